From an optimization exercise on the open Yosys and OpenROAD flow, aimed at small area, a short achievable clock period and few clock cycles per item; shortcuts taken in it are not production practice.
At most, simulation tests tie the RTL to the original design; equivalence was not proved.
The runs stand in the order in which they began. Some may have run side by side, so a run need not build on the results above it, and the first need not be the original design.
The series may have gaps, and a smaller design here may also do less where the tests do not look.
Only the layout flow was run in runs 2 to 4 and 9; the RTL was not checked for function there.

### design/flow/design.v
`timescale 1ns / 1ps
module xoodoo_nc#(
parameter integer x=1,  
parameter integer y=3,  
parameter integer z=32,  
parameter integer HASH_IN_SIZE = 96,  
parameter integer CONCAT_FACTOR = 1,  
parameter integer HASH_SIZE = CONCAT_FACTOR*96,
parameter integer rounds = 3,
parameter integer rc_round = 12-rounds,  
parameter integer RC_0=32'h00000058,
parameter integer RC_1=32'h00000038,
parameter integer RC_2=32'h000003C0,
parameter integer RC_3=32'h000000D0,
parameter integer RC_4=32'h00000120,
parameter integer RC_5=32'h00000014,
parameter integer RC_6=32'h00000060,
parameter integer RC_7=32'h0000002C,
parameter integer RC_8=32'h00000380,
parameter integer RC_9=32'h000000F0,
parameter integer RC_10=32'h000001A0,
parameter integer RC_11=32'h00000012
)
(
input clk,
input rst,  
input dv,
input [HASH_IN_SIZE-1:0] state,  
output [HASH_SIZE-1:0] out,
output out_valid
    );
    reg [HASH_SIZE-1:0] out_o;
    wire [HASH_IN_SIZE-1:0]round_out[0:rounds-1];
    reg out_valid_o;
    assign out=out_o;
    assign out_valid = out_valid_o;
    generate
        round_fn ROUND_1(     
        .state(state),
        .RC(RC_8),
        .round(round_out[0])
        );
        round_fn ROUND_2(     
        .state(round_out[0]),
        .RC(RC_9),
        .round(round_out[1])
        );
        round_fn ROUND_3(     
        .state(round_out[1]),
        .RC(RC_10),
        .round(round_out[2])
        );
    endgenerate
    integer i,j,k;
    always@(posedge clk) begin
        if(rst)begin
            out_valid_o <= 1'b0;
        end
        else if(dv)begin
            out_o <= round_out[rounds-1];
            out_valid_o <= dv;
        end
        else begin
            out_valid_o <= 1'b0;
        end
    end
endmodule
module round_fn#(
parameter integer y=3  
)
(
input [95:0] state,
input [31:0] RC,
output reg [95:0] round
);
    reg [31:0] A [0:y-1];  
    reg [31:0] P;
    reg [31:0] E, E1, E2;
    reg [31:0] B [0:y-1];
    integer i,j;
    always@(*)begin
        A[0] = state[31:0];
        A[1] = state[63:32];
        A[2] = state[95:64];
        P = A[0] ^ A[1] ^ A[2];  
        E = {P[26:0],P[31:27]} ^ {P[17:0],P[31:18]};  
        for(i=0;i<y;i=i+1)begin
            A[i] = A[i] ^ E;
        end
        A[2] = {A[2][20:0],A[2][31:21]};  
        A[0] = A[0] ^ RC;
        B[0] = ~A[1] & A[2];
        B[1] = ~A[2] & A[0];
        B[2] = ~A[0] & A[1];
        for(j=0;j<y;j=j+1)begin
            A[j] = A[j] ^ B[j];
        end
        A[1] = {A[1][30:0],A[1][31]};  
        A[2] = {A[2][23:0],A[2][31:24]};  
        round={A[2],A[1],A[0]};
    end
endmodule
### design/flow/run.sh
#!/bin/bash
# synth_recipe.tcl (not shown) runs the flow's synth.tcl, then flattens the netlist and writes it again
# the make line also repeats each setting of config.mk as NAME=value (left out here)
make -C /OpenROAD-flow-scripts/flow DESIGN_CONFIG=/design/flow/config.mk WORK_HOME=/design/flow/orfs CLKGATE_MAP_FILE= SYNTH_SCRIPT=/design/flow/synth_recipe.tcl finish
### design/flow/config.mk
export PLATFORM = sky130hd
export DESIGN_NAME = xoodoo_nc
export DESIGN_NICKNAME = xoodoo_nc
export VERILOG_FILES = /design/flow/design.v
export SDC_FILE = /design/flow/constraint.sdc
export NUM_CORES = 4
export LEC_CHECK = 0
export CAP_MARGIN = 20
export CORE_MARGIN = 2
export CORE_UTILIZATION = 40
export SLEW_MARGIN = 20
### design/flow/constraint.sdc
create_clock -name core_clock -period 7.0 [get_ports {clk}]
set_input_delay 1.4000 -clock core_clock [delete_from_list [all_inputs] [get_ports {clk}]]
set_output_delay 1.4000 -clock core_clock [all_outputs]
set_load 0.01 [all_outputs]
==> flow_summary_export.csv, run 1 <==
group,metric,value,unit
outcome,outcome,"timing/DRC/antenna clean",
sta,setup_viol,0,
setup_path,critPathRequiredTime,7.11,ns
logic_synthesis,postSynthCellCount,1214,
place,gp_congestion,0.907,
cts,cts_setup_buffers,0,
logic_synthesis,synth-simple-area-share,0.0699,
floorplan,core,39500,sq um
logic_synthesis,synth_xor_area_frac,0.614,
floorplan,die_area,41400,sq um
global_route,met1_usage,0.331,
setup_path,crit_top_cell,"xnor3_1",
place,io_buffers,195,
logic_synthesis,seq_area_frac_synth,0.182,
floorplan,ioPinCount,196,
cts,ctsResizeCount,0,
cts,numCtsBuffers,9,
floorplan,die_w,204,um
routing,antenna_left,0,
setup_path,worst_path_largest_cell_delay,0.71,ns
global_route,top_usage_layer,"met2",
min_path,hp-class,"input port to flop",
floorplan,die_height,204,um
setup_path,crit_path_end_kind,"flop",
global_route,track_usage,0.239,
sta,relSlewSlack,0.426,
sta,tightestPinTransition,0.855,ns
routing,first_iter_violations,646,
routing,drt_first_pass_iters,5,
global_route,grt_use_met3,0.0243,
layout,finish.utilization,0.520,
sta,fin_crit_sh,0.971,
cts,cts-root-buf,"clkbuf_16",
layout,area_growth,29.2,%
sta,min_period,6.79,ns
global_route,antenna_found_initial,0,
logic_synthesis,synth_compound_area_frac,0.000786,
cts,clock_sink_count,97,
setup_path,cpMaxStageDelayCell,"xnor3_1",
sta,rsz0062_at_grt,"no",
layout,drive_gt1_frac,0.214,
layout,final_nets,1746,
sta,max_freq,0.147,GHz
cts,clockBufferDepth,2,
global_route,grt_start_max_net_pins,68,
sta,drv_slew,0,
setup_path,worstPathMaxFanout,6,
logic_synthesis,yosysWarningCount,4,
setup_path,cp-start-kind,"input port",
logic_synthesis,synth_top_family_by_area,"XOR/XNOR gates",
layout,layout_common_cells,"xnor2_1 (244), buf_4 (232), clkdlybuf4s50_1 (195)",
logic_synthesis,yosysUniqueCellTypes,30,
routing,wl_per_cell,22.3,um
global_route,grt_pass1_vias,10900,
global_route,grtUsageMet2,0.410,
place,dp.final_hpwl,42400,um
layout,num-fill-cells,3432,
cts,cts_max_level,3,
global_route,overflow,0,
layout,multi_input_area,12900,sq um
cts,cts_tree,"yes",
job,maxCapViolCount,0,
routing,drcViolationCount,0,
logic_synthesis,muxShareOfSynthArea,0.123,
sta,hold_viol_final,0,
logic_synthesis,ys_ff_latch,97,
logic_synthesis,synth_area,15900,sq um
setup_path,cp.arrival,6.91,ns
cts,clk_pin_slew,0.07,ns
floorplan,rows,73,
layout,layout.cells.most_common,"xnor2_1",
layout,ff_latch_area,2900,sq um
logic_synthesis,synth_nets,1313,
setup_path,criticalPathCategory,"input port to flop",
routing,viasPerCell,4.90,
routing,routed_wl,48600,um
floorplan,initial_core_util,0.403,
logic_synthesis,syn_avg_cell_area,13.1,sq um
cts,cts_hold_buf,0,
routing,route.vias.total,10700,
global_route,grt_pass1_wl,71100,um
setup_path,path_cells,"clkdlybuf4s50_1, xnor3_1, xnor3_1, mux2i_1, xor2_1, xnor3_1, xnor3_1, mux2i_1, xnor2_1, xnor3_1, xor3_1, nor2_1, xnor2_1",
logic_synthesis,synth-adder-area-share,0,
## routing by layer
metal	part of all wire	vias to the layer above
met5	0	-
met4	0.015	0
met3	0.047	39
met2	0.48	279
met1	0.46	5314
li1	-	5045
## registers in the layout, summed over array words and instances, names as in the netlist
register	flops
out_o	96
out_valid_o	1
## layout make-up
class | instances | share of cell area
Timing Repair Buffer | 428 | 0.180
Clock buffer | 9 | 0.0109
Clock inverter | 7 | 0.00413
Tap cell | 525 | 0.0319
Sequential cell | 97 | 0.141
Multi-Input combinational cell | 1079 | 0.626
Antenna cell | 1 | 0.000122
Inverter | 32 | 0.00584
## logic make-up after synthesis
kind of cell | count (synthesis)
multiplexers | 191
AO/OA/AOI/OAI | 2
AND/OR/NAND/NOR | 228
XOR/XNOR | 658
buffers and inverters | 38
flip-flops | 97
## per-stage QoR
step | TNS [ns] | instances | instance area [sq um] | hold slack, ns | worst slack [ns]
after floorplan | 0 | 1214 | 15900 | 1.47 | 0.764
after global placement | -0.182 | 2161 | 20300 | 2.00 | -0.0746
after detailed placement | -0.440 | 2161 | 20300 | 2.00 | -0.131
after CTS | 0 | 2177 | 20600 | 1.61 | 0.233
after global routing | 0 | 2177 | 20600 | 1.65 | 0.0445
final | 0 | 2178 | 20600 | 1.63 | 0.205
## synthesized netlist by cell type
cell | number | area share
inv_1 | 32 | 0.0075
edfxtp_1 | 96 | 0.18
xnor2_2 | 21 | 0.021
mux2i_1 | 177 | 0.11
nand2b_1 | 28 | 0.011
and2b_1 | 1 | 0.00047
xor2_1 | 117 | 0.064
xor2_2 | 12 | 0.012
or2_2 | 12 | 0.0047
buf_2 | 1 | 0.00031
nand2_1 | 66 | 0.016
nand2b_4 | 1 | 0.00086
xor3_1 | 49 | 0.073
or3_1 | 1 | 0.00039
mux2i_4 | 1 | 0.0014
xnor3_1 | 173 | 0.24
nor2_1 | 64 | 0.015
dfxtp_1 | 1 | 0.0013
o21ai_0 | 1 | 0.00031
xnor2_1 | 244 | 0.13
clkbuf_1 | 2 | 0.00047
o211ai_1 | 1 | 0.00047
mux2_2 | 5 | 0.0035
and2_1 | 17 | 0.0067
mux2i_2 | 8 | 0.0069
buf_4 | 3 | 0.0014
nor2b_1 | 37 | 0.015
nor2b_2 | 1 | 0.00055
xnor3_2 | 24 | 0.036
xor3_2 | 18 | 0.028
## path summary, 6_finish.rpt
path | startpoint | end | slack [ns] | depth (start not counted)
worst max-delay path | state[42] | out_o[38] | 0.21 | 13
worst min-delay path | dv | out_valid_o | 1.63 | 2
## worst max-delay path: cells and delay by family
| kind | cells | cell delay, ns |
|---|---|---|
| XOR/XNOR | 9 | 4.28 |
| AND/OR/NAND/NOR | 1 | 0.18 |
| buffers and inverters | 1 | 0.60 |
| multiplexers | 2 | 0.42 |
Testbench counts, summed over its fixed seeds: cycles 16,000, items 16,000.
Power of run 1 is not shown: default switching activity piles up to over one toggle a cycle in this logic, so the estimate is an artifact.
==> run 2: changes to the inputs <==
==> design/flow/design.v (replaced) <==
module xoodoo_nc #(
    parameter [5:0] CUT = 6'b100010
) (
    input         clk,
    input         rst,    
    input         dv,
    input  [95:0] state,
    output [95:0] out,
    output        out_valid
);
    localparam integer NST = CUT[0] + CUT[1] + CUT[2] + CUT[3] + CUT[4] + 1;
    function [31:0] rotl;
        input [31:0] v;
        input integer n;
        rotl = (v << n) | (v >> (32 - n));
    endfunction
    function [95:0] half_a;
        input [95:0] s;
        input [31:0] rc;
        reg [31:0] a0, a1, a2, p, e;
        begin
            a0 = s[31:0]; a1 = s[63:32]; a2 = s[95:64];
            p = a0 ^ a1 ^ a2;
            e = rotl(p, 5) ^ rotl(p, 14);
            a0 = a0 ^ e ^ rc;
            a1 = a1 ^ e;
            a2 = rotl(a2 ^ e, 11);
            half_a = {a2, a1, a0};
        end
    endfunction
    function [95:0] half_b;
        input [95:0] s;
        reg [31:0] a0, a1, a2, b0, b1, b2;
        begin
            a0 = s[31:0]; a1 = s[63:32]; a2 = s[95:64];
            b0 = a0 ^ (~a1 & a2);
            b1 = a1 ^ (~a2 & a0);
            b2 = a2 ^ (~a0 & a1);
            half_b = {rotl(b2, 8), rotl(b1, 1), b0};
        end
    endfunction
    wire [95:0] h [0:6];
    assign h[0] = state;
    genvar k;
    generate
        for (k = 0; k < 6; k = k + 1) begin : g_half
            wire [95:0] c;
            if (k % 2 == 0) begin : g_a
                assign c = half_a(h[k], k == 0 ? 32'h380 : k == 2 ? 32'hF0 : 32'h1A0);
            end else begin : g_b
                assign c = half_b(h[k]);
            end
            if (CUT[k] || k == 5) begin : g_reg
                reg [95:0] r;
                always @(posedge clk) r <= c;
                assign h[k+1] = r;
            end else begin : g_comb
                assign h[k+1] = c;
            end
        end
    endgenerate
    assign out = h[6];
    reg  [NST-1:0] v;
    wire [NST:0]   v_in = {v, dv};
    always @(posedge clk) begin
        if (rst) v <= {NST{1'b0}};
        else     v <= v_in[NST-1:0];
    end
    assign out_valid = v[NST-1];
endmodule
==> flow_summary_export.csv, run 2 <==
group,metric,value,unit
routing,viasPerCell,4.75,
job,maxCapViolCount,0,
logic_synthesis,postSynthCellCount,1410,
cts,ctsResizeCount,0,
floorplan,ioPinCount,196,
layout,layout.cells.most_common,"xnor2_1",
outcome,outcome,"timing/DRC/antenna clean",
place,gp_congestion,0.906,
floorplan,rows,71,
cts,clk_pin_slew,0.08,ns
setup_path,worstPathMaxFanout,6,
cts,insertion_delay,0.45,ns
place,io_buffers,195,
global_route,met1_usage,0.318,
cts,clock_sink_count,194,
layout,largest_reg_flops,192,
layout,drive_gt1_frac,0.0557,
logic_synthesis,ys_ff_latch,194,
cts,cts_tree,"yes",
place,dp.final_hpwl,40200,um
routing,drt_first_pass_iters,6,
logic_synthesis,async_reset_ff_frac,0,
global_route,grt_pass1_vias,9702,
layout,reg_top3,"g_half.g_reg.r x192, v x2",
setup_path,rr_worst_depth,8,
cts,cts_setup_buffers,0,
logic_synthesis,synth_top_area_share,0.254,
global_route,grt_pass1_wl,65400,um
setup_path,worst_path_largest_cell_delay,0.68,ns
setup_path,critPathRequiredTime,7.34,ns
min_path,min_to,"v[1]",
sta,clock_skew,0.0112,ns
min_path,hp-class,"flop to flop",
global_route,track_usage,0.235,
routing,route.vias.total,10200,
logic_synthesis,synth_nets,1509,
setup_path,criticalPathCategory,"flop to flop",
logic_synthesis,yosysUniqueCellTypes,29,
logic_synthesis,seq_area_frac_synth,0.254,
global_route,grt_start_max_net_pins,19,
floorplan,die_height,199,um
floorplan,die_w,199,um
min_path,min_from,"v[0]",
logic_synthesis,yosysMostFrequentCell,"xnor2_1",
global_route,antenna_found_initial,1,
sta,min_period,4.17,ns
global_route,overflow,0,
floorplan,core,37600,sq um
global_route,top_usage_layer,"met2",
setup_path,cp_top_family,"XOR/XNOR gates",
layout,area_growth,20.7,%
min_path,hold_path_depth,1,
sta,drv_slew,0,
logic_synthesis,syn_avg_cell_area,10.8,sq um
floorplan,die_area,39700,sq um
global_route,grtUsageMet2,0.396,
setup_path,timing.rr.start,"g_half[1].g_reg.r[6]",
sta,hold_viol_final,0,
setup_path,cp-start-kind,"flop",
routing,routed_wl,46200,um
sta,tightestPinTransition,0.975,ns
setup_path,crit_path_end_kind,"flop",
routing,first_iter_violations,612,
cts,cts_max_level,4,
layout,final_nets,1719,
routing,drcViolationCount,0,
routing,antenna_left,0,
setup_path,path_buf_inv,0,
logic_synthesis,synth_area,15300,sq um
layout,largest-register,"g_half.g_reg.r",
logic_synthesis,yosysWarningCount,1,
cts,clockBufferDepth,2,
cts,cts_hold_buf,0,
cts,numCtsBuffers,17,
sta,fin_crit_sh,0.595,
layout,layout_common_cells,"xnor2_1 (311), mux2i_1 (220), clkdlybuf4s50_1 (195)",
logic_synthesis,synth_edf_count,0,
logic_synthesis,synthTopCellsByArea,"dfxtp_1 (25%), xnor2_1 (18%), mux2i_1 (14%)",
setup_path,path_cells,"xnor3_1, xor3_1, mux2_2, xor2_1, xnor3_1, xnor3_1, mux2i_1, xnor2_1",
logic_synthesis,ys_top_cells_by_count,"xnor2_1 (311), mux2i_1 (220), dfxtp_1 (194)",
cts,cts-root-buf,"clkbuf_16",
setup_path,timing.rr.end,"g_half[5].g_reg.r[6]",
sta,relSlewSlack,0.345,
floorplan,initial_core_util,0.406,
global_route,grt_use_met3,0.0294,
sta,rsz0062_at_grt,"no",
setup_path,cpMaxStageDelayCell,"dfxtp_1",
logic_synthesis,ys.flop_type,"dfxtp_1",
sta,max_freq,0.240,GHz
setup_path,crit_top_cell,"xnor3_1",
routing,wl_per_cell,21.6,um
setup_path,cp.arrival,4.51,ns
setup_path,rrSetupSlack,2.83,ns
sta,fin_tns_setup,0,ns
sta,setup_viol,0,
layout,antennaDiodeCount,0,
logic_synthesis,synth_top_area_cell,"dfxtp_1",
## run 2: changes by cell type after synthesis, sizes merged, moves of 29 or more
cell	before	now
xnor3	197	88
xor2	129	176
mux2i	186	222
edfxtp	96	0
o21ai	1	30
xnor2	265	316
nor2	64	96
a21oi	0	31
dfxtp	1	194
## run 2: cell type report
type | count | area, sq um
Tap cell | 511 | 639
Inverter | 42 | 158
Sequential cell | 194 | 3880
Clock inverter | 13 | 139
Multi-Input combinational cell | 1169 | 11200
Clock buffer | 19 | 453
Timing Repair Buffer | 196 | 1960
Fill cell | 3367 | 19100
## run 2: kinds of logic after synthesis
logic type	Yosys count	synth area share
xor gates and xnor gates	624	0.489
and+or+nand+nor	257	0.0745
muxes	227	0.150
DFF	194	0.254
AOI/OAI and AO/OA	61	0.0200
buffers and inverters	47	0.0120
## run 2: layer usage
metal,vias up,part of all wire
li1,5058,-
met4,0,0.021
met2,261,0.47
met3,35,0.037
met5,-,0
met1,4836,0.47
## run 2: worst max-delay path by stage
stage	end	slack [ns]	start	depth (start not counted)
CTS	g_half[5].g_reg.r[39]	2.89	g_half[1].g_reg.r[6]	8
floorplan	g_half[5].g_reg.r[17]	3.79	g_half[1].g_reg.r[48]	8
detailed placement	g_half[1].g_reg.r[22]	2.62	state[61]	7
global route	g_half[5].g_reg.r[39]	2.78	g_half[1].g_reg.r[6]	8
global placement	g_half[1].g_reg.r[22]	2.65	state[61]	7
finish	g_half[5].g_reg.r[6]	2.83	g_half[1].g_reg.r[6]	8
## run 2: metrics by stage
stage               setup WS (ns)  area [sq um]  hold WS [ns]  instances  utilization
global placement             2.65         17800         0.419       2112        0.475
CTS                          2.89         18400         0.453       2144        0.490
detailed placement           2.62         17800         0.429       2112        0.475
floorplan                    3.79         15300         0.414       1410            -
finish                       2.83         18400         0.448       2144        0.490
global route                 2.78         18400         0.459       2144        0.490
Power of run 2 is left out for the same reason.
==> run 3: changes to the inputs <==
--- a/design/flow/design.v
+++ b/design/flow/design.v
@@ -1,4 +1,4 @@
 module xoodoo_nc #(
-    parameter [5:0] CUT = 6'b100010
+    parameter [5:0] CUT = 6'b100101
 ) (
     input         clk,
==> flow_summary_export.csv, run 3 <==
group,metric,value,unit
setup_path,path_cells,"nor2b_1, xnor2_1, xnor3_2, xor2_1, mux2i_1, xnor2_1",
global_route,met1_usage,0.249,
logic_synthesis,synth_compound_area_frac,0,
sta,setup_viol,0,
global_route,grt_pass1_vias,9750,
logic_synthesis,syn_avg_cell_area,11.4,sq um
logic_synthesis,synth_top_area_share,0.355,
min_path,hp-class,"flop to flop",
logic_synthesis,yosysMostFrequentCell,"xnor2_1",
layout,layout.cells.most_common,"xnor2_1",
layout,num-fill-cells,3620,
layout,antennaDiodeCount,0,
floorplan,core,40600,sq um
global_route,overflow,0,
cts,cts_max_level,2,
routing,antenna_left,0,
logic_synthesis,synth-simple-area-share,0.0983,
setup_path,worst_path_largest_cell_delay,0.85,ns
cts,cts_setup_buffers,0,
cts,cts_hold_buf,0,
routing,wl_per_cell,19.3,um
cts,cts-root-buf,"clkbuf_16",
cts,insertion_delay,0.52,ns
layout,drive_gt1_frac,0.0726,
logic_synthesis,async_reset_ff_frac,0,
logic_synthesis,synth_edf_count,0,
layout,ff_latch_area,5830,sq um
logic_synthesis,synth-adder-area-share,0,
routing,drt_first_pass_iters,4,
floorplan,initial_core_util,0.404,
routing,routed_wl,42900,um
layout,layout_common_cells,"xnor2_1 (475), dfxtp_1 (291), xor2_1 (210)",
cts,cts_tree,"yes",
logic_synthesis,yosysWarningCount,1,
logic_synthesis,muxShareOfSynthArea,0.0585,
sta,relSlewSlack,0.267,
floorplan,die_w,207,um
logic_synthesis,ys_top_cells_by_count,"xnor2_1 (475), dfxtp_1 (291), xor2_1 (210)",
logic_synthesis,postSynthCellCount,1442,
global_route,top_usage_layer,"met2",
logic_synthesis,ys_ff_latch,291,
routing,first_iter_violations,294,
global_route,antenna_found_initial,0,
sta,max_freq,0.346,GHz
job,maxCapViolCount,0,
cts,ctsResizeCount,0,
logic_synthesis,synth_nets,1541,
cts,clk_pin_slew,0.06,ns
sta,fin_tns_setup,0,ns
floorplan,ioPinCount,196,
routing,drcViolationCount,0,
floorplan,rows,74,
layout,multi_input_area,10500,sq um
global_route,grt_use_met3,0.0331,
sta,min_period,2.89,ns
setup_path,critPathRequiredTime,7.44,ns
logic_synthesis,synth_area,16400,sq um
logic_synthesis,synthTopCellsByArea,"dfxtp_1 (35%), xnor2_1 (25%), xor2_1 (11%)",
outcome,outcome,"timing/DRC/antenna clean",
setup_path,path_buf_inv,0,
sta,rsz0062_at_grt,"no",
global_route,grt_pass1_wl,61300,um
sta,fin_crit_sh,0.413,
cts,clockBufferDepth,3,
sta,hold_viol_final,0,
setup_path,cp_top_family,"XOR/XNOR gates",
setup_path,crit_top_cell,"xnor2_1",
global_route,grtUsageMet2,0.347,
setup_path,cp.arrival,3.33,ns
setup_path,cp-start-kind,"flop",
setup_path,crit_path_end_kind,"flop",
routing,route.vias.total,9647,
floorplan,die_height,207,um
cts,numCtsBuffers,34,
global_route,track_usage,0.202,
logic_synthesis,seq_area_frac_synth,0.355,
layout,largest_reg_flops,288,
sta,clock_skew,0.0199,ns
floorplan,die_area,42700,sq um
global_route,grt_start_max_net_pins,14,
place,gp_congestion,0.872,
logic_synthesis,synth_top_family_by_area,"XOR/XNOR gates",
setup_path,worstPathMaxFanout,5,
cts,clock_sink_count,291,
logic_synthesis,ys.flop_type,"dfxtp_1",
layout,largest-register,"g_half.g_reg.r",
logic_synthesis,synth_xor_area_frac,0.483,
layout,area_growth,23.2,%
setup_path,criticalPathCategory,"flop to flop",
routing,viasPerCell,4.33,
place,io_buffers,195,
sta,tightestPinTransition,1.09,ns
logic_synthesis,yosysUniqueCellTypes,24,
sta,drv_slew,0,
place,dp.final_hpwl,37900,um
layout,reg_top3,"g_half.g_reg.r x288, v x3",
setup_path,cpMaxStageDelayCell,"xnor2_1",
logic_synthesis,synth_top_area_cell,"dfxtp_1",
layout,final_nets,1772,
run 3: cell types whose count changed after synthesis, sizes merged, moves of 8 or more:
cell	previous run	this run
a21oi	31	0
and2	11	3
dfxtp	194	291
inv	42	21
mux2i	222	96
nand2	91	18
nor2	96	13
nor2b	20	189
o21ai	30	0
xnor2	316	499
xnor3	88	53
xor2	176	210
xor3	44	13
run 3: cells by family (layout without fill, tap and decap cells):
logic type | count (synthesis) | after routing
DFF | 291 | 291
and+or+nand+nor | 259 | 259
xor gates and xnor gates | 775 | 775
muxes | 96 | 96
buffers and inverters | 21 | 273
run 3: worst paths after layout:
check | startpoint | to | slack (ns) | cells past startpoint
worst min-delay path | v[1] | v[2] | 0.45 | 1
worst min register to register | v[1] | v[2] | 0.45 | 1
worst max register to register | g_half[2].g_reg.r[73] | g_half[5].g_reg.r[86] | 4.11 | 6
worst max-delay path | g_half[2].g_reg.r[73] | g_half[5].g_reg.r[86] | 4.11 | 6
run 3: routing by layer:
layer | share of wire | routed length, um | up-vias
met3 | 0.046 | 1980 | 67
li1 | - | - | 4972
met2 | 0.48 | 20400 | 230
met1 | 0.43 | 18600 | 4378
met5 | 0 | 0 | -
met4 | 0.043 | 1840 | 0
run 3: area by class of cell:
cell class                      instances  share of cell area
Sequential cell                       291               0.288
Inverter                               21             0.00390
Timing Repair Buffer                  195              0.0965
Clock buffer                           44              0.0491
Multi-Input combinational cell       1130               0.520
Tap cell                              532              0.0329
Clock inverter                         13              0.0100
run 3: through the flow:
| step | area (sq um) | hold WS [ns] | instances | worst slack [ns] | util |
|---|---|---|---|---|---|
| floorplan | 16400 | 0.414 | 1442 | 4.74 | - |
| global placement | 19000 | 0.426 | 2169 | 3.77 | 0.468 |
| detailed placement | 19000 | 0.435 | 2169 | 3.77 | 0.468 |
| CTS | 20200 | 0.449 | 2226 | 4.11 | 0.498 |
| global route | 20200 | 0.459 | 2226 | 4.03 | 0.498 |
| finish | 20200 | 0.446 | 2226 | 4.11 | 0.498 |
Power of run 3 is left out for the same reason.
==> run 4: changes to the inputs <==
--- a/design/flow/design.v
+++ b/design/flow/design.v
@@ -1,4 +1,4 @@
 module xoodoo_nc #(
-    parameter [5:0] CUT = 6'b100101
+    parameter [5:0] CUT = 6'b110101
 ) (
     input         clk,
==> flow_summary_export.csv, run 4 <==
group,metric,value,unit
outcome,outcome,"timing/DRC/antenna clean",
global_route,track_usage,0.195,
routing,route.vias.total,10200,
setup_path,worst_path_largest_cell_delay,0.54,ns
logic_synthesis,yosysUniqueCellTypes,11,
setup_path,path_cells,"clkdlybuf4s50_1",
sta,relSlewSlack,0.392,
setup_path,timing.rr.end,"g_half[4].g_reg.r[67]",
min_path,min_to,"v[2]",
cts,cts_tree,"yes",
cts,cts_hold_buf,0,
layout,final_nets,1882,
routing,routed_wl,45700,um
layout,layout_common_cells,"xnor2_1 (718), dfxtp_1 (388), clkdlybuf4s50_1 (195)",
routing,first_iter_violations,351,
sta,hold_viol_final,0,
global_route,grt_pass1_vias,10500,
setup_path,critPathRequiredTime,5.60,ns
logic_synthesis,ys_ff_latch,388,
floorplan,die_area,47700,sq um
global_route,top_usage_layer,"met2",
logic_synthesis,muxShareOfSynthArea,0,
floorplan,core,45400,sq um
setup_path,rr_worst_depth,5,
sta,clock_skew,0.0167,ns
logic_synthesis,synth_top_area_cell,"dfxtp_1",
cts,clk_pin_slew,0.06,ns
logic_synthesis,ys_top_cells_by_count,"xnor2_1 (718), dfxtp_1 (388), nor2b_1 (170)",
setup_path,worstPathMaxFanout,1,
routing,antenna_left,0,
cts,cts_setup_buffers,0,
cts,cts_max_level,2,
setup_path,cp_top_family,"buffers and inverters",
logic_synthesis,yosysWarningCount,1,
logic_synthesis,yosysMostFrequentCell,"xnor2_1",
floorplan,die_height,218,um
floorplan,ioPinCount,196,
logic_synthesis,synth_top_family_by_area,"XOR/XNOR gates",
layout,area_growth,22.5,%
place,io_buffers,195,
cts,insertion_delay,0.58,ns
logic_synthesis,syn_avg_cell_area,11.9,sq um
sta,max_freq,0.352,GHz
min_path,hp-class,"flop to flop",
floorplan,die_w,218,um
setup_path,cpMaxStageDelayCell,"clkdlybuf4s50_1",
logic_synthesis,async_reset_ff_frac,0,
floorplan,rows,78,
setup_path,rrSetupSlack,4.53,ns
cts,clockBufferDepth,3,
layout,reg_top3,"g_half.g_reg.r x384, v x4",
setup_path,crit_path_end_kind,"primary output",
logic_synthesis,synth_compound_area_frac,0,
global_route,antenna_found_initial,1,
routing,viasPerCell,4.21,
global_route,overflow,0,
min_path,min_from,"v[1]",
cts,numCtsBuffers,42,
logic_synthesis,ys.flop_type,"dfxtp_1",
logic_synthesis,synth_xor_area_frac,0.476,
min_path,hold_path_depth,1,
place,gp_congestion,0.876,
place,dp.final_hpwl,40200,um
layout,largest_reg_flops,384,
logic_synthesis,synth_area,18400,sq um
layout,drive_gt1_frac,0.0688,
cts,ctsResizeCount,0,
floorplan,initial_core_util,0.405,
sta,rsz0062_at_grt,"no",
layout,largest-register,"g_half.g_reg.r",
setup_path,path_buf_inv,1,
logic_synthesis,synthTopCellsByArea,"dfxtp_1 (42%), xnor2_1 (34%), xnor3_1 (6.2%)",
setup_path,criticalPathCategory,"flop to primary output",
logic_synthesis,synth_top_area_share,0.422,
logic_synthesis,synth_edf_count,0,
sta,tightestPinTransition,0.905,ns
global_route,met1_usage,0.228,
global_route,grt_start_max_net_pins,15,
sta,min_period,2.84,ns
sta,setup_viol,0,
logic_synthesis,seq_area_frac_synth,0.422,
sta,fin_crit_sh,0.405,
global_route,grt_pass1_wl,66400,um
job,maxCapViolCount,0,
global_route,grtUsageMet2,0.338,
logic_synthesis,synth-adder-area-share,0,
layout,num-fill-cells,4078,
routing,drt_first_pass_iters,4,
logic_synthesis,postSynthCellCount,1544,
setup_path,cp.arrival,1.44,ns
logic_synthesis,synth_nets,1643,
sta,drv_slew,0,
routing,drcViolationCount,0,
logic_synthesis,synth-simple-area-share,0.102,
layout,layout.cells.most_common,"xnor2_1",
setup_path,timing.rr.start,"g_half[2].g_reg.r[83]",
routing,wl_per_cell,18.9,um
cts,cts-root-buf,"clkbuf_16",
cts,clock_sink_count,388,
global_route,grt_use_met3,0.0392,
sta,fin_tns_setup,0,ns
setup_path,cp-start-kind,"flop",
## run 4: cell count changes after synthesis, sizes merged, moves of 16 or more
cell	delta
dfxtp	+97
mux2i	-96
nand2	-18
inv	-21
nor2b	-16
xor2	-168
nand2b	+72
xnor2	+259
and2b	+16
## run 4: worst max path at each step
stage | cells past startpoint | startpoint | end | slack, ns
floorplan | 4 | state[25] | g_half[0].g_reg.r[7] | 4.74
global placement | 5 | state[31] | g_half[0].g_reg.r[79] | 3.77
detailed placement | 5 | state[31] | g_half[0].g_reg.r[45] | 3.75
CTS | 1 | g_half[5].g_reg.r[47] | out[47] | 4.11
global route | 1 | g_half[5].g_reg.r[10] | out[10] | 4.10
finish | 1 | g_half[5].g_reg.r[14] | out[14] | 4.16
## run 4: per-stage QoR
stage	utilization	instance area, sq um	instances	worst slack (ns)	hold WS, ns
CTS	0.497	22500	2417	4.11	0.452
floorplan	-	18400	1544	4.74	0.414
detailed placement	0.465	21100	2339	3.75	0.439
finish	0.497	22500	2418	4.16	0.443
global route	0.497	22500	2417	4.10	0.469
global placement	0.465	21100	2339	3.77	0.431
## run 4: kinds of logic (layout without fill, tap and decap cells)
| family | after synthesis | in the layout |
|---|---|---|
| xor gates and xnor gates | 864 | 864 |
| DFF | 388 | 388 |
| and+or+nand+nor | 292 | 292 |
| other | 0 | 1 |
| buffers and inverters | 0 | 273 |
## run 4: cell type report
class                   instances  area, sq um  share of cell area
multi-input cells            1156        10600               0.472
flip-flops and latches        388         7770               0.345
repair buffers                195         1950              0.0866
clock buffers                  58         1190              0.0529
well taps                     600          751              0.0333
clock inverters                20          243              0.0108
diodes                          1         2.50            0.000111
## run 4: layer usage
metal	part of all wire	wire length (um)	vias up
li1	-	-	5248
met1	0.42	19200	4609
met2	0.49	22200	229
met3	0.040	1850	85
met4	0.053	2420	0
met5	0	0	-
Power of run 4 is left out for the same reason.
==> run 5: changes to the inputs <==
==> design/flow/design.v (replaced) <==
module xoodoo_nc #(
    parameter [5:0] CUT = 6'b100101
) (
    input         clk,
    input         rst,    
    input         dv,
    input  [95:0] state,
    output [95:0] out,
    output        out_valid
);
    localparam integer NST = CUT[0] + CUT[1] + CUT[2] + CUT[3] + CUT[4] + 1;
    wire [95:0] h [0:6];
    assign h[0] = state;
    genvar k;
    generate
        for (k = 0; k < 6; k = k + 1) begin : g_half
            wire [95:0] c;
            if (k % 2 == 0) begin : g_a
                xoo_theta #(.RC(k == 0 ? 32'h380 : k == 2 ? 32'hF0 : 32'h1A0))
                    u_theta (.s(h[k]), .o(c));
            end else begin : g_b
                xoo_chi u_chi (.s(h[k]), .o(c));
            end
            if (CUT[k] || k == 5) begin : g_reg
                reg [95:0] r;
                always @(posedge clk) r <= c;
                assign h[k+1] = r;
            end else begin : g_comb
                assign h[k+1] = c;
            end
        end
    endgenerate
    assign out = h[6];
    reg  [NST-1:0] v;
    wire [NST:0]   v_in = {v, dv};
    always @(posedge clk) begin
        if (rst) v <= {NST{1'b0}};
        else     v <= v_in[NST-1:0];
    end
    assign out_valid = v[NST-1];
endmodule
module xoo_xor32 #(
    parameter [31:0] K = 32'h0
) (
    input  [31:0] a,
    input  [31:0] b,
    output [31:0] y
);
    assign y = a ^ b ^ K;
endmodule
module xoo_theta #(
    parameter [31:0] RC = 32'h0
) (
    input  [95:0] s,
    output [95:0] o
);
    wire [31:0] a0 = s[31:0], a1 = s[63:32], a2 = s[95:64];
    wire [31:0] p01, p, e, b0, b1, b2;
    xoo_xor32 u_p01 (.a(a0),  .b(a1), .y(p01));
    xoo_xor32 u_p   (.a(p01), .b(a2), .y(p));
    xoo_xor32 u_e   (.a({p[26:0], p[31:27]}), .b({p[17:0], p[31:18]}), .y(e));
    xoo_xor32 #(.K(RC)) u_b0 (.a(a0), .b(e), .y(b0));
    xoo_xor32 u_b1  (.a(a1), .b(e), .y(b1));
    xoo_xor32 u_b2  (.a(a2), .b(e), .y(b2));
    assign o = {b2[20:0], b2[31:21], b1, b0};
endmodule
module xoo_chi (
    input  [95:0] s,
    output [95:0] o
);
    wire [31:0] a0 = s[31:0], a1 = s[63:32], a2 = s[95:64];
    wire [31:0] b0 = a0 ^ (~a1 & a2);
    wire [31:0] b1 = a1 ^ (~a2 & a0);
    wire [31:0] b2 = a2 ^ (~a0 & a1);
    assign o = {b2[23:0], b2[31:24], b1[30:0], b1[31], b0};
endmodule
--- a/design/flow/config.mk
+++ b/design/flow/config.mk
@@ -10,2 +10,3 @@
 export CORE_UTILIZATION = 40
 export SLEW_MARGIN = 20
+export SYNTH_HIERARCHICAL = 1
==> flow_summary_export.csv, run 5 <==
group,metric,value,unit
outcome,outcome,"timing/DRC/antenna clean",
global_route,grt_start_max_net_pins,15,
cts,numCtsBuffers,31,
setup_path,cp-start-kind,"flop",
setup_path,worstPathMaxFanout,3,
routing,drcViolationCount,0,
floorplan,rows,71,
sta,setup_viol,0,
layout,largest-register,"g_half.g_reg.r",
floorplan,initial_core_util,0.405,
routing,drt-met1-wl,17900,um
logic_synthesis,yosysMostFrequentCell,"xor2_1",
logic_synthesis,synthTopCellsByArea,"dfxtp_1 (38%), xor2_1 (33%), xnor2_1 (17%)",
routing,route.vias.total,9294,
logic_synthesis,ys.flop_type,"dfxtp_1",
routing,wl_met3,1380,um
layout,finish.utilization,0.501,
logic_synthesis,seq_area_frac_synth,0.383,
logic_synthesis,async_reset_ff_frac,0,
routing,antenna_left,0,
setup_path,worst_path_largest_cell_delay,0.51,ns
cts,clockBufferDepth,3,
sta,tightestPinTransition,0.741,ns
floorplan,core,37600,sq um
logic_synthesis,yosysWarningCount,7,
setup_path,rrSetupSlack,4.15,ns
sta,fin_crit_sh,0.407,
min_path,hp-class,"flop to flop",
cts,clock_sink_count,291,
cts,cts_tree,"yes",
sta,min_period,2.85,ns
floorplan,ioPinCount,196,
setup_path,critPathRequiredTime,7.44,ns
layout,final_nets,1773,
setup_path,criticalPathCategory,"flop to flop",
setup_path,cpMaxStageDelayCell,"xor2_1",
setup_path,crit_top_cell,"xor2_1",
cts,cts_setup_buffers,0,
logic_synthesis,synth_area,15200,sq um
cts,insertion_delay,0.57,ns
setup_path,cp.arrival,3.29,ns
logic_synthesis,synth_top_area_share,0.383,
global_route,overflow,0,
sta,max_freq,0.351,GHz
sta,relSlewSlack,0.503,
setup_path,timing.rr.end,"g_half[5].g_reg.r[51]",
global_route,track_usage,0.216,
sta,rsz0062_at_grt,"no",
place,placed_area,17800,sq um
global_route,grt_pass1_wl,60600,um
sta,hold_viol_final,0,
cts,cts-root-buf,"clkbuf_16",
setup_path,path_cells,"nand2b_1, xnor2_1, xor2_1, xor2_1, xor2_1, xor2_1, nand2b_1, xnor2_1",
cts,clk_pin_slew,0.06,ns
routing,wl_met2,21400,um
min_path,hold_path_depth,1,
layout,antennaDiodeCount,0,
layout,layout.cells.most_common,"xor2_1",
setup_path,cp_top_family,"XOR/XNOR gates",
logic_synthesis,syn_avg_cell_area,10.5,sq um
layout,reg_top3,"g_half.g_reg.r x288, v x3",
place,io_buffers,195,
layout,largest_reg_flops,288,
setup_path,crit_path_end_kind,"flop",
setup_path,path_buf_inv,0,
routing,viasPerCell,4.21,
job,maxCapViolCount,0,
logic_synthesis,synth_edf_count,0,
floorplan,die_area,39600,sq um
logic_synthesis,ys_top_cells_by_count,"xor2_1 (566), xnor2_1 (298), dfxtp_1 (291)",
global_route,antenna_found_initial,0,
setup_path,rr_worst_depth,8,
cts,ctsResizeCount,0,
layout,num-fill-cells,3491,
logic_synthesis,yosysUniqueCellTypes,5,
cts,cts_max_level,1,
logic_synthesis,synth_nets,1545,
sta,clock_skew,0.0183,ns
logic_synthesis,synth_top_area_cell,"dfxtp_1",
logic_synthesis,postSynthCellCount,1446,
logic_synthesis,ys_ff_latch,291,
place,dp.final_hpwl,37800,um
setup_path,timing.rr.start,"g_half[2].g_reg.r[76]",
layout,drive_gt1_frac,0.0318,
routing,routed.top_layer,"met4",
routing,routed_wl,41900,um
setup_path,startpoint,"g_half[2].g_reg.r[76]",
routing,wl_per_cell,19.0,um
min_path,min_from,"v[0]",
layout,final_area,18800,sq um
floorplan,die_w,199,um
routing,drt_first_pass_iters,4,
cts,cts_hold_buf,0,
min_path,min_to,"v[1]",
layout,layout_common_cells,"xor2_1 (566), xnor2_1 (298), dfxtp_1 (291)",
layout,area_growth,23.9,%
place,gp_congestion,0.874,
sta,drv_slew,0,
sta,fin_tns_setup,0,ns
routing,first_iter_violations,275,
floorplan,die_height,199,um
global_route,grt_pass1_vias,9619,
-- run 5: metal layers --
layer	global-route usage	up-vias
met4	0.0702	0
li1	-	4841
met1	0.255	4189
met3	0.0249	55
met5	0	-
met2	0.403	209
-- run 5: cells by family after synthesis --
family | Yosys count | synth area share
xor+xnor | 864 | 0.497
simple gates | 291 | 0.120
flops | 291 | 0.383
-- run 5: area by class of cell --
cell class              count  area [sq um]  area share
repair buffers            195          1950       0.104
clock buffers              37           828      0.0440
clock inverters            20           209      0.0111
well taps                 511           639      0.0339
flip-flops and latches    291          5830       0.309
multi-input cells        1155          9390       0.498
-- run 5: modules after synthesis (local to each module, per instance), a selection --
module | flops+latches | cells inside | times used
xoo_chi | 0 | 192 | 3
xoodoo_nc | 291 | 294 | 1
xoo_xor32 | 0 | 32 | 15
-- run 5: worst max-delay path by stage --
stage / endpoint / slack, ns / cells after the start
finish: g_half[5].g_reg.r[51] / 4.15 / 8
global route: g_half[5].g_reg.r[68] / 4.00 / 7
CTS: g_half[5].g_reg.r[7] / 3.98 / 7
detailed placement: g_half[0].g_reg.r[60] / 3.52 / 5
global placement: g_half[0].g_reg.r[48] / 3.50 / 5
floorplan: g_half[0].g_reg.r[7] / 4.67 / 4
-- run 5: worst register-to-register path, cell delays in order, from the launching register on --
cell and delay [ns]:
dfxtp_1 0.33, nand2b_1 0.15, xnor2_1 0.40, xor2_1 0.25, xor2_1 0.51, xor2_1 0.49, xor2_1 0.33, nand2b_1 0.12
xnor2_1 0.14
-- run 5: metrics by stage --
stage                     cells  hold slack [ns]  setup slack (ns)
after floorplan            1446            0.414              4.67
after CTS                  2209            0.457              3.98
after global routing       2209            0.469              4.00
after global placement     2152            0.432              3.50
after detailed placement   2152            0.431              3.52
final                      2209            0.455              4.15
Testbench counts for the RTL of run 5, summed over its fixed seeds: cycles 16,016, items 16,000.
Power of run 5 is left out for the same reason.
==> run 6: changes to the inputs <==
--- a/design/flow/config.mk
+++ b/design/flow/config.mk
@@ -9,4 +9,5 @@
 export CORE_MARGIN = 2
 export CORE_UTILIZATION = 40
+export SETUP_SLACK_MARGIN = 4.6
 export SLEW_MARGIN = 20
 export SYNTH_HIERARCHICAL = 1
==> flow_summary_export.csv, run 6 <==
group,metric,value,unit
place,io_buffers,195,
setup_path,worstPathMaxFanout,3,
cts,clock_sink_count,291,
global_route,grt_pass1_wl,63200,um
logic_synthesis,ys_top_cells_by_count,"xor2_1 (566), xnor2_1 (298), dfxtp_1 (291)",
setup_path,path_cells,"nand2b_1, xnor2_4, xor2_1, xor2_2, buf_4, xor2_4, xor2_1, nand2b_1, xnor2_1",
sta,tightestPinTransition,0.738,ns
floorplan,die_area,39600,sq um
setup_path,path_buf_inv,1,
logic_synthesis,ys_ff_latch,291,
layout,antennaDiodeCount,0,
sta,clock_skew,0.0198,ns
job,maxCapViolCount,0,
sta,fin_tns_setup,0,ns
sta,setup_viol,0,
layout,largest_reg_flops,288,
sta,relSlewSlack,0.505,
sta,rsz0062_at_grt,"yes",
global_route,overflow,0,
setup_path,crit_path_end_kind,"flop",
place,dp.final_hpwl,37800,um
cts,cts-root-buf,"clkbuf_16",
outcome,outcome,"timing/DRC/antenna clean",
routing,drt_first_pass_iters,4,
routing,viasPerCell,4.20,
logic_synthesis,synth_area,15200,sq um
floorplan,die_height,199,um
setup_path,cpMaxStageDelayCell,"dfxtp_1",
global_route,track_usage,0.226,
routing,wl_per_cell,19.3,um
layout,layout_common_cells,"xor2_1 (315), nand2b_1 (287), dfxtp_1 (256)",
logic_synthesis,yosysUniqueCellTypes,5,
routing,route.vias.total,9735,
logic_synthesis,ys.flop_type,"dfxtp_1",
layout,finish.utilization,0.606,
logic_synthesis,synth_nets,1545,
floorplan,rows,71,
global_route,antenna_found_initial,0,
floorplan,initial_core_util,0.405,
setup_path,critPathRequiredTime,7.44,ns
layout,area_growth,49.6,%
logic_synthesis,yosysMostFrequentCell,"xor2_1",
sta,drv_slew,0,
place,placed_area,17800,sq um
cts,clk_pin_slew,0.07,ns
setup_path,cp-start-kind,"flop",
setup_path,timing.rr.end,"g_half[5].g_reg.r[32]",
logic_synthesis,yosysWarningCount,7,
sta,min_period,2.41,ns
place,gp_congestion,0.874,
cts,cts_hold_buf,0,
logic_synthesis,syn_avg_cell_area,10.5,sq um
sta,fin_crit_sh,0.344,
setup_path,cp.arrival,2.85,ns
logic_synthesis,synth_top_area_cell,"dfxtp_1",
logic_synthesis,synth_top_area_share,0.383,
routing,drcViolationCount,0,
setup_path,criticalPathCategory,"flop to flop",
logic_synthesis,async_reset_ff_frac,0,
cts,insertion_delay,0.57,ns
layout,final_area,22800,sq um
floorplan,die_w,199,um
cts,clockBufferDepth,3,
layout,largest-register,"g_half.g_reg.r",
cts,cts_max_level,1,
logic_synthesis,synthTopCellsByArea,"dfxtp_1 (38%), xor2_1 (33%), xnor2_1 (17%)",
cts,cts_tree,"yes",
setup_path,rrSetupSlack,4.59,ns
setup_path,cp_top_family,"XOR/XNOR gates",
logic_synthesis,synth_edf_count,0,
layout,layout.cells.most_common,"xor2_1",
sta,hold_viol_final,0,
logic_synthesis,postSynthCellCount,1446,
floorplan,core,37600,sq um
min_path,hold_path_depth,1,
setup_path,startpoint,"g_half[2].g_reg.r[89]",
min_path,min_to,"v[1]",
setup_path,timing.rr.start,"g_half[2].g_reg.r[89]",
layout,reg_top3,"g_half.g_reg.r x288, v x3",
global_route,grt_start_max_net_pins,15,
layout,drive_gt1_frac,0.350,
min_path,min_from,"v[0]",
setup_path,worst_path_largest_cell_delay,0.34,ns
cts,numCtsBuffers,31,
logic_synthesis,seq_area_frac_synth,0.383,
layout,final_nets,1884,
floorplan,ioPinCount,196,
global_route,grt_pass1_vias,10200,
routing,routed_wl,44700,um
routing,antenna_left,0,
routing,first_iter_violations,245,
min_path,hp-class,"flop to flop",
sta,max_freq,0.415,GHz
setup_path,rr_worst_depth,9,
## run 6: worst max-delay path by stage
stage | to | slack [ns] | depth (start not counted)
6_report | g_half[5].g_reg.r[32] | 4.59 | 9
5_1_grt | g_half[5].g_reg.r[32] | 4.41 | 9
4_1_cts | g_half[5].g_reg.r[90] | 4.51 | 8
3_5_place_dp | g_half[0].g_reg.r[60] | 3.52 | 5
3_3_place_gp | g_half[0].g_reg.r[48] | 3.50 | 5
2_1_floorplan | g_half[0].g_reg.r[7] | 4.67 | 4
## run 6: layer usage
layer / routed length, um / track usage / share of wire / vias to the layer above
met1: 18000 / 0.263 / 0.40 / 4578
met3: 1590 / 0.0324 / 0.036 / 87
met2: 22900 / 0.406 / 0.51 / 234
li1: - / - / - / 4836
met5: 0 / 0 / 0 / -
met4: 2190 / 0.110 / 0.049 / 0
## run 6: per-module statistics from Yosys, one instance, submodules excluded, excerpt
module	cells	area, sq um	times used
xoo_xor32	32	280	15
xoo_chi	192	1440	3
xoodoo_nc	294	5840	1
## run 6: cells by family after synthesis
logic type,Yosys count,share of synthesized area
xor+xnor,864,0.497
simple gates,291,0.120
flops,291,0.383
## run 6: through the flow
| stage | worst slack, ns | hold slack (ns) | instances |
|---|---|---|---|
| 6_report | 4.59 | 0.455 | 2320 |
| 3_5_place_dp | 3.52 | 0.431 | 2152 |
| 5_1_grt | 4.41 | 0.469 | 2320 |
| 3_3_place_gp | 3.50 | 0.432 | 2152 |
| 2_1_floorplan | 4.67 | 0.414 | 1446 |
| 4_1_cts | 4.51 | 0.457 | 2272 |
## run 6: timing repair
| action | in CTS | in global routing |
|---|---|---|
| endpoints found under the hold margin | 0 | 0 |
| pin swaps | 81 | 57 |
| gates resized for setup | 670 | 251 |
| setup buffers | 63 | 48 |
| setup endpoints to repair | 297 | 281 |
## run 6: cell type report
| class | instances | area, sq um |
|---|---|---|
| clock buffers | 37 | 828 |
| clock inverters | 20 | 209 |
| fillers | 3072 | 14800 |
| multi-input cells | 1155 | 12500 |
| flip-flops and latches | 291 | 5870 |
| well taps | 511 | 639 |
| repair buffers | 306 | 2660 |
Power of run 6 is left out for the same reason.
==> run 7: changes to the inputs <==
==> design/flow/flow/run.sh (new file) <==
#!/bin/bash
# The standard layout, with plain buffers (not delay cells) on the ports.
set -euo pipefail
bash standard.sh "BUFFER_PORTS_ARGS=-buffer_cell sky130_fd_sc_hd__buf_1" finish > standard.log 2>&1
==> design/flow/standard.sh (new file) <==
#!/bin/bash
# synth_recipe.tcl (not shown) runs the flow's synth.tcl, then flattens the netlist and writes it again
# the make line also repeats each setting of config.mk as NAME=value (left out here)
make -C /OpenROAD-flow-scripts/flow DESIGN_CONFIG=/design/flow/config.mk WORK_HOME=/design/flow/orfs CLKGATE_MAP_FILE= SYNTH_SCRIPT=/design/flow/synth_recipe.tcl "${@:-finish}"
--- a/design/flow/config.mk
+++ b/design/flow/config.mk
@@ -9,5 +9,4 @@
 export CORE_MARGIN = 2
 export CORE_UTILIZATION = 40
-export SETUP_SLACK_MARGIN = 4.6
 export SLEW_MARGIN = 20
 export SYNTH_HIERARCHICAL = 1
removed: design/flow/run.sh
==> flow_summary_export.csv, run 7 <==
group,metric,value,unit
setup_path,rrSetupSlack,4.19,ns
routing,routed_wl,40800,um
place,gp_congestion,0.894,
sta,min_period,2.81,ns
sta,drv_slew,0,
sta,fin_crit_sh,0.401,
logic_synthesis,synth_nets,1545,
setup_path,startpoint,"g_half[2].g_reg.r[71]",
cts,cts-root-buf,"clkbuf_16",
setup_path,worst_path_largest_cell_delay,0.58,ns
sta,relSlewSlack,0.520,
routing,viasPerCell,4.23,
logic_synthesis,seq_area_frac_synth,0.383,
cts,clk_pin_slew,0.06,ns
floorplan,initial_core_util,0.405,
logic_synthesis,yosysUniqueCellTypes,5,
sta,tightestPinTransition,0.715,ns
layout,largest-register,"g_half.g_reg.r",
setup_path,crit_path_end_kind,"flop",
logic_synthesis,syn_avg_cell_area,10.5,sq um
setup_path,timing.rr.end,"g_half[5].g_reg.r[1]",
logic_synthesis,synth_top_area_share,0.383,
routing,wl_per_cell,18.4,um
cts,clockBufferDepth,3,
cts,numCtsBuffers,34,
min_path,hp-class,"flop to flop",
place,io_buffers,195,
cts,cts_hold_buf,0,
global_route,grt_pass1_vias,9535,
cts,insertion_delay,0.54,ns
sta,clock_skew,0.0235,ns
logic_synthesis,ys_top_cells_by_count,"xor2_1 (566), xnor2_1 (298), dfxtp_1 (291)",
routing,first_iter_violations,324,
logic_synthesis,ys.flop_type,"dfxtp_1",
layout,drive_gt1_frac,0.0329,
global_route,overflow,0,
logic_synthesis,synthTopCellsByArea,"dfxtp_1 (38%), xor2_1 (33%), xnor2_1 (17%)",
logic_synthesis,yosysWarningCount,7,
layout,final_nets,1776,
sta,fin_tns_setup,0,ns
setup_path,timing.rr.start,"g_half[2].g_reg.r[71]",
routing,route.vias.total,9351,
min_path,min_to,"v[2]",
layout,largest_reg_flops,288,
sta,rsz0062_at_grt,"no",
min_path,hold_path_depth,1,
floorplan,core,37600,sq um
logic_synthesis,postSynthCellCount,1446,
logic_synthesis,synth_top_area_cell,"dfxtp_1",
setup_path,criticalPathCategory,"flop to flop",
setup_path,cp_top_family,"XOR/XNOR gates",
setup_path,path_cells,"nand2b_1, xnor2_1, xor2_1, xor2_1, xor2_1, xor2_1, nand2b_1, xnor2_1",
layout,layout_common_cells,"xor2_1 (566), xnor2_1 (298), dfxtp_1 (291)",
setup_path,path_buf_inv,0,
layout,layout.cells.most_common,"xor2_1",
place,dp.final_hpwl,36100,um
setup_path,cp.arrival,3.23,ns
logic_synthesis,synth_area,15200,sq um
setup_path,crit_top_cell,"xor2_1",
sta,max_freq,0.356,GHz
logic_synthesis,ys_ff_latch,291,
cts,cts_max_level,2,
outcome,outcome,"timing/DRC/antenna clean",
setup_path,rr_worst_depth,8,
floorplan,die_height,199,um
layout,area_growth,16.6,%
layout,reg_top3,"g_half.g_reg.r x288, v x3",
logic_synthesis,async_reset_ff_frac,0,
job,maxCapViolCount,0,
cts,cts_tree,"yes",
cts,cts_setup_buffers,0,
setup_path,critPathRequiredTime,7.42,ns
floorplan,die_w,199,um
floorplan,rows,71,
cts,ctsResizeCount,0,
floorplan,die_area,39600,sq um
cts,clock_sink_count,291,
sta,hold_viol_final,0,
routing,drcViolationCount,0,
global_route,antenna_found_initial,1,
min_path,min_from,"v[1]",
routing,drt_first_pass_iters,4,
logic_synthesis,synth_edf_count,0,
setup_path,cpMaxStageDelayCell,"xor2_1",
global_route,grt_start_max_net_pins,14,
logic_synthesis,yosysMostFrequentCell,"xor2_1",
sta,setup_viol,0,
layout,antennaDiodeCount,0,
setup_path,worstPathMaxFanout,3,
global_route,grt_pass1_wl,59100,um
global_route,track_usage,0.209,
setup_path,cp-start-kind,"flop",
floorplan,ioPinCount,196,
routing,antenna_left,0,
[run 7: kinds of logic after synthesis]
group         count (synthesis)  share of synthesized area
xor+xnor                    864                      0.497
flops                       291                      0.383
simple gates                291                      0.120
[run 7: metal layers]
layer  up-vias  track usage  part of all wire  wire, um
li1       4841            -                 -         -
met1      4276        0.259              0.45     18500
met2       186        0.376              0.49     20100
met3        48       0.0280             0.033      1350
met4         0       0.0572             0.020       827
met5         -            0                 0         0
[run 7: worst max path at each step]
stage               cells after the start  slack [ns]                     to
CTS                                     7        4.17   g_half[5].g_reg.r[1]
detailed placement                      5        3.90  g_half[0].g_reg.r[48]
global route                            8        4.10   g_half[5].g_reg.r[6]
global placement                        5        3.93  g_half[0].g_reg.r[48]
finish                                  8        4.19   g_half[5].g_reg.r[1]
floorplan                               4        4.67   g_half[0].g_reg.r[7]
[run 7: final cells by class]
class                           instances  area [sq um]
Fill cell                            3617         19800
Multi-Input combinational cell       1155          9390
Sequential cell                       291          5830
Clock buffer                           43           956
Timing Repair Buffer                  195           732
Tap cell                              511           639
Clock inverter                         16           194
[run 7: Yosys stat by module (local to each module, per instance), excerpt]
module,copies in the design,cells inside,area (sq um),flip-flops and latches
xoo_xor32,15,32,280,0
xoodoo_nc,1,294,5840,291
xoo_chi,3,192,1440,0
[run 7: metrics by stage]
step	setup slack [ns]	hold WS [ns]	std cells	util	instance area, sq um
2_1_floorplan	4.67	0.414	1446	-	15200
3_3_place_gp	3.93	0.425	2152	0.441	16600
3_5_place_dp	3.90	0.437	2152	0.441	16600
4_1_cts	4.17	0.444	2211	0.472	17700
5_1_grt	4.10	0.472	2211	0.472	17700
6_report	4.19	0.441	2211	0.472	17700
Power of run 7 is left out for the same reason.
==> run 8: changes to the inputs <==
==> design/flow/flow/run.sh (replaced) <==
#!/bin/bash
# The standard layout, with plain buffers (not delay cells) on the ports.
set -euo pipefail
bash standard.sh "BUFFER_PORTS_ARGS=-buffer_cell sky130_fd_sc_hd__buf_2" finish > standard.log 2>&1
==> flow_summary_export.csv, run 8 <==
group,metric,value,unit
logic_synthesis,synth_nets,1545,
routing,wl_per_cell,18.4,um
global_route,grt_start_max_net_pins,15,
global_route,grt_pass1_vias,9468,
min_path,min_to,"v[2]",
logic_synthesis,synthTopCellsByArea,"dfxtp_1 (38%), xor2_1 (33%), xnor2_1 (17%)",
layout,area_growth,17.1,%
setup_path,worst_path_largest_cell_delay,0.58,ns
sta,rsz0062_at_grt,"no",
sta,fin_tns_setup,0,ns
logic_synthesis,ys.flop_type,"dfxtp_1",
layout,largest_reg_flops,288,
floorplan,core,37600,sq um
sta,relSlewSlack,0.490,
routing,first_iter_violations,277,
cts,numCtsBuffers,31,
logic_synthesis,ys_top_cells_by_count,"xor2_1 (566), xnor2_1 (298), dfxtp_1 (291)",
cts,cts_setup_buffers,0,
cts,cts_tree,"yes",
logic_synthesis,synth_top_area_cell,"dfxtp_1",
cts,cts_max_level,1,
floorplan,ioPinCount,196,
routing,routed_wl,40700,um
routing,antenna_left,0,
floorplan,die_w,199,um
logic_synthesis,muxShareOfSynthArea,0,
logic_synthesis,ys_ff_latch,291,
routing,viasPerCell,4.23,
sta,clock_skew,0.0121,ns
cts,clockBufferDepth,3,
logic_synthesis,synth_area,15200,sq um
logic_synthesis,synth_top_family_by_area,"XOR/XNOR gates",
sta,drv_slew,0,
setup_path,rrSetupSlack,4.19,ns
min_path,hold_path_depth,1,
setup_path,timing.rr.end,"g_half[5].g_reg.r[1]",
cts,ctsResizeCount,0,
logic_synthesis,synth_compound_area_frac,0,
global_route,antenna_found_initial,0,
sta,min_period,2.81,ns
setup_path,cp.arrival,3.26,ns
global_route,overflow,0,
cts,cts_hold_buf,0,
layout,final_nets,1773,
min_path,hp-class,"flop to flop",
cts,insertion_delay,0.57,ns
setup_path,crit_top_cell,"xor2_1",
routing,drt_first_pass_iters,4,
setup_path,critPathRequiredTime,7.45,ns
place,dp.final_hpwl,36400,um
floorplan,die_area,39600,sq um
layout,layout.cells.most_common,"xor2_1",
logic_synthesis,synth_edf_count,0,
layout,antennaDiodeCount,0,
cts,clock_sink_count,291,
layout,reg_top3,"g_half.g_reg.r x288, v x3",
sta,max_freq,0.356,GHz
layout,layout_common_cells,"xor2_1 (566), xnor2_1 (298), dfxtp_1 (291)",
logic_synthesis,yosysMostFrequentCell,"xor2_1",
sta,fin_crit_sh,0.402,
logic_synthesis,synth-adder-area-share,0,
global_route,track_usage,0.208,
place,gp_congestion,0.912,
logic_synthesis,yosysWarningCount,7,
min_path,min_from,"v[1]",
place,io_buffers,195,
floorplan,die_height,199,um
setup_path,cpMaxStageDelayCell,"xnor2_1",
floorplan,initial_core_util,0.405,
setup_path,cp-start-kind,"flop",
logic_synthesis,seq_area_frac_synth,0.383,
layout,drive_gt1_frac,0.142,
outcome,outcome,"timing/DRC/antenna clean",
global_route,grt_pass1_wl,59200,um
logic_synthesis,async_reset_ff_frac,0,
logic_synthesis,synth_top_area_share,0.383,
setup_path,timing.rr.start,"g_half[2].g_reg.r[0]",
logic_synthesis,syn_avg_cell_area,10.5,sq um
routing,drcViolationCount,0,
floorplan,rows,71,
cts,clk_pin_slew,0.06,ns
setup_path,path_cells,"nand2b_1, xnor2_1, xor2_1, xor2_1, xor2_1, nand2b_1, xnor2_1",
setup_path,worstPathMaxFanout,3,
logic_synthesis,synth_xor_area_frac,0.497,
sta,tightestPinTransition,0.759,ns
logic_synthesis,postSynthCellCount,1446,
routing,route.vias.total,9319,
setup_path,criticalPathCategory,"flop to flop",
layout,largest-register,"g_half.g_reg.r",
logic_synthesis,yosysUniqueCellTypes,5,
sta,setup_viol,0,
job,maxCapViolCount,0,
cts,cts-root-buf,"clkbuf_16",
setup_path,rr_worst_depth,7,
logic_synthesis,synth-simple-area-share,0.120,
sta,hold_viol_final,0,
setup_path,crit_path_end_kind,"flop",
-- run 8: cell types whose count changed in the layout (fill, tap and decap cells not counted) --
cell and change:
buf_1 -195, bufinv_16 -1, clkbuf_16 -4, clkinv_8 -2, buf_2 +195, clkinvlp_4 +1, inv_6 -1, clkbuf_1 +5
clkinv_2 -4
-- run 8: cell families (layout without fill, tap and decap cells) --
kind of cell	count (synthesis)	in the layout
AND/OR/NAND/NOR	291	291
XOR/XNOR	864	864
flip-flops	291	291
buffers and inverters	0	248
-- run 8: final cells by class --
cell class	instances	area [sq um]
clock inverter	9	110
multi-input combinational	1155	9390
sequential	291	5830
fill	3564	19800
tap	511	639
clock buffer	44	875
timing repair buffer	195	976
-- run 8: worst max-delay path by stage --
stage | from | end | slack (ns) | cells after the start
after floorplan | state[57] | g_half[0].g_reg.r[7] | 4.67 | 4
after global placement | state[33] | g_half[0].g_reg.r[38] | 4.00 | 5
after detailed placement | state[33] | g_half[0].g_reg.r[38] | 3.96 | 5
after CTS | g_half[2].g_reg.r[0] | g_half[5].g_reg.r[1] | 4.13 | 7
after global routing | g_half[2].g_reg.r[0] | g_half[5].g_reg.r[1] | 4.06 | 7
final | g_half[2].g_reg.r[0] | g_half[5].g_reg.r[1] | 4.19 | 7
-- run 8: stage by stage --
stage | cell area [sq um] | hold slack (ns) | std cells | setup slack (ns) | util
after global placement | 16800 | 0.431 | 2152 | 4.00 | 0.448
final | 17800 | 0.457 | 2205 | 4.19 | 0.474
after global routing | 17800 | 0.456 | 2205 | 4.06 | 0.474
after CTS | 17800 | 0.453 | 2205 | 4.13 | 0.474
after detailed placement | 16800 | 0.423 | 2152 | 3.96 | 0.448
after floorplan | 15200 | 0.414 | 1446 | 4.67 | -
-- run 8: worst max-delay path, delay by kind of cell, from the launching register on --
family / cells / cell delay [ns]
flip-flops: 1 / 0.33
AND/OR/NAND/NOR: 2 / 0.29
XOR/XNOR: 5 / 2.06
-- run 8: per-layer routing --
| layer | wire length [um] | track usage | vias up |
|---|---|---|---|
| met4 | 794 | 0.0500 | 0 |
| li1 | - | - | 4834 |
| met5 | 0 | 0 | - |
| met3 | 1500 | 0.0280 | 42 |
| met2 | 20200 | 0.378 | 194 |
| met1 | 18100 | 0.259 | 4249 |
-- run 8: modules after synthesis (local to each module, per instance), excerpt --
module	flip-flops and latches	times used	cells
xoodoo_nc	291	1	294
xoo_chi	0	3	192
xoo_xor32	0	15	32
Power of run 8 is left out for the same reason.
==> run 9: changes to the inputs <==
--- a/design/flow/design.v
+++ b/design/flow/design.v
@@ -1,4 +1,4 @@
 module xoodoo_nc #(
-    parameter [5:0] CUT = 6'b100101
+    parameter [5:0] CUT = 6'b110101
 ) (
     input         clk,
==> flow_summary_export.csv, run 9 <==
group,metric,value,unit
outcome,outcome,"timing/DRC/antenna clean",
logic_synthesis,synthTopCellsByArea,"dfxtp_1 (45%), xor2_1 (29%), xnor2_1 (15%)",
cts,cts_tree,"yes",
routing,drt_first_pass_iters,4,
sta,clock_skew,0.0132,ns
global_route,grt_start_max_net_pins,15,
cts,insertion_delay,0.56,ns
floorplan,core,42100,sq um
sta,tightestPinTransition,0.724,ns
place,gp_congestion,0.875,
routing,route.vias.total,9895,
sta,relSlewSlack,0.514,
logic_synthesis,async_reset_ff_frac,0,
min_path,min_from,"v[1]",
floorplan,ioPinCount,196,
logic_synthesis,syn_avg_cell_area,11.1,sq um
sta,fin_tns_setup,0,ns
logic_synthesis,synth_edf_count,0,
sta,setup_viol,0,
layout,antennaDiodeCount,0,
setup_path,worstPathMaxFanout,3,
cts,ctsResizeCount,0,
routing,drcViolationCount,0,
setup_path,criticalPathCategory,"flop to flop",
layout,final_area,20200,sq um
sta,min_period,2.44,ns
routing,wl_per_cell,18.3,um
logic_synthesis,postSynthCellCount,1544,
global_route,track_usage,0.195,
sta,max_freq,0.411,GHz
cts,clock_sink_count,388,
logic_synthesis,yosysWarningCount,7,
setup_path,startpoint,"g_half[0].g_reg.r[95]",
logic_synthesis,synth_nets,1643,
layout,drive_gt1_frac,0.143,
routing,antenna_left,0,
floorplan,die_height,211,um
setup_path,cp.arrival,2.86,ns
sta,drv_slew,0,
layout,final_nets,1881,
routing,first_iter_violations,306,
logic_synthesis,yosysMostFrequentCell,"xor2_1",
sta,hold_viol_final,0,
logic_synthesis,synth_area,17200,sq um
cts,cts_setup_buffers,0,
logic_synthesis,synth_top_area_cell,"dfxtp_1",
layout,largest_reg_flops,384,
logic_synthesis,ys_ff_latch,388,
layout,largest-register,"g_half.g_reg.r",
layout,finish.utilization,0.480,
logic_synthesis,seq_area_frac_synth,0.453,
floorplan,die_area,44600,sq um
place,io_buffers,195,
floorplan,rows,75,
logic_synthesis,yosysUniqueCellTypes,5,
job,maxCapViolCount,0,
routing,viasPerCell,4.21,
sta,rsz0062_at_grt,"no",
global_route,overflow,0,
cts,clk_pin_slew,0.06,ns
logic_synthesis,synth_top_area_share,0.453,
place,dp.final_hpwl,37700,um
layout,reg_top3,"g_half.g_reg.r x384, v x4",
global_route,grt_pass1_vias,10000,
layout,layout.cells.most_common,"xor2_1",
floorplan,die_w,211,um
floorplan,initial_core_util,0.407,
cts,cts_hold_buf,0,
setup_path,crit_path_end_kind,"flop",
layout,num-fill-cells,3900,
cts,clockBufferDepth,3,
setup_path,cp-start-kind,"flop",
layout,area_growth,17.9,%
routing,routed_wl,43000,um
setup_path,critPathRequiredTime,7.42,ns
setup_path,timing.rr.start,"g_half[0].g_reg.r[95]",
sta,fin_crit_sh,0.348,
layout,layout_common_cells,"xor2_1 (566), dfxtp_1 (388), xnor2_1 (298)",
place,placed_area,18800,sq um
min_path,hp-class,"flop to flop",
global_route,antenna_found_initial,0,
logic_synthesis,ys.flop_type,"dfxtp_1",
cts,numCtsBuffers,41,
cts,cts-root-buf,"clkbuf_16",
logic_synthesis,ys_top_cells_by_count,"xor2_1 (566), dfxtp_1 (388), xnor2_1 (298)",
cts,cts_max_level,2,
global_route,grt_pass1_wl,62000,um
-- run 9: changes by cell type in the layout (fill, tap and decap cells not counted), moves of 2 or more --
cell,delta
bufinv_16,+2
dfxtp_1,+97
clkinvlp_4,-2
clkbuf_8,+5
clkbuf_16,+12
-- run 9: Yosys stat by module (local to each module, per instance), a selection --
module,copies in the design,flip-flops and latches
xoo_chi,3,0
xoo_xor32,15,0
xoodoo_nc,1,388
-- run 9: through the flow --
stage / cells / setup slack, ns / hold slack (ns)
after floorplan: 1544 / 4.67 / 0.414
after global routing: 2350 / 4.48 / 0.460
final: 2350 / 4.56 / 0.446
after global placement: 2278 / 3.94 / 0.425
after CTS: 2350 / 4.52 / 0.453
after detailed placement: 2278 / 3.95 / 0.438
-- run 9: path summary, 6_finish.rpt --
check,end,slack (ns),depth (start not counted)
worst min register to register,v[2],0.45,1
worst min-delay path,v[2],0.45,1
worst max register to register,g_half[2].g_reg.r[37],4.56,6
worst max-delay path,g_half[2].g_reg.r[37],4.56,6
-- run 9: cell type report --
cell class / count / area [sq um] / area share
clock buffer: 61 / 1240 / 0.0615
clock inverter: 11 / 171 / 0.00847
multi-input combinational: 1156 / 9390 / 0.464
sequential: 388 / 7770 / 0.384
tap: 539 / 674 / 0.0333
timing repair buffer: 195 / 976 / 0.0482
-- run 9: cell families (layout without fill, tap and decap cells) --
| group | Yosys count | after routing | synth area share |
|---|---|---|---|
| flops | 388 | 388 | 0.453 |
| simple gates | 292 | 292 | 0.106 |
| xor+xnor | 864 | 864 | 0.441 |
| buf+inv | 0 | 267 | 0 |
-- run 9: critical path, cell delays in order, from the launching register on --
cell	delay (ns)
dfxtp_1	0.33
nand2b_1	0.16
xnor2_1	0.39
xor2_1	0.22
xor2_1	0.29
xor2_1	0.54
xor2_1	0.38
-- run 9: metal layers --
metal  up-vias  global-route usage  part of all wire
met2       206               0.355              0.50
li1       5158                   -                 -
met4         0              0.0546             0.025
met1      4471               0.235              0.44
met3        60              0.0335             0.040
met5         -                   0                 0
Power of run 9 is left out for the same reason.
==> run 10: changes to the inputs <==
--- a/design/flow/design.v
+++ b/design/flow/design.v
@@ -1,4 +1,4 @@
 module xoodoo_nc #(
-    parameter [5:0] CUT = 6'b110101
+    parameter [5:0] CUT = 6'b100101
 ) (
     input         clk,
--- a/design/flow/config.mk
+++ b/design/flow/config.mk
@@ -9,4 +9,5 @@
 export CORE_MARGIN = 2
 export CORE_UTILIZATION = 40
+export SETUP_SLACK_MARGIN = 4.5
 export SLEW_MARGIN = 20
 export SYNTH_HIERARCHICAL = 1
==> flow_summary_export.csv, run 10 <==
group,metric,value,unit
cts,cts_max_level,1,
sta,hold_viol_final,0,
logic_synthesis,synth_edf_count,0,
logic_synthesis,synth_compound_area_frac,0,
place,gp_congestion,0.912,
sta,tightestPinTransition,0.703,ns
routing,drcViolationCount,0,
setup_path,crit_top_cell,"xor2_2",
layout,layout.cells.most_common,"xor2_1",
min_path,hold_path_depth,1,
logic_synthesis,async_reset_ff_frac,0,
routing,viasPerCell,4.21,
layout,largest-register,"g_half.g_reg.r",
setup_path,path_cells,"nand2b_1, xnor2_1, xor2_1, xor2_2, buf_4, xor2_2, xor2_2, nand2b_1, xnor2_1",
sta,fin_crit_sh,0.349,
min_path,hp-class,"flop to flop",
logic_synthesis,synthTopCellsByArea,"dfxtp_1 (38%), xor2_1 (33%), xnor2_1 (17%)",
setup_path,worstPathMaxFanout,3,
logic_synthesis,synth_top_family_by_area,"XOR/XNOR gates",
cts,cts-root-buf,"clkbuf_16",
logic_synthesis,synth-adder-area-share,0,
layout,area_growth,26.7,%
setup_path,timing.rr.start,"g_half[2].g_reg.r[91]",
logic_synthesis,ys_ff_latch,291,
floorplan,initial_core_util,0.405,
floorplan,rows,71,
logic_synthesis,synth_xor_area_frac,0.497,
outcome,outcome,"timing/DRC/antenna clean",
cts,cts_hold_buf,0,
logic_synthesis,synth_top_area_cell,"dfxtp_1",
logic_synthesis,synth_area,15200,sq um
floorplan,ioPinCount,196,
logic_synthesis,ys.flop_type,"dfxtp_1",
setup_path,rr_worst_depth,9,
global_route,grt_pass1_vias,9583,
setup_path,timing.rr.end,"g_half[5].g_reg.r[54]",
layout,largest_reg_flops,288,
setup_path,startpoint,"g_half[2].g_reg.r[91]",
cts,insertion_delay,0.57,ns
routing,drt_first_pass_iters,4,
setup_path,rrSetupSlack,4.56,ns
logic_synthesis,syn_avg_cell_area,10.5,sq um
sta,setup_viol,0,
cts,clk_pin_slew,0.06,ns
layout,ff_latch_area,5830,sq um
global_route,grt_pass1_wl,59700,um
min_path,min_to,"v[2]",
logic_synthesis,postSynthCellCount,1446,
setup_path,path_buf_inv,1,
cts,clock_sink_count,291,
layout,drive_gt1_frac,0.242,
job,maxCapViolCount,0,
sta,relSlewSlack,0.528,
layout,num-fill-cells,3412,
routing,first_iter_violations,273,
global_route,overflow,0,
floorplan,die_w,199,um
cts,clockBufferDepth,3,
global_route,track_usage,0.210,
global_route,top_usage_layer,"met2",
logic_synthesis,synth_nets,1545,
layout,final_nets,1802,
setup_path,cp_top_family,"XOR/XNOR gates",
routing,antenna_left,0,
sta,min_period,2.44,ns
logic_synthesis,yosysMostFrequentCell,"xor2_1",
setup_path,crit_path_end_kind,"flop",
routing,routed_wl,41100,um
setup_path,cpMaxStageDelayCell,"xor2_2",
place,io_buffers,195,
setup_path,cp.arrival,2.89,ns
sta,fin_tns_setup,0,ns
setup_path,cp-start-kind,"flop",
layout,multi_input_area,10600,sq um
global_route,met1_usage,0.260,
sta,clock_skew,0.0121,ns
floorplan,die_height,199,um
logic_synthesis,seq_area_frac_synth,0.383,
setup_path,critPathRequiredTime,7.44,ns
min_path,min_from,"v[1]",
global_route,grtUsageMet2,0.387,
place,dp.final_hpwl,36400,um
logic_synthesis,synth-simple-area-share,0.120,
layout,reg_top3,"g_half.g_reg.r x288, v x3",
floorplan,die_area,39600,sq um
layout,antennaDiodeCount,0,
logic_synthesis,yosysWarningCount,7,
global_route,antenna_found_initial,0,
setup_path,criticalPathCategory,"flop to flop",
global_route,grt_start_max_net_pins,15,
logic_synthesis,muxShareOfSynthArea,0,
sta,whs,0.456,ns
routing,wl_per_cell,18.4,um
sta,drv_slew,0,
cts,cts_tree,"yes",
setup_path,worst_path_largest_cell_delay,0.38,ns
layout,layout_common_cells,"xor2_1 (473), dfxtp_1 (291), nand2b_1 (288)",
routing,route.vias.total,9407,
logic_synthesis,ys_top_cells_by_count,"xor2_1 (566), xnor2_1 (298), dfxtp_1 (291)",
sta,max_freq,0.409,GHz
cts,numCtsBuffers,31,
floorplan,core,37600,sq um
logic_synthesis,synth_top_area_share,0.383,
sta,rsz0062_at_grt,"yes",
global_route,grt_use_met3,0.0281,
logic_synthesis,yosysUniqueCellTypes,5,
[run 10: cell types whose count changed after synthesis]
cell	change
nor2b_1	-1
dfxtp_1	-97
[run 10: per-stage QoR]
step,util,std cells,worst slack [ns],cell area (sq um)
floorplan,-,1446,4.67,15200
CTS,0.490,2217,4.47,18400
detailed placement,0.448,2152,3.96,16800
global placement,0.448,2152,4.00,16800
global route,0.513,2234,4.41,19300
finish,0.513,2234,4.56,19300
[run 10: worst reg2reg max path: stages (launching register included)]
cell,delay (ns)
dfxtp_1,0.35
nand2b_1,0.17
xnor2_1,0.31
xor2_1,0.26
xor2_2,0.14
buf_4,0.18
xor2_2,0.38
xor2_2,0.18
nand2b_1,0.21
xnor2_1,0.13
[run 10: Yosys stat by module, one instance, submodules excluded, a selection]
module / cells inside / copies in the design
xoo_chi: 192 / 3
xoodoo_nc: 294 / 1
xoo_xor32: 32 / 15
[run 10: worst max path at each step]
stage          cells past startpoint                     to
2_1_floorplan                      4   g_half[0].g_reg.r[7]
3_3_place_gp                       5  g_half[0].g_reg.r[38]
3_5_place_dp                       5  g_half[0].g_reg.r[38]
4_1_cts                            7  g_half[5].g_reg.r[13]
5_1_grt                            9  g_half[5].g_reg.r[28]
6_report                           9  g_half[5].g_reg.r[54]
[run 10: layout make-up]
type / instances / area share
Sequential cell: 291 / 0.302
Timing Repair Buffer: 224 / 0.0619
Clock buffer: 44 / 0.0454
Clock inverter: 9 / 0.00571
Tap cell: 511 / 0.0332
Multi-Input combinational cell: 1155 / 0.552
[run 10: repair_timing]
action,in CTS,in global routing
endpoints found under the setup margin,91,94
setup buffers,12,17
gates resized for setup,68,92
gates cloned,0,0
pin swaps,2,9
[run 10: routing by layer]
metal | routed length, um | up-vias
met5 | 0 | -
met4 | 744 | 0
met3 | 1500 | 44
met2 | 21000 | 200
met1 | 17900 | 4348
li1 | - | 4815
[run 10: logic make-up (layout without fill, tap and decap cells)]
| family | count (synthesis) | in the layout |
|---|---|---|
| XOR/XNOR | 864 | 864 |
| flip-flops | 291 | 291 |
| AND/OR/NAND/NOR | 291 | 291 |
| buffers and inverters | 0 | 277 |
Testbench counts for the RTL of run 10, summed over its fixed seeds: cycles 16,016, items 16,000.
Power of run 10 is left out for the same reason.
==> run 11: changes to the inputs <==
--- a/design/flow/config.mk
+++ b/design/flow/config.mk
@@ -8,5 +8,6 @@
 export CAP_MARGIN = 20
 export CORE_MARGIN = 2
-export CORE_UTILIZATION = 40
+export CORE_UTILIZATION = 60
+export PLACE_DENSITY = 0.75
 export SETUP_SLACK_MARGIN = 4.5
 export SLEW_MARGIN = 20
==> flow_summary_export.csv, run 11 <==
group,metric,value,unit
place,placed_area,16600,sq um
routing,antenna_left,0,
logic_synthesis,synth-simple-area-share,0.120,
layout,area_growth,24.7,%
floorplan,die_w,163,um
cts,cts_tree,"yes",
setup_path,worstPathMaxFanout,3,
sta,relSlewSlack,0.512,
sta,hold_viol_final,0,
logic_synthesis,seq_area_frac_synth,0.383,
sta,tightestPinTransition,0.727,ns
setup_path,cp.arrival,3.00,ns
min_path,hold_path_depth,1,
layout,largest-register,"g_half.g_reg.r",
logic_synthesis,synth_top_family_by_area,"XOR/XNOR gates",
place,gp_congestion,0.920,
logic_synthesis,synth-adder-area-share,0,
cts,numCtsBuffers,30,
setup_path,crit_path_end_kind,"flop",
sta,fin_crit_sh,0.366,
cts,clk_pin_slew,0.06,ns
sta,rsz0062_at_grt,"yes",
sta,fin_tns_setup,0,ns
routing,viasPerCell,4.73,
sta,drv_slew,0,
layout,layout_common_cells,"xor2_1 (480), dfxtp_1 (291), nand2b_1 (288)",
floorplan,initial_core_util,0.608,
global_route,grt_start_max_net_pins,15,
cts,cts-root-buf,"clkbuf_16",
logic_synthesis,synth_edf_count,0,
logic_synthesis,synth_xor_area_frac,0.497,
outcome,outcome,"timing/DRC/antenna clean",
floorplan,die_area,26600,sq um
layout,antennaDiodeCount,0,
routing,drcViolationCount,0,
setup_path,critPathRequiredTime,7.43,ns
sta,setup_viol,0,
routing,first_iter_violations,416,
floorplan,die_height,163,um
setup_path,rr_worst_depth,9,
layout,largest_reg_flops,288,
floorplan,ioPinCount,196,
global_route,antenna_found_initial,0,
logic_synthesis,yosysWarningCount,7,
layout,final_area,19000,sq um
place,io_buffers,195,
global_route,grt_pass1_wl,56600,um
logic_synthesis,synth_top_area_cell,"dfxtp_1",
cts,cts_max_level,1,
routing,routed_wl,39000,um
logic_synthesis,yosysMostFrequentCell,"xor2_1",
min_path,hp-class,"flop to flop",
layout,reg_top3,"g_half.g_reg.r x288, v x3",
setup_path,criticalPathCategory,"flop to flop",
routing,route.vias.total,9702,
logic_synthesis,ys_ff_latch,291,
floorplan,rows,58,
setup_path,cp-start-kind,"flop",
layout,drive_gt1_frac,0.235,
logic_synthesis,yosysUniqueCellTypes,5,
sta,max_freq,0.390,GHz
logic_synthesis,postSynthCellCount,1446,
logic_synthesis,async_reset_ff_frac,0,
global_route,grt_pass1_vias,9900,
cts,clock_sink_count,291,
sta,min_period,2.56,ns
routing,wl_per_cell,19.0,um
logic_synthesis,synth_nets,1545,
cts,clockBufferDepth,3,
logic_synthesis,synthTopCellsByArea,"dfxtp_1 (38%), xor2_1 (33%), xnor2_1 (17%)",
logic_synthesis,ys_top_cells_by_count,"xor2_1 (566), xnor2_1 (298), dfxtp_1 (291)",
logic_synthesis,synth_compound_area_frac,0,
place,dp.final_hpwl,33300,um
sta,clock_skew,0.0199,ns
floorplan,core,25000,sq um
layout,layout.cells.most_common,"xor2_1",
cts,insertion_delay,0.56,ns
logic_synthesis,synth_area,15200,sq um
sta,whs,0.444,ns
logic_synthesis,muxShareOfSynthArea,0,
logic_synthesis,synth_top_area_share,0.383,
logic_synthesis,ys.flop_type,"dfxtp_1",
global_route,track_usage,0.291,
job,maxCapViolCount,0,
logic_synthesis,syn_avg_cell_area,10.5,sq um
layout,final_nets,1795,
global_route,overflow,0,
routing,drt_first_pass_iters,4,
run 11: changes by cell type in the layout (fill, tap and decap cells not counted), moves of 4 or more:
cell,previous run,this run
xnor2_2,55,51
clkinv_2,2,8
xor2_2,81,77
xnor2_1,243,247
buf_4,29,22
xor2_1,473,480
run 11: worst paths after layout:
kind,slack [ns],end,startpoint
setup / recovery,4.44,g_half[5].g_reg.r[73],g_half[2].g_reg.r[91]
setup reg to reg,4.44,g_half[5].g_reg.r[73],g_half[2].g_reg.r[91]
hold / removal,0.44,v[2],v[1]
hold reg to reg,0.44,v[2],v[1]
run 11: what timing repair did:
item / in CTS / in global routing
cloned: 0 / 0
pin swaps: 2 / 10
setup endpoints to repair: 90 / 95
hold buffers: 0 / 0
gates resized for setup: 67 / 79
buffers inserted: 1 / 22
run 11: worst max-delay path, stage by stage (launching register included):
cell	delay [ns]
dfxtp_1	0.34
nand2b_1	0.19
xnor2_2	0.26
xor2_1	0.36
xor2_2	0.17
buf_4	0.19
xor2_4	0.30
xor2_1	0.37
nand2b_1	0.12
xnor2_1	0.13
run 11: per-layer routing:
metal  vias up  GRT usage  part of all wire
li1       4810          -                 -
met1      4562      0.325              0.40
met2       250      0.566              0.52
met3        80     0.0328             0.034
met4         0     0.0969             0.048
met5         -          0                 0
run 11: cells by family (layout without fill, tap and decap cells):
group,Yosys count,count (layout)
flip-flops,291,291
AND/OR/NAND/NOR,291,291
XOR/XNOR,864,864
buffers and inverters,0,274
run 11: stage by stage:
step                      instances  utilization  setup slack (ns)
final                          2050        0.758              4.44
after global routing           2050        0.758              4.36
after CTS                      2028        0.726              4.44
after detailed placement       1971        0.663              4.00
after global placement         1971        0.663              4.10
after floorplan                1446            -              4.67
run 11: area by class of cell:
class                           count  area [sq um]
Clock inverter                     16           215
Timing Repair Buffer              218          1160
Sequential cell                   291          5830
Multi-Input combinational cell   1155         10500
Fill cell                        1689          6060
Clock buffer                       40           840
Tap cell                          330           413
run 11: per-module statistics from Yosys (local to each module, per instance), excerpt:
module / flip-flops and latches / area (sq um) / copies in the design / cells
xoo_chi: 0 / 1440 / 3 / 192
xoo_xor32: 0 / 280 / 15 / 32
xoodoo_nc: 291 / 5840 / 1 / 294
Power of run 11 is left out for the same reason.
==> run 12: changes to the inputs <==
--- a/design/flow/config.mk
+++ b/design/flow/config.mk
@@ -8,6 +8,6 @@
 export CAP_MARGIN = 20
 export CORE_MARGIN = 2
-export CORE_UTILIZATION = 60
-export PLACE_DENSITY = 0.75
+export CORE_UTILIZATION = 40
+export CTS_BUF_LIST = sky130_fd_sc_hd__clkbuf_8
 export SETUP_SLACK_MARGIN = 4.5
 export SLEW_MARGIN = 20
==> flow_summary_export.csv, run 12 <==
group,metric,value,unit
setup_path,path_cells,"buf_6",
logic_synthesis,synth_edf_count,0,
routing,antenna_left,0,
logic_synthesis,ys_ff_latch,291,
global_route,overflow,0,
sta,drv_slew,0,
sta,fin_crit_sh,0.350,
floorplan,core,37600,sq um
routing,viasPerCell,4.18,
place,dp.final_hpwl,36400,um
routing,route.vias.total,9472,
place,gp_congestion,0.912,
setup_path,critPathRequiredTime,5.60,ns
job,maxCapViolCount,0,
routing,wl_met2,20500,um
sta,fin_tns_setup,0,ns
setup_path,worst_path_largest_cell_delay,0.33,ns
sta,min_period,2.45,ns
routing,drcViolationCount,0,
sta,relSlewSlack,0.496,
floorplan,die_height,199,um
logic_synthesis,ys.flop_type,"dfxtp_1",
logic_synthesis,yosysUniqueCellTypes,5,
layout,largest_reg_flops,288,
cts,clock_sink_count,291,
cts,cts_tree,"yes",
layout,area_growth,27.8,%
floorplan,ioPinCount,196,
logic_synthesis,seq_area_frac_synth,0.383,
cts,clockBufferDepth,3,
global_route,grt_pass1_vias,9751,
global_route,antenna_found_initial,0,
global_route,grt_start_max_net_pins,13,
layout,reg_top3,"g_half.g_reg.r x288, v x3",
routing,first_iter_violations,256,
setup_path,crit_path_end_kind,"primary output",
layout,layout_common_cells,"xor2_1 (478), nand2b_1 (288), dfxtp_1 (269)",
logic_synthesis,syn_avg_cell_area,10.5,sq um
logic_synthesis,synth_top_area_share,0.383,
logic_synthesis,async_reset_ff_frac,0,
sta,setup_viol,0,
setup_path,worstPathMaxFanout,1,
cts,cts-root-buf,"clkbuf_8",
sta,rsz0062_at_grt,"yes",
logic_synthesis,yosysMostFrequentCell,"xor2_1",
floorplan,initial_core_util,0.405,
cts,insertion_delay,0.61,ns
setup_path,cp_top_family,"flip-flops",
logic_synthesis,synth_area,15200,sq um
cts,cts_max_level,2,
routing,drt_first_pass_iters,4,
floorplan,die_area,39600,sq um
floorplan,rows,71,
routing,routed.top_layer,"met4",
setup_path,path_buf_inv,1,
floorplan,die_w,199,um
logic_synthesis,postSynthCellCount,1446,
outcome,outcome,"timing/DRC/antenna clean",
global_route,track_usage,0.212,
routing,wl_per_cell,18.3,um
min_path,hp-class,"flop to flop",
sta,hold_viol_final,0,
sta,tightestPinTransition,0.751,ns
setup_path,cp.arrival,1.05,ns
cts,numCtsBuffers,49,
setup_path,cpMaxStageDelayCell,"dfxtp_2",
layout,antennaDiodeCount,0,
place,io_buffers,195,
routing,routed_wl,41300,um
logic_synthesis,synth_top_area_cell,"dfxtp_1",
routing,drt-met1-wl,17900,um
layout,layout.cells.most_common,"xor2_1",
setup_path,cp-start-kind,"flop",
layout,final_nets,1820,
logic_synthesis,ys_top_cells_by_count,"xor2_1 (566), xnor2_1 (298), dfxtp_1 (291)",
layout,drive_gt1_frac,0.261,
logic_synthesis,synthTopCellsByArea,"dfxtp_1 (38%), xor2_1 (33%), xnor2_1 (17%)",
setup_path,criticalPathCategory,"flop to primary output",
logic_synthesis,yosysWarningCount,7,
cts,clk_pin_slew,0.06,ns
sta,clock_skew,0.0272,ns
layout,largest-register,"g_half.g_reg.r",
logic_synthesis,synth_nets,1545,
routing,wl_met3,1590,um
global_route,grt_pass1_wl,59700,um
sta,max_freq,0.408,GHz
-- run 12: cell counts after synthesis --
No cell type changed its count.
-- run 12: repair_timing --
item	in CTS	in global routing
buffers inserted	7	22
hold buffers	0	0
resized for setup	85	107
setup endpoints to repair	106	117
pin swaps	3	10
-- run 12: path summary, 6_finish.rpt --
check / startpoint / to / slack (ns) / cells past startpoint
max reg2reg: g_half[2].g_reg.r[46] / g_half[5].g_reg.r[30] / 4.56 / 9
max: g_half[5].g_reg.r[68] / out[68] / 4.55 / 1
min: v[1] / v[2] / 0.46 / 1
min reg2reg: v[1] / v[2] / 0.46 / 1
-- run 12: cells by family after synthesis --
family | count (synthesis) | synth area share
xor gates and xnor gates | 864 | 0.497
DFF | 291 | 0.383
and+or+nand+nor | 291 | 0.120
-- run 12: cell type report --
cell class,count,area (sq um)
timing repair buffer,224,1310
multi-input combinational,1155,10600
tap,511,639
clock inverter,27,277
fill,3422,18100
sequential,291,5850
clock buffer,57,785
-- run 12: layer usage --
metal	vias up	track usage
met4	0	0.0630
met1	4317	0.257
met2	224	0.384
li1	4858	-
met5	-	0
met3	73	0.0329
-- run 12: Yosys stat by module, one instance, submodules excluded, a selection --
| module | flops+latches | cells |
|---|---|---|
| xoo_xor32 | 0 | 32 |
| xoodoo_nc | 291 | 294 |
| xoo_chi | 0 | 192 |
-- run 12: stage by stage --
| step | cell area, sq um | utilization | instances | setup WS [ns] | hold WS, ns |
|---|---|---|---|---|---|
| floorplan | 15200 | - | 1446 | 4.67 | 0.414 |
| global placement | 16800 | 0.448 | 2152 | 4.00 | 0.431 |
| detailed placement | 16800 | 0.448 | 2152 | 3.96 | 0.423 |
| CTS | 18500 | 0.493 | 2243 | 4.45 | 0.452 |
| global route | 19400 | 0.517 | 2265 | 4.40 | 0.455 |
| finish | 19400 | 0.517 | 2265 | 4.55 | 0.456 |
-- run 12: worst reg2reg max path: cells and delay by family (launching register included) --
kind,cells,cell delay (ns)
flip-flops,1,0.35
buffers and inverters,1,0.20
XOR/XNOR,6,1.48
AND/OR/NAND/NOR,2,0.30
Power of run 12 is left out for the same reason.
==> run 13: changes to the inputs <==
--- a/design/flow/config.mk
+++ b/design/flow/config.mk
@@ -9,5 +9,6 @@
 export CORE_MARGIN = 2
 export CORE_UTILIZATION = 40
-export CTS_BUF_LIST = sky130_fd_sc_hd__clkbuf_8
+export CTS_CLUSTER_DIAMETER = 100
+export CTS_CLUSTER_SIZE = 25
 export SETUP_SLACK_MARGIN = 4.5
 export SLEW_MARGIN = 20
==> flow_summary_export.csv, run 13 <==
group,metric,value,unit
setup_path,rrSetupSlack,4.54,ns
layout,final_nets,1789,
cts,cts-root-buf,"clkbuf_16",
routing,antenna_left,0,
floorplan,initial_core_util,0.405,
outcome,outcome,"timing/DRC/antenna clean",
global_route,grt_start_max_net_pins,26,
logic_synthesis,ys.flop_type,"dfxtp_1",
min_path,min_from,"v[1]",
cts,insertion_delay,0.51,ns
min_path,hp-class,"flop to flop",
logic_synthesis,synth_top_area_cell,"dfxtp_1",
routing,routed_wl,40500,um
min_path,hold_path_depth,1,
setup_path,worstPathMaxFanout,3,
cts,clockBufferDepth,3,
routing,route.vias.total,9265,
floorplan,core,37600,sq um
place,dp.final_hpwl,36400,um
logic_synthesis,seq_area_frac_synth,0.383,
sta,max_freq,0.406,GHz
global_route,overflow,0,
logic_synthesis,ys_ff_latch,291,
logic_synthesis,synth_top_area_share,0.383,
job,maxCapViolCount,0,
cts,clock_sink_count,291,
floorplan,die_w,199,um
sta,setup_viol,0,
layout,area_growth,23.7,%
routing,viasPerCell,4.20,
layout,reg_top3,"g_half.g_reg.r x288, v x3",
setup_path,rr_worst_depth,5,
sta,fin_crit_sh,0.352,
logic_synthesis,ys_top_cells_by_count,"xor2_1 (566), xnor2_1 (298), dfxtp_1 (291)",
logic_synthesis,postSynthCellCount,1446,
floorplan,rows,71,
place,io_buffers,195,
layout,drive_gt1_frac,0.234,
setup_path,path_cells,"nand2b_1, xnor2_1, xor2_1, xor2_1, xor2_1",
sta,fin_tns_setup,0,ns
setup_path,timing.rr.end,"g_half[2].g_reg.r[92]",
place,gp_congestion,0.912,
routing,drt_first_pass_iters,4,
logic_synthesis,yosysWarningCount,7,
setup_path,cp.arrival,2.87,ns
layout,num-fill-cells,3457,
sta,hold_viol_final,0,
logic_synthesis,synthTopCellsByArea,"dfxtp_1 (38%), xor2_1 (33%), xnor2_1 (17%)",
setup_path,worst_path_largest_cell_delay,0.58,ns
routing,wl_per_cell,18.3,um
setup_path,crit_top_cell,"xor2_1",
layout,layout.cells.most_common,"xor2_1",
setup_path,critPathRequiredTime,7.40,ns
sta,min_period,2.46,ns
global_route,antenna_found_initial,0,
setup_path,criticalPathCategory,"flop to flop",
layout,layout_common_cells,"xor2_1 (475), dfxtp_1 (291), nand2b_1 (288)",
sta,tightestPinTransition,0.699,ns
cts,cts_tree,"yes",
layout,largest_reg_flops,288,
setup_path,path_buf_inv,0,
layout,antennaDiodeCount,0,
cts,clk_pin_slew,0.09,ns
floorplan,die_area,39600,sq um
sta,clock_skew,0.0224,ns
logic_synthesis,yosysMostFrequentCell,"xor2_1",
floorplan,die_height,199,um
setup_path,cp_top_family,"XOR/XNOR gates",
sta,rsz0062_at_grt,"yes",
global_route,grt_pass1_wl,58500,um
cts,numCtsBuffers,16,
setup_path,timing.rr.start,"g_half[0].g_reg.r[27]",
setup_path,startpoint,"g_half[0].g_reg.r[27]",
logic_synthesis,yosysUniqueCellTypes,5,
cts,cts_hold_buf,0,
routing,first_iter_violations,301,
sta,relSlewSlack,0.531,
routing,drcViolationCount,0,
logic_synthesis,synth_nets,1545,
global_route,grt_pass1_vias,9433,
setup_path,crit_path_end_kind,"flop",
global_route,track_usage,0.207,
logic_synthesis,async_reset_ff_frac,0,
layout,largest-register,"g_half.g_reg.r",
min_path,min_to,"v[2]",
logic_synthesis,synth_edf_count,0,
cts,cts_max_level,1,
sta,drv_slew,0,
floorplan,ioPinCount,196,
setup_path,cpMaxStageDelayCell,"xor2_1",
logic_synthesis,synth_area,15200,sq um
setup_path,cp-start-kind,"flop",
logic_synthesis,syn_avg_cell_area,10.5,sq um
run 13: cell families after synthesis:
group            after synthesis  synth area share
XOR/XNOR                     864             0.497
flip-flops                   291             0.383
AND/OR/NAND/NOR              291             0.120
run 13: worst max path at each step:
stage / endpoint / slack, ns / cells past startpoint
after floorplan: g_half[0].g_reg.r[7] / 4.67 / 4
after global placement: g_half[0].g_reg.r[38] / 4.00 / 5
after detailed placement: g_half[0].g_reg.r[38] / 3.96 / 5
after CTS: g_half[5].g_reg.r[1] / 4.43 / 8
after global routing: g_half[5].g_reg.r[17] / 4.43 / 9
final: g_half[2].g_reg.r[92] / 4.54 / 5
run 13: per-layer routing:
metal | vias up | part of all wire | global-route usage
met2 | 191 | 0.49 | 0.360
li1 | 4774 | - | -
met1 | 4246 | 0.44 | 0.256
met3 | 54 | 0.036 | 0.0285
met5 | - | 0 | 0
met4 | 0 | 0.039 | 0.0871
run 13: stage by stage:
| stage | instances | util | setup WS (ns) | hold WS, ns | cell area, sq um |
|---|---|---|---|---|---|
| final | 2207 | 0.501 | 4.54 | 0.460 | 18800 |
| after global routing | 2207 | 0.501 | 4.43 | 0.462 | 18800 |
| after floorplan | 1446 | - | 4.67 | 0.414 | 15200 |
| after global placement | 2152 | 0.448 | 4.00 | 0.431 | 16800 |
| after detailed placement | 2152 | 0.448 | 3.96 | 0.423 | 16800 |
| after CTS | 2186 | 0.479 | 4.43 | 0.459 | 18000 |
run 13: modules after synthesis, one instance, submodules excluded, excerpt:
module / area (sq um) / flip-flops and latches
xoodoo_nc: 5840 / 291
xoo_xor32: 280 / 0
xoo_chi: 1440 / 0
run 13: layout make-up:
type | instances | area, sq um | share of cell area
Timing Repair Buffer | 226 | 1210 | 0.0642
Clock inverter | 6 | 115 | 0.00612
Tap cell | 511 | 639 | 0.0340
Multi-Input combinational cell | 1155 | 10600 | 0.563
Sequential cell | 291 | 5830 | 0.310
Clock buffer | 18 | 429 | 0.0228
run 13: timing repair:
item,4_1_cts,5_1_grt
hold endpoints to repair,0,0
resized for setup,70,87
setup buffers,10,21
setup endpoints to repair,93,95
pin swaps,2,7
Power of run 13 is left out for the same reason.
==> run 14: changes to the inputs <==
--- a/design/flow/config.mk
+++ b/design/flow/config.mk
@@ -9,6 +9,6 @@
 export CORE_MARGIN = 2
 export CORE_UTILIZATION = 40
-export CTS_CLUSTER_DIAMETER = 100
-export CTS_CLUSTER_SIZE = 25
+export CTS_CLUSTER_DIAMETER = 120
+export CTS_CLUSTER_SIZE = 30
 export SETUP_SLACK_MARGIN = 4.5
 export SLEW_MARGIN = 20
==> flow_summary_export.csv, run 14 <==
group,metric,value,unit
routing,drcViolationCount,0,
logic_synthesis,synthTopCellsByArea,"dfxtp_1 (38%), xor2_1 (33%), xnor2_1 (17%)",
outcome,outcome,"timing/DRC/antenna clean",
setup_path,critPathCapture,"g_half[5].g_reg.r[82]",
logic_synthesis,synth_edf_count,0,
logic_synthesis,ys_top_cells_by_count,"xor2_1 (566), xnor2_1 (298), dfxtp_1 (291)",
place,io_buffers,195,
routing,wl_per_cell,18.5,um
setup_path,cp-start-kind,"flop",
setup_path,rr_worst_depth,9,
setup_path,criticalPathCategory,"flop to flop",
global_route,grt_pass1_vias,9408,
routing,route.vias.total,9288,
logic_synthesis,synth_area,15200,sq um
layout,multi_input_area,10800,sq um
logic_synthesis,yosysWarningCount,7,
setup_path,crit_path_end_kind,"flop",
cts,numCtsBuffers,13,
layout,final_nets,1785,
setup_path,timing.rr.end,"g_half[5].g_reg.r[82]",
setup_path,worstPathMaxFanout,3,
floorplan,core,37600,sq um
setup_path,worst_path_largest_cell_delay,0.37,ns
cts,clock_sink_count,291,
floorplan,rows,71,
sta,clock_skew,0.0124,ns
routing,viasPerCell,4.23,
logic_synthesis,ys.flop_type,"dfxtp_1",
layout,largest-register,"g_half.g_reg.r",
logic_synthesis,muxShareOfSynthArea,0,
setup_path,timing.rr.start,"g_half[2].g_reg.r[91]",
logic_synthesis,syn_avg_cell_area,10.5,sq um
logic_synthesis,synth_top_family_by_area,"XOR/XNOR gates",
layout,antennaDiodeCount,0,
setup_path,critPathRequiredTime,7.38,ns
global_route,track_usage,0.207,
global_route,antenna_found_initial,0,
logic_synthesis,ys_ff_latch,291,
routing,drt_first_pass_iters,4,
place,dp.final_hpwl,36400,um
cts,clk_pin_slew,0.11,ns
floorplan,initial_core_util,0.405,
global_route,grt_pass1_wl,59000,um
logic_synthesis,synth_top_area_cell,"dfxtp_1",
setup_path,crit_cells,9,
routing,routed_wl,40600,um
layout,drive_gt1_frac,0.238,
floorplan,die_area,39600,sq um
sta,hold_viol_final,0,
routing,first_iter_violations,331,
logic_synthesis,seq_area_frac_synth,0.383,
layout,layout_common_cells,"xor2_1 (468), dfxtp_1 (291), nand2b_1 (288)",
sta,min_period,2.46,ns
layout,num-fill-cells,3453,
setup_path,cpMaxStageDelayCell,"dfxtp_1",
sta,drv_slew,0,
setup_path,path_buf_inv,1,
min_path,hp-class,"flop to flop",
floorplan,die_height,199,um
logic_synthesis,synth_nets,1545,
logic_synthesis,async_reset_ff_frac,0,
cts,clockBufferDepth,3,
layout,area_growth,23.3,%
sta,fin_crit_sh,0.351,
setup_path,startpoint,"g_half[2].g_reg.r[91]",
floorplan,ioPinCount,196,
layout,ff_latch_area,5830,sq um
cts,cts_tree,"yes",
logic_synthesis,postSynthCellCount,1446,
logic_synthesis,yosysMostFrequentCell,"xor2_1",
global_route,overflow,0,
cts,cts_hold_buf,0,
cts,insertion_delay,0.50,ns
setup_path,rrSetupSlack,4.54,ns
logic_synthesis,yosysUniqueCellTypes,5,
sta,max_freq,0.406,GHz
sta,setup_viol,0,
layout,reg_top3,"g_half.g_reg.r x288, v x3",
cts,cts-root-buf,"clkbuf_16",
cts,cts_max_level,1,
layout,largest_reg_flops,288,
sta,fin_tns_setup,0,ns
layout,layout.cells.most_common,"xor2_1",
place,gp_congestion,0.912,
logic_synthesis,synth_compound_area_frac,0,
floorplan,die_w,199,um
setup_path,cp.arrival,2.84,ns
global_route,grt_start_max_net_pins,31,
setup_path,path_cells,"nand2b_1, xnor2_1, xor2_1, xor2_2, buf_4, xor2_2, xor2_2, nand2b_1, xnor2_1",
job,maxCapViolCount,0,
sta,rsz0062_at_grt,"yes",
logic_synthesis,synth-adder-area-share,0,
logic_synthesis,synth_top_area_share,0.383,
routing,antenna_left,0,
logic_synthesis,synth-simple-area-share,0.120,
logic_synthesis,synth_xor_area_frac,0.497,
setup_path,crit_top_cell,"xor2_2",
setup_path,cp_top_family,"XOR/XNOR gates",
sta,relSlewSlack,0.523,
sta,tightestPinTransition,0.710,ns
## run 14: cell count changes in the layout (fill, tap and decap cells not counted), sizes merged
cell,previous run,this run
buf,226,225
clkinvlp,1,0
bufinv,3,0
inv,2,0
clkbuf,18,13
clkinv,0,2
## run 14: worst min path at each step
| stage | slack (ns) | cells after the start | to | startpoint |
|---|---|---|---|---|
| floorplan | 0.41 | 1 | v[1] | v[0] |
| global placement | 0.43 | 1 | v[1] | v[0] |
| detailed placement | 0.42 | 1 | v[1] | v[0] |
| CTS | 0.46 | 1 | v[1] | v[0] |
| global route | 0.46 | 1 | v[1] | v[0] |
| finish | 0.46 | 1 | v[1] | v[0] |
## run 14: modules after synthesis (local to each module, per instance), a selection
module / copies in the design / cells inside
xoo_xor32: 15 / 32
xoodoo_nc: 1 / 294
xoo_chi: 3 / 192
## run 14: worst register-to-register path, stage by stage (launching register included)
cell      delay [ns]
dfxtp_1         0.37
nand2b_1        0.17
xnor2_1         0.33
xor2_1          0.27
xor2_2          0.15
buf_4           0.18
xor2_2          0.38
xor2_2          0.27
nand2b_1        0.11
xnor2_1         0.14
## run 14: routing by layer
metal / share of wire / track usage / up-vias / wire [um]
met5: 0 / 0 / - / 0
met4: 0.022 / 0.0437 / 0 / 905
met3: 0.028 / 0.0207 / 32 / 1130
met2: 0.51 / 0.383 / 178 / 20600
met1: 0.44 / 0.259 / 4327 / 18000
li1: - / - / 4751 / -
## run 14: cell type report
cell class,instances,share of cell area
clock inverters,2,0.000734
well taps,511,0.0341
multi-input cells,1155,0.573
repair buffers,225,0.0640
clock buffers,13,0.0173
flip-flops and latches,291,0.311
## run 14: cells by family after synthesis
kind of cell	count (synthesis)
and+or+nand+nor	291
xor gates and xnor gates	864
DFF	291
## run 14: timing repair
action	CTS	global route
cloned	0	0
gates resized for setup	70	105
setup endpoints to repair	94	96
buffers inserted	13	17
pin swaps	2	12
## run 14: metrics by stage
step	hold WS, ns	util	cells	worst slack [ns]	cell area [sq um]
6_report	0.464	0.499	2197	4.54	18800
3_5_place_dp	0.423	0.448	2152	3.96	16800
5_1_grt	0.465	0.499	2197	4.42	18800
2_1_floorplan	0.414	-	1446	4.67	15200
4_1_cts	0.461	0.474	2180	4.46	17800
3_3_place_gp	0.431	0.448	2152	4.00	16800
Power of run 14 is left out for the same reason.
==> run 15: changes to the inputs <==
--- a/design/flow/config.mk
+++ b/design/flow/config.mk
@@ -9,7 +9,7 @@
 export CORE_MARGIN = 2
 export CORE_UTILIZATION = 40
-export CTS_CLUSTER_DIAMETER = 120
-export CTS_CLUSTER_SIZE = 30
-export SETUP_SLACK_MARGIN = 4.5
+export CTS_CLUSTER_DIAMETER = 100
+export CTS_CLUSTER_SIZE = 25
+export SETUP_SLACK_MARGIN = 4.6
 export SLEW_MARGIN = 20
 export SYNTH_HIERARCHICAL = 1
==> flow_summary_export.csv, run 15 <==
group,metric,value,unit
sta,setup_viol,0,
routing,viasPerCell,4.23,
logic_synthesis,yosysWarningCount,7,
place,placed_area,16800,sq um
logic_synthesis,synth_area,15200,sq um
setup_path,crit_path_end_kind,"flop",
cts,clock_sink_count,291,
cts,cts_hold_buf,0,
sta,setup_ws,4.62,ns
global_route,overflow,0,
global_route,antenna_found_initial,0,
place,place_ws,3.96,ns
sta,max_freq,0.420,GHz
setup_path,cp-start-kind,"flop",
logic_synthesis,yosysUniqueCellTypes,5,
cts,cts_tree,"yes",
floorplan,die_area,39600,sq um
layout,antennaDiodeCount,0,
job,maxCapViolCount,0,
min_path,hp-class,"flop to flop",
sta,relSlewSlack,0.504,
sta,fin_crit_sh,0.340,
logic_synthesis,synthTopCellsByArea,"dfxtp_1 (38%), xor2_1 (33%), xnor2_1 (17%)",
routing,first_iter_violations,258,
logic_synthesis,syn_avg_cell_area,10.5,sq um
layout,final_area,20100,sq um
routing,drcViolationCount,0,
logic_synthesis,ys_ff_latch,291,
sta,tightestPinTransition,0.739,ns
layout,drive_gt1_frac,0.314,
cts,clk_pin_slew,0.09,ns
floorplan,die_height,199,um
global_route,grt_pass1_vias,9523,
outcome,outcome,"timing/DRC/antenna clean",
cts,cts-root-buf,"clkbuf_16",
setup_path,rr_worst_depth,9,
cts,clockBufferDepth,3,
logic_synthesis,synth_top_area_cell,"dfxtp_1",
floorplan,rows,71,
min_path,hold_path_depth,1,
logic_synthesis,async_reset_ff_frac,0,
setup_path,critPathRequiredTime,7.44,ns
sta,fin_tns_setup,0,ns
layout,layout_common_cells,"xor2_1 (402), nand2b_1 (285), dfxtp_1 (275)",
sta,whs,0.460,ns
logic_synthesis,ys.flop_type,"dfxtp_1",
place,io_buffers,195,
global_route,grt_start_max_net_pins,26,
cts,cts_max_level,1,
layout,largest-register,"g_half.g_reg.r",
routing,route.vias.total,9439,
setup_path,worstPathMaxFanout,3,
logic_synthesis,yosysMostFrequentCell,"xor2_1",
place,dp.final_hpwl,36400,um
layout,area_growth,32.4,%
sta,min_period,2.38,ns
cts,insertion_delay,0.51,ns
sta,hold_viol_final,0,
floorplan,initial_core_util,0.405,
global_route,track_usage,0.208,
sta,clock_skew,0.0225,ns
floorplan,die_w,199,um
logic_synthesis,seq_area_frac_synth,0.383,
place,gp_congestion,0.912,
logic_synthesis,ys_top_cells_by_count,"xor2_1 (566), xnor2_1 (298), dfxtp_1 (291)",
setup_path,criticalPathCategory,"flop to flop",
floorplan,core,37600,sq um
cts,numCtsBuffers,16,
layout,layout.cells.most_common,"xor2_1",
routing,drt_first_pass_iters,4,
logic_synthesis,postSynthCellCount,1446,
layout,reg_top3,"g_half.g_reg.r x288, v x3",
layout,final_nets,1815,
logic_synthesis,synth_edf_count,0,
layout,largest_reg_flops,288,
floorplan,ioPinCount,196,
global_route,grt_pass1_wl,59300,um
setup_path,cp.arrival,2.82,ns
sta,drv_slew,0,
logic_synthesis,synth_nets,1545,
routing,antenna_left,0,
routing,wl_per_cell,18.6,um
routing,routed_wl,41500,um
sta,rsz0062_at_grt,"yes",
logic_synthesis,synth_top_area_share,0.383,
run 15: cell counts after synthesis:
Identical to the previous run, type by type.
run 15: layout make-up:
class	instances	area, sq um
fillers	3276	17400
clock buffers	18	429
multi-input cells	1155	11600
repair buffers	252	1480
clock inverters	6	115
flip-flops and latches	291	5850
well taps	511	639
run 15: modules after synthesis (local to each module, per instance), excerpt:
module / flip-flops and latches / cells inside
xoo_chi: 0 / 192
xoo_xor32: 0 / 32
xoodoo_nc: 291 / 294
run 15: cell families (layout without fill, tap and decap cells):
logic type	Yosys count	after routing	synth area share
DFF	291	291	0.383
buffers and inverters	0	276	0
and+or+nand+nor	291	291	0.120
xor gates and xnor gates	864	864	0.497
run 15: final timing paths:
kind	slack, ns	endpoint	from
max	4.62	g_half[5].g_reg.r[24]	g_half[2].g_reg.r[51]
min	0.46	v[2]	v[1]
max reg2reg	4.62	g_half[5].g_reg.r[24]	g_half[2].g_reg.r[51]
min reg2reg	0.46	v[2]	v[1]
run 15: critical path, cell delays in order (launching register included):
cell      delay (ns)
dfxtp_1         0.36
nand2b_1        0.19
xnor2_2         0.27
xor2_2          0.25
xor2_2          0.14
buf_4           0.17
xor2_2          0.33
xor2_1          0.32
nand2b_1        0.17
xnor2_1         0.12
run 15: repair_timing:
action	4_1_cts	5_1_grt
pin swaps	8	36
buffers inserted	23	34
setup endpoints to repair	106	129
resized for setup	125	180
hold endpoints to repair	0	0
run 15: per-stage QoR:
step	util	std cells
final	0.536	2233
after global routing	0.536	2233
after CTS	0.492	2199
after detailed placement	0.448	2152
after global placement	0.448	2152
after floorplan	-	1446
run 15: metal layers:
| layer | part of all wire | up-vias | global-route usage | wire, um |
|---|---|---|---|---|
| met4 | 0.022 | 0 | 0.0345 | 921 |
| met5 | 0 | - | 0 | 0 |
| met3 | 0.032 | 45 | 0.0214 | 1320 |
| met1 | 0.43 | 4452 | 0.261 | 18000 |
| met2 | 0.51 | 193 | 0.388 | 21200 |
| li1 | - | 4749 | - | - |
Power of run 15 is left out for the same reason.
==> run 16: changes to the inputs <==
--- a/design/flow/config.mk
+++ b/design/flow/config.mk
@@ -11,5 +11,5 @@
 export CTS_CLUSTER_DIAMETER = 100
 export CTS_CLUSTER_SIZE = 25
-export SETUP_SLACK_MARGIN = 4.6
+export SETUP_SLACK_MARGIN = 4.4
 export SLEW_MARGIN = 20
 export SYNTH_HIERARCHICAL = 1
==> flow_summary_export.csv, run 16 <==
group,metric,value,unit
logic_synthesis,seq_area_frac_synth,0.383,
floorplan,die_height,199,um
logic_synthesis,yosysWarningCount,7,
sta,fin_tns_setup,0,ns
logic_synthesis,ys.flop_type,"dfxtp_1",
sta,min_period,2.51,ns
routing,route.vias.total,9216,
floorplan,die_w,199,um
routing,routed_wl,40400,um
global_route,track_usage,0.206,
routing,drcViolationCount,0,
floorplan,initial_core_util,0.405,
routing,first_iter_violations,273,
logic_synthesis,synthTopCellsByArea,"dfxtp_1 (38%), xor2_1 (33%), xnor2_1 (17%)",
layout,largest-register,"g_half.g_reg.r",
global_route,top_usage_layer,"met2",
sta,relSlewSlack,0.524,
floorplan,rows,71,
cts,clockBufferDepth,3,
min_path,hp-class,"flop to flop",
logic_synthesis,synth_top_area_cell,"dfxtp_1",
sta,drv_slew,0,
layout,layout.cells.most_common,"xor2_1",
logic_synthesis,async_reset_ff_frac,0,
layout,drive_gt1_frac,0.197,
routing,viasPerCell,4.20,
outcome,outcome,"timing/DRC/antenna clean",
logic_synthesis,ys_top_cells_by_count,"xor2_1 (566), xnor2_1 (298), dfxtp_1 (291)",
layout,layout_common_cells,"xor2_1 (500), dfxtp_1 (291), nand2b_1 (288)",
sta,whs,0.460,ns
logic_synthesis,syn_avg_cell_area,10.5,sq um
cts,numCtsBuffers,16,
floorplan,die_area,39600,sq um
layout,instances_no_fill,2193,
setup_path,rrSetupSlack,4.49,ns
job,maxCapViolCount,0,
cts,cts_tree,"yes",
layout,area_growth,20.2,%
cts,cts_hold_buf,0,
logic_synthesis,synth_top_area_share,0.383,
logic_synthesis,synth_edf_count,0,
routing,antenna_left,0,
global_route,grt_pass1_wl,58200,um
sta,fin_crit_sh,0.359,
layout,final_nets,1775,
routing,wl_per_cell,18.4,um
global_route,overflow,0,
setup_path,criticalPathCategory,"flop to flop",
setup_path,cp.arrival,2.89,ns
place,dp.cells,2152,
logic_synthesis,synth_area,15200,sq um
layout,finish.utilization,0.487,
setup_path,crit_path_end_kind,"flop",
cts,clk_pin_slew,0.09,ns
cts,insertion_delay,0.51,ns
setup_path,worstPathMaxFanout,3,
logic_synthesis,yosysUniqueCellTypes,5,
sta,tightestPinTransition,0.709,ns
sta,clock_skew,0.0256,ns
floorplan,ioPinCount,196,
global_route,grt_pass1_vias,9374,
routing,drt_first_pass_iters,4,
layout,num-fill-cells,3504,
layout,largest_reg_flops,288,
setup_path,startpoint,"g_half[2].g_reg.r[86]",
place,dp.final_hpwl,36400,um
logic_synthesis,yosysMostFrequentCell,"xor2_1",
layout,reg_top3,"g_half.g_reg.r x288, v x3",
setup_path,critPathRequiredTime,7.38,ns
min_path,min_from,"v[1]",
sta,setup_viol,0,
floorplan,core,37600,sq um
global_route,grtUsageMet2,0.358,
place,io_buffers,195,
cts,cts-root-buf,"clkbuf_16",
layout,ff_latch_area,5830,sq um
setup_path,cp-start-kind,"flop",
global_route,antenna_found_initial,0,
global_route,grt_use_met3,0.0288,
logic_synthesis,postSynthCellCount,1446,
sta,rsz0062_at_grt,"yes",
place,gp_congestion,0.912,
cts,cts_max_level,1,
layout,antennaDiodeCount,0,
logic_synthesis,synth_nets,1545,
global_route,met1_usage,0.255,
global_route,grt_start_max_net_pins,26,
sta,hold_viol_final,0,
cts,clock_sink_count,291,
setup_path,timing.rr.start,"g_half[2].g_reg.r[86]",
layout,multi_input_area,10200,sq um
sta,max_freq,0.398,GHz
logic_synthesis,ys_ff_latch,291,
==> run 16: final cells by class <==
class / instances / area share
multi-input cells: 1155 / 0.556
well taps: 511 / 0.0350
clock inverters: 6 / 0.00630
repair buffers: 212 / 0.0604
flip-flops and latches: 291 / 0.319
clock buffers: 18 / 0.0235
==> run 16: path summary, 6_finish.rpt <==
| check | to | cells past startpoint |
|---|---|---|
| min reg2reg | v[2] | 1 |
| max reg2reg | g_half[5].g_reg.r[77] | 8 |
| max | g_half[5].g_reg.r[77] | 8 |
| min | v[2] | 1 |
==> run 16: metal layers <==
layer  vias up  part of all wire
li1       4762                 -
met3        56             0.039
met5         -                 0
met4         0             0.038
met2       202              0.48
met1      4196              0.44
==> run 16: Yosys stat by module (local to each module, per instance), excerpt <==
module | cell area [sq um] | copies in the design | flip-flops and latches | cells
xoodoo_nc | 5840 | 1 | 291 | 294
xoo_chi | 1440 | 3 | 0 | 192
xoo_xor32 | 280 | 15 | 0 | 32
==> run 16: what timing repair did <==
item | CTS | global route
gates resized for setup | 35 | 67
setup buffers | 2 | 15
setup endpoints to repair | 71 | 92
pin swaps | 0 | 1
==> run 16: kinds of logic (layout without fill, tap and decap cells) <==
kind of cell	count (synthesis)	in the layout	share of synthesized area
buf+inv	0	236	0
flops	291	291	0.383
simple gates	291	291	0.120
xor+xnor	864	864	0.497
==> run 16: critical path, stage by stage (launching register included) <==
cell	delay [ns]
dfxtp_1	0.36
nand2b_1	0.17
xnor2_1	0.31
xor2_1	0.26
xor2_2	0.32
xor2_2	0.40
xnor2_1	0.23
nand2b_1	0.20
xnor2_1	0.12
==> run 16: stage by stage <==
step / area [sq um] / setup WS (ns)
floorplan: 15200 / 4.67
global placement: 16800 / 4.00
detailed placement: 16800 / 3.96
CTS: 17700 / 4.37
global route: 18300 / 4.33
finish: 18300 / 4.49
Power of run 16 is left out for the same reason.
==> run 17: changes to the inputs <==
==> design/flow/flow/run.sh (replaced) <==
#!/bin/bash
# The standard layout, with plain buffers (not delay cells) on the ports.
set -euo pipefail
bash standard.sh "BUFFER_PORTS_ARGS=-buffer_cell sky130_fd_sc_hd__buf_1" finish > standard.log 2>&1
--- a/design/flow/config.mk
+++ b/design/flow/config.mk
@@ -11,5 +11,5 @@
 export CTS_CLUSTER_DIAMETER = 100
 export CTS_CLUSTER_SIZE = 25
-export SETUP_SLACK_MARGIN = 4.4
+export SETUP_SLACK_MARGIN = 4.5
 export SLEW_MARGIN = 20
 export SYNTH_HIERARCHICAL = 1
==> flow_summary_export.csv, run 17 <==
group,metric,value,unit
logic_synthesis,yosysUniqueCellTypes,5,
setup_path,timing.rr.start,"g_half[2].g_reg.r[21]",
floorplan,rows,71,
sta,relSlewSlack,0.483,
setup_path,critPathRequiredTime,7.41,ns
floorplan,initial_core_util,0.405,
sta,min_period,2.50,ns
cts,cts_tree,"yes",
layout,ff_latch_area,5830,sq um
logic_synthesis,postSynthCellCount,1446,
setup_path,path_cells,"nand2b_1, xnor2_1, xor2_2, buf_4, xor2_2, xor2_1, nand2b_1, xnor2_1",
logic_synthesis,async_reset_ff_frac,0,
global_route,grt_pass1_vias,9449,
layout,reg_top3,"g_half.g_reg.r x288, v x3",
sta,clock_skew,0.0391,ns
layout,layout.cells.most_common,"xor2_1",
floorplan,die_w,199,um
setup_path,rrSetupSlack,4.50,ns
min_path,min_to,"v[2]",
logic_synthesis,synth_top_area_cell,"dfxtp_1",
cts,clk_pin_slew,0.11,ns
setup_path,worst_path_largest_cell_delay,0.61,ns
global_route,grt_use_met3,0.0283,
routing,routed_wl,40500,um
place,placed_area,16600,sq um
setup_path,crit_path_end_kind,"flop",
outcome,outcome,"timing/DRC/antenna clean",
layout,num-fill-cells,3507,
floorplan,ioPinCount,196,
setup_path,rr_worst_depth,8,
logic_synthesis,ys_ff_latch,291,
layout,drive_gt1_frac,0.122,
job,maxCapViolCount,0,
routing,drcViolationCount,0,
global_route,grt_pass1_wl,58300,um
sta,fin_crit_sh,0.357,
layout,antennaDiodeCount,0,
routing,route.vias.total,9307,
logic_synthesis,synth_nets,1545,
logic_synthesis,syn_avg_cell_area,10.5,sq um
cts,numCtsBuffers,16,
cts,clock_sink_count,291,
sta,setup_viol,0,
place,dp.cells,2152,
floorplan,core,37600,sq um
sta,drv_slew,0,
floorplan,die_area,39600,sq um
sta,hold_viol_final,0,
layout,largest-register,"g_half.g_reg.r",
sta,rsz0062_at_grt,"yes",
global_route,overflow,0,
cts,clockBufferDepth,3,
layout,final_area,18600,sq um
logic_synthesis,seq_area_frac_synth,0.383,
min_path,hp-class,"flop to flop",
min_path,hold_path_depth,1,
layout,area_growth,22.4,%
setup_path,timing.rr.end,"g_half[5].g_reg.r[13]",
floorplan,die_height,199,um
setup_path,cp.arrival,2.90,ns
logic_synthesis,synth_edf_count,0,
routing,antenna_left,0,
sta,fin_tns_setup,0,ns
logic_synthesis,yosysMostFrequentCell,"xor2_1",
layout,multi_input_area,10700,sq um
cts,cts-root-buf,"clkbuf_16",
setup_path,cpMaxStageDelayCell,"xnor2_1",
logic_synthesis,ys_top_cells_by_count,"xor2_1 (566), xnor2_1 (298), dfxtp_1 (291)",
layout,largest_reg_flops,288,
global_route,grt_start_max_net_pins,26,
logic_synthesis,synth_top_area_share,0.383,
setup_path,criticalPathCategory,"flop to flop",
sta,whs,0.447,ns
logic_synthesis,synth_area,15200,sq um
cts,insertion_delay,0.52,ns
place,gp_congestion,0.894,
logic_synthesis,yosysWarningCount,7,
sta,tightestPinTransition,0.769,ns
global_route,met1_usage,0.256,
routing,wl_per_cell,18.4,um
setup_path,cp-start-kind,"flop",
cts,cts_max_level,1,
layout,instances_no_fill,2204,
min_path,min_from,"v[1]",
global_route,top_usage_layer,"met2",
place,io_buffers,195,
layout,layout_common_cells,"xor2_1 (465), dfxtp_1 (291), nand2b_1 (288)",
place,dp.final_hpwl,36100,um
routing,drt_first_pass_iters,4,
setup_path,worstPathMaxFanout,3,
global_route,track_usage,0.205,
logic_synthesis,ys.flop_type,"dfxtp_1",
layout,final_nets,1787,
routing,viasPerCell,4.22,
global_route,antenna_found_initial,0,
sta,max_freq,0.401,GHz
routing,first_iter_violations,275,
global_route,grtUsageMet2,0.357,
logic_synthesis,synthTopCellsByArea,"dfxtp_1 (38%), xor2_1 (33%), xnor2_1 (17%)",
run 17: cell types whose count changed in the layout (fill, tap and decap cells not counted), moves of 2 or more:
cell / previous run / this run
buf_1: 0 / 195
buf_2: 195 / 0
xor2_1: 500 / 465
xor2_2: 61 / 88
xnor2_1: 267 / 244
xnor2_2: 31 / 53
buf_4: 17 / 27
xor2_4: 5 / 13
bufinv_16: 3 / 0
buf_12: 0 / 2
clkinv_2: 0 / 2
inv_8: 0 / 2
run 17: how the worst max path moves through the flow:
stage,start,to,slack (ns)
CTS,g_half[2].g_reg.r[53],g_half[5].g_reg.r[5],4.45
floorplan,state[57],g_half[0].g_reg.r[7],4.67
global route,g_half[2].g_reg.r[75],g_half[5].g_reg.r[5],4.37
finish,g_half[2].g_reg.r[21],g_half[5].g_reg.r[13],4.50
detailed placement,state[43],g_half[0].g_reg.r[48],3.90
global placement,state[11],g_half[0].g_reg.r[48],3.93
run 17: critical path, delay by kind of cell, from the launching register on:
family,cells,cell delay [ns]
AND/OR/NAND/NOR,2,0.28
buffers and inverters,1,0.19
XOR/XNOR,5,1.54
flip-flops,1,0.36
run 17: modules after synthesis (local to each module, per instance), a selection:
module / times used / cells inside
xoodoo_nc: 1 / 294
xoo_chi: 3 / 192
xoo_xor32: 15 / 32
run 17: through the flow:
| stage | worst slack (ns) | utilization |
|---|---|---|
| after global routing | 4.37 | 0.495 |
| after CTS | 4.45 | 0.471 |
| after floorplan | 4.67 | - |
| final | 4.50 | 0.495 |
| after detailed placement | 3.90 | 0.441 |
| after global placement | 3.93 | 0.441 |
run 17: cell families (layout without fill, tap and decap cells):
| family | after synthesis | count (layout) | share of synthesized area |
|---|---|---|---|
| xor+xnor | 864 | 864 | 0.497 |
| buf+inv | 0 | 247 | 0 |
| flops | 291 | 291 | 0.383 |
| simple gates | 291 | 291 | 0.120 |
run 17: timing repair:
item / 4_1_cts / 5_1_grt
resized for setup: 71 / 98
hold buffers: 0 / 0
hold endpoints to repair: 0 / 0
pin swaps: 6 / 8
setup buffers: 11 / 18
endpoints found under the setup margin: 96 / 100
run 17: cell type report:
class | count | area share
clock buffer | 18 | 0.0230
multi-input combinational | 1155 | 0.575
timing repair buffer | 224 | 0.0523
sequential | 291 | 0.313
tap | 511 | 0.0343
clock inverter | 5 | 0.00222
run 17: per-layer routing:
layer	share of wire	wire, um	vias to the layer above
met5	0	0	-
met4	0.041	1660	0
met3	0.037	1490	62
met2	0.48	19400	207
met1	0.44	18000	4291
li1	-	-	4747
Power of run 17 is left out for the same reason.
==> run 18: changes to the inputs <==
==> design/flow/flow/run.sh (replaced) <==
#!/bin/bash
# The standard layout, with plain buffers (not delay cells) on the ports and
# no dummy loads in the clock tree.
set -euo pipefail
bash standard.sh "BUFFER_PORTS_ARGS=-buffer_cell sky130_fd_sc_hd__buf_2" \
  "CTS_ARGS=-sink_clustering_enable -repair_clock_nets -dont_use_dummy_load -sink_clustering_size 25 -sink_clustering_max_diameter 100" \
  finish > standard.log 2>&1
==> flow_summary_export.csv, run 18 <==
group,metric,value,unit
sta,setup_viol,0,
sta,relSlewSlack,0.528,
logic_synthesis,synth_area,15200,sq um
floorplan,die_height,199,um
logic_synthesis,ys_ff_latch,291,
outcome,outcome,"timing/DRC/antenna clean",
routing,drt_first_pass_iters,4,
logic_synthesis,ys.flop_type,"dfxtp_1",
layout,antennaDiodeCount,0,
global_route,track_usage,0.207,
routing,wl_per_cell,18.5,um
layout,final_area,18800,sq um
floorplan,ioPinCount,196,
global_route,overflow,0,
logic_synthesis,async_reset_ff_frac,0,
routing,route.vias.total,9215,
cts,cts_max_level,1,
min_path,hp-class,"flop to flop",
sta,min_period,2.45,ns
setup_path,crit_top_cell,"xor2_2",
routing,antenna_left,0,
place,dp.final_hpwl,36400,um
cts,clk_pin_slew,0.09,ns
floorplan,core,37600,sq um
layout,largest_reg_flops,288,
layout,layout.cells.most_common,"xor2_1",
logic_synthesis,synth_edf_count,0,
sta,clock_skew,0.0408,ns
cts,numCtsBuffers,16,
cts,clock_sink_count,291,
logic_synthesis,synth_nets,1545,
cts,clockBufferDepth,3,
global_route,grt_start_max_net_pins,26,
floorplan,initial_core_util,0.405,
logic_synthesis,synth_top_area_share,0.383,
setup_path,crit_path_end_kind,"flop",
setup_path,criticalPathCategory,"flop to flop",
setup_path,path_cells,"nand2b_1, xnor2_1, xor2_1, xor2_2, xor2_2, xor2_2, nand2b_1, xnor2_1",
setup_path,worstPathMaxFanout,3,
global_route,grt_pass1_vias,9398,
layout,drive_gt1_frac,0.237,
sta,tightestPinTransition,0.703,ns
floorplan,rows,71,
setup_path,cpMaxStageDelayCell,"xor2_2",
layout,layout_common_cells,"xor2_1 (463), dfxtp_1 (291), nand2b_1 (288)",
place,placed_area,16800,sq um
logic_synthesis,postSynthCellCount,1446,
sta,drv_slew,0,
logic_synthesis,yosysUniqueCellTypes,5,
cts,cts-root-buf,"clkbuf_16",
sta,hold_viol_final,0,
sta,fin_tns_setup,0,ns
setup_path,worst_path_largest_cell_delay,0.39,ns
logic_synthesis,ys_top_cells_by_count,"xor2_1 (566), xnor2_1 (298), dfxtp_1 (291)",
routing,drcViolationCount,0,
job,maxCapViolCount,0,
sta,whs,0.459,ns
place,gp_congestion,0.912,
logic_synthesis,yosysMostFrequentCell,"xor2_1",
layout,largest-register,"g_half.g_reg.r",
global_route,antenna_found_initial,0,
cts,insertion_delay,0.51,ns
layout,final_nets,1787,
routing,first_iter_violations,273,
logic_synthesis,synth_top_area_cell,"dfxtp_1",
sta,max_freq,0.408,GHz
routing,viasPerCell,4.19,
logic_synthesis,yosysWarningCount,7,
logic_synthesis,seq_area_frac_synth,0.383,
setup_path,rrSetupSlack,4.55,ns
cts,cts_hold_buf,0,
layout,area_growth,23.5,%
logic_synthesis,syn_avg_cell_area,10.5,sq um
layout,reg_top3,"g_half.g_reg.r x288, v x3",
logic_synthesis,synthTopCellsByArea,"dfxtp_1 (38%), xor2_1 (33%), xnor2_1 (17%)",
setup_path,cp-start-kind,"flop",
sta,rsz0062_at_grt,"yes",
setup_path,critPathRequiredTime,7.38,ns
floorplan,die_w,199,um
cts,cts_tree,"yes",
setup_path,cp.arrival,2.83,ns
place,io_buffers,195,
sta,fin_crit_sh,0.350,
routing,routed_wl,40600,um
global_route,grt_pass1_wl,58400,um
floorplan,die_area,39600,sq um
==> run 18: cell count changes in the layout (fill, tap and decap cells not counted), sizes merged <==
cell	before	now
inv	3	0
clkbuf	18	16
clkinv	2	0
==> run 18: cell families after synthesis <==
group,share of synthesized area
and+or+nand+nor,0.120
xor gates and xnor gates,0.497
DFF,0.383
==> run 18: metal layers <==
metal | vias to the layer above | routed length [um] | track usage
li1 | 4750 | - | -
met1 | 4206 | 17700 | 0.256
met2 | 200 | 19700 | 0.360
met3 | 59 | 1510 | 0.0285
met4 | 0 | 1640 | 0.0835
met5 | - | 0 | 0
==> run 18: Yosys stat by module (local to each module, per instance), a selection <==
module | flip-flops and latches | cell area [sq um]
xoo_chi | 0 | 1440
xoodoo_nc | 291 | 5840
xoo_xor32 | 0 | 280
==> run 18: path summary, 6_finish.rpt <==
kind                      endpoint  cells past startpoint                  start
min reg2reg                   v[2]                      1                   v[1]
max reg2reg  g_half[5].g_reg.r[82]                      8  g_half[2].g_reg.r[91]
max          g_half[5].g_reg.r[82]                      8  g_half[2].g_reg.r[91]
min                           v[2]                      1                   v[1]
==> run 18: critical path: cells and delay by family (launching register included) <==
kind	cells	cell delay [ns]
flip-flops	1	0.36
XOR/XNOR	6	1.71
AND/OR/NAND/NOR	2	0.28
==> run 18: layout make-up <==
type	count	area (sq um)
fill	3446	18800
multi-input combinational	1155	10700
tap	511	639
sequential	291	5830
timing repair buffer	224	1210
clock buffer	16	400
==> run 18: timing repair <==
action                     4_1_cts  5_1_grt
pin swaps                        2        8
setup endpoints to repair       95       95
resized for setup               74       98
setup buffers                    9       20
==> run 18: metrics by stage <==
stage,util,instances,setup WS [ns]
after floorplan,-,1446,4.67
after global placement,0.448,2152,4.00
after detailed placement,0.448,2152,3.96
after CTS,0.475,2177,4.44
after global routing,0.500,2197,4.37
final,0.500,2197,4.55
Power of run 18 is left out for the same reason.
==> run 19: changes to the inputs <==
==> design/flow/flow/run.sh (replaced) <==
#!/bin/bash
# The standard layout, with plain buffers (not delay cells) on the ports.
set -euo pipefail
bash standard.sh "BUFFER_PORTS_ARGS=-buffer_cell sky130_fd_sc_hd__buf_2" finish > standard.log 2>&1
--- a/design/flow/config.mk
+++ b/design/flow/config.mk
@@ -11,4 +11,5 @@
 export CTS_CLUSTER_DIAMETER = 100
 export CTS_CLUSTER_SIZE = 25
+export PLACE_DENSITY = 0.8
 export SETUP_SLACK_MARGIN = 4.5
 export SLEW_MARGIN = 20
==> flow_summary_export.csv, run 19 <==
group,metric,value,unit
outcome,outcome,"timing/DRC/antenna clean",
setup_path,crit_path_end_kind,"flop",
global_route,overflow,0,
setup_path,cp-start-kind,"input port",
logic_synthesis,seq_area_frac_synth,0.383,
routing,antenna_left,0,
floorplan,ioPinCount,196,
logic_synthesis,yosysUniqueCellTypes,5,
setup_path,critPathRequiredTime,7.43,ns
logic_synthesis,yosysMostFrequentCell,"xor2_1",
logic_synthesis,synthTopCellsByArea,"dfxtp_1 (38%), xor2_1 (33%), xnor2_1 (17%)",
sta,hold_viol_final,0,
cts,cts_tree,"yes",
routing,drt_first_pass_iters,4,
sta,fin_crit_sh,0.352,
global_route,grt_start_max_net_pins,26,
cts,clock_sink_count,291,
layout,largest-register,"g_half.g_reg.r",
floorplan,die_w,199,um
global_route,antenna_found_initial,0,
layout,largest_reg_flops,288,
setup_path,criticalPathCategory,"input port to flop",
place,dp.final_hpwl,35700,um
min_path,hp-class,"flop to flop",
sta,relSlewSlack,0.445,
logic_synthesis,synth_top_area_share,0.383,
global_route,grt_pass1_vias,9814,
min_path,min_from,"v[1]",
layout,layout.cells.most_common,"xor2_1",
global_route,grt_pass1_wl,57700,um
routing,first_iter_violations,297,
cts,insertion_delay,0.53,ns
setup_path,timing.rr.start,"g_half[2].g_reg.r[41]",
logic_synthesis,synth_top_area_cell,"dfxtp_1",
place,io_buffers,195,
place,gp_congestion,0.933,
routing,viasPerCell,4.31,
logic_synthesis,ys_top_cells_by_count,"xor2_1 (566), xnor2_1 (298), dfxtp_1 (291)",
sta,rsz0062_at_grt,"yes",
cts,clockBufferDepth,3,
logic_synthesis,syn_avg_cell_area,10.5,sq um
job,maxCapViolCount,0,
min_path,min_to,"v[2]",
setup_path,worstPathMaxFanout,3,
sta,tightestPinTransition,0.826,ns
logic_synthesis,ys_ff_latch,291,
layout,final_nets,1793,
logic_synthesis,yosysWarningCount,7,
setup_path,rrSetupSlack,4.54,ns
logic_synthesis,ys.flop_type,"dfxtp_1",
logic_synthesis,synth_nets,1545,
cts,clk_pin_slew,0.09,ns
layout,finish.utilization,0.501,
floorplan,core,37600,sq um
layout,layout_common_cells,"xor2_1 (466), dfxtp_1 (291), nand2b_1 (288)",
layout,reg_top3,"g_half.g_reg.r x288, v x3",
sta,drv_slew,0,
floorplan,die_area,39600,sq um
layout,area_growth,23.7,%
layout,drive_gt1_frac,0.237,
logic_synthesis,postSynthCellCount,1446,
floorplan,rows,71,
global_route,track_usage,0.201,
setup_path,timing.rr.end,"g_half[5].g_reg.r[23]",
logic_synthesis,synth_area,15200,sq um
floorplan,initial_core_util,0.405,
routing,wl_per_cell,18.4,um
sta,setup_viol,0,
cts,numCtsBuffers,16,
setup_path,cp.arrival,2.90,ns
logic_synthesis,async_reset_ff_frac,0,
floorplan,die_height,199,um
sta,fin_tns_setup,0,ns
layout,antennaDiodeCount,0,
routing,routed_wl,40600,um
routing,route.vias.total,9527,
setup_path,rr_worst_depth,9,
logic_synthesis,synth_edf_count,0,
sta,clock_skew,0.0357,ns
sta,max_freq,0.406,GHz
cts,cts-root-buf,"clkbuf_16",
routing,drcViolationCount,0,
min_path,hold_path_depth,1,
sta,min_period,2.47,ns
cts,cts_max_level,1,
==> run 19: worst max path at each step <==
stage / start / to / cells past startpoint
2_1_floorplan: state[57] / g_half[0].g_reg.r[7] / 4
3_3_place_gp: state[54] / g_half[0].g_reg.r[59] / 5
3_5_place_dp: state[54] / g_half[0].g_reg.r[70] / 5
4_1_cts: g_half[2].g_reg.r[64] / g_half[5].g_reg.r[15] / 8
5_1_grt: g_half[2].g_reg.r[34] / g_half[5].g_reg.r[88] / 9
6_report: state[33] / g_half[0].g_reg.r[81] / 5
==> run 19: timing repair <==
| action | 4_1_cts | 5_1_grt |
|---|---|---|
| gates cloned | 0 | 0 |
| pin swaps | 9 | 19 |
| hold buffers | 0 | 0 |
| resized for setup | 67 | 94 |
| endpoints found under the setup margin | 94 | 96 |
| setup buffers | 3 | 32 |
==> run 19: cell families (layout without fill, tap and decap cells) <==
family        count (synthesis)  count (layout)  synth area share
xor+xnor                    864             864             0.497
flops                       291             291             0.383
simple gates                291             291             0.120
buf+inv                       0             253                 0
==> run 19: per-module statistics from Yosys, one instance, submodules excluded, excerpt <==
| module | flops+latches | cells |
|---|---|---|
| xoo_chi | 0 | 192 |
| xoo_xor32 | 0 | 32 |
| xoodoo_nc | 291 | 294 |
==> run 19: area by class of cell <==
type / instances / area [sq um]
Clock buffer: 19 / 443
Timing Repair Buffer: 230 / 1240
Sequential cell: 291 / 5830
Multi-Input combinational cell: 1155 / 10600
Clock inverter: 4 / 41.3
Tap cell: 511 / 639
Fill cell: 3394 / 18800
==> run 19: through the flow <==
step / worst slack, ns / hold slack (ns) / area (sq um) / std cells
final: 4.53 / 0.457 / 18800 / 2210
after detailed placement: 3.99 / 0.438 / 16800 / 2152
after global placement: 4.02 / 0.431 / 16800 / 2152
after global routing: 4.40 / 0.473 / 18800 / 2210
after CTS: 4.43 / 0.461 / 17800 / 2178
after floorplan: 4.67 / 0.414 / 15200 / 1446
==> run 19: critical path, stage by stage <==
cell    delay, ns
buf_2        0.11
xor2_1       0.19
xor2_1       0.52
xor2_1       0.47
xor2_1       0.20
==> run 19: per-layer routing <==
layer / track usage / wire length, um / up-vias
met5: 0 / 0 / -
met4: 0.0597 / 1420 / 0
met3: 0.0258 / 1580 / 55
met2: 0.364 / 20000 / 226
met1: 0.248 / 17600 / 4484
li1: - / - / 4762
Power of run 19 is left out for the same reason.
==> run 20: changes to the inputs <==
--- a/design/flow/config.mk
+++ b/design/flow/config.mk
@@ -8,8 +8,8 @@
 export CAP_MARGIN = 20
 export CORE_MARGIN = 2
-export CORE_UTILIZATION = 40
+export CORE_UTILIZATION = 55
 export CTS_CLUSTER_DIAMETER = 100
 export CTS_CLUSTER_SIZE = 25
-export PLACE_DENSITY = 0.8
+export PLACE_DENSITY = 0.65
 export SETUP_SLACK_MARGIN = 4.5
 export SLEW_MARGIN = 20
==> flow_summary_export.csv, run 20 <==
group,metric,value,unit
min_path,hp-class,"flop to flop",
setup_path,rr_worst_depth,10,
global_route,antenna_found_initial,0,
sta,setup_viol,0,
logic_synthesis,ys_top_cells_by_count,"xor2_1 (566), xnor2_1 (298), dfxtp_1 (291)",
global_route,track_usage,0.263,
place,io_buffers,195,
setup_path,cp-start-kind,"flop",
global_route,grt_pass1_wl,55000,um
layout,num-fill-cells,2150,
layout,layout_common_cells,"xor2_1 (480), dfxtp_1 (291), nand2b_1 (288)",
logic_synthesis,yosysMostFrequentCell,"xor2_1",
sta,min_period,2.50,ns
cts,clockBufferDepth,3,
logic_synthesis,synth_edf_count,0,
logic_synthesis,postSynthCellCount,1446,
setup_path,startpoint,"g_half[2].g_reg.r[76]",
sta,max_freq,0.400,GHz
floorplan,ioPinCount,196,
min_path,hold_path_depth,1,
logic_synthesis,synth_nets,1545,
logic_synthesis,syn_avg_cell_area,10.5,sq um
floorplan,core,27000,sq um
layout,multi_input_area,10500,sq um
logic_synthesis,ys_ff_latch,291,
layout,antennaDiodeCount,0,
sta,clock_skew,0.0151,ns
routing,route.vias.total,9380,
routing,viasPerCell,4.62,
logic_synthesis,yosysUniqueCellTypes,5,
place,gp_congestion,0.879,
logic_synthesis,ys.flop_type,"dfxtp_1",
setup_path,criticalPathCategory,"flop to flop",
floorplan,initial_core_util,0.563,
sta,relSlewSlack,0.482,
cts,cts_tree,"yes",
logic_synthesis,synth_area,15200,sq um
cts,clk_pin_slew,0.09,ns
setup_path,crit_path_end_kind,"flop",
sta,tightestPinTransition,0.771,ns
cts,insertion_delay,0.50,ns
cts,cts_max_level,1,
sta,hold_viol_final,0,
setup_path,timing.rr.start,"g_half[2].g_reg.r[76]",
cts,clock_sink_count,291,
place,dp.cells,1982,
logic_synthesis,synth_top_area_cell,"dfxtp_1",
outcome,outcome,"timing/DRC/antenna clean",
sta,drv_slew,0,
layout,layout.cells.most_common,"xor2_1",
job,maxCapViolCount,0,
logic_synthesis,async_reset_ff_frac,0,
layout,instances_no_fill,2032,
place,dp.final_hpwl,33700,um
setup_path,path_buf_inv,2,
layout,largest-register,"g_half.g_reg.r",
logic_synthesis,synthTopCellsByArea,"dfxtp_1 (38%), xor2_1 (33%), xnor2_1 (17%)",
logic_synthesis,yosysWarningCount,7,
routing,wl_per_cell,18.8,um
setup_path,crit_cells,10,
global_route,grt_start_max_net_pins,26,
logic_synthesis,synth_top_area_share,0.383,
routing,drt_first_pass_iters,4,
setup_path,critPathRequiredTime,7.42,ns
floorplan,die_height,170,um
setup_path,worstPathMaxFanout,3,
sta,fin_crit_sh,0.357,
cts,numCtsBuffers,15,
setup_path,worst_path_largest_cell_delay,0.35,ns
global_route,overflow,0,
min_path,min_from,"v[1]",
cts,cts_hold_buf,0,
layout,final_nets,1790,
global_route,grt_pass1_vias,9389,
layout,ff_latch_area,5830,sq um
cts,cts-root-buf,"clkbuf_16",
setup_path,cp.arrival,2.92,ns
setup_path,path_cells,"nand2b_1, xnor2_2, xor2_1, xor2_2, buf_4, xor2_2, buf_4, xor2_1, nand2b_1, xnor2_1",
sta,rsz0062_at_grt,"yes",
setup_path,cp_top_family,"XOR/XNOR gates",
routing,first_iter_violations,308,
floorplan,die_area,29000,sq um
layout,reg_top3,"g_half.g_reg.r x288, v x3",
layout,largest_reg_flops,288,
logic_synthesis,seq_area_frac_synth,0.383,
setup_path,cpMaxStageDelayCell,"dfxtp_1",
routing,routed_wl,38100,um
floorplan,die_w,170,um
floorplan,rows,60,
sta,fin_tns_setup,0,ns
layout,drive_gt1_frac,0.226,
layout,area_growth,20.8,%
routing,drcViolationCount,0,
routing,antenna_left,0,
## run 20: cell counts after synthesis
Identical to the previous run, type by type.
## run 20: final cells by class
class	count	area share
well taps	341	0.0232
repair buffers	228	0.0673
multi-input cells	1155	0.571
clock inverters	2	0.000749
clock buffers	15	0.0204
flip-flops and latches	291	0.317
## run 20: what timing repair did
item / 4_1_cts / 5_1_grt
gates resized for setup: 65 / 80
buffers inserted: 4 / 29
pin swaps: 3 / 14
setup endpoints to repair: 93 / 96
## run 20: final timing paths
kind / slack, ns / endpoint
setup / recovery: 4.50 / g_half[5].g_reg.r[90]
hold / removal: 0.45 / v[2]
setup reg to reg: 4.50 / g_half[5].g_reg.r[90]
hold reg to reg: 0.45 / v[2]
## run 20: cell families (layout without fill, tap and decap cells)
family                 after synthesis  in the layout  synth area share
XOR/XNOR                           864            864             0.497
buffers and inverters                0            245                 0
AND/OR/NAND/NOR                    291            291             0.120
flip-flops                         291            291             0.383
## run 20: per-module statistics from Yosys, one instance, submodules excluded, excerpt
module / cell area, sq um / flip-flops and latches / cells / times used
xoo_chi: 1440 / 0 / 192 / 3
xoodoo_nc: 5840 / 291 / 294 / 1
xoo_xor32: 280 / 0 / 32 / 15
## run 20: layer usage
metal / part of all wire / vias to the layer above / track usage
met2: 0.52 / 208 / 0.487
met1: 0.41 / 4339 / 0.303
met3: 0.033 / 57 / 0.0300
met4: 0.045 / 0 / 0.120
li1: - / 4776 / -
met5: 0 / - / 0
## run 20: metrics by stage
| step | hold WS, ns | setup slack [ns] | area, sq um | utilization |
|---|---|---|---|---|
| 5_1_grt | 0.468 | 4.37 | 18400 | 0.680 |
| 4_1_cts | 0.454 | 4.42 | 17500 | 0.649 |
| 2_1_floorplan | 0.414 | 4.67 | 15200 | - |
| 6_report | 0.450 | 4.50 | 18400 | 0.680 |
| 3_3_place_gp | 0.422 | 4.09 | 16600 | 0.615 |
| 3_5_place_dp | 0.430 | 4.06 | 16600 | 0.615 |
## run 20: worst register-to-register path, delay by kind of cell, from the launching register on
family,cells,cell delay (ns)
XOR/XNOR,6,1.35
buffers and inverters,2,0.36
flip-flops,1,0.35
AND/OR/NAND/NOR,2,0.35
Power of run 20 is left out for the same reason.
==> run 21: changes to the inputs <==
==> design/flow/flow/run.sh (replaced) <==
#!/bin/bash
# The standard layout, with plain buffers (not delay cells) on the ports and
# no dummy loads in the clock tree.
set -euo pipefail
bash standard.sh "BUFFER_PORTS_ARGS=-buffer_cell sky130_fd_sc_hd__buf_2" \
  "CTS_ARGS=-sink_clustering_enable -repair_clock_nets -dont_use_dummy_load -sink_clustering_size 25 -sink_clustering_max_diameter 100" \
  finish > standard.log 2>&1
==> design/flow/config.mk (replaced) <==
export PLATFORM = sky130hd
export DESIGN_NAME = xoodoo_nc
export DESIGN_NICKNAME = xoodoo_nc
export VERILOG_FILES = /design/flow/design.v
export SDC_FILE = /design/flow/constraint.sdc
export NUM_CORES = 4
export LEC_CHECK = 0
export CAP_MARGIN = 20
export CORE_MARGIN = 2
export CORE_UTILIZATION = 40
export SETUP_SLACK_MARGIN = 4.55
export SLEW_MARGIN = 20
export SYNTH_HIERARCHICAL = 1
==> flow_summary_export.csv, run 21 <==
group,metric,value,unit
routing,drt_first_pass_iters,4,
sta,rsz0062_at_grt,"yes",
cts,insertion_delay,0.51,ns
cts,cts_max_level,1,
sta,max_freq,0.409,GHz
sta,setup_viol,0,
logic_synthesis,synth_top_area_share,0.383,
sta,relSlewSlack,0.511,
sta,min_period,2.44,ns
layout,area_growth,27.5,%
floorplan,rows,71,
setup_path,worstPathMaxFanout,3,
logic_synthesis,synth_nets,1545,
layout,drive_gt1_frac,0.270,
logic_synthesis,ys_top_cells_by_count,"xor2_1 (566), xnor2_1 (298), dfxtp_1 (291)",
global_route,antenna_found_initial,0,
global_route,grt_pass1_wl,59100,um
logic_synthesis,yosysMostFrequentCell,"xor2_1",
layout,largest_reg_flops,288,
outcome,outcome,"timing/DRC/antenna clean",
cts,numCtsBuffers,16,
logic_synthesis,postSynthCellCount,1446,
setup_path,cp.arrival,2.86,ns
cts,clockBufferDepth,3,
logic_synthesis,yosysWarningCount,7,
floorplan,die_area,39600,sq um
logic_synthesis,seq_area_frac_synth,0.383,
logic_synthesis,synthTopCellsByArea,"dfxtp_1 (38%), xor2_1 (33%), xnor2_1 (17%)",
routing,routed_wl,41100,um
floorplan,die_height,199,um
cts,clock_sink_count,291,
logic_synthesis,synth_area,15200,sq um
floorplan,ioPinCount,196,
layout,layout.cells.most_common,"xor2_1",
sta,clock_skew,0.0407,ns
setup_path,rrSetupSlack,4.56,ns
place,io_buffers,195,
routing,viasPerCell,4.22,
routing,wl_per_cell,18.5,um
floorplan,initial_core_util,0.405,
sta,tightestPinTransition,0.728,ns
floorplan,core,37600,sq um
place,gp_congestion,0.912,
cts,clk_pin_slew,0.09,ns
sta,hold_viol_final,0,
routing,route.vias.total,9347,
layout,num-fill-cells,3389,
setup_path,cp-start-kind,"flop",
sta,fin_tns_setup,0,ns
logic_synthesis,synth_edf_count,0,
cts,cts-root-buf,"clkbuf_16",
global_route,grt_pass1_vias,9447,
layout,final_nets,1806,
min_path,hp-class,"flop to flop",
logic_synthesis,synth_top_area_cell,"dfxtp_1",
routing,antenna_left,0,
layout,antennaDiodeCount,0,
logic_synthesis,syn_avg_cell_area,10.5,sq um
sta,fin_crit_sh,0.349,
floorplan,die_w,199,um
routing,first_iter_violations,258,
layout,layout_common_cells,"xor2_1 (440), dfxtp_1 (290), nand2b_1 (287)",
layout,reg_top3,"g_half.g_reg.r x288, v x3",
layout,largest-register,"g_half.g_reg.r",
global_route,overflow,0,
logic_synthesis,async_reset_ff_frac,0,
routing,drcViolationCount,0,
logic_synthesis,ys_ff_latch,291,
global_route,track_usage,0.207,
cts,cts_hold_buf,0,
logic_synthesis,yosysUniqueCellTypes,5,
global_route,grt_start_max_net_pins,26,
place,dp.final_hpwl,36400,um
setup_path,critPathRequiredTime,7.41,ns
sta,drv_slew,0,
setup_path,criticalPathCategory,"flop to flop",
cts,cts_tree,"yes",
logic_synthesis,ys.flop_type,"dfxtp_1",
setup_path,crit_path_end_kind,"flop",
job,maxCapViolCount,0,
[run 21: final cells by class]
type,instances,area (sq um),share of cell area
Sequential cell,291,5830,0.300
Multi-Input combinational cell,1155,11200,0.575
Timing Repair Buffer,243,1380,0.0710
Tap cell,511,639,0.0330
Clock buffer,16,400,0.0206
[run 21: logic make-up after synthesis]
family,count (synthesis),synth area share
simple gates,291,0.120
flops,291,0.383
xor+xnor,864,0.497
[run 21: final timing paths]
path,from,to,cells past startpoint
worst min register to register,v[1],v[2],1
worst min-delay path,v[1],v[2],1
worst max-delay path,g_half[2].g_reg.r[71],g_half[5].g_reg.r[94],9
worst max register to register,g_half[2].g_reg.r[71],g_half[5].g_reg.r[94],9
[run 21: per-layer routing]
metal / vias up / part of all wire / global-route usage / routed length, um
met2: 175 / 0.51 / 0.384 / 20900
met5: - / 0 / 0 / 0
met3: 41 / 0.031 / 0.0212 / 1270
met1: 4364 / 0.44 / 0.261 / 18100
li1: 4767 / - / - / -
met4: 0 / 0.020 / 0.0370 / 811
[run 21: modules after synthesis (local to each module, per instance), a selection]
module / flops+latches / times used / cells inside / area, sq um
xoodoo_nc: 291 / 1 / 294 / 5840
xoo_chi: 0 / 3 / 192 / 1440
xoo_xor32: 0 / 15 / 32 / 280
[run 21: critical path: stages (launching register included)]
cell and delay [ns]:
dfxtp_1 0.36, nand2b_1 0.19, xnor2_2 0.30, xor2_1 0.26
xor2_2 0.14, buf_4 0.19, xor2_4 0.27, xor2_1 0.32
nand2b_1 0.12, xnor2_1 0.22
[run 21: what timing repair did]
item / CTS / global route
setup buffers: 15 / 33
setup endpoints to repair: 99 / 104
resized for setup: 95 / 131
pin swaps: 2 / 29
[run 21: metrics by stage]
step | setup slack [ns] | utilization | area, sq um | hold WS (ns) | instances
after floorplan | 4.67 | - | 15200 | 0.414 | 1446
after global placement | 4.00 | 0.448 | 16800 | 0.431 | 2152
final | 4.56 | 0.516 | 19400 | 0.459 | 2216
after CTS | 4.47 | 0.481 | 18100 | 0.458 | 2183
after global routing | 4.46 | 0.516 | 19400 | 0.461 | 2216
after detailed placement | 3.96 | 0.448 | 16800 | 0.423 | 2152
Power of run 21 is left out for the same reason.
==> run 22: changes to the inputs <==
==> design/flow/flow/run.sh (replaced) <==
#!/bin/bash
# The standard layout, with plain buffers (not delay cells) on the ports and
# no dummy loads in the clock tree.
set -euo pipefail
bash standard.sh "BUFFER_PORTS_ARGS=-buffer_cell sky130_fd_sc_hd__buf_2" \
  "CTS_ARGS=-sink_clustering_enable -repair_clock_nets -dont_use_dummy_load -sink_clustering_size 30 -sink_clustering_max_diameter 120" \
  finish > standard.log 2>&1
--- a/design/flow/config.mk
+++ b/design/flow/config.mk
@@ -9,5 +9,5 @@
 export CORE_MARGIN = 2
 export CORE_UTILIZATION = 40
-export SETUP_SLACK_MARGIN = 4.55
+export SETUP_SLACK_MARGIN = 4.5
 export SLEW_MARGIN = 20
 export SYNTH_HIERARCHICAL = 1
==> flow_summary_export.csv, run 22 <==
group,metric,value,unit
job,maxCapViolCount,0,
sta,setup_ws,4.56,ns
cts,cts-root-buf,"clkbuf_16",
cts,numCtsBuffers,13,
cts,cts_tree,"yes",
global_route,track_usage,0.206,
routing,route.vias.total,9238,
place,dp.final_hpwl,36400,um
logic_synthesis,synth_compound_area_frac,0,
routing,routed_wl,40600,um
place,io_buffers,195,
cts,cts_hold_buf,0,
floorplan,ioPinCount,196,
layout,area_growth,22.6,%
sta,clock_skew,0.0149,ns
routing,antenna_left,0,
sta,min_period,2.44,ns
layout,layout.cells.most_common,"xor2_1",
layout,largest_reg_flops,288,
logic_synthesis,synth_edf_count,0,
cts,cts_max_level,1,
global_route,grt_start_max_net_pins,31,
setup_path,crit_path_end_kind,"flop",
sta,hold_viol_final,0,
layout,finish.utilization,0.496,
cts,clock_sink_count,291,
routing,drcViolationCount,0,
logic_synthesis,synthTopCellsByArea,"dfxtp_1 (38%), xor2_1 (33%), xnor2_1 (17%)",
logic_synthesis,synth-simple-area-share,0.120,
layout,reg_top3,"g_half.g_reg.r x288, v x3",
logic_synthesis,ys.flop_type,"dfxtp_1",
sta,fin_crit_sh,0.349,
global_route,overflow,0,
setup_path,critPathRequiredTime,7.38,ns
logic_synthesis,synth_xor_area_frac,0.497,
setup_path,cp-start-kind,"flop",
layout,largest-register,"g_half.g_reg.r",
logic_synthesis,ys_ff_latch,291,
logic_synthesis,postSynthCellCount,1446,
min_path,hp-class,"flop to flop",
layout,antennaDiodeCount,0,
logic_synthesis,async_reset_ff_frac,0,
logic_synthesis,syn_avg_cell_area,10.5,sq um
sta,relSlewSlack,0.515,
setup_path,cp.arrival,2.82,ns
sta,max_freq,0.409,GHz
logic_synthesis,seq_area_frac_synth,0.383,
logic_synthesis,synth_top_area_share,0.383,
sta,setup_viol,0,
logic_synthesis,synth_nets,1545,
floorplan,die_area,39600,sq um
layout,drive_gt1_frac,0.231,
place,place_ws,3.96,ns
setup_path,criticalPathCategory,"flop to flop",
logic_synthesis,yosysWarningCount,7,
logic_synthesis,synth_area,15200,sq um
global_route,grt_pass1_vias,9351,
cts,insertion_delay,0.50,ns
global_route,grt_pass1_wl,58700,um
setup_path,worstPathMaxFanout,3,
sta,tightestPinTransition,0.722,ns
floorplan,rows,71,
floorplan,core,37600,sq um
routing,viasPerCell,4.21,
place,gp_congestion,0.912,
logic_synthesis,ys_top_cells_by_count,"xor2_1 (566), xnor2_1 (298), dfxtp_1 (291)",
logic_synthesis,synth_top_family_by_area,"XOR/XNOR gates",
routing,first_iter_violations,312,
cts,clk_pin_slew,0.11,ns
logic_synthesis,synth_top_area_cell,"dfxtp_1",
floorplan,die_height,199,um
layout,final_nets,1784,
layout,layout_common_cells,"xor2_1 (469), dfxtp_1 (291), nand2b_1 (288)",
logic_synthesis,muxShareOfSynthArea,0,
global_route,antenna_found_initial,0,
sta,fin_tns_setup,0,ns
floorplan,initial_core_util,0.405,
cts,clockBufferDepth,3,
logic_synthesis,synth-adder-area-share,0,
outcome,outcome,"timing/DRC/antenna clean",
sta,rsz0062_at_grt,"yes",
logic_synthesis,yosysUniqueCellTypes,5,
logic_synthesis,yosysMostFrequentCell,"xor2_1",
sta,drv_slew,0,
routing,drt_first_pass_iters,4,
floorplan,die_w,199,um
routing,wl_per_cell,18.5,um
==> run 22: path summary, 6_finish.rpt <==
path / startpoint / endpoint / slack [ns] / depth (start not counted)
setup / recovery: g_half[2].g_reg.r[12] / g_half[5].g_reg.r[67] / 4.56 / 9
hold / removal: v[0] / v[1] / 0.46 / 1
setup reg to reg: g_half[2].g_reg.r[12] / g_half[5].g_reg.r[67] / 4.56 / 9
hold reg to reg: v[0] / v[1] / 0.46 / 1
==> run 22: critical path, cell delays in order (launching register included) <==
cell,delay (ns)
dfxtp_1,0.44
nand2b_1,0.13
xnor2_2,0.25
xor2_1,0.28
xor2_2,0.16
buf_4,0.20
xor2_2,0.29
xor2_1,0.31
nand2b_1,0.11
xnor2_1,0.14
==> run 22: area by class of cell <==
| cell class | count | area, sq um |
|---|---|---|
| clock buffer | 13 | 325 |
| fill | 3452 | 18900 |
| multi-input combinational | 1155 | 10700 |
| sequential | 291 | 5830 |
| tap | 511 | 639 |
| timing repair buffer | 224 | 1190 |
==> run 22: kinds of logic after synthesis <==
logic type and after synthesis:
flip-flops 291, AND/OR/NAND/NOR 291, XOR/XNOR 864
==> run 22: metal layers <==
metal  up-vias  wire length [um]  part of all wire  track usage
met5         -                 0                 0            0
met4         0               726             0.018       0.0370
met1      4284             18100              0.45        0.259
met3        29              1130             0.028       0.0207
li1       4745                 -                 -            -
met2       180             20700              0.51        0.382
==> run 22: what timing repair did <==
action / 4_1_cts / 5_1_grt
resized for setup: 64 / 100
endpoints found under the setup margin: 94 / 96
pin swaps: 2 / 7
setup buffers: 7 / 22
==> run 22: per-stage QoR <==
stage / hold slack [ns] / cell area, sq um / instances
after detailed placement: 0.423 / 16800 / 2152
after global routing: 0.465 / 18600 / 2194
final: 0.464 / 18600 / 2194
after global placement: 0.431 / 16800 / 2152
after CTS: 0.461 / 17700 / 2172
after floorplan: 0.414 / 15200 / 1446
==> run 22: modules after synthesis, one instance, submodules excluded, excerpt <==
module / flops+latches / cells inside / area, sq um
xoo_chi: 0 / 192 / 1440
xoo_xor32: 0 / 32 / 280
xoodoo_nc: 291 / 294 / 5840
Power of run 22 is left out for the same reason.
==> run 23: changes to the inputs <==
==> design/flow/design.v (replaced) <==
module xoodoo_nc (
    input         clk,
    input         rst,    
    input         dv,
    input  [95:0] state,
    output [95:0] out,
    output        out_valid
);
    localparam [31:0] RC1 = 32'h00000380;
    localparam [31:0] RC2 = 32'h000000F0;
    localparam [31:0] RC3 = 32'h000001A0;
    wire [31:0] s0 = state[31:0], s1 = state[63:32], s2 = state[95:64];
    wire [31:0] d1, p1, e1, n0_1, t2_1;
    xoo_xor32 #(.K(RC1))  u1_d  (.a(s0), .b(s1), .y(d1));    
    xoo_xor32 #(.K(RC1))  u1_p  (.a(d1), .b(s2), .y(p1));    
    xoo_xor32             u1_e  (.a({p1[26:0], p1[31:27]}), .b({p1[17:0], p1[31:18]}), .y(e1));
    xoo_xor32 #(.K(~RC1)) u1_n0 (.a(s0), .b(e1), .y(n0_1));  
    xoo_xor32             u1_a2 (.a(s2), .b(e1), .y(t2_1));
    wire [31:0] a2_1 = {t2_1[20:0], t2_1[31:21]};
    reg [95:0] r1;    
    always @(posedge clk) r1 <= {a2_1, d1, n0_1};
    wire [31:0] q1_n0 = r1[31:0], q1_d = r1[63:32], q1_a2 = r1[95:64];
    wire [31:0] c1_b0, c1_g, c1_b1, c1_h, c1_b2;
    xoo_mux2i32           u2_b0 (.s(q1_a2), .a1(q1_d), .a0(q1_n0), .y(c1_b0));
    xoo_nand2b32          u2_g  (.a(q1_n0), .b(q1_a2), .y(c1_g));     
    xoo_xor32 #(.K(~32'h0)) u2_b1 (.a(q1_d), .b(c1_g), .y(c1_b1));
    xoo_nand2_32          u2_h  (.a(q1_n0), .b(q1_d), .y(c1_h));      
    xoo_xor32 #(.K(~32'h0)) u2_b2 (.a(q1_a2), .b(c1_h), .y(c1_b2));
    wire [31:0] x0_2 = c1_b0;
    wire [31:0] x1_2 = {c1_b1[30:0], c1_b1[31]};
    wire [31:0] x2_2 = {c1_b2[23:0], c1_b2[31:24]};
    wire [31:0] d2, p2, e2, n0_2, a1_2, t2_2;
    xoo_xor32 #(.K(RC2))  u2_d  (.a(x0_2), .b(x1_2), .y(d2));
    xoo_xor32 #(.K(RC2))  u2_p  (.a(d2), .b(x2_2), .y(p2));
    xoo_xor32             u2_e  (.a({p2[26:0], p2[31:27]}), .b({p2[17:0], p2[31:18]}), .y(e2));
    xoo_xor32 #(.K(~RC2)) u2_n0 (.a(x0_2), .b(e2), .y(n0_2));
    xoo_xor32             u2_a1 (.a(x1_2), .b(e2), .y(a1_2));
    xoo_xor32             u2_a2 (.a(x2_2), .b(e2), .y(t2_2));
    wire [31:0] a2_2 = {t2_2[20:0], t2_2[31:21]};
    wire [31:0] c2_b0, c2_nb1;
    xoo_mux2i32           u2_c0 (.s(a2_2), .a1(d2), .a0(n0_2), .y(c2_b0));
    xoo_mux2i32           u2_c1 (.s(a2_2), .a1(a1_2), .a0(d2), .y(c2_nb1));
    reg [95:0] r2;    
    always @(posedge clk) r2 <= {a2_2, c2_nb1, c2_b0};
    wire [31:0] q2_b0 = r2[31:0], q2_nb1 = r2[63:32], q2_a2 = r2[95:64];
    wire [31:0] c2_g, c2_b2;
    xoo_nor2_32           u3_g  (.a(q2_b0), .b(q2_nb1), .y(c2_g));    
    xoo_xor32             u3_b2 (.a(q2_a2), .b(c2_g), .y(c2_b2));
    wire [31:0] x0_3  = q2_b0;
    wire [31:0] x1n_3 = {q2_nb1[30:0], q2_nb1[31]};
    wire [31:0] x2_3  = {c2_b2[23:0], c2_b2[31:24]};
    wire [31:0] d3, p3, e3, n0_3, t2_3;
    xoo_xor32 #(.K(~RC3)) u3_d  (.a(x0_3), .b(x1n_3), .y(d3));
    xoo_xor32 #(.K(RC3))  u3_p  (.a(d3), .b(x2_3), .y(p3));
    xoo_xor32             u3_e  (.a({p3[26:0], p3[31:27]}), .b({p3[17:0], p3[31:18]}), .y(e3));
    xoo_xor32 #(.K(~RC3)) u3_n0 (.a(x0_3), .b(e3), .y(n0_3));
    xoo_xor32             u3_a2 (.a(x2_3), .b(e3), .y(t2_3));
    wire [31:0] a2_3 = {t2_3[20:0], t2_3[31:21]};
    wire [31:0] c3_b0, c3_g, c3_b1, c3_h, c3_b2;
    xoo_mux2i32           u3_b0 (.s(a2_3), .a1(d3), .a0(n0_3), .y(c3_b0));
    xoo_nand2b32          u3_gg (.a(n0_3), .b(a2_3), .y(c3_g));
    xoo_xor32 #(.K(~32'h0)) u3_b1 (.a(d3), .b(c3_g), .y(c3_b1));
    xoo_nand2_32          u3_h  (.a(n0_3), .b(d3), .y(c3_h));
    xoo_xor32 #(.K(~32'h0)) u3_b2o (.a(a2_3), .b(c3_h), .y(c3_b2));
    reg [95:0] r3;    
    always @(posedge clk)
        r3 <= {c3_b2[23:0], c3_b2[31:24], c3_b1[30:0], c3_b1[31], c3_b0};
    assign out = r3;
    reg [2:0] v;
    always @(posedge clk) begin
        if (rst) v <= 3'b000;
        else     v <= {v[1:0], dv};
    end
    assign out_valid = v[2];
endmodule
module xoo_xor32 #(
    parameter [31:0] K = 32'h0
) (
    input  [31:0] a,
    input  [31:0] b,
    output [31:0] y
);
    assign y = a ^ b ^ K;
endmodule
module xoo_mux2i32 (
    input  [31:0] s,
    input  [31:0] a1,
    input  [31:0] a0,
    output [31:0] y
);
    assign y = ~((s & a1) | (~s & a0));
endmodule
module xoo_nand2b32 (
    input  [31:0] a,
    input  [31:0] b,
    output [31:0] y
);
    assign y = ~(~a & b);
endmodule
module xoo_nand2_32 (
    input  [31:0] a,
    input  [31:0] b,
    output [31:0] y
);
    assign y = ~(a & b);
endmodule
module xoo_nor2_32 (
    input  [31:0] a,
    input  [31:0] b,
    output [31:0] y
);
    assign y = ~(a | b);
endmodule
==> design/flow/flow/run.sh (replaced) <==
#!/bin/bash
# The standard layout, with plain buffers (not delay cells) on the ports.
set -euo pipefail
bash standard.sh "BUFFER_PORTS_ARGS=-buffer_cell sky130_fd_sc_hd__buf_2" finish > standard.log 2>&1
--- a/design/flow/config.mk
+++ b/design/flow/config.mk
@@ -9,5 +9,6 @@
 export CORE_MARGIN = 2
 export CORE_UTILIZATION = 40
-export SETUP_SLACK_MARGIN = 4.5
+export CTS_CLUSTER_DIAMETER = 100
+export CTS_CLUSTER_SIZE = 25
 export SLEW_MARGIN = 20
 export SYNTH_HIERARCHICAL = 1
==> flow_summary_export.csv, run 23 <==
group,metric,value,unit
global_route,met1_usage,0.272,
layout,final_area,15700,sq um
layout,final_nets,1565,
logic_synthesis,synth_edf_count,0,
setup_path,criticalPathCategory,"flop to flop",
global_route,antenna_found_initial,0,
logic_synthesis,synth_top_area_cell,"dfxtp_1",
routing,first_iter_violations,323,
cts,cts_max_level,1,
sta,hold_viol_final,0,
setup_path,timing.rr.start,"r1[8]",
place,io_buffers,195,
sta,min_period,3.25,ns
setup_path,cp.arrival,3.67,ns
routing,drt_first_pass_iters,6,
sta,drv_slew,0,
layout,drive_gt1_frac,0.144,
logic_synthesis,yosysMostFrequentCell,"xor2_1",
global_route,overflow,0,
global_route,grt_use_met3,0.0223,
cts,ctsResizeCount,0,
routing,antenna_left,0,
place,dp.final_hpwl,33600,um
outcome,outcome,"timing/DRC/antenna clean",
place,gp_congestion,0.939,
sta,fin_crit_sh,0.464,
setup_path,startpoint,"r1[8]",
setup_path,worst_path_largest_cell_delay,0.61,ns
routing,routed_wl,37700,um
setup_path,worstPathMaxFanout,3,
setup_path,critPathRequiredTime,7.42,ns
setup_path,crit_path_end_kind,"flop",
logic_synthesis,synth_nets,1353,
logic_synthesis,yosysUniqueCellTypes,8,
layout,instances_no_fill,1913,
cts,numCtsBuffers,15,
cts,cts_hold_buf,0,
sta,setup_viol,0,
sta,whs,0.461,ns
logic_synthesis,yosysWarningCount,7,
cts,clock_sink_count,291,
floorplan,initial_core_util,0.409,
floorplan,rows,67,
routing,route.vias.total,8336,
place,dp.cells,1897,
sta,relSlewSlack,0.491,
sta,rsz0062_at_grt,"no",
setup_path,cp-start-kind,"flop",
layout,area_growth,14.0,%
sta,max_freq,0.308,GHz
setup_path,cpMaxStageDelayCell,"xor2_1",
logic_synthesis,ys_ff_latch,291,
cts,clk_pin_slew,0.09,ns
global_route,grt_pass1_wl,54100,um
global_route,grt_start_max_net_pins,26,
job,maxCapViolCount,0,
logic_synthesis,ys.flop_type,"dfxtp_1",
setup_path,path_cells,"nand2b_1, xnor2_1, xor2_1, xor2_1, xor2_1, xor2_1, mux2i_1",
routing,drcViolationCount,0,
min_path,min_from,"v[0]",
floorplan,die_height,190,um
global_route,grt_pass1_vias,8321,
sta,fin_tns_setup,0,ns
floorplan,die_area,35900,sq um
global_route,top_usage_layer,"met2",
layout,layout_common_cells,"xor2_1 (412), dfxtp_1 (291), xnor2_1 (260)",
logic_synthesis,synthTopCellsByArea,"dfxtp_1 (42%), xor2_1 (26%), xnor2_1 (17%)",
global_route,track_usage,0.207,
sta,tightestPinTransition,0.758,ns
layout,reg_top3,"r1 x96, r2 x96, r3 x96",
min_path,hp-class,"flop to flop",
cts,insertion_delay,0.50,ns
logic_synthesis,seq_area_frac_synth,0.423,
logic_synthesis,synth_top_area_share,0.423,
layout,antennaDiodeCount,0,
setup_path,rr_worst_depth,7,
logic_synthesis,async_reset_ff_frac,0,
cts,clockBufferDepth,3,
routing,wl_per_cell,19.7,um
floorplan,die_w,190,um
layout,layout.cells.most_common,"xor2_1",
cts,cts-root-buf,"clkbuf_16",
min_path,hold_path_depth,1,
floorplan,ioPinCount,196,
logic_synthesis,synth_area,13800,sq um
global_route,grtUsageMet2,0.364,
cts,cts_setup_buffers,0,
logic_synthesis,postSynthCellCount,1254,
place,placed_area,15300,sq um
logic_synthesis,syn_avg_cell_area,11.0,sq um
setup_path,crit_top_cell,"xor2_1",
floorplan,core,33700,sq um
sta,clock_skew,0.0199,ns
routing,viasPerCell,4.36,
logic_synthesis,ys_top_cells_by_count,"xor2_1 (412), dfxtp_1 (291), xnor2_1 (260)",
cts,cts_tree,"yes",
-- run 23: changes by cell type after synthesis --
| cell | before | now |
|---|---|---|
| nand2b_1 | 288 | 64 |
| xnor2_1 | 298 | 260 |
| nand2_1 | 0 | 64 |
| xor2_1 | 566 | 412 |
| mux2i_1 | 0 | 128 |
| nor2_1 | 0 | 32 |
-- run 23: final cells by class --
| type | instances | area, sq um |
|---|---|---|
| fill | 3266 | 18000 |
| multi-input combinational | 963 | 7950 |
| sequential | 291 | 5830 |
| timing repair buffer | 195 | 976 |
| tap | 448 | 561 |
| clock buffer | 15 | 375 |
| clock inverter | 1 | 11.3 |
-- run 23: path summary, 6_finish.rpt --
path             to  slack [ns]
max reg2reg  r2[25]        3.75
max          r2[25]        3.75
min            v[1]        0.46
min reg2reg    v[1]        0.46
-- run 23: Yosys stat by module (local to each module, per instance), a selection --
| module | cells | times used | flip-flops and latches | area (sq um) |
|---|---|---|---|---|
| xoodoo_nc | 294 | 1 | 291 | 5840 |
| xoo_mux2i32 | 32 | 4 | 0 | 320 |
| xoo_xor32 | 32 | 8 | 0 | 280 |
| xoo_nand2b32 | 32 | 2 | 0 | 200 |
| xoo_nand2_32 | 32 | 2 | 0 | 120 |
| xoo_nor2_32 | 32 | 1 | 0 | 120 |
-- run 23: per-stage QoR --
| stage | util | setup slack, ns |
|---|---|---|
| 2_1_floorplan | - | 4.72 |
| 3_3_place_gp | 0.454 | 3.79 |
| 3_5_place_dp | 0.454 | 3.78 |
| 4_1_cts | 0.466 | 3.75 |
| 5_1_grt | 0.466 | 3.62 |
| 6_report | 0.466 | 3.75 |
-- run 23: cell families after synthesis --
group | share of synthesized area
and+or+nand+nor | 0.0566
muxes | 0.0930
xor gates and xnor gates | 0.427
DFF | 0.423
-- run 23: metal layers --
metal | vias to the layer above | wire, um | part of all wire
li1 | 4335 | - | -
met1 | 3742 | 17500 | 0.46
met2 | 216 | 17800 | 0.47
met3 | 43 | 1420 | 0.038
met4 | 0 | 961 | 0.025
met5 | - | 0 | 0
-- run 23: critical path, delay by kind of cell, from the launching register on --
kind,cells,cell delay [ns]
flops,1,0.33
xor+xnor,5,2.42
simple gates,1,0.15
mux,1,0.26
Testbench counts for the RTL of run 23, summed over its fixed seeds: cycles 16,016, items 16,000.
Power of run 23 is left out for the same reason.
==> run 24: changes to the inputs <==
--- a/design/flow/config.mk
+++ b/design/flow/config.mk
@@ -11,4 +11,5 @@
 export CTS_CLUSTER_DIAMETER = 100
 export CTS_CLUSTER_SIZE = 25
+export SETUP_SLACK_MARGIN = 4.5
 export SLEW_MARGIN = 20
 export SYNTH_HIERARCHICAL = 1
==> flow_summary_export.csv, run 24 <==
group,metric,value,unit
outcome,outcome,"timing/DRC/antenna clean",
floorplan,die_area,35900,sq um
logic_synthesis,synth_nets,1353,
logic_synthesis,ys_ff_latch,291,
layout,num-fill-cells,3035,
routing,wl_per_cell,19.5,um
sta,max_freq,0.405,GHz
global_route,track_usage,0.210,
logic_synthesis,yosysMostFrequentCell,"xor2_1",
global_route,grt_pass1_wl,54600,um
setup_path,startpoint,"state[2]",
cts,cts_tree,"yes",
place,io_buffers,195,
setup_path,path_cells,"buf_2, xor2_1, xor2_1, xor2_1, xnor2_1",
layout,final_nets,1600,
setup_path,timing.rr.start,"r1[63]",
min_path,hold_path_depth,1,
floorplan,die_w,190,um
layout,antennaDiodeCount,0,
setup_path,criticalPathCategory,"input port to flop",
min_path,hp-class,"flop to flop",
logic_synthesis,async_reset_ff_frac,0,
sta,hold_viol_final,0,
layout,layout_common_cells,"dfxtp_1 (290), xor2_1 (276), xnor2_1 (216)",
floorplan,initial_core_util,0.409,
sta,drv_slew,0,
sta,setup_viol,0,
layout,reg_top3,"r1 x96, r2 x96, r3 x96",
routing,first_iter_violations,305,
min_path,min_to,"v[1]",
floorplan,die_height,190,um
setup_path,critPathRequiredTime,7.35,ns
place,dp.cells,1897,
place,gp_congestion,0.939,
cts,clockBufferDepth,3,
setup_path,cpMaxStageDelayCell,"xor2_1",
cts,clock_sink_count,291,
sta,rsz0062_at_grt,"yes",
routing,viasPerCell,4.34,
floorplan,rows,67,
setup_path,rr_worst_depth,7,
setup_path,crit_top_cell,"xor2_1",
logic_synthesis,yosysUniqueCellTypes,8,
sta,min_period,2.47,ns
layout,instances_no_fill,1948,
logic_synthesis,synth_top_area_share,0.423,
setup_path,worstPathMaxFanout,2,
sta,whs,0.461,ns
layout,finish.utilization,0.526,
setup_path,cp.arrival,2.82,ns
cts,numCtsBuffers,15,
layout,layout.cells.most_common,"dfxtp_1",
routing,route.vias.total,8462,
cts,cts_max_level,1,
global_route,grt_pass1_vias,8474,
routing,antenna_left,0,
logic_synthesis,synth_edf_count,0,
sta,clock_skew,0.0177,ns
setup_path,worst_path_largest_cell_delay,0.45,ns
logic_synthesis,synth_top_area_cell,"dfxtp_1",
sta,tightestPinTransition,0.732,ns
cts,insertion_delay,0.50,ns
floorplan,ioPinCount,196,
layout,area_growth,28.6,%
floorplan,core,33700,sq um
routing,drcViolationCount,0,
logic_synthesis,yosysWarningCount,7,
sta,fin_crit_sh,0.353,
layout,drive_gt1_frac,0.303,
logic_synthesis,postSynthCellCount,1254,
sta,fin_tns_setup,0,ns
logic_synthesis,ys_top_cells_by_count,"xor2_1 (412), dfxtp_1 (291), xnor2_1 (260)",
min_path,min_from,"v[0]",
setup_path,timing.rr.end,"r2[23]",
cts,cts-root-buf,"clkbuf_16",
routing,drt_first_pass_iters,4,
setup_path,rrSetupSlack,4.55,ns
cts,cts_hold_buf,0,
logic_synthesis,seq_area_frac_synth,0.423,
global_route,grt_start_max_net_pins,26,
sta,relSlewSlack,0.509,
setup_path,crit_path_end_kind,"flop",
global_route,overflow,0,
job,maxCapViolCount,0,
setup_path,cp-start-kind,"input port",
logic_synthesis,ys.flop_type,"dfxtp_1",
logic_synthesis,syn_avg_cell_area,11.0,sq um
logic_synthesis,synthTopCellsByArea,"dfxtp_1 (42%), xor2_1 (26%), xnor2_1 (17%)",
logic_synthesis,synth_area,13800,sq um
routing,routed_wl,38100,um
place,dp.final_hpwl,33600,um
global_route,antenna_found_initial,0,
cts,clk_pin_slew,0.10,ns
[run 24: cell counts after synthesis]
Identical to the previous run, type by type.
[run 24: worst max-delay path, delay by kind of cell]
kind	cells	cell delay (ns)
xor+xnor	4	1.31
buf+inv	1	0.11
[run 24: final cells by class]
| cell class | instances | area [sq um] | area share |
|---|---|---|---|
| Multi-Input combinational cell | 963 | 9690 | 0.547 |
| Sequential cell | 291 | 5830 | 0.329 |
| Timing Repair Buffer | 230 | 1250 | 0.0706 |
| Tap cell | 448 | 561 | 0.0316 |
| Clock buffer | 15 | 375 | 0.0212 |
| Clock inverter | 1 | 11.3 | 0.000636 |
[run 24: cell families after synthesis]
family | Yosys count | share of synthesized area
flip-flops | 291 | 0.423
XOR/XNOR | 672 | 0.427
AND/OR/NAND/NOR | 163 | 0.0566
multiplexers | 128 | 0.0930
[run 24: Yosys stat by module (local to each module, per instance), a selection]
module | cell area [sq um] | flip-flops and latches
xoo_nand2b32 | 200 | 0
xoodoo_nc | 5840 | 291
xoo_nand2_32 | 120 | 0
xoo_nor2_32 | 120 | 0
xoo_xor32 | 280 | 0
xoo_mux2i32 | 320 | 0
[run 24: layer usage]
layer / up-vias / share of wire / GRT usage
met1: 3898 / 0.45 / 0.275
li1: 4287 / - / -
met3: 49 / 0.039 / 0.0231
met2: 228 / 0.48 / 0.368
met4: 0 / 0.033 / 0.0572
met5: - / 0 / 0
[run 24: worst max-delay path by stage]
stage	slack, ns	endpoint	cells after the start
2_1_floorplan	4.72	r1[64]	4
3_3_place_gp	3.79	r2[57]	7
3_5_place_dp	3.78	r2[25]	7
4_1_cts	4.44	r2[4]	7
5_1_grt	4.43	r2[4]	7
6_report	4.53	r1[16]	5
[run 24: metrics by stage]
stage | setup WS [ns] | area [sq um]
2_1_floorplan | 4.72 | 13800
3_3_place_gp | 3.79 | 15300
3_5_place_dp | 3.78 | 15300
4_1_cts | 4.44 | 16800
5_1_grt | 4.43 | 17700
6_report | 4.53 | 17700
[run 24: what timing repair did]
item / 4_1_cts / 5_1_grt
setup buffers: 19 / 16
endpoints found under the setup margin: 94 / 84
endpoints found under the hold margin: 0 / 0
pin swaps: 14 / 26
resized for setup: 123 / 111
Power of run 24 is left out for the same reason.
==> run 25: changes to the inputs <==
--- a/design/flow/config.mk
+++ b/design/flow/config.mk
@@ -11,5 +11,5 @@
 export CTS_CLUSTER_DIAMETER = 100
 export CTS_CLUSTER_SIZE = 25
-export SETUP_SLACK_MARGIN = 4.5
+export SETUP_SLACK_MARGIN = 4.4
 export SLEW_MARGIN = 20
 export SYNTH_HIERARCHICAL = 1
==> flow_summary_export.csv, run 25 <==
group,metric,value,unit
setup_path,timing.rr.start,"r1[88]",
cts,insertion_delay,0.50,ns
global_route,grt_pass1_wl,54300,um
global_route,track_usage,0.208,
global_route,antenna_found_initial,0,
outcome,outcome,"timing/DRC/antenna clean",
sta,rsz0062_at_grt,"yes",
cts,numCtsBuffers,15,
logic_synthesis,ys_ff_latch,291,
sta,setup_ws,4.40,ns
logic_synthesis,ys.flop_type,"dfxtp_1",
routing,route.vias.total,8389,
logic_synthesis,synthTopCellsByArea,"dfxtp_1 (42%), xor2_1 (26%), xnor2_1 (17%)",
sta,whs,0.461,ns
floorplan,ioPinCount,196,
logic_synthesis,synth_top_area_cell,"dfxtp_1",
cts,cts_max_level,1,
logic_synthesis,yosysWarningCount,7,
sta,tightestPinTransition,0.766,ns
layout,finish.utilization,0.505,
routing,drcViolationCount,0,
logic_synthesis,synth_edf_count,0,
min_path,min_from,"v[0]",
logic_synthesis,syn_avg_cell_area,11.0,sq um
sta,fin_tns_setup,0,ns
floorplan,initial_core_util,0.409,
sta,hold_viol_final,0,
cts,cts-root-buf,"clkbuf_16",
logic_synthesis,postSynthCellCount,1254,
sta,min_period,2.60,ns
floorplan,core,33700,sq um
global_route,grt_start_max_net_pins,26,
logic_synthesis,seq_area_frac_synth,0.423,
layout,drive_gt1_frac,0.251,
routing,first_iter_violations,322,
layout,layout.cells.most_common,"xor2_1",
routing,wl_per_cell,19.6,um
sta,setup_viol,0,
logic_synthesis,synth_area,13800,sq um
floorplan,die_height,190,um
place,io_buffers,195,
global_route,overflow,0,
layout,layout_common_cells,"xor2_1 (311), dfxtp_1 (291), xnor2_1 (228)",
setup_path,cp.arrival,3.00,ns
logic_synthesis,yosysMostFrequentCell,"xor2_1",
sta,clock_skew,0.0195,ns
floorplan,die_area,35900,sq um
routing,viasPerCell,4.35,
cts,cts_hold_buf,0,
setup_path,rr_worst_depth,6,
min_path,hp-class,"flop to flop",
cts,clk_pin_slew,0.10,ns
cts,clock_sink_count,291,
global_route,grt_pass1_vias,8385,
setup_path,crit_path_end_kind,"flop",
setup_path,worstPathMaxFanout,3,
cts,clockBufferDepth,3,
logic_synthesis,synth_top_area_share,0.423,
routing,antenna_left,0,
logic_synthesis,synth_nets,1353,
layout,final_nets,1581,
place,gp_congestion,0.939,
layout,area_growth,23.5,%
routing,routed_wl,37900,um
logic_synthesis,ys_top_cells_by_count,"xor2_1 (412), dfxtp_1 (291), xnor2_1 (260)",
routing,drt_first_pass_iters,4,
min_path,min_to,"v[1]",
layout,antennaDiodeCount,0,
setup_path,timing.rr.end,"r2[8]",
job,maxCapViolCount,0,
sta,drv_slew,0,
layout,reg_top3,"r1 x96, r2 x96, r3 x96",
place,place_ws,3.78,ns
logic_synthesis,yosysUniqueCellTypes,8,
setup_path,criticalPathCategory,"flop to flop",
setup_path,critPathRequiredTime,7.40,ns
sta,fin_crit_sh,0.371,
cts,cts_tree,"yes",
min_path,hold_path_depth,1,
place,dp.final_hpwl,33600,um
logic_synthesis,async_reset_ff_frac,0,
setup_path,cp-start-kind,"flop",
sta,max_freq,0.385,GHz
floorplan,die_w,190,um
floorplan,rows,67,
sta,relSlewSlack,0.486,
setup_path,rrSetupSlack,4.40,ns
run 25: cell count changes in the layout (fill, tap and decap cells not counted), sizes merged:
| cell | previous run | this run |
|---|---|---|
| buf | 230 | 211 |
run 25: cell families after synthesis:
kind of cell	Yosys count	share of synthesized area
mux	128	0.0930
flops	291	0.423
simple gates	163	0.0566
xor+xnor	672	0.427
run 25: timing repair:
action,CTS,global route
pin swaps,6,10
cloned,0,0
setup endpoints to repair,71,66
gates resized for setup,79,79
buffers inserted,7,9
run 25: routing by layer:
| layer | up-vias | routed length, um | track usage |
|---|---|---|---|
| li1 | 4281 | - | - |
| met2 | 225 | 18000 | 0.365 |
| met4 | 0 | 1150 | 0.0552 |
| met1 | 3836 | 17200 | 0.274 |
| met5 | - | 0 | 0 |
| met3 | 47 | 1520 | 0.0227 |
run 25: area by class of cell:
cell class	count	area [sq um]
Clock inverter	1	11.3
Clock buffer	15	375
Multi-Input combinational cell	963	9140
Timing Repair Buffer	211	1100
Tap cell	448	561
Sequential cell	291	5830
Fill cell	3124	16700
run 25: per-stage QoR:
step / area, sq um / std cells
2_1_floorplan: 13800 / 1254
3_3_place_gp: 15300 / 1897
3_5_place_dp: 15300 / 1897
4_1_cts: 16300 / 1920
5_1_grt: 17000 / 1929
6_report: 17000 / 1929
run 25: worst max-delay path by stage:
stage	start	end
2_1_floorplan	state[48]	r1[64]
3_3_place_gp	r1[8]	r2[57]
3_5_place_dp	r1[8]	r2[25]
4_1_cts	r1[9]	r2[3]
5_1_grt	r1[88]	r2[8]
6_report	r1[88]	r2[8]
run 25: critical path, cell delays in order (launching register included):
cell and delay, ns:
dfxtp_1 0.45, mux2i_1 0.43, xor2_2 0.28, xor2_2 0.36, xor2_2 0.31, xor2_2 0.35, mux2i_1 0.31
run 25: modules after synthesis, one instance, submodules excluded, excerpt:
module        cells inside  flops+latches  cell area, sq um  copies in the design
xoo_xor32               32              0               280                     8
xoo_mux2i32             32              0               320                     4
xoo_nand2_32            32              0               120                     2
xoo_nand2b32            32              0               200                     2
xoo_nor2_32             32              0               120                     1
xoodoo_nc              294            291              5840                     1
Power of run 25 is left out for the same reason.
==> run 26: changes to the inputs <==
--- a/design/flow/config.mk
+++ b/design/flow/config.mk
@@ -8,8 +8,9 @@
 export CAP_MARGIN = 20
 export CORE_MARGIN = 2
-export CORE_UTILIZATION = 40
+export CORE_UTILIZATION = 60
 export CTS_CLUSTER_DIAMETER = 100
 export CTS_CLUSTER_SIZE = 25
-export SETUP_SLACK_MARGIN = 4.4
+export PLACE_DENSITY = 0.7
+export SETUP_SLACK_MARGIN = 4.5
 export SLEW_MARGIN = 20
 export SYNTH_HIERARCHICAL = 1
==> flow_summary_export.csv, run 26 <==
group,metric,value,unit
outcome,outcome,"timing/DRC/antenna clean",
cts,clockBufferDepth,3,
routing,route.vias.total,8583,
logic_synthesis,synth_top_area_share,0.423,
routing,routed_wl,35400,um
sta,setup_viol,0,
global_route,grt_pass1_vias,8480,
cts,cts_tree,"yes",
routing,drt_first_pass_iters,4,
floorplan,initial_core_util,0.610,
sta,whs,0.450,ns
setup_path,criticalPathCategory,"flop to flop",
layout,drive_gt1_frac,0.275,
global_route,track_usage,0.288,
cts,clock_sink_count,291,
logic_synthesis,synth_top_area_cell,"dfxtp_1",
setup_path,rrSetupSlack,4.49,ns
cts,numCtsBuffers,15,
floorplan,die_area,24200,sq um
routing,drcViolationCount,0,
setup_path,critPathRequiredTime,7.39,ns
global_route,grt_start_max_net_pins,26,
layout,layout.cells.most_common,"dfxtp_1",
sta,clock_skew,0.0189,ns
place,io_buffers,195,
sta,rsz0062_at_grt,"yes",
layout,layout_common_cells,"dfxtp_1 (290), xor2_1 (283), xnor2_1 (226)",
layout,reg_top3,"r1 x96, r2 x96, r3 x96",
logic_synthesis,synth_xor_area_frac,0.427,
logic_synthesis,yosysWarningCount,7,
sta,relSlewSlack,0.409,
logic_synthesis,seq_area_frac_synth,0.423,
sta,tightestPinTransition,0.881,ns
logic_synthesis,syn_avg_cell_area,11.0,sq um
sta,fin_crit_sh,0.359,
logic_synthesis,synth_area,13800,sq um
routing,wl_per_cell,20.0,um
setup_path,startpoint,"r1[26]",
routing,antenna_left,0,
logic_synthesis,ys.flop_type,"dfxtp_1",
setup_path,timing.rr.end,"r2[52]",
logic_synthesis,ys_ff_latch,291,
routing,first_iter_violations,354,
global_route,overflow,0,
logic_synthesis,yosysUniqueCellTypes,8,
job,maxCapViolCount,0,
setup_path,crit_path_end_kind,"flop",
logic_synthesis,yosysMostFrequentCell,"xor2_1",
sta,hold_viol_final,0,
floorplan,die_height,156,um
setup_path,cp-start-kind,"flop",
routing,viasPerCell,4.85,
setup_path,cp.arrival,2.90,ns
logic_synthesis,synth-adder-area-share,0,
cts,clk_pin_slew,0.09,ns
sta,min_period,2.51,ns
global_route,grt_pass1_wl,50900,um
logic_synthesis,muxShareOfSynthArea,0.0930,
global_route,antenna_found_initial,0,
sta,drv_slew,0,
floorplan,die_w,156,um
setup_path,timing.rr.start,"r1[26]",
layout,final_nets,1584,
setup_path,critPathCapture,"r2[52]",
logic_synthesis,synth-simple-area-share,0.0566,
logic_synthesis,synth_top_family_by_area,"XOR/XNOR gates",
sta,max_freq,0.398,GHz
logic_synthesis,synthTopCellsByArea,"dfxtp_1 (42%), xor2_1 (26%), xnor2_1 (17%)",
setup_path,rr_worst_depth,8,
sta,fin_tns_setup,0,ns
floorplan,ioPinCount,196,
floorplan,rows,55,
layout,area_growth,23.8,%
min_path,hp-class,"flop to flop",
logic_synthesis,async_reset_ff_frac,0,
logic_synthesis,postSynthCellCount,1254,
cts,insertion_delay,0.49,ns
logic_synthesis,ys_top_cells_by_count,"xor2_1 (412), dfxtp_1 (291), xnor2_1 (260)",
floorplan,core,22600,sq um
logic_synthesis,synth_edf_count,0,
place,gp_congestion,0.941,
logic_synthesis,synth_nets,1353,
cts,cts-root-buf,"clkbuf_16",
place,dp.final_hpwl,30700,um
cts,cts_max_level,1,
layout,antennaDiodeCount,0,
setup_path,worstPathMaxFanout,3,
logic_synthesis,synth_compound_area_frac,0,
run 26: cell families (layout without fill, tap and decap cells):
kind of cell,after synthesis,count (layout)
XOR/XNOR,672,672
flip-flops,291,291
AND/OR/NAND/NOR,163,163
multiplexers,128,128
buffers and inverters,0,231
run 26: timing repair:
action                                  CTS  global route
setup buffers                             9            10
hold buffers                              0             0
endpoints found under the setup margin   90            87
pin swaps                                13            14
gates resized for setup                  99            89
run 26: worst min-delay path by stage:
| stage | startpoint | endpoint | cells past startpoint |
|---|---|---|---|
| floorplan | v[0] | v[1] | 1 |
| global placement | v[0] | v[1] | 1 |
| detailed placement | v[1] | v[2] | 1 |
| CTS | v[1] | v[2] | 1 |
| global route | v[1] | v[2] | 1 |
| finish | v[1] | v[2] | 1 |
run 26: per-module statistics from Yosys, one instance, submodules excluded, a selection:
| module | times used | flip-flops and latches | cells |
|---|---|---|---|
| xoo_nand2b32 | 2 | 0 | 32 |
| xoo_nor2_32 | 1 | 0 | 32 |
| xoo_xor32 | 8 | 0 | 32 |
| xoo_mux2i32 | 4 | 0 | 32 |
| xoodoo_nc | 1 | 291 | 294 |
| xoo_nand2_32 | 2 | 0 | 32 |
run 26: per-stage QoR:
| step | util | cells | setup slack [ns] | instance area, sq um |
|---|---|---|---|---|
| final | 0.755 | 1770 | 4.49 | 17100 |
| after detailed placement | 0.669 | 1734 | 3.97 | 15100 |
| after global placement | 0.669 | 1734 | 3.98 | 15100 |
| after CTS | 0.723 | 1760 | 4.46 | 16300 |
| after floorplan | - | 1254 | 4.72 | 13800 |
| after global routing | 0.755 | 1770 | 4.37 | 17100 |
run 26: layer usage:
layer,vias up,track usage,wire length (um)
met2,267,0.526,17800
li1,4269,-,-
met5,-,0,0
met3,65,0.0306,1410
met4,0,0.131,1890
met1,3982,0.341,14300
run 26: worst max-delay path, stage by stage (launching register included):
cell and delay (ns):
dfxtp_1 0.34, nand2b_1 0.18, xnor2_2 0.36, xor2_2 0.26, xor2_2 0.28, xor2_1 0.37
xor2_1 0.18, buf_4 0.15, mux2i_1 0.28
run 26: area by class of cell:
cell class	count	area [sq um]
Tap cell	285	357
Fill cell	1571	5520
Multi-Input combinational cell	963	9340
Clock inverter	2	37.5
Clock buffer	15	375
Timing Repair Buffer	214	1120
Sequential cell	291	5830
Power of run 26 is left out for the same reason.
==> run 27: changes to the inputs <==
==> design/flow/flow/run.sh (replaced) <==
#!/bin/bash
# The standard layout, with plain buffers (not delay cells) on the ports.
set -euo pipefail
bash standard.sh "BUFFER_PORTS_ARGS=-buffer_cell sky130_fd_sc_hd__buf_1" finish > standard.log 2>&1
==> flow_summary_export.csv, run 27 <==
group,metric,value,unit
logic_synthesis,synth_top_area_cell,"dfxtp_1",
logic_synthesis,syn_avg_cell_area,11.0,sq um
logic_synthesis,ys_ff_latch,291,
sta,rsz0062_at_grt,"yes",
global_route,top_usage_layer,"met2",
logic_synthesis,yosysUniqueCellTypes,8,
floorplan,die_area,24200,sq um
sta,whs,0.454,ns
logic_synthesis,muxShareOfSynthArea,0.0930,
layout,layout.cells.most_common,"dfxtp_1",
min_path,hold_path_depth,1,
place,placed_area,14900,sq um
routing,antenna_left,0,
setup_path,criticalPathCategory,"flop to flop",
layout,area_growth,23.4,%
logic_synthesis,synth-simple-area-share,0.0566,
sta,drv_slew,0,
global_route,grt_pass1_vias,8536,
logic_synthesis,synth_area,13800,sq um
place,dp.cells,1734,
logic_synthesis,synth_top_area_share,0.423,
logic_synthesis,yosysMostFrequentCell,"xor2_1",
cts,numCtsBuffers,15,
cts,clockBufferDepth,3,
layout,reg_top3,"r1 x96, r2 x96, r3 x96",
min_path,hp-class,"flop to flop",
setup_path,critPathRequiredTime,7.38,ns
logic_synthesis,postSynthCellCount,1254,
setup_path,rrSetupSlack,4.47,ns
logic_synthesis,yosysWarningCount,7,
min_path,min_to,"v[1]",
logic_synthesis,synth_compound_area_frac,0,
sta,tightestPinTransition,0.763,ns
routing,drt_first_pass_iters,4,
routing,route.vias.total,8614,
setup_path,rr_worst_depth,8,
sta,setup_viol,0,
global_route,grt_pass1_wl,50200,um
sta,hold_viol_final,0,
cts,clock_sink_count,291,
cts,insertion_delay,0.50,ns
sta,max_freq,0.395,GHz
floorplan,die_height,156,um
cts,clk_pin_slew,0.09,ns
routing,routed_wl,35600,um
place,io_buffers,195,
logic_synthesis,synth_top_family_by_area,"XOR/XNOR gates",
cts,cts_tree,"yes",
job,maxCapViolCount,0,
floorplan,rows,55,
logic_synthesis,synth_edf_count,0,
global_route,grt_start_max_net_pins,26,
global_route,met1_usage,0.338,
place,dp.final_hpwl,30400,um
setup_path,cpMaxStageDelayCell,"dfxtp_1",
setup_path,worst_path_largest_cell_delay,0.45,ns
sta,relSlewSlack,0.487,
logic_synthesis,ys_top_cells_by_count,"xor2_1 (412), dfxtp_1 (291), xnor2_1 (260)",
setup_path,cp.arrival,2.91,ns
setup_path,cp-start-kind,"flop",
layout,antennaDiodeCount,0,
logic_synthesis,synthTopCellsByArea,"dfxtp_1 (42%), xor2_1 (26%), xnor2_1 (17%)",
layout,final_area,17000,sq um
routing,drcViolationCount,0,
floorplan,die_w,156,um
cts,cts_hold_buf,0,
place,gp_congestion,0.952,
floorplan,core,22600,sq um
setup_path,worstPathMaxFanout,3,
global_route,overflow,0,
routing,first_iter_violations,300,
logic_synthesis,synth-adder-area-share,0,
setup_path,path_buf_inv,1,
cts,cts_max_level,1,
sta,clock_skew,0.0178,ns
logic_synthesis,synth_nets,1353,
logic_synthesis,seq_area_frac_synth,0.423,
layout,layout_common_cells,"dfxtp_1 (291), xor2_1 (284), xnor2_1 (216)",
layout,drive_gt1_frac,0.157,
sta,fin_tns_setup,0,ns
logic_synthesis,synth_xor_area_frac,0.427,
global_route,grt_use_met3,0.0404,
floorplan,ioPinCount,196,
floorplan,initial_core_util,0.610,
outcome,outcome,"timing/DRC/antenna clean",
logic_synthesis,ys.flop_type,"dfxtp_1",
setup_path,crit_top_cell,"xor2_2",
layout,final_nets,1589,
setup_path,timing.rr.end,"r2[35]",
logic_synthesis,async_reset_ff_frac,0,
setup_path,cp_top_family,"XOR/XNOR gates",
global_route,grtUsageMet2,0.505,
routing,viasPerCell,4.85,
setup_path,timing.rr.start,"r1[82]",
routing,wl_per_cell,20.1,um
setup_path,path_cells,"nand2b_1, xnor2_2, xor2_2, xor2_2, buf_4, xor2_2, xor2_2, mux2i_1",
global_route,antenna_found_initial,0,
layout,instances_no_fill,1775,
min_path,min_from,"v[0]",
global_route,track_usage,0.286,
sta,fin_crit_sh,0.361,
sta,min_period,2.53,ns
cts,cts-root-buf,"clkbuf_16",
setup_path,crit_path_end_kind,"flop",
[run 27: cell counts after synthesis]
Identical to the previous run, type by type.
[run 27: layout make-up]
type                    count  area (sq um)
clock buffers              15           375
flip-flops and latches    291          5830
well taps                 285           357
fillers                  1580          5570
repair buffers            219           912
clock inverters             2          20.0
multi-input cells         963          9510
[run 27: modules after synthesis, one instance, submodules excluded, excerpt]
module | area (sq um) | flip-flops and latches
xoodoo_nc | 5840 | 291
xoo_xor32 | 280 | 0
xoo_nor2_32 | 120 | 0
xoo_nand2_32 | 120 | 0
xoo_nand2b32 | 200 | 0
xoo_mux2i32 | 320 | 0
[run 27: how the worst max path moves through the flow]
| stage | end | from | cells after the start | slack, ns |
|---|---|---|---|---|
| global placement | r1[6] | state[1] | 5 | 4.14 |
| CTS | r2[44] | r1[91] | 8 | 4.47 |
| global route | r2[57] | r1[95] | 8 | 4.37 |
| detailed placement | r1[1] | state[19] | 5 | 4.10 |
| finish | r2[35] | r1[82] | 8 | 4.47 |
| floorplan | r1[64] | state[48] | 4 | 4.72 |
[run 27: what timing repair did]
| action | in CTS | in global routing |
|---|---|---|
| gates resized for setup | 103 | 108 |
| pin swaps | 21 | 20 |
| buffers inserted | 11 | 13 |
| endpoints found under the setup margin | 83 | 92 |
[run 27: worst register-to-register path: stages (launching register included)]
cell      delay [ns]
dfxtp_1         0.45
nand2b_1        0.13
xnor2_2         0.30
xor2_2          0.30
xor2_2          0.15
buf_4           0.16
xor2_2          0.24
xor2_2          0.32
mux2i_1         0.37
[run 27: through the flow]
| stage | worst slack, ns | util |
|---|---|---|
| floorplan | 4.72 | - |
| global placement | 4.14 | 0.658 |
| detailed placement | 4.10 | 0.658 |
| CTS | 4.47 | 0.713 |
| global route | 4.37 | 0.753 |
| finish | 4.47 | 0.753 |
[run 27: cell families after synthesis]
group	after synthesis
flip-flops	291
XOR/XNOR	672
AND/OR/NAND/NOR	163
multiplexers	128
[run 27: metal layers]
| metal | wire length (um) | part of all wire | vias up |
|---|---|---|---|
| met4 | 2130 | 0.060 | 0 |
| li1 | - | - | 4261 |
| met5 | 0 | 0 | - |
| met3 | 1550 | 0.043 | 81 |
| met2 | 17600 | 0.49 | 283 |
| met1 | 14400 | 0.40 | 3989 |
Power of run 27 is left out for the same reason.
==> run 28: changes to the inputs <==
==> design/flow/flow/run.sh (replaced) <==
#!/bin/bash
# The standard layout, with plain buffers (not delay cells) on the ports.
set -euo pipefail
bash standard.sh "BUFFER_PORTS_ARGS=-buffer_cell sky130_fd_sc_hd__buf_2" finish > standard.log 2>&1
--- a/design/flow/config.mk
+++ b/design/flow/config.mk
@@ -12,5 +12,5 @@
 export CTS_CLUSTER_SIZE = 25
 export PLACE_DENSITY = 0.7
-export SETUP_SLACK_MARGIN = 4.5
+export SETUP_SLACK_MARGIN = 4.55
 export SLEW_MARGIN = 20
 export SYNTH_HIERARCHICAL = 1
==> flow_summary_export.csv, run 28 <==
group,metric,value,unit
cts,clockBufferDepth,3,
sta,min_period,2.51,ns
setup_path,path_buf_inv,0,
routing,antenna_left,0,
cts,cts-root-buf,"clkbuf_16",
routing,viasPerCell,4.91,
layout,drive_gt1_frac,0.305,
sta,clock_skew,0.0282,ns
sta,drv_slew,0,
layout,reg_top3,"r1 x96, r2 x96, r3 x96",
cts,clk_pin_slew,0.09,ns
logic_synthesis,ys_top_cells_by_count,"xor2_1 (412), dfxtp_1 (291), xnor2_1 (260)",
layout,instances_no_fill,1788,
routing,first_iter_violations,358,
job,maxCapViolCount,0,
setup_path,worst_path_largest_cell_delay,0.41,ns
setup_path,path_cells,"nand2b_1, xnor2_4, xor2_2, xor2_2, xor2_2, xor2_2, mux2i_1",
logic_synthesis,synthTopCellsByArea,"dfxtp_1 (42%), xor2_1 (26%), xnor2_1 (17%)",
sta,rsz0062_at_grt,"yes",
logic_synthesis,synth_area,13800,sq um
setup_path,criticalPathCategory,"flop to flop",
layout,multi_input_area,9640,sq um
min_path,hp-class,"flop to flop",
floorplan,rows,55,
cts,cts_max_level,1,
global_route,grt_pass1_vias,8562,
logic_synthesis,synth_edf_count,0,
layout,final_nets,1602,
setup_path,crit_path_end_kind,"flop",
floorplan,die_area,24200,sq um
global_route,grt_start_max_net_pins,26,
logic_synthesis,ys_ff_latch,291,
place,dp.final_hpwl,30700,um
logic_synthesis,postSynthCellCount,1254,
routing,routed_wl,36400,um
setup_path,cp-start-kind,"flop",
cts,numCtsBuffers,15,
outcome,outcome,"timing/DRC/antenna clean",
place,gp_congestion,0.941,
cts,cts_tree,"yes",
routing,route.vias.total,8776,
logic_synthesis,synth_top_area_cell,"dfxtp_1",
cts,cts_hold_buf,0,
cts,insertion_delay,0.50,ns
floorplan,core,22600,sq um
sta,relSlewSlack,0.401,
routing,drt_first_pass_iters,4,
layout,layout_common_cells,"dfxtp_1 (290), xor2_1 (268), xnor2_1 (217)",
sta,hold_viol_final,0,
logic_synthesis,yosysUniqueCellTypes,8,
logic_synthesis,seq_area_frac_synth,0.423,
layout,ff_latch_area,5830,sq um
layout,finish.utilization,0.776,
sta,fin_crit_sh,0.358,
logic_synthesis,async_reset_ff_frac,0,
setup_path,critPathRequiredTime,7.38,ns
floorplan,die_height,156,um
logic_synthesis,syn_avg_cell_area,11.0,sq um
setup_path,crit_top_cell,"xor2_2",
global_route,grt_pass1_wl,51500,um
routing,wl_per_cell,20.3,um
layout,layout.cells.most_common,"dfxtp_1",
global_route,track_usage,0.291,
sta,setup_viol,0,
floorplan,die_w,156,um
setup_path,worstPathMaxFanout,3,
sta,tightestPinTransition,0.892,ns
logic_synthesis,yosysMostFrequentCell,"xor2_1",
logic_synthesis,yosysWarningCount,7,
setup_path,cp_top_family,"XOR/XNOR gates",
logic_synthesis,ys.flop_type,"dfxtp_1",
global_route,overflow,0,
global_route,antenna_found_initial,0,
place,io_buffers,195,
routing,drcViolationCount,0,
logic_synthesis,synth_nets,1353,
floorplan,ioPinCount,196,
place,dp.cells,1734,
logic_synthesis,synth_top_area_share,0.423,
setup_path,cp.arrival,2.89,ns
cts,clock_sink_count,291,
sta,fin_tns_setup,0,ns
layout,area_growth,27.1,%
layout,antennaDiodeCount,0,
sta,max_freq,0.399,GHz
sta,whs,0.450,ns
setup_path,cpMaxStageDelayCell,"dfxtp_1",
floorplan,initial_core_util,0.610,
layout,num-fill-cells,1469,
-- run 28: cell count changes in the layout (fill, tap and decap cells not counted), sizes merged --
cell      before  now
buf          219  232
bufinv         0    1
clkinvlp       0    1
inv            2    0
-- run 28: modules after synthesis, one instance, submodules excluded, excerpt --
module	copies in the design	cells	cell area, sq um	flops+latches
xoodoo_nc	1	294	5840	291
xoo_nand2_32	2	32	120	0
xoo_nand2b32	2	32	200	0
xoo_xor32	8	32	280	0
xoo_mux2i32	4	32	320	0
xoo_nor2_32	1	32	120	0
-- run 28: path summary, 6_finish.rpt --
kind | from | end | slack [ns] | cells past startpoint
hold reg to reg | v[1] | v[2] | 0.45 | 1
hold / removal | v[1] | v[2] | 0.45 | 1
setup / recovery | r1[95] | r2[16] | 4.49 | 7
setup reg to reg | r1[95] | r2[16] | 4.49 | 7
-- run 28: cell type report --
class	count	area share
multi-input cells	963	0.551
flip-flops and latches	291	0.333
repair buffers	232	0.0723
clock buffers	15	0.0214
well taps	285	0.0204
clock inverters	2	0.00214
-- run 28: cells by family after synthesis --
logic type,synth area share
xor+xnor,0.427
mux,0.0930
flops,0.423
simple gates,0.0566
-- run 28: routing by layer --
layer	up-vias	routed length (um)	share of wire	GRT usage
met5	-	0	0	0
met3	81	1440	0.040	0.0301
li1	4288	-	-	-
met1	4119	14600	0.40	0.346
met2	288	18400	0.51	0.536
met4	0	1890	0.052	0.123
-- run 28: metrics by stage --
stage	cell area (sq um)	setup WS, ns
6_report	17500	4.49
4_1_cts	16500	4.46
5_1_grt	17500	4.45
2_1_floorplan	13800	4.72
3_5_place_dp	15100	3.97
3_3_place_gp	15100	3.98
-- run 28: repair_timing --
item                       CTS  global route
setup endpoints to repair  110            89
setup buffers               19            18
pin swaps                   23            19
gates resized for setup    120           109
Power of run 28 is left out for the same reason.
==> run 29: changes to the inputs <==
--- a/design/flow/config.mk
+++ b/design/flow/config.mk
@@ -12,5 +12,5 @@
 export CTS_CLUSTER_SIZE = 25
 export PLACE_DENSITY = 0.7
-export SETUP_SLACK_MARGIN = 4.55
+export SETUP_SLACK_MARGIN = 4.6
 export SLEW_MARGIN = 20
 export SYNTH_HIERARCHICAL = 1
==> flow_summary_export.csv, run 29 <==
group,metric,value,unit
floorplan,ioPinCount,196,
global_route,track_usage,0.294,
logic_synthesis,yosysUniqueCellTypes,8,
sta,rsz0062_at_grt,"yes",
setup_path,cp.arrival,2.86,ns
cts,clockBufferDepth,3,
sta,setup_viol,0,
floorplan,initial_core_util,0.610,
layout,antennaDiodeCount,0,
setup_path,worstPathMaxFanout,3,
outcome,outcome,"timing/DRC/antenna clean",
logic_synthesis,ys_ff_latch,291,
logic_synthesis,ys.flop_type,"dfxtp_1",
logic_synthesis,ys_top_cells_by_count,"xor2_1 (412), dfxtp_1 (291), xnor2_1 (260)",
layout,final_nets,1619,
setup_path,cp-start-kind,"flop",
routing,viasPerCell,4.95,
routing,route.vias.total,8935,
cts,cts_tree,"yes",
logic_synthesis,synth_edf_count,0,
routing,drt_first_pass_iters,5,
sta,setup_ws,4.55,ns
logic_synthesis,synth_nets,1353,
floorplan,die_area,24200,sq um
logic_synthesis,yosysMostFrequentCell,"xor2_1",
global_route,grt_pass1_vias,8705,
logic_synthesis,seq_area_frac_synth,0.423,
place,gp_congestion,0.941,
global_route,overflow,0,
sta,max_freq,0.408,GHz
layout,area_growth,30.9,%
logic_synthesis,synth_top_area_share,0.423,
cts,cts_max_level,1,
sta,whs,0.450,ns
logic_synthesis,postSynthCellCount,1254,
place,place_ws,3.97,ns
floorplan,die_height,156,um
routing,routed_wl,37300,um
cts,insertion_delay,0.50,ns
min_path,hp-class,"flop to flop",
sta,relSlewSlack,0.489,
setup_path,criticalPathCategory,"flop to flop",
routing,wl_per_cell,20.7,um
place,placed_area,15100,sq um
cts,clock_sink_count,291,
logic_synthesis,synth_top_area_cell,"dfxtp_1",
sta,tightestPinTransition,0.761,ns
setup_path,crit_path_end_kind,"flop",
cts,clk_pin_slew,0.09,ns
sta,drv_slew,0,
routing,antenna_left,0,
setup_path,crit_top_cell,"xor2_2",
place,dp.final_hpwl,30700,um
cts,numCtsBuffers,15,
global_route,grt_start_max_net_pins,26,
job,maxCapViolCount,0,
floorplan,core,22600,sq um
layout,reg_top3,"r1 x96, r2 x96, r3 x96",
sta,hold_viol_final,0,
layout,drive_gt1_frac,0.341,
global_route,antenna_found_initial,0,
logic_synthesis,synthTopCellsByArea,"dfxtp_1 (42%), xor2_1 (26%), xnor2_1 (17%)",
place,io_buffers,195,
logic_synthesis,yosysWarningCount,7,
sta,min_period,2.45,ns
routing,drcViolationCount,0,
cts,cts-root-buf,"clkbuf_16",
floorplan,die_w,156,um
floorplan,rows,55,
layout,final_area,18000,sq um
routing,first_iter_violations,359,
global_route,grt_pass1_wl,52100,um
sta,clock_skew,0.0241,ns
layout,layout.cells.most_common,"dfxtp_1",
setup_path,critPathRequiredTime,7.41,ns
logic_synthesis,synth_area,13800,sq um
logic_synthesis,syn_avg_cell_area,11.0,sq um
sta,fin_tns_setup,0,ns
layout,layout_common_cells,"dfxtp_1 (288), xor2_1 (247), xnor2_1 (203)",
setup_path,worst_path_largest_cell_delay,0.44,ns
setup_path,path_cells,"nand2b_1, xnor2_2, xor2_2, buf_4, xor2_4, xor2_2, xor2_2, mux2i_1",
sta,fin_crit_sh,0.351,
logic_synthesis,async_reset_ff_frac,0,
setup_path,cpMaxStageDelayCell,"dfxtp_1",
## run 29: cell type report
cell class | count | area, sq um
clock buffers | 15 | 375
clock inverters | 2 | 37.5
fillers | 1365 | 4540
multi-input cells | 963 | 10100
flip-flops and latches | 291 | 5830
well taps | 285 | 357
repair buffers | 249 | 1380
## run 29: critical path, delay by kind of cell (launching register included)
kind          cells  cell delay [ns]
mux               1             0.25
xor+xnor          5             1.36
buf+inv           1             0.18
simple gates      1             0.15
flops             1             0.44
## run 29: cell families (layout without fill, tap and decap cells)
group,after synthesis,count (layout),synth area share
xor gates and xnor gates,672,672,0.427
buffers and inverters,0,266,0
DFF,291,291,0.423
muxes,128,128,0.0930
and+or+nand+nor,163,163,0.0566
## run 29: per-module statistics from Yosys, one instance, submodules excluded, a selection
module | times used | cells inside | flip-flops and latches | area (sq um)
xoo_nand2_32 | 2 | 32 | 0 | 120
xoo_nor2_32 | 1 | 32 | 0 | 120
xoo_nand2b32 | 2 | 32 | 0 | 200
xoo_xor32 | 8 | 32 | 0 | 280
xoodoo_nc | 1 | 294 | 291 | 5840
xoo_mux2i32 | 4 | 32 | 0 | 320
## run 29: repair_timing
item | CTS | global route
gates resized for setup | 156 | 127
hold endpoints to repair | 0 | 0
setup endpoints to repair | 133 | 99
hold buffers | 0 | 0
pin swaps | 27 | 36
setup buffers | 32 | 22
## run 29: path summary, 6_finish.rpt
kind / startpoint / endpoint / slack [ns] / depth (start not counted)
worst max register to register: r1[88] / r2[41] / 4.55 / 8
worst max-delay path: r1[88] / r2[41] / 4.55 / 8
worst min-delay path: v[1] / v[2] / 0.45 / 1
worst min register to register: v[1] / v[2] / 0.45 / 1
## run 29: through the flow
step / utilization / cells
after floorplan: - / 1254
after global placement: 0.669 / 1734
after detailed placement: 0.669 / 1734
after CTS: 0.750 / 1783
after global routing: 0.799 / 1805
final: 0.799 / 1805
## run 29: metal layers
layer	vias to the layer above	global-route usage	part of all wire	wire, um
li1	4311	-	-	-
met1	4210	0.347	0.39	14700
met2	328	0.538	0.50	18800
met3	86	0.0315	0.046	1700
met4	0	0.132	0.059	2180
met5	-	0	0	0
Power of run 29 is left out for the same reason.
==> run 30: changes to the inputs <==
--- a/design/flow/config.mk
+++ b/design/flow/config.mk
@@ -8,9 +8,9 @@
 export CAP_MARGIN = 20
 export CORE_MARGIN = 2
-export CORE_UTILIZATION = 60
+export CORE_UTILIZATION = 65
 export CTS_CLUSTER_DIAMETER = 100
 export CTS_CLUSTER_SIZE = 25
-export PLACE_DENSITY = 0.7
-export SETUP_SLACK_MARGIN = 4.6
+export PLACE_DENSITY = 0.8
+export SETUP_SLACK_MARGIN = 4.5
 export SLEW_MARGIN = 20
 export SYNTH_HIERARCHICAL = 1
==> flow_summary_export.csv, run 30 <==
group,metric,value,unit
logic_synthesis,ys.flop_type,"dfxtp_1",
routing,viasPerCell,5.10,
layout,instances_no_fill,1760,
min_path,min_to,"v[2]",
min_path,hp-class,"flop to flop",
cts,clock_sink_count,291,
min_path,hold_path_depth,1,
layout,final_nets,1584,
routing,route.vias.total,8969,
cts,cts_hold_buf,0,
global_route,antenna_found_initial,0,
outcome,outcome,"timing/DRC/antenna clean",
cts,cts_max_level,1,
global_route,grt_pass1_wl,51900,um
global_route,track_usage,0.318,
sta,min_period,2.57,ns
setup_path,rr_worst_depth,6,
logic_synthesis,yosysMostFrequentCell,"xor2_1",
cts,cts-root-buf,"clkbuf_16",
routing,wl_per_cell,20.9,um
setup_path,crit_path_end_kind,"flop",
logic_synthesis,ys_top_cells_by_count,"xor2_1 (412), dfxtp_1 (291), xnor2_1 (260)",
layout,area_growth,24.1,%
layout,drive_gt1_frac,0.284,
floorplan,rows,53,
layout,layout_common_cells,"dfxtp_1 (291), xor2_1 (281), xnor2_1 (221)",
setup_path,critPathRequiredTime,7.40,ns
setup_path,rrSetupSlack,4.43,ns
logic_synthesis,synth_nets,1353,
sta,hold_viol_final,0,
logic_synthesis,postSynthCellCount,1254,
place,dp.cells,1724,
global_route,overflow,0,
floorplan,initial_core_util,0.659,
layout,antennaDiodeCount,0,
floorplan,die_area,22400,sq um
sta,tightestPinTransition,0.756,ns
setup_path,cp.arrival,2.98,ns
logic_synthesis,syn_avg_cell_area,11.0,sq um
cts,clk_pin_slew,0.09,ns
cts,insertion_delay,0.49,ns
sta,setup_viol,0,
job,maxCapViolCount,0,
cts,clockBufferDepth,3,
logic_synthesis,yosysWarningCount,7,
routing,drcViolationCount,0,
cts,numCtsBuffers,15,
sta,clock_skew,0.0173,ns
sta,relSlewSlack,0.492,
logic_synthesis,synth_top_area_share,0.423,
logic_synthesis,async_reset_ff_frac,0,
layout,num-fill-cells,1260,
routing,antenna_left,0,
logic_synthesis,synth_top_area_cell,"dfxtp_1",
cts,cts_tree,"yes",
sta,max_freq,0.389,GHz
logic_synthesis,synth_edf_count,0,
logic_synthesis,ys_ff_latch,291,
layout,layout.cells.most_common,"dfxtp_1",
sta,fin_crit_sh,0.368,
setup_path,worstPathMaxFanout,3,
place,io_buffers,195,
floorplan,die_w,150,um
floorplan,die_height,150,um
routing,first_iter_violations,384,
routing,drt_first_pass_iters,5,
sta,drv_slew,0,
layout,reg_top3,"r1 x96, r2 x96, r3 x96",
logic_synthesis,synth_area,13800,sq um
setup_path,criticalPathCategory,"flop to flop",
routing,routed_wl,36800,um
logic_synthesis,yosysUniqueCellTypes,8,
setup_path,cp-start-kind,"flop",
place,gp_congestion,0.963,
floorplan,ioPinCount,196,
sta,fin_tns_setup,0,ns
setup_path,timing.rr.start,"r1[47]",
floorplan,core,20900,sq um
setup_path,timing.rr.end,"r2[16]",
global_route,grt_start_max_net_pins,26,
logic_synthesis,seq_area_frac_synth,0.423,
min_path,min_from,"v[1]",
logic_synthesis,synthTopCellsByArea,"dfxtp_1 (42%), xor2_1 (26%), xnor2_1 (17%)",
place,dp.final_hpwl,30700,um
global_route,grt_pass1_vias,8967,
sta,rsz0062_at_grt,"yes",
run 30: logic make-up (layout without fill, tap and decap cells):
logic type             Yosys count  in the layout  synth area share
AND/OR/NAND/NOR                163            163            0.0566
multiplexers                   128            128            0.0930
XOR/XNOR                       672            672             0.427
buffers and inverters            0            231                 0
flip-flops                     291            291             0.423
run 30: how the worst max path moves through the flow:
stage / from / to / slack, ns
floorplan: state[48] / r1[64] / 4.72
finish: r1[47] / r2[16] / 4.43
global route: r1[71] / r2[24] / 4.38
detailed placement: state[6] / r1[11] / 4.08
global placement: state[6] / r1[11] / 4.16
CTS: r2[42] / r3[44] / 4.48
run 30: layer usage:
metal	track usage	part of all wire
met3	0.0326	0.041
met4	0.134	0.060
met5	0	0
met2	0.597	0.51
met1	0.367	0.39
run 30: critical path, stage by stage (launching register included):
cell and delay (ns):
dfxtp_1 0.41, nand2_1 0.09, xnor2_1 0.62, xor2_2 0.38, xor2_2 0.36, xor2_2 0.35, mux2i_1 0.28
run 30: modules after synthesis, one instance, submodules excluded, a selection:
module	times used	flip-flops and latches	cells inside
xoo_nand2_32	2	0	32
xoo_xor32	8	0	32
xoo_nand2b32	2	0	32
xoo_mux2i32	4	0	32
xoo_nor2_32	1	0	32
xoodoo_nc	1	291	294
run 30: cell type report:
type / instances / area [sq um] / area share
clock buffer: 16 / 389 / 0.0228
clock inverter: 1 / 8.76 / 0.000513
multi-input combinational: 963 / 9400 / 0.550
sequential: 291 / 5830 / 0.341
tap: 275 / 344 / 0.0201
timing repair buffer: 214 / 1120 / 0.0655
run 30: per-stage QoR:
step | cell area, sq um | setup WS, ns | util | hold slack (ns)
2_1_floorplan | 13800 | 4.72 | - | 0.414
3_3_place_gp | 15100 | 4.16 | 0.722 | 0.422
3_5_place_dp | 15100 | 4.08 | 0.722 | 0.444
4_1_cts | 16400 | 4.48 | 0.784 | 0.459
5_1_grt | 17100 | 4.38 | 0.818 | 0.465
6_report | 17100 | 4.43 | 0.818 | 0.456
run 30: repair_timing:
| item | in CTS | in global routing |
|---|---|---|
| endpoints found under the hold margin | 0 | 0 |
| gates resized for setup | 113 | 87 |
| setup endpoints to repair | 90 | 87 |
| pin swaps | 20 | 14 |
| setup buffers | 9 | 10 |
Power of run 30 is left out for the same reason.
==> run 31: changes to the inputs <==
--- a/design/flow/config.mk
+++ b/design/flow/config.mk
@@ -8,8 +8,8 @@
 export CAP_MARGIN = 20
 export CORE_MARGIN = 2
-export CORE_UTILIZATION = 65
+export CORE_UTILIZATION = 75
 export CTS_CLUSTER_DIAMETER = 100
 export CTS_CLUSTER_SIZE = 25
-export PLACE_DENSITY = 0.8
+export PLACE_DENSITY = 0.85
 export SETUP_SLACK_MARGIN = 4.5
 export SLEW_MARGIN = 20
==> flow_summary_export.csv, run 31 <==
group,metric,value,unit
floorplan,die_w,140,um
place,io_buffers,195,
logic_synthesis,ys.flop_type,"dfxtp_1",
global_route,antenna_found_initial,2,
floorplan,initial_core_util,0.767,
floorplan,die_height,140,um
outcome,error,"[ERROR DPL-0033] detailed placement checks failed during check placement.",
logic_synthesis,synth_edf_count,0,
floorplan,ioPinCount,196,
logic_synthesis,synth_top_area_cell,"dfxtp_1",
place,gp_congestion,1.07,
outcome,outcome,"aborted with a tool error",
sta,crit_endpoint,"r2[42]$_DFF_P_/D",
cts,clock_sink_count,291,
logic_synthesis,synthTopCellsByArea,"dfxtp_1 (42%), xor2_1 (26%), xnor2_1 (17%)",
logic_synthesis,async_reset_ff_frac,0,
logic_synthesis,yosysWarningCount,7,
sta,endpoint_type,"register data pin",
cts,cts_max_level,1,
outcome,lastStage,"global routing (5_1_grt)",
logic_synthesis,postSynthCellCount,1254,
place,dp.final_hpwl,28300,um
cts,numCtsBuffers,15,
logic_synthesis,synth_top_area_share,0.423,
cts,clockBufferDepth,3,
logic_synthesis,yosysMostFrequentCell,"xor2_1",
logic_synthesis,synth_area,13800,sq um
logic_synthesis,yosysUniqueCellTypes,8,
logic_synthesis,ys_ff_latch,291,
logic_synthesis,synth_nets,1353,
logic_synthesis,syn_avg_cell_area,11.0,sq um
place,placed_area,15000,sq um
cts,cts-root-buf,"clkbuf_16",
logic_synthesis,seq_area_frac_synth,0.423,
global_route,grt_start_max_net_pins,26,
logic_synthesis,ys_top_cells_by_count,"xor2_1 (412), dfxtp_1 (291), xnor2_1 (260)",
cts,cts_hold_buf,0,
floorplan,rows,49,
==> run 31: per-stage QoR <==
step,instances,util,setup WS [ns]
4_1_cts,1699,0.899,4.45
3_5_place_dp,1678,0.837,4.14
3_3_place_gp,1678,0.837,4.19
2_1_floorplan,1254,-,4.72
==> run 31: cells by family after synthesis <==
family	share of synthesized area
XOR/XNOR	0.427
multiplexers	0.0930
AND/OR/NAND/NOR	0.0566
flip-flops	0.423
==> run 31: worst min path at each step <==
stage | depth (start not counted) | to | slack, ns
2_1_floorplan | 1 | v[1] | 0.41
3_3_place_gp | 1 | v[1] | 0.42
3_5_place_dp | 1 | v[1] | 0.44
4_1_cts | 1 | v[1] | 0.45
==> run 31: repair_timing <==
| item | in CTS |
|---|---|
| endpoints found under the setup margin | 71 |
| pin swaps | 15 |
| setup buffers | 4 |
| hold endpoints to repair | 0 |
| gates resized for setup | 90 |
==> run 31: Yosys stat by module, one instance, submodules excluded, a selection <==
module | cells inside | times used
xoodoo_nc | 294 | 1
xoo_mux2i32 | 32 | 4
xoo_xor32 | 32 | 8
xoo_nand2b32 | 32 | 2
xoo_nand2_32 | 32 | 2
xoo_nor2_32 | 32 | 1
==> run 32: changes to the inputs <==
--- a/design/flow/config.mk
+++ b/design/flow/config.mk
@@ -8,8 +8,9 @@
 export CAP_MARGIN = 20
 export CORE_MARGIN = 2
-export CORE_UTILIZATION = 75
+export CORE_UTILIZATION = 60
 export CTS_CLUSTER_DIAMETER = 100
 export CTS_CLUSTER_SIZE = 25
-export PLACE_DENSITY = 0.85
+export GPL_ROUTABILITY_DRIVEN = 0
+export PLACE_DENSITY = 0.7
 export SETUP_SLACK_MARGIN = 4.5
 export SLEW_MARGIN = 20
==> flow_summary_export.csv, run 32 <==
group,metric,value,unit
floorplan,initial_core_util,0.610,
global_route,grt_pass1_vias,8492,
layout,final_nets,1588,
cts,clockBufferDepth,3,
cts,numCtsBuffers,15,
routing,wl_per_cell,20.0,um
logic_synthesis,synth_compound_area_frac,0,
sta,fin_crit_sh,0.366,
setup_path,cp-start-kind,"flop",
setup_path,critPathRequiredTime,7.41,ns
global_route,grt_pass1_wl,49600,um
global_route,track_usage,0.279,
logic_synthesis,synth_area,13800,sq um
setup_path,worstPathMaxFanout,3,
logic_synthesis,syn_avg_cell_area,11.0,sq um
global_route,overflow,0,
routing,route.vias.total,8752,
logic_synthesis,synth_top_area_share,0.423,
sta,setup_viol,0,
min_path,hp-class,"flop to flop",
setup_path,rrSetupSlack,4.44,ns
sta,hold_viol_final,0,
layout,layout.cells.most_common,"dfxtp_1",
logic_synthesis,ys_top_cells_by_count,"xor2_1 (412), dfxtp_1 (291), xnor2_1 (260)",
floorplan,die_area,24200,sq um
logic_synthesis,seq_area_frac_synth,0.423,
layout,drive_gt1_frac,0.286,
logic_synthesis,synth_top_family_by_area,"XOR/XNOR gates",
routing,drcViolationCount,0,
floorplan,rows,55,
sta,max_freq,0.391,GHz
place,io_buffers,195,
routing,antenna_left,0,
logic_synthesis,synth_top_area_cell,"dfxtp_1",
logic_synthesis,synth_xor_area_frac,0.427,
floorplan,ioPinCount,196,
setup_path,cp.arrival,2.97,ns
layout,antennaDiodeCount,0,
job,maxCapViolCount,0,
logic_synthesis,yosysWarningCount,7,
sta,relSlewSlack,0.435,
sta,fin_tns_setup,0,ns
setup_path,crit_path_end_kind,"flop",
logic_synthesis,async_reset_ff_frac,0,
setup_path,rr_worst_depth,8,
logic_synthesis,synthTopCellsByArea,"dfxtp_1 (42%), xor2_1 (26%), xnor2_1 (17%)",
sta,clock_skew,0.0236,ns
cts,cts_tree,"yes",
setup_path,startpoint,"r1[90]",
logic_synthesis,yosysUniqueCellTypes,8,
logic_synthesis,synth_nets,1353,
global_route,antenna_found_initial,0,
sta,drv_slew,0,
cts,clk_pin_slew,0.10,ns
cts,cts-root-buf,"clkbuf_16",
outcome,outcome,"timing/DRC/antenna clean",
layout,finish.utilization,0.759,
floorplan,core,22600,sq um
layout,reg_top3,"r1 x96, r2 x96, r3 x96",
logic_synthesis,yosysMostFrequentCell,"xor2_1",
layout,area_growth,24.5,%
place,dp.final_hpwl,29200,um
cts,cts_max_level,1,
floorplan,die_w,156,um
sta,rsz0062_at_grt,"yes",
routing,viasPerCell,4.94,
routing,routed_wl,35400,um
routing,first_iter_violations,365,
setup_path,timing.rr.start,"r1[90]",
sta,tightestPinTransition,0.842,ns
layout,layout_common_cells,"dfxtp_1 (290), xor2_1 (284), xnor2_1 (217)",
logic_synthesis,ys_ff_latch,291,
routing,drt_first_pass_iters,4,
logic_synthesis,synth-adder-area-share,0,
cts,clock_sink_count,291,
logic_synthesis,synth_edf_count,0,
floorplan,die_height,156,um
logic_synthesis,postSynthCellCount,1254,
logic_synthesis,synth-simple-area-share,0.0566,
setup_path,critPathCapture,"r2[52]",
setup_path,criticalPathCategory,"flop to flop",
sta,min_period,2.56,ns
cts,cts_hold_buf,0,
setup_path,timing.rr.end,"r2[52]",
logic_synthesis,muxShareOfSynthArea,0.0930,
logic_synthesis,ys.flop_type,"dfxtp_1",
cts,insertion_delay,0.50,ns
global_route,grt_start_max_net_pins,26,
run 32: metrics by stage:
step	hold slack, ns	area [sq um]	cells	setup WS [ns]
2_1_floorplan	0.414	13800	1254	4.72
3_3_place_gp	0.419	15100	1734	4.13
3_5_place_dp	0.428	15100	1734	4.15
4_1_cts	0.453	16200	1759	4.45
5_1_grt	0.466	17100	1773	4.37
6_report	0.448	17100	1773	4.44
run 32: kinds of logic (layout without fill, tap and decap cells):
| logic type | after synthesis | in the layout |
|---|---|---|
| XOR/XNOR | 672 | 672 |
| buffers and inverters | 0 | 234 |
| flip-flops | 291 | 291 |
| multiplexers | 128 | 128 |
| AND/OR/NAND/NOR | 163 | 163 |
run 32: worst max-delay path, cell delays in order (launching register included):
cell and delay [ns]:
dfxtp_1 0.42, nand2b_1 0.12, xnor2_2 0.37, xor2_2 0.30, xor2_2 0.18, buf_4 0.19
xor2_2 0.23, xor2_1 0.36, mux2i_1 0.30
run 32: per-module statistics from Yosys (local to each module, per instance), a selection:
module        cells inside  flip-flops and latches
xoodoo_nc              294                     291
xoo_mux2i32             32                       0
xoo_xor32               32                       0
xoo_nand2b32            32                       0
xoo_nand2_32            32                       0
xoo_nor2_32             32                       0
run 32: timing repair:
action,4_1_cts,5_1_grt
endpoints found under the setup margin,74,89
setup buffers,9,14
pin swaps,16,26
gates resized for setup,90,112
run 32: layer usage:
layer	share of wire	global-route usage	up-vias
li1	-	-	4277
met2	0.48	0.498	338
met5	0	0	-
met3	0.046	0.0312	115
met4	0.060	0.126	0
met1	0.41	0.340	4022
run 32: how the worst min path moves through the flow:
stage,startpoint,endpoint,slack [ns],cells past startpoint
6_report,v[1],v[2],0.45,1
4_1_cts,v[1],v[2],0.45,1
3_5_place_dp,v[1],v[2],0.43,1
3_3_place_gp,v[0],v[1],0.42,1
5_1_grt,v[1],v[2],0.47,1
2_1_floorplan,v[0],v[1],0.41,1
run 32: layout make-up:
class,count,area (sq um)
multi-input combinational,963,9420
sequential,291,5830
fill,1567,5430
timing repair buffer,218,1150
clock buffer,15,375
tap,285,357
clock inverter,1,11.3
Power of run 32 is left out for the same reason.
==> run 33: changes to the inputs <==
==> design/flow/flow/run.sh (replaced) <==
#!/bin/bash
# The standard layout, with plain buffers (not delay cells) on the ports and
# no dummy loads in the clock tree.
set -euo pipefail
bash standard.sh "BUFFER_PORTS_ARGS=-buffer_cell sky130_fd_sc_hd__buf_2" \
  "CTS_ARGS=-sink_clustering_enable -repair_clock_nets -dont_use_dummy_load -sink_clustering_size 25 -sink_clustering_max_diameter 100" \
  finish > standard.log 2>&1
--- a/design/flow/config.mk
+++ b/design/flow/config.mk
@@ -11,5 +11,4 @@
 export CTS_CLUSTER_DIAMETER = 100
 export CTS_CLUSTER_SIZE = 25
-export GPL_ROUTABILITY_DRIVEN = 0
 export PLACE_DENSITY = 0.7
 export SETUP_SLACK_MARGIN = 4.5
==> flow_summary_export.csv, run 33 <==
group,metric,value,unit
global_route,grt_pass1_vias,8455,
routing,route.vias.total,8606,
floorplan,initial_core_util,0.610,
floorplan,ioPinCount,196,
cts,cts-root-buf,"clkbuf_16",
logic_synthesis,synth_edf_count,0,
sta,clock_skew,0.0178,ns
sta,fin_crit_sh,0.364,
layout,finish.utilization,0.752,
global_route,grt_pass1_wl,51000,um
sta,tightestPinTransition,0.853,ns
routing,antenna_left,0,
routing,drcViolationCount,0,
global_route,antenna_found_initial,0,
layout,antennaDiodeCount,0,
sta,max_freq,0.392,GHz
outcome,outcome,"timing/DRC/antenna clean",
logic_synthesis,ys_top_cells_by_count,"xor2_1 (412), dfxtp_1 (291), xnor2_1 (260)",
routing,viasPerCell,4.87,
global_route,grt_start_max_net_pins,26,
setup_path,worstPathMaxFanout,3,
min_path,hp-class,"flop to flop",
routing,routed_wl,35400,um
logic_synthesis,yosysUniqueCellTypes,8,
logic_synthesis,synth_nets,1353,
logic_synthesis,syn_avg_cell_area,11.0,sq um
logic_synthesis,yosysMostFrequentCell,"xor2_1",
layout,reg_top3,"r1 x96, r2 x96, r3 x96",
setup_path,startpoint,"r1[81]",
sta,fin_tns_setup,0,ns
logic_synthesis,async_reset_ff_frac,0,
floorplan,die_height,156,um
global_route,overflow,0,
layout,num-fill-cells,1573,
setup_path,crit_path_end_kind,"flop",
cts,cts_max_level,1,
floorplan,core,22600,sq um
setup_path,cp-start-kind,"flop",
sta,hold_viol_final,0,
place,io_buffers,195,
job,maxCapViolCount,0,
setup_path,timing.rr.start,"r1[81]",
routing,drt_first_pass_iters,4,
cts,clockBufferDepth,3,
global_route,track_usage,0.288,
sta,drv_slew,0,
setup_path,cp.arrival,2.93,ns
logic_synthesis,seq_area_frac_synth,0.423,
place,dp.final_hpwl,30700,um
cts,cts_hold_buf,0,
cts,numCtsBuffers,15,
logic_synthesis,ys_ff_latch,291,
layout,drive_gt1_frac,0.272,
floorplan,die_area,24200,sq um
logic_synthesis,synth_top_area_cell,"dfxtp_1",
floorplan,die_w,156,um
logic_synthesis,synthTopCellsByArea,"dfxtp_1 (42%), xor2_1 (26%), xnor2_1 (17%)",
cts,cts_tree,"yes",
place,dp.cells,1734,
layout,layout.cells.most_common,"dfxtp_1",
sta,rsz0062_at_grt,"yes",
logic_synthesis,ys.flop_type,"dfxtp_1",
logic_synthesis,postSynthCellCount,1254,
setup_path,criticalPathCategory,"flop to flop",
min_path,min_from,"v[1]",
cts,insertion_delay,0.49,ns
cts,clk_pin_slew,0.09,ns
layout,layout_common_cells,"dfxtp_1 (290), xor2_1 (284), xnor2_1 (228)",
sta,relSlewSlack,0.427,
sta,min_period,2.55,ns
logic_synthesis,synth_area,13800,sq um
layout,area_growth,23.3,%
floorplan,rows,55,
layout,instances_no_fill,1767,
routing,wl_per_cell,20.0,um
place,gp_congestion,0.941,
setup_path,critPathRequiredTime,7.38,ns
routing,first_iter_violations,325,
cts,clock_sink_count,291,
logic_synthesis,yosysWarningCount,7,
logic_synthesis,synth_top_area_share,0.423,
layout,final_nets,1583,
sta,setup_viol,0,
==> run 33: cell counts after synthesis <==
No cell type changed its count.
==> run 33: worst paths after layout <==
path | end | slack, ns | cells after the start
worst max-delay path | r2[11] | 4.45 | 8
worst min-delay path | v[2] | 0.45 | 1
worst max register to register | r2[11] | 4.45 | 8
worst min register to register | v[2] | 0.45 | 1
==> run 33: what timing repair did <==
| item | CTS | global route |
|---|---|---|
| pin swaps | 14 | 14 |
| buffers inserted | 9 | 9 |
| resized for setup | 99 | 86 |
| endpoints found under the setup margin | 88 | 83 |
==> run 33: area by class of cell <==
type | instances | area (sq um) | share of cell area
Sequential cell | 291 | 5830 | 0.343
Clock buffer | 15 | 375 | 0.0221
Tap cell | 285 | 357 | 0.0210
Multi-Input combinational cell | 963 | 9310 | 0.548
Timing Repair Buffer | 213 | 1110 | 0.0654
==> run 33: critical path, stage by stage (launching register included) <==
cell and delay [ns]:
dfxtp_1 0.41, nand2b_1 0.09, xnor2_1 0.34, xor2_1 0.31, xor2_2 0.15, buf_4 0.19
xor2_2 0.34, xor2_2 0.29, mux2i_1 0.33
==> run 33: cells by family (layout without fill, tap and decap cells) <==
| group | after synthesis | in the layout | share of synthesized area |
|---|---|---|---|
| buf+inv | 0 | 228 | 0 |
| mux | 128 | 128 | 0.0930 |
| xor+xnor | 672 | 672 | 0.427 |
| simple gates | 163 | 163 | 0.0566 |
| flops | 291 | 291 | 0.423 |
==> run 33: metrics by stage <==
step	hold slack (ns)	instance area, sq um	setup WS [ns]
after global routing	0.457	17000	4.34
final	0.450	17000	4.45
after detailed placement	0.434	15100	3.97
after global placement	0.419	15100	3.98
after floorplan	0.414	13800	4.72
after CTS	0.454	16300	4.47
==> run 33: per-module statistics from Yosys (local to each module, per instance), a selection <==
module	flip-flops and latches	copies in the design
xoo_nand2b32	0	2
xoo_xor32	0	8
xoo_nand2_32	0	2
xoo_nor2_32	0	1
xoo_mux2i32	0	4
xoodoo_nc	291	1
==> run 33: routing by layer <==
| layer | wire (um) | up-vias | track usage |
|---|---|---|---|
| met5 | 0 | - | 0 |
| met4 | 1730 | 0 | 0.131 |
| met3 | 1460 | 62 | 0.0306 |
| met2 | 17900 | 277 | 0.526 |
| met1 | 14300 | 4004 | 0.341 |
| li1 | - | 4263 | - |
Power of run 33 is left out for the same reason.
==> run 34: changes to the inputs <==
==> design/flow/flow/run.sh (replaced) <==
#!/bin/bash
# The standard layout, with plain buffers (not delay cells) on the ports.
set -euo pipefail
bash standard.sh "BUFFER_PORTS_ARGS=-buffer_cell sky130_fd_sc_hd__buf_2" finish > standard.log 2>&1
--- a/design/flow/config.mk
+++ b/design/flow/config.mk
@@ -8,8 +8,8 @@
 export CAP_MARGIN = 20
 export CORE_MARGIN = 2
-export CORE_UTILIZATION = 60
+export CORE_UTILIZATION = 50
 export CTS_CLUSTER_DIAMETER = 100
 export CTS_CLUSTER_SIZE = 25
-export PLACE_DENSITY = 0.7
+export PLACE_DENSITY = 0.65
 export SETUP_SLACK_MARGIN = 4.5
 export SLEW_MARGIN = 20
==> flow_summary_export.csv, run 34 <==
group,metric,value,unit
sta,fin_crit_sh,0.362,
setup_path,worstPathMaxFanout,3,
logic_synthesis,async_reset_ff_frac,0,
layout,reg_top3,"r1 x96, r2 x96, r3 x96",
setup_path,criticalPathCategory,"flop to flop",
cts,cts_hold_buf,0,
floorplan,rows,60,
routing,viasPerCell,4.65,
sta,hold_viol_final,0,
global_route,grt_start_max_net_pins,26,
logic_synthesis,yosysMostFrequentCell,"xor2_1",
cts,numCtsBuffers,15,
layout,num-fill-cells,2168,
setup_path,cp-start-kind,"flop",
cts,insertion_delay,0.50,ns
min_path,hp-class,"flop to flop",
sta,rsz0062_at_grt,"yes",
floorplan,die_w,170,um
logic_synthesis,synth_area,13800,sq um
floorplan,ioPinCount,196,
global_route,grt_pass1_vias,8518,
place,dp.final_hpwl,32900,um
floorplan,die_area,28900,sq um
cts,cts-root-buf,"clkbuf_16",
cts,cts_tree,"yes",
layout,antennaDiodeCount,0,
logic_synthesis,ys_ff_latch,291,
sta,tightestPinTransition,0.834,ns
routing,antenna_left,0,
sta,fin_tns_setup,0,ns
layout,drive_gt1_frac,0.297,
logic_synthesis,synth_xor_area_frac,0.427,
routing,route.vias.total,8512,
logic_synthesis,synth_nets,1353,
sta,clock_skew,0.0147,ns
place,gp_congestion,0.925,
layout,layout_common_cells,"dfxtp_1 (289), xor2_1 (275), xnor2_1 (213)",
logic_synthesis,synth-simple-area-share,0.0566,
layout,final_nets,1589,
logic_synthesis,synth_top_area_share,0.423,
sta,drv_slew,0,
routing,routed_wl,37600,um
logic_synthesis,ys.flop_type,"dfxtp_1",
routing,drt_first_pass_iters,4,
global_route,grt_pass1_wl,53200,um
global_route,track_usage,0.258,
cts,clock_sink_count,291,
floorplan,die_height,170,um
job,maxCapViolCount,0,
setup_path,crit_path_end_kind,"flop",
floorplan,initial_core_util,0.510,
sta,relSlewSlack,0.440,
global_route,overflow,0,
floorplan,core,27000,sq um
outcome,outcome,"timing/DRC/antenna clean",
logic_synthesis,muxShareOfSynthArea,0.0930,
routing,wl_per_cell,20.5,um
sta,setup_viol,0,
routing,drcViolationCount,0,
logic_synthesis,synth_edf_count,0,
layout,ff_latch_area,5830,sq um
logic_synthesis,synth-adder-area-share,0,
place,io_buffers,195,
sta,max_freq,0.395,GHz
global_route,antenna_found_initial,0,
logic_synthesis,postSynthCellCount,1254,
layout,area_growth,27.5,%
cts,cts_max_level,1,
setup_path,critPathRequiredTime,7.38,ns
logic_synthesis,synth_compound_area_frac,0,
logic_synthesis,yosysWarningCount,7,
cts,clk_pin_slew,0.09,ns
sta,min_period,2.53,ns
logic_synthesis,synth_top_family_by_area,"XOR/XNOR gates",
logic_synthesis,synthTopCellsByArea,"dfxtp_1 (42%), xor2_1 (26%), xnor2_1 (17%)",
cts,clockBufferDepth,3,
logic_synthesis,syn_avg_cell_area,11.0,sq um
layout,layout.cells.most_common,"dfxtp_1",
logic_synthesis,seq_area_frac_synth,0.423,
logic_synthesis,synth_top_area_cell,"dfxtp_1",
setup_path,cp.arrival,2.91,ns
logic_synthesis,ys_top_cells_by_count,"xor2_1 (412), dfxtp_1 (291), xnor2_1 (260)",
routing,first_iter_violations,402,
logic_synthesis,yosysUniqueCellTypes,8,
layout,multi_input_area,9710,sq um
layout,finish.utilization,0.650,
-- run 34: cell types whose count changed in the layout (fill, tap and decap cells not counted), sizes merged --
cell	before	now
clkinvlp	0	1
clkbuf	15	17
buf	213	219
-- run 34: per-module statistics from Yosys, one instance, submodules excluded, a selection --
module,times used,flip-flops and latches
xoodoo_nc,1,291
xoo_mux2i32,4,0
xoo_xor32,8,0
xoo_nand2b32,2,0
xoo_nand2_32,2,0
xoo_nor2_32,1,0
-- run 34: worst paths after layout --
check	slack, ns	cells after the start	from	endpoint
worst max register to register	4.47	9	r1[24]	r2[41]
worst max-delay path	4.47	9	r1[24]	r2[41]
worst min register to register	0.44	1	v[1]	v[2]
worst min-delay path	0.44	1	v[1]	v[2]
-- run 34: logic make-up after synthesis --
logic type | after synthesis
simple gates | 163
flops | 291
xor+xnor | 672
mux | 128
-- run 34: area by class of cell --
| cell class | count | area share |
|---|---|---|
| Multi-Input combinational cell | 963 | 0.553 |
| Sequential cell | 291 | 0.332 |
| Timing Repair Buffer | 219 | 0.0673 |
| Tap cell | 341 | 0.0243 |
| Clock buffer | 17 | 0.0229 |
| Clock inverter | 1 | 0.000428 |
-- run 34: worst max-delay path, cell delays in order, from the launching register on --
cell	delay (ns)
dfxtp_1	0.36
nand2b_1	0.19
xnor2_2	0.31
xor2_2	0.16
buf_4	0.16
xor2_4	0.17
buf_12	0.15
xor2_4	0.25
xor2_2	0.30
mux2i_1	0.37
-- run 34: routing by layer --
| metal | routed length [um] | vias to the layer above | global-route usage |
|---|---|---|---|
| met2 | 18500 | 237 | 0.453 |
| met4 | 1680 | 0 | 0.114 |
| met1 | 16000 | 3935 | 0.320 |
| met3 | 1410 | 58 | 0.0284 |
| met5 | 0 | - | 0 |
| li1 | - | 4282 | - |
-- run 34: metrics by stage --
step	setup slack [ns]	hold slack (ns)	cell area [sq um]	std cells
2_1_floorplan	4.72	0.414	13800	1254
3_3_place_gp	3.95	0.418	15200	1790
3_5_place_dp	3.98	0.422	15200	1790
4_1_cts	4.42	0.444	16700	1824
5_1_grt	4.38	0.481	17600	1832
6_report	4.47	0.443	17600	1832
-- run 34: what timing repair did --
| action | in CTS | in global routing |
|---|---|---|
| gates resized for setup | 132 | 102 |
| buffers inserted | 16 | 8 |
| gates cloned | 0 | 0 |
| endpoints found under the setup margin | 102 | 82 |
| pin swaps | 16 | 13 |
Power of run 34 is left out for the same reason.
==> run 35: changes to the inputs <==
--- a/design/flow/config.mk
+++ b/design/flow/config.mk
@@ -8,8 +8,8 @@
 export CAP_MARGIN = 20
 export CORE_MARGIN = 2
-export CORE_UTILIZATION = 50
-export CTS_CLUSTER_DIAMETER = 100
-export CTS_CLUSTER_SIZE = 25
-export PLACE_DENSITY = 0.65
+export CORE_UTILIZATION = 60
+export CTS_CLUSTER_DIAMETER = 120
+export CTS_CLUSTER_SIZE = 30
+export PLACE_DENSITY = 0.7
 export SETUP_SLACK_MARGIN = 4.5
 export SLEW_MARGIN = 20
==> flow_summary_export.csv, run 35 <==
group,metric,value,unit
global_route,grt_pass1_wl,50700,um
layout,area_growth,24.7,%
global_route,grt_start_max_net_pins,31,
setup_path,crit_path_end_kind,"flop",
sta,clock_skew,0.0283,ns
logic_synthesis,synth_top_area_cell,"dfxtp_1",
layout,layout.cells.most_common,"dfxtp_1",
routing,first_iter_violations,326,
setup_path,criticalPathCategory,"flop to flop",
setup_path,crit_top_cell,"xor2_2",
logic_synthesis,async_reset_ff_frac,0,
setup_path,critPathRequiredTime,7.44,ns
cts,cts-root-buf,"clkbuf_16",
sta,tightestPinTransition,0.788,ns
layout,reg_top3,"r1 x96, r2 x96, r3 x96",
logic_synthesis,yosysMostFrequentCell,"xor2_1",
cts,insertion_delay,0.50,ns
logic_synthesis,synth_top_area_share,0.423,
logic_synthesis,yosysWarningCount,7,
cts,clock_sink_count,291,
cts,cts_hold_buf,0,
sta,setup_viol,0,
outcome,outcome,"timing/DRC/antenna clean",
floorplan,core,22600,sq um
floorplan,ioPinCount,196,
cts,clockBufferDepth,3,
floorplan,die_height,156,um
sta,max_freq,0.391,GHz
global_route,track_usage,0.288,
layout,drive_gt1_frac,0.284,
logic_synthesis,synth_area,13800,sq um
logic_synthesis,synth_nets,1353,
setup_path,cp-start-kind,"flop",
layout,num-fill-cells,1548,
logic_synthesis,seq_area_frac_synth,0.423,
logic_synthesis,ys_ff_latch,291,
setup_path,path_buf_inv,0,
cts,cts_max_level,1,
cts,numCtsBuffers,13,
setup_path,startpoint,"r1[80]",
sta,relSlewSlack,0.471,
layout,layout_common_cells,"dfxtp_1 (291), xor2_1 (275), xnor2_1 (224)",
place,dp.final_hpwl,30700,um
setup_path,timing.rr.end,"r2[33]",
sta,rsz0062_at_grt,"yes",
logic_synthesis,postSynthCellCount,1254,
routing,wl_per_cell,20.2,um
setup_path,timing.rr.start,"r1[80]",
sta,drv_slew,0,
logic_synthesis,yosysUniqueCellTypes,8,
min_path,hp-class,"flop to flop",
sta,fin_crit_sh,0.366,
setup_path,crit_cells,7,
logic_synthesis,synthTopCellsByArea,"dfxtp_1 (42%), xor2_1 (26%), xnor2_1 (17%)",
routing,antenna_left,0,
cts,cts_tree,"yes",
routing,routed_wl,35700,um
floorplan,die_area,24200,sq um
global_route,overflow,0,
place,io_buffers,195,
sta,fin_tns_setup,0,ns
logic_synthesis,syn_avg_cell_area,11.0,sq um
setup_path,cpMaxStageDelayCell,"dfxtp_1",
floorplan,die_w,156,um
setup_path,rrSetupSlack,4.44,ns
routing,viasPerCell,4.86,
logic_synthesis,ys_top_cells_by_count,"xor2_1 (412), dfxtp_1 (291), xnor2_1 (260)",
logic_synthesis,synth_edf_count,0,
floorplan,rows,55,
setup_path,worstPathMaxFanout,3,
global_route,antenna_found_initial,0,
setup_path,cp_top_family,"XOR/XNOR gates",
cts,clk_pin_slew,0.12,ns
setup_path,worst_path_largest_cell_delay,0.46,ns
global_route,grt_pass1_vias,8384,
routing,drcViolationCount,0,
setup_path,critPathCapture,"r2[33]",
layout,final_nets,1585,
sta,min_period,2.56,ns
setup_path,path_cells,"nand2b_1, xnor2_2, xor2_2, xor2_4, xor2_2, xor2_2, mux2i_1",
setup_path,rr_worst_depth,7,
place,gp_congestion,0.941,
floorplan,initial_core_util,0.610,
routing,drt_first_pass_iters,4,
job,maxCapViolCount,0,
logic_synthesis,ys.flop_type,"dfxtp_1",
routing,route.vias.total,8605,
sta,hold_viol_final,0,
setup_path,cp.arrival,3.00,ns
layout,antennaDiodeCount,0,
==> run 35: final cells by class <==
class,count,area (sq um),share of cell area
Multi-Input combinational cell,963,9510,0.554
Sequential cell,291,5830,0.339
Timing Repair Buffer,217,1140,0.0665
Tap cell,285,357,0.0208
Clock buffer,13,325,0.0189
Clock inverter,1,11.3,0.000656
==> run 35: cell families (layout without fill, tap and decap cells) <==
kind of cell | count (synthesis) | in the layout | synth area share
xor+xnor | 672 | 672 | 0.427
mux | 128 | 128 | 0.0930
simple gates | 163 | 163 | 0.0566
buf+inv | 0 | 231 | 0
flops | 291 | 291 | 0.423
==> run 35: worst min path at each step <==
stage,depth (start not counted),to,from
after floorplan,1,v[1],v[0]
after global placement,1,v[1],v[0]
after detailed placement,1,v[2],v[1]
after CTS,1,v[2],v[1]
after global routing,1,v[2],v[1]
final,1,v[2],v[1]
==> run 35: metal layers <==
layer,wire length [um],GRT usage,up-vias
met5,0,0,-
met4,1780,0.131,0
met3,1310,0.0323,60
met2,18000,0.525,264
met1,14600,0.341,4014
li1,-,-,4267
==> run 35: timing repair <==
action / 4_1_cts / 5_1_grt
setup buffers: 7 / 15
resized for setup: 100 / 108
pin swaps: 14 / 19
endpoints found under the setup margin: 92 / 87
==> run 35: worst register-to-register path: stages (launching register included) <==
cell and delay (ns):
dfxtp_1 0.46, nand2b_1 0.13, xnor2_2 0.38, xor2_2 0.32
xor2_4 0.28, xor2_2 0.38, xor2_2 0.30, mux2i_1 0.25
==> run 35: stage by stage <==
stage | setup WS [ns] | hold slack, ns | instance area [sq um] | utilization | instances
detailed placement | 3.97 | 0.434 | 15100 | 0.669 | 1734
floorplan | 4.72 | 0.414 | 13800 | - | 1254
global route | 4.39 | 0.457 | 17200 | 0.761 | 1770
finish | 4.44 | 0.449 | 17200 | 0.761 | 1770
global placement | 3.98 | 0.419 | 15100 | 0.669 | 1734
CTS | 4.41 | 0.454 | 16200 | 0.719 | 1755
==> run 35: Yosys stat by module (local to each module, per instance), excerpt <==
module	flops+latches	cell area, sq um	copies in the design	cells inside
xoo_mux2i32	0	320	4	32
xoo_nand2_32	0	120	2	32
xoo_nand2b32	0	200	2	32
xoo_nor2_32	0	120	1	32
xoo_xor32	0	280	8	32
xoodoo_nc	291	5840	1	294
Power of run 35 is left out for the same reason.

-- re-timing with driven ports --
The flow's constraints put no driver on any port. The routed layouts listed below were extracted and timed again, unchanged, in two steps.
Step 1: set_driving_cell puts a clkbuf_16 on clk and a buf_2 on each other input, an assumption about the parent block.
Step 2 adds t to the input delays and takes it off the output delays; t is the mean of the earliest and latest rising clock arrival at the registers after step 1. Input paths then give back, and output paths get back, about the clock's delay inside the block.
Slacks: ideal / step 1 / step 2; pairs: ideal / step 1.
run | t (ns) | setup WS [ns] | worst setup path at the end
run 1 | 0.399 | 0.205 / 0.228 / -0.171 | input to register
run 2 | 0.504 | 2.834 / 2.834 / 2.627 | input to register
run 3 | 0.569 | 4.109 / 4.109 / 3.794 | input to register
run 4 | 0.621 | 4.163 / 4.109 / 3.801 | input to register
run 5 | 0.615 | 4.152 / 4.125 / 3.549 | input to register
run 6 | 0.614 | 4.590 / 4.548 / 4.055 | input to register
run 7 | 0.579 | 4.193 / 4.193 / 3.946 | input to register
run 8 | 0.621 | 4.189 / 4.189 / 4.010 | input to register
run 9 | 0.603 | 4.564 / 4.542 / 3.999 | input to register
run 10 | 0.619 | 4.557 / 4.510 / 4.055 | input to register
run 11 | 0.601 | 4.436 / 4.436 / 4.064 | input to register
run 12 | 0.645 | 4.552 / 4.503 / 4.079 | input to register
run 13 | 0.554 | 4.538 / 4.538 / 4.067 | input to register
run 14 | 0.549 | 4.540 / 4.540 / 4.090 | input to register
run 15 | 0.556 | 4.618 / 4.583 / 4.105 | input to register
run 16 | 0.555 | 4.486 / 4.486 / 4.044 | input to register
run 17 | 0.554 | 4.504 / 4.504 / 4.018 | input to register
run 18 | 0.544 | 4.551 / 4.551 / 4.051 | input to register
run 19 | 0.561 | 4.535 / 4.542 / 4.006 | input to register
run 20 | 0.540 | 4.498 / 4.498 / 4.048 | input to register
run 21 | 0.546 | 4.556 / 4.556 / 4.090 | input to register
run 22 | 0.546 | 4.555 / 4.555 / 4.093 | input to register
run 23 | 0.542 | 3.752 / 3.752 / 3.752 | register to register
run 24 | 0.542 | 4.532 / 4.552 / 4.023 | input to register
run 25 | 0.542 | 4.401 / 4.401 / 4.061 | input to register
run 26 | 0.532 | 4.489 / 4.489 / 4.151 | input to register
run 27 | 0.548 | 4.471 / 4.471 / 4.117 | input to register
run 28 | 0.537 | 4.494 / 4.494 / 4.081 | input to register
run 29 | 0.538 | 4.546 / 4.546 / 4.056 | input to register
run 30 | 0.536 | 4.427 / 4.427 / 4.073 | input to register
run 32 | 0.535 | 4.440 / 4.440 / 4.209 | input to register
run 33 | 0.531 | 4.449 / 4.449 / 4.109 | input to register
run 34 | 0.540 | 4.469 / 4.469 / 4.029 | input to register
run 35 | 0.544 | 4.440 / 4.440 / 4.141 | input to register
With both steps, setup timing fails in run 1, where it was met with ideal ports. The setup slack of run 5, which loses most, moves by -0.027 ns with the drivers and by -0.603 ns with both steps.
